What follows belongs to an exercise in optimizing a design on an open flow for small area; a production flow would make more cautious choices.
The RTL was checked by simulation tests, not by an equivalence proof against the original design.
Runs are listed by start time; runs that overlapped did not see each other's results, and the first one shown may already differ from the original design.
The series may have gaps, and a smaller design here may also do less where the tests do not look.
No activity file was given, so power comes from the tool's default toggle rates.

==> design/flow/design.v <==
function integer clog2;
	input integer value;
	begin  
		value = value-1;
		for (clog2=0; value>0; clog2=clog2+1)
			value = value>>1;
		end  
endfunction
function integer clog4;
	input integer value2;
	begin  
		value2 = value2-1;
		for (clog4=0; value2>0; clog4=clog4+1)
			value2 = value2>>2;
		end  
endfunction
`timescale 1 ns/ 1 ps
module cordic#(
	parameter pipeline = 16
)(
	input				sys_clk,
	input				sys_nrst,
	input				sys_en,
	input	[15 : 0]	phase_in,
	output	[16 : 0]	eps,
	output	[16 : 0]	sin,
	output	[16 : 0]	cos
);
	localparam const_k = 16'h9b74;
	wire			[15 : 0]	rot			[15 : 0];
	assign rot[0]		= 16'h2000;     
	assign rot[1]		= 16'h12e4;     
	assign rot[2]		= 16'h09fb;     
	assign rot[3]		= 16'h0511;     
	assign rot[4]		= 16'h028b;     
	assign rot[5]		= 16'h0145;     
	assign rot[6]		= 16'h00a3;     
	assign rot[7]		= 16'h0051;     
	assign rot[8]		= 16'h0028;     
	assign rot[9]		= 16'h0014;     
	assign rot[10]		= 16'h000a;     
	assign rot[11]		= 16'h0005;     
	assign rot[12]		= 16'h0003;     
	assign rot[13]		= 16'h0002;     
	assign rot[14]		= 16'h0001;     
	assign rot[15]		= 16'h0000;     
	reg signed		[16 : 0]	eps_r;
	reg signed		[16 : 0]	sin_r;
	reg signed		[16 : 0]	cos_r;
	reg signed		[16 : 0]	x			[pipeline : 0];
	reg signed		[16 : 0]	y			[pipeline : 0];
	reg signed		[16 : 0]	z			[pipeline : 0];
	reg				[1 : 0]		quadrant	[pipeline : 0];
	always@(posedge sys_clk or negedge sys_nrst)begin
		if(!sys_nrst)begin
			x[0] <= 17'b0;
			y[0] <= 17'b0;
			z[0] <= 17'b0;
		end else begin
			if(sys_en)begin
				x[0] <= {1'b0, const_k};
				y[0] <= 17'b0;
				z[0] <= {3'b0,phase_in[13:0]};
			end
		end
	end
	always@(posedge sys_clk or negedge sys_nrst)begin
		if(!sys_nrst)begin
			x[1] <= 17'b0;
			y[1] <= 17'b0;
			z[1] <= 17'b0;
		end else begin
			if(sys_en)begin
				if(z[0][16])begin
					x[1] <= x[0] + y[0];
					y[1] <= x[0] - y[0];
					z[1] <= z[0] + rot[0];
				end else begin
					x[1] <= x[0] - y[0]; 
					y[1] <= x[0] + y[0]; 
					z[1] <= z[0] - rot[0]; 
				end
			end
		end
	end
	generate
		genvar j;
		for(j = 2; j <= pipeline; j = j + 1)begin : pipeline_comp_loop0
			always@(posedge sys_clk or negedge sys_nrst)begin
				if(!sys_nrst)begin
					x[j] <= 17'b0;
					y[j] <= 17'b0;
					z[j] <= 17'b0;
				end else begin
					if(sys_en)begin
						if(z[j-1][16])begin
							x[j] <= x[j-1] + (y[j-1]>>>(j-1));
							y[j] <= y[j-1] - (x[j-1]>>>(j-1));
							z[j] <= z[j-1] + rot[j-1]; 
						end else begin
							x[j] <= x[j-1] - (y[j-1]>>>(j-1));
							y[j] <= y[j-1] + (x[j-1]>>>(j-1));
							z[j] <= z[j-1] - rot[j-1]; 
						end
					end
				end
			end
		end
	endgenerate
	always@(posedge sys_clk or negedge sys_nrst)begin
		if(!sys_nrst)begin
			quadrant[0] <= 'b0;
		end else begin
			if(sys_en)begin
				quadrant[0] <= phase_in[15:14];
			end
		end
	end
	generate
		genvar i;
		for(i = 1; i <= pipeline; i = i + 1)begin : pipeline_loop0
			always@(posedge sys_clk or negedge sys_nrst)begin
				if(!sys_nrst)begin
					quadrant[i] <= 'b0;
				end else begin
					if(sys_en)begin
						quadrant[i] <= quadrant[i-1];
					end
				end
			end
		end
	endgenerate
	assign sin = sin_r;
	assign cos = cos_r;
	assign eps = eps_r;
	always@(posedge sys_clk or negedge sys_nrst)begin
		if(!sys_nrst)begin
			eps_r <= 'd0;
		end else begin
			if(sys_en)begin
				eps_r <= z[16];
			end
		end
	end
	always@(posedge sys_clk or negedge sys_nrst)begin
		if(!sys_nrst)begin
			cos_r <= 'd0;
			sin_r <= 'd0;
		end else begin
			if(sys_en)begin
				case(quadrant[16])
					2'b00:begin
						cos_r <= $signed(x[16]);
						sin_r <= $signed(y[16]);
					end
					2'b01:begin
						cos_r <= -$signed(y[16]); 
						sin_r <= $signed(x[16]); 
					end
					2'b10:begin
						cos_r <= -$signed(x[16]); 
						sin_r <= -$signed(y[16]); 
					end
					2'b11:begin
						cos_r <= $signed(y[16]); 
						sin_r <= -$signed(x[16]); 
					end
				endcase
			end
		end
	end
endmodule
`timescale 1 ns/ 1 ps
module twiddle_mod#(
	parameter division		= 16,
	parameter fft_length	= 16,
	parameter ff_in_en		= 0,
	parameter ff_out_en		= 0,
	parameter dsp_ff_num	= 0
)(
	input							sys_clk,
	input							sys_nrst,
	input							sys_en,
	output	[16 : 0]				tw_fac_r,
	output	[16 : 0]				tw_fac_i,
	output							cordic_rdy
);
function integer clog2;
	input integer value;
	begin  
		value = value-1;
		for (clog2=0; value>0; clog2=clog2+1)
			value = value>>1;
		end  
endfunction
function integer clog4;
	input integer value2;
	begin  
		value2 = value2-1;
		for (clog4=0; value2>0; clog4=clog4+1)
			value2 = value2>>2;
		end  
endfunction
	localparam phase_bw = 16;
	localparam cordic_bw = clog2(division);
	localparam tick_bw = clog2(fft_length);
	localparam pwr_cmp = clog4(fft_length) - clog4(division);
	localparam offset = (pwr_cmp > 0) ? 1 : 0;
	localparam tick_ff_path_dsp = (dsp_ff_num > 0) ? pwr_cmp * dsp_ff_num : 0;
	localparam tick_ff_path_num = (ff_in_en + ff_out_en) * 2;
	localparam cordic_offset = (tick_ff_path_num) * (pwr_cmp + 1) + tick_ff_path_dsp;
	localparam cordic_rdy_cnt = 17 + (fft_length / 4) - cordic_offset;
	localparam cordic_init_cnt = (division / 4) * offset - cordic_offset;
	reg							cordic_rdy_r;
	reg		[tick_bw : 0]		cordic_init;
	reg		[cordic_bw-1 : 0]	phase_cnt;
	always@(posedge sys_clk or negedge sys_nrst)begin
		if(!sys_nrst)begin
			phase_cnt <= 'd0;
		end else begin
			if(sys_en)begin
				if(cordic_init[0+:(cordic_bw-2)] == {(cordic_bw-2){1'b1}})begin
					phase_cnt <= 'd0;
				end else begin
					phase_cnt <= phase_cnt - 
						{{(cordic_bw-2){1'b0}}, cordic_init[cordic_bw-2], cordic_init[cordic_bw-1]};
				end
			end
		end
	end
	cordic#(
		.pipeline		(16)
	)cordic_s0(
		.sys_clk		(sys_clk),
		.sys_nrst		(sys_nrst),
		.sys_en			(sys_en),
		.phase_in		({phase_cnt, {(phase_bw-cordic_bw){1'b0}}}),
		.cos			(tw_fac_r),
		.sin			(tw_fac_i),
		.eps			()
	);
	always@(posedge sys_clk or negedge sys_nrst)begin
		if(!sys_nrst)begin
			cordic_init <= cordic_init_cnt;
		end else if(sys_en)begin
			cordic_init <= cordic_init + 'd1;
		end
	end
	always@(posedge sys_clk)begin
		if(!sys_nrst)begin
			cordic_rdy_r <= 1'b0;
		end else if(sys_en)begin
			if(cordic_init == cordic_rdy_cnt)begin
				cordic_rdy_r <= 1'b1;
			end
		end
	end
	assign cordic_rdy = cordic_rdy_r;
endmodule
`timescale 1 ns/ 1 ps
module mult_r22sdf#(
	parameter data_resolution = 16,
	parameter pipeline_num = 0
)(
	input								sys_clk,
	input								sys_nrst,
	input								sys_en,
	input	[data_resolution-1 : 0]		din_r,
	input	[data_resolution-1 : 0]		din_i,
	input	[data_resolution : 0]		tw_fac_r,
	input	[data_resolution : 0]		tw_fac_i,
	output	[data_resolution-1 : 0]		dout_r,
	output	[data_resolution-1 : 0]		dout_i
);
	wire	[data_resolution*2+1 : 0]		mul_r;
	wire	[data_resolution*2+1 : 0]		mul_i;
	wire									glb_rst;
	assign glb_rst = !sys_nrst;
	generate
		if(pipeline_num == 1)begin: BALANCE_PIPELINE
			reg		[data_resolution*2 : 0]		r_ac;
			reg		[data_resolution*2 : 0]		r_bd;
			reg		[data_resolution*2 : 0]		r_bc;
			reg		[data_resolution*2 : 0]		r_ad;
			always@(posedge sys_clk)begin
				if(glb_rst)begin
					r_ac <= 'd0;
					r_bd <= 'd0;
					r_bc <= 'd0;
					r_ad <= 'd0;
				end else if(sys_en) begin
					r_ac <= $signed(din_r) * $signed(tw_fac_r);
					r_bd <= $signed(din_i) * $signed(tw_fac_i);
					r_bc <= $signed(din_i) * $signed(tw_fac_r);
					r_ad <= $signed(din_r) * $signed(tw_fac_i);
				end
			end
			assign mul_r = $signed(r_ac) - $signed(r_bd);
			assign mul_i = $signed(r_bc) + $signed(r_ad);
		end else if(pipeline_num == 2)begin: INTERMEDIATE_OUT_PIPELINE
			reg		[data_resolution*2 : 0]		r_ac;
			reg		[data_resolution*2 : 0]		r_bd;
			reg		[data_resolution*2 : 0]		r_bc;
			reg		[data_resolution*2 : 0]		r_ad;
			reg		[data_resolution*2+1 : 0]	mul_r_r;
			reg		[data_resolution*2+1 : 0]	mul_i_r;
			always@(posedge sys_clk)begin
				if(glb_rst)begin
					r_ac <= 'd0;
					r_bd <= 'd0;
					r_bc <= 'd0;
					r_ad <= 'd0;
				end else if(sys_en) begin
					r_ac <= $signed(din_r) * $signed(tw_fac_r);
					r_bd <= $signed(din_i) * $signed(tw_fac_i);
					r_bc <= $signed(din_i) * $signed(tw_fac_r);
					r_ad <= $signed(din_r) * $signed(tw_fac_i);
				end
			end
			always@(posedge sys_clk)begin
				if(glb_rst)begin
					mul_r_r <= 'd0;
					mul_i_r <= 'd0;
				end else if(sys_en) begin
					mul_r_r <= $signed(r_ac) - $signed(r_bd);
					mul_i_r <= $signed(r_bc) + $signed(r_ad);
				end
			end
			assign mul_r = mul_r_r;
			assign mul_i = mul_i_r;
		end else if(pipeline_num == 3)begin: IO_INTER_PIPELINE
			reg		[data_resolution-1 : 0]		din_r_r;
			reg		[data_resolution-1 : 0]		din_i_r;
			reg		[data_resolution : 0]		tw_fac_r_r;
			reg		[data_resolution : 0]		tw_fac_i_r;
			reg		[data_resolution*2 : 0]		r_ac;
			reg		[data_resolution*2 : 0]		r_bd;
			reg		[data_resolution*2 : 0]		r_bc;
			reg		[data_resolution*2 : 0]		r_ad;
			reg		[data_resolution*2+1 : 0]	mul_r_r;
			reg		[data_resolution*2+1 : 0]	mul_i_r;
			always@(posedge sys_clk)begin
				if(glb_rst)begin
					din_r_r <= 'd0;
					din_i_r <= 'd0;
					tw_fac_r_r <= 'd0;
					tw_fac_i_r <= 'd0;
				end else if(sys_en) begin
					din_r_r <= din_r;
					din_i_r <= din_i;
					tw_fac_r_r <= tw_fac_r;
					tw_fac_i_r <= tw_fac_i;
				end
			end
			always@(posedge sys_clk)begin
				if(glb_rst)begin
					r_ac <= 'd0;
					r_bd <= 'd0;
					r_bc <= 'd0;
					r_ad <= 'd0;
				end else if(sys_en) begin
					r_ac <= $signed(din_r_r) * $signed(tw_fac_r_r);
					r_bd <= $signed(din_i_r) * $signed(tw_fac_i_r);
					r_bc <= $signed(din_i_r) * $signed(tw_fac_r_r);
					r_ad <= $signed(din_r_r) * $signed(tw_fac_i_r);
				end
			end
			always@(posedge sys_clk)begin
				if(glb_rst)begin
					mul_r_r <= 'd0;
					mul_i_r <= 'd0;
				end else if(sys_en) begin
					mul_r_r <= $signed(r_ac) - $signed(r_bd);
					mul_i_r <= $signed(r_bc) + $signed(r_ad);
				end
			end
			assign mul_r = mul_r_r;
			assign mul_i = mul_i_r;
		end else begin: NO_PIPELINE
			assign mul_r = $signed(din_r) * $signed(tw_fac_r) - $signed(din_i) * $signed(tw_fac_i);
			assign mul_i = $signed(din_i) * $signed(tw_fac_r) + $signed(din_r) * $signed(tw_fac_i);
		end
	endgenerate
	assign dout_r = mul_r[16 +: data_resolution];
	assign dout_i = mul_i[16 +: data_resolution];
endmodule
`timescale 1 ns/ 1 ps
module bf2i#(
	parameter data_resolution = 16,
	parameter delay_num = 2,
	parameter ff_in_en = 0,
	parameter ff_out_en = 0
)(
	input								sys_clk,
	input								sys_nrst,
	input								sys_en,
	input								sel,
	input	[data_resolution-1 : 0]		din_r,
	input	[data_resolution-1 : 0]		din_i,
	output	[data_resolution-1 : 0]		dout_r,
	output	[data_resolution-1 : 0]		dout_i
);
function integer clog2;
	input integer value;
	begin  
		value = value-1;
		for (clog2=0; value>0; clog2=clog2+1)
			value = value>>1;
		end  
endfunction
function integer clog4;
	input integer value2;
	begin  
		value2 = value2-1;
		for (clog4=0; value2>0; clog4=clog4+1)
			value2 = value2>>2;
		end  
endfunction
	reg		[data_resolution-1 : 0]		buff_r_d0;
	reg		[data_resolution-1 : 0]		buff_r_d1;
	reg		[data_resolution-1 : 0]		buff_i_d0;
	reg		[data_resolution-1 : 0]		buff_i_d1;
	wire	[data_resolution-1 : 0]		din_r_w;
	wire	[data_resolution-1 : 0]		din_i_w;
	wire								sel_w;
	wire	[data_resolution-1 : 0]		delay_r_w;
	wire	[data_resolution-1 : 0]		delay_i_w;
	genvar i;
	generate
		if(delay_num < 4096)begin : DELAY_FRABIC
			reg		[data_resolution-1 : 0]		delay_r		[delay_num-1 : 0];
			reg		[data_resolution-1 : 0]		delay_i		[delay_num-1 : 0];
			for(i=0;i<delay_num;i=i+1)begin
				always@(posedge sys_clk or negedge sys_nrst)begin
					if(!sys_nrst)begin
						delay_r[i] <= 'd0;
						delay_i[i] <= 'd0;
					end else begin
						if(sys_en)begin
							if(i == 0)begin
								delay_r[0] <= buff_r_d1;
								delay_i[0] <= buff_i_d1;
							end else begin
								delay_r[i] <= delay_r[i-1];
								delay_i[i] <= delay_i[i-1];
							end
						end
					end
				end
			end
			assign delay_r_w = delay_r[delay_num-1];
			assign delay_i_w = delay_i[delay_num-1];
		end else begin : DELAY_BRAM
			reg		[clog2(delay_num)-1 : 0]	delay_bram_tick_in;
			reg		[clog2(delay_num)-1 : 0]	delay_bram_tick_out;
			always@(posedge sys_clk)begin
				if(!sys_nrst)begin
					delay_bram_tick_in <= 'd0;
					delay_bram_tick_out <= 'd1;
				end else if(sys_en)begin
					if(delay_bram_tick_in == (delay_num - 2))begin
						delay_bram_tick_in <= 'd0;
					end else begin
						delay_bram_tick_in <= delay_bram_tick_in + 'd1;
					end
					if(delay_bram_tick_out == (delay_num - 2))begin
						delay_bram_tick_out <= 'd0;
					end else begin
						delay_bram_tick_out <= delay_bram_tick_out + 'd1;
					end
				end
			end
			xilinx_simple_dual_port_2_clock_ram #(
				.RAM_WIDTH			(data_resolution),
				.RAM_DEPTH			(delay_num - 1),
				.RAM_PERFORMANCE	("HIGH_PERFORMANCE"),
				.INIT_FILE			("")
			)delay_line_real(
				.rstb	(!sys_nrst),
				.clka	(sys_clk),
				.wea	(sys_en),
				.addra	(delay_bram_tick_in),
				.dina	(buff_r_d1),
				.clkb	(sys_clk),
				.enb	(sys_en),
				.regceb	(1'b1),
				.addrb	(delay_bram_tick_out),
				.doutb	(delay_r_w)
			);
			xilinx_simple_dual_port_2_clock_ram #(
				.RAM_WIDTH			(data_resolution),
				.RAM_DEPTH			(delay_num - 1),
				.RAM_PERFORMANCE	("HIGH_PERFORMANCE"),
				.INIT_FILE			("")
			)delay_line_imag(
				.rstb	(!sys_nrst),
				.clka	(sys_clk),
				.wea	(sys_en),
				.addra	(delay_bram_tick_in),
				.dina	(buff_i_d1),
				.clkb	(sys_clk),
				.enb	(sys_en),
				.regceb	(1'b1),
				.addrb	(delay_bram_tick_out),
				.doutb	(delay_i_w)
			);
		end
	endgenerate
	always@(*)begin
		case(sel_w)
			1'b0: begin
				buff_r_d0 = $signed(delay_r_w);
				buff_i_d0 = $signed(delay_i_w);
				buff_r_d1 = $signed(din_r_w);
				buff_i_d1 = $signed(din_i_w);
			end
			1'b1: begin
				buff_r_d1 = $signed(delay_r_w) - $signed(din_r_w);
				buff_i_d1 = $signed(delay_i_w) - $signed(din_i_w);
				buff_r_d0 = $signed(delay_r_w) + $signed(din_r_w);
				buff_i_d0 = $signed(delay_i_w) + $signed(din_i_w);
			end
		endcase
	end
	generate
		if(ff_in_en)begin : FF_IN_EN
			reg		[data_resolution-1 : 0]		din_r_r;
			reg		[data_resolution-1 : 0]		din_i_r;
			reg									sel_r;
			always@(posedge sys_clk or negedge sys_nrst)begin
				if(!sys_nrst)begin
					din_r_r <= 'd0;
					din_i_r <= 'd0;
					sel_r <= 1'b0;
				end else begin
					if(sys_en)begin
						din_r_r <= din_r;
						din_i_r <= din_i;
						sel_r <= sel;
					end
				end
			end
			assign din_r_w = din_r_r;
			assign din_i_w = din_i_r;
			assign sel_w = sel_r;
		end else begin
			assign din_r_w = din_r;
			assign din_i_w = din_i;
			assign sel_w = sel;
		end
	endgenerate
	generate
		if(ff_out_en)begin : FF_OUT_EN
			reg	[data_resolution-1 : 0]		buff_r_d0_r;
			reg	[data_resolution-1 : 0]		buff_i_d0_r;
			always@(posedge sys_clk or negedge sys_nrst)begin
				if(!sys_nrst)begin
					buff_r_d0_r <= 'd0;
					buff_i_d0_r <= 'd0;
				end else begin
					if(sys_en)begin
						buff_r_d0_r <= buff_r_d0;
						buff_i_d0_r <= buff_i_d0;
					end
				end
			end
			assign dout_r = buff_r_d0_r;
			assign dout_i = buff_i_d0_r;
		end else begin
			assign dout_r = buff_r_d0;
			assign dout_i = buff_i_d0;
		end
	endgenerate
endmodule
`timescale 1 ns/ 1 ps
module bf2ii#(
	parameter data_resolution = 16,
	parameter delay_num = 1,
	parameter ff_in_en = 0,
	parameter ff_out_en = 0
)(
	input								sys_clk,
	input								sys_nrst,
	input								sys_en,
	input	[1 : 0]						sel,
	input	[data_resolution-1 : 0]		din_r,
	input	[data_resolution-1 : 0]		din_i,
	output	[data_resolution-1 : 0]		dout_r,
	output	[data_resolution-1 : 0]		dout_i
);
function integer clog2;
	input integer value;
	begin  
		value = value-1;
		for (clog2=0; value>0; clog2=clog2+1)
			value = value>>1;
		end  
endfunction
function integer clog4;
	input integer value2;
	begin  
		value2 = value2-1;
		for (clog4=0; value2>0; clog4=clog4+1)
			value2 = value2>>2;
		end  
endfunction
	reg		[data_resolution-1 : 0]		buff_r_d0;
	reg		[data_resolution-1 : 0]		buff_r_d1;
	reg		[data_resolution-1 : 0]		buff_i_d0;
	reg		[data_resolution-1 : 0]		buff_i_d1;
	wire	[data_resolution-1 : 0]		din_r_w;
	wire	[data_resolution-1 : 0]		din_i_w;
	wire	[1 : 0]						sel_w;
	wire	[data_resolution-1 : 0]		delay_r_w;
	wire	[data_resolution-1 : 0]		delay_i_w;
	genvar i;
	generate
		if(delay_num < 4096)begin : DELAY_FRABIC
			reg		[data_resolution-1 : 0]		delay_r		[delay_num-1 : 0];
			reg		[data_resolution-1 : 0]		delay_i		[delay_num-1 : 0];
			for(i=0;i<delay_num;i=i+1)begin
				always@(posedge sys_clk or negedge sys_nrst)begin
					if(!sys_nrst)begin
						delay_r[i] <= 'd0;
						delay_i[i] <= 'd0;
					end else begin
						if(sys_en)begin
							if(i == 0)begin
								delay_r[0] <= buff_r_d1;
								delay_i[0] <= buff_i_d1;
							end else begin
								delay_r[i] <= delay_r[i-1];
								delay_i[i] <= delay_i[i-1];
							end
						end
					end
				end
			end
			assign delay_r_w = delay_r[delay_num-1];
			assign delay_i_w = delay_i[delay_num-1];
		end else begin : DELAY_BRAM
			reg		[clog2(delay_num)-1 : 0]	delay_bram_tick_in;
			reg		[clog2(delay_num)-1 : 0]	delay_bram_tick_out;
			always@(posedge sys_clk)begin
				if(!sys_nrst)begin
					delay_bram_tick_in <= 'd0;
					delay_bram_tick_out <= 'd1;
				end else if(sys_en)begin
					if(delay_bram_tick_in == (delay_num - 2))begin
						delay_bram_tick_in <= 'd0;
					end else begin
						delay_bram_tick_in <= delay_bram_tick_in + 'd1;
					end
					if(delay_bram_tick_out == (delay_num - 2))begin
						delay_bram_tick_out <= 'd0;
					end else begin
						delay_bram_tick_out <= delay_bram_tick_out + 'd1;
					end
				end
			end
			xilinx_simple_dual_port_2_clock_ram #(
				.RAM_WIDTH			(data_resolution),
				.RAM_DEPTH			(delay_num - 1),
				.RAM_PERFORMANCE	("HIGH_PERFORMANCE"),
				.INIT_FILE			("")
			)delay_line_real(
				.rstb	(!sys_nrst),
				.clka	(sys_clk),
				.wea	(sys_en),
				.addra	(delay_bram_tick_in),
				.dina	(buff_r_d1),
				.clkb	(sys_clk),
				.enb	(sys_en),
				.regceb	(1'b1),
				.addrb	(delay_bram_tick_out),
				.doutb	(delay_r_w)
			);
			xilinx_simple_dual_port_2_clock_ram #(
				.RAM_WIDTH			(data_resolution),
				.RAM_DEPTH			(delay_num - 1),
				.RAM_PERFORMANCE	("HIGH_PERFORMANCE"),
				.INIT_FILE			("")
			)delay_line_imag(
				.rstb	(!sys_nrst),
				.clka	(sys_clk),
				.wea	(sys_en),
				.addra	(delay_bram_tick_in),
				.dina	(buff_i_d1),
				.clkb	(sys_clk),
				.enb	(sys_en),
				.regceb	(1'b1),
				.addrb	(delay_bram_tick_out),
				.doutb	(delay_i_w)
			);
		end
	endgenerate
	always@(*)begin
		case(sel_w)
			2'b10, 2'b00: begin
				buff_r_d0 = $signed(delay_r_w);
				buff_i_d0 = $signed(delay_i_w);
				buff_r_d1 = $signed(din_r_w);
				buff_i_d1 = $signed(din_i_w);
			end
			2'b01: begin
				buff_r_d1 = $signed(delay_r_w) - $signed(din_i_w);
				buff_i_d1 = $signed(delay_i_w) + $signed(din_r_w);
				buff_r_d0 = $signed(delay_r_w) + $signed(din_i_w);
				buff_i_d0 = $signed(delay_i_w) - $signed(din_r_w);
			end
			2'b11: begin
				buff_r_d1 = $signed(delay_r_w) - $signed(din_r_w);
				buff_i_d1 = $signed(delay_i_w) - $signed(din_i_w);
				buff_r_d0 = $signed(delay_r_w) + $signed(din_r_w);
				buff_i_d0 = $signed(delay_i_w) + $signed(din_i_w);
			end
		endcase
	end
	generate
		if(ff_in_en)begin : FF_IN_EN
			reg		[data_resolution-1 : 0]		din_r_r;
			reg		[data_resolution-1 : 0]		din_i_r;
			reg		[1 : 0]						sel_r;
			always@(posedge sys_clk or negedge sys_nrst)begin
				if(!sys_nrst)begin
					din_r_r <= 'd0;
					din_i_r <= 'd0;
					sel_r <= 'd0;
				end else begin
					if(sys_en)begin
						din_r_r <= din_r;
						din_i_r <= din_i;
						sel_r <= sel;
					end
				end
			end
			assign din_r_w = din_r_r;
			assign din_i_w = din_i_r;
			assign sel_w = sel_r;
		end else begin
			assign din_r_w = din_r;
			assign din_i_w = din_i;
			assign sel_w = sel;
		end
	endgenerate
	generate
		if(ff_out_en)begin : FF_OUT_EN
			reg	[data_resolution-1 : 0]		buff_r_d0_r;
			reg	[data_resolution-1 : 0]		buff_i_d0_r;
			always@(posedge sys_clk or negedge sys_nrst)begin
				if(!sys_nrst)begin
					buff_r_d0_r <= 'd0;
					buff_i_d0_r <= 'd0;
				end else begin
					if(sys_en)begin
						buff_r_d0_r <= buff_r_d0;
						buff_i_d0_r <= buff_i_d0;
					end
				end
			end
			assign dout_r = buff_r_d0_r;
			assign dout_i = buff_i_d0_r;
		end else begin
			assign dout_r = buff_r_d0;
			assign dout_i = buff_i_d0;
		end
	endgenerate
endmodule
`timescale 1 ns/ 1 ps
module r22sdf_4pt#(
	parameter data_resolution	= 16,
	parameter delay_tick		= 0,
	parameter delay_stage		= 0,
	parameter ff_in_en			= 0,
	parameter ff_out_en			= 0,
	parameter dsp_ff_num		= 0
)(
	input								sys_clk,
	input								sys_nrst,
	input								sys_en,
	input	[data_resolution-1 : 0]		din_r,
	input	[data_resolution-1 : 0]		din_i,
	output	[data_resolution-1 : 0]		dout_r,
	output	[data_resolution-1 : 0]		dout_i
);
function integer clog2;
	input integer value;
	begin  
		value = value-1;
		for (clog2=0; value>0; clog2=clog2+1)
			value = value>>1;
		end  
endfunction
function integer clog4;
	input integer value2;
	begin  
		value2 = value2-1;
		for (clog4=0; value2>0; clog4=clog4+1)
			value2 = value2>>2;
		end  
endfunction
	localparam bf2i_delay = 4**(delay_stage)*2;
	localparam bf2ii_delay = 4**(delay_stage);
	localparam tick_bit_width = clog2(bf2i_delay);
	localparam tickd_ff_path_dsp = (dsp_ff_num * delay_tick);
	localparam tickd_ff_path_in_bf2i	= (ff_in_en > 0) ? (2 * delay_tick + 0) : 0;
	localparam tickd_ff_path_in_bf2ii	= (ff_in_en > 0) ? (2 * delay_tick + 1) : 0;
	localparam tickd_ff_path_out_bf2i	= (ff_out_en > 0) ? (2 * delay_tick + 0) : 0;
	localparam tickd_ff_path_out_bf2ii	= (ff_out_en > 0) ? (2 * delay_tick + 1) : 0;
	localparam tick_cnt_bf2i_init	= -(tickd_ff_path_in_bf2i + tickd_ff_path_out_bf2i + tickd_ff_path_dsp);
	localparam tick_cnt_bf2ii_init	= -(tickd_ff_path_in_bf2ii + tickd_ff_path_out_bf2ii + tickd_ff_path_dsp);
	wire	[data_resolution-1 : 0]		d_bus_r;
	wire	[data_resolution-1 : 0]		d_bus_i;
	reg		[tick_bit_width : 0]		tick_cnt_bf2i;
	always@(posedge sys_clk or negedge sys_nrst)begin
		if(!sys_nrst)begin
			tick_cnt_bf2i <= tick_cnt_bf2i_init;
		end else begin
			if(sys_en)begin
				tick_cnt_bf2i <= tick_cnt_bf2i + 'd1;
			end
		end
	end
	bf2i#(
		.data_resolution	(data_resolution),
		.delay_num			(bf2i_delay),
		.ff_in_en			(ff_in_en),
		.ff_out_en			(ff_out_en)
	)bf2i_inst_s0(
		.sys_clk			(sys_clk),
		.sys_nrst			(sys_nrst),
		.sys_en				(sys_en),
		.sel				(tick_cnt_bf2i[tick_bit_width]),
		.din_r				(din_r),
		.din_i				(din_i),
		.dout_r				(d_bus_r),
		.dout_i				(d_bus_i)
	);
	reg		[tick_bit_width : 0]		tick_cnt_bf2ii;
	always@(posedge sys_clk or negedge sys_nrst)begin
		if(!sys_nrst)begin
			tick_cnt_bf2ii <= tick_cnt_bf2ii_init;
		end else begin
			if(sys_en)begin
				tick_cnt_bf2ii <= tick_cnt_bf2ii + 'd1;
			end
		end
	end
	bf2ii#(
		.data_resolution	(data_resolution),
		.delay_num			(bf2ii_delay),
		.ff_in_en			(ff_in_en),
		.ff_out_en			(ff_out_en)
	)bf2ii_inst_s0(
		.sys_clk			(sys_clk),
		.sys_nrst			(sys_nrst),
		.sys_en				(sys_en),
		.sel				(tick_cnt_bf2ii[tick_bit_width:tick_bit_width-1]),
		.din_r				(d_bus_r),
		.din_i				(d_bus_i),
		.dout_r				(dout_r),
		.dout_i				(dout_i)
	);
endmodule
`timescale 1 ns/ 1 ps
module r22sdf_mod#(
	parameter data_resolution	= 16,
	parameter fft_length		= 4,
	parameter mod_stage			= 0,
	parameter ff_in_en			= 0,
	parameter ff_out_en			= 0,
	parameter dsp_ff_num		= 0
)(
	input								sys_clk,
	input								sys_nrst,
	input								sys_en,
	input	[data_resolution-1 : 0]		din_r,
	input	[data_resolution-1 : 0]		din_i,
	input								sys_en_glb,
	output								cordic_rdy,
	output	[data_resolution-1 : 0]		dout_r,
	output	[data_resolution-1 : 0]		dout_i
);
function integer clog2;
	input integer value;
	begin  
		value = value-1;
		for (clog2=0; value>0; clog2=clog2+1)
			value = value>>1;
		end  
endfunction
function integer clog4;
	input integer value2;
	begin  
		value2 = value2-1;
		for (clog4=0; value2>0; clog4=clog4+1)
			value2 = value2>>2;
		end  
endfunction
	localparam delay_tick		= clog4(fft_length) - 1 - mod_stage;
	localparam delay_stage		= mod_stage;
	localparam division			= 4**(mod_stage + 1);
	wire	[data_resolution-1 : 0]		dout_r_w;
	wire	[data_resolution-1 : 0]		dout_i_w;
	r22sdf_4pt#(
		.data_resolution	(data_resolution),
		.delay_tick			(delay_tick),
		.delay_stage		(mod_stage),
		.ff_in_en			(ff_in_en),
		.ff_out_en			(ff_out_en),
		.dsp_ff_num			(dsp_ff_num)
	)r22sdf_4pt_inst0(
		.sys_clk			(sys_clk),
		.sys_nrst			(sys_nrst),
		.sys_en				(sys_en_glb),
		.din_r				(din_r),
		.din_i				(din_i),
		.dout_r				(dout_r_w),
		.dout_i				(dout_i_w)
	);
	generate
		if(mod_stage > 0)begin: intermediate_stages
			wire	[data_resolution : 0]		tw_fac_r;
			wire	[data_resolution : 0]		tw_fac_i;
			wire	[data_resolution-1 : 0]		dout_r_mul;
			wire	[data_resolution-1 : 0]		dout_i_mul;
			twiddle_mod#(
				.division			(division),
				.fft_length			(fft_length),
				.ff_in_en			(ff_in_en),
				.ff_out_en			(ff_out_en),
				.dsp_ff_num			(dsp_ff_num)
			)twiddle_mod_inst0(
				.sys_clk			(sys_clk),
				.sys_nrst			(sys_nrst),
				.sys_en				(sys_en),
				.tw_fac_r			(tw_fac_r),
				.tw_fac_i			(tw_fac_i),
				.cordic_rdy			(cordic_rdy)
			);
			mult_r22sdf#(
				.data_resolution	(data_resolution),
				.pipeline_num		(dsp_ff_num)
			)mult_r22sdf_inst0(
				.sys_clk			(sys_clk),
				.sys_nrst			(sys_nrst),
				.sys_en				(sys_en),
				.din_r				(dout_r_w),
				.din_i				(dout_i_w),
				.tw_fac_r			(tw_fac_r),
				.tw_fac_i			(tw_fac_i),
				.dout_r				(dout_r_mul),
				.dout_i				(dout_i_mul)
			);
			assign dout_r = dout_r_mul;
			assign dout_i = dout_i_mul;
		end else begin
			assign cordic_rdy = 1;
			assign dout_r = dout_r_w;
			assign dout_i = dout_i_w;
		end
	endgenerate
endmodule
`timescale 1 ns/ 1 ps
module r22sdf_64pt#(
	parameter data_resolution	= 16,
	parameter fft_length		= 64,
	parameter inter_input_ff	= 1,
	parameter inter_output_ff	= 1,
	parameter dsp_ff_num		= 3
)(
	input								sys_clk,
	input								sys_nrst,
	input								sys_en,
	input	[data_resolution-1 : 0]		din_r,
	input	[data_resolution-1 : 0]		din_i,
	output	[data_resolution-1 : 0]		dout_r,
	output	[data_resolution-1 : 0]		dout_i
);
	wire	[data_resolution-1 : 0]		dout_r_2t1;
	wire	[data_resolution-1 : 0]		dout_i_2t1;
	wire	[data_resolution-1 : 0]		dout_r_1t0;
	wire	[data_resolution-1 : 0]		dout_i_1t0;
	wire					sys_en_glb;
	wire	[2 : 0]			cordic_rdy;
	assign sys_en_glb = sys_en & cordic_rdy[2];
	r22sdf_mod#(
		.mod_stage			(2),
		.data_resolution	(data_resolution),
		.fft_length			(fft_length),
		.ff_in_en			(inter_input_ff),
		.ff_out_en			(inter_output_ff),
		.dsp_ff_num			(dsp_ff_num)
	)r22sdf_mod_s2(
		.sys_clk			(sys_clk),
		.sys_nrst			(sys_nrst),
		.sys_en				(sys_en),
		.sys_en_glb			(sys_en_glb),
		.cordic_rdy			(cordic_rdy[2]),
		.din_r				(din_r),
		.din_i				(din_i),
		.dout_r				(dout_r_2t1),
		.dout_i				(dout_i_2t1)
	);
	r22sdf_mod#(
		.mod_stage			(1),
		.data_resolution	(data_resolution),
		.fft_length			(fft_length),
		.ff_in_en			(inter_input_ff),
		.ff_out_en			(inter_output_ff),
		.dsp_ff_num			(dsp_ff_num)
	)r22sdf_mod_s1(
		.sys_clk			(sys_clk),
		.sys_nrst			(sys_nrst),
		.sys_en				(sys_en),
		.sys_en_glb			(sys_en_glb),
		.cordic_rdy			(cordic_rdy[1]),
		.din_r				(dout_r_2t1),
		.din_i				(dout_i_2t1),
		.dout_r				(dout_r_1t0),
		.dout_i				(dout_i_1t0)
	);
	r22sdf_mod#(
		.mod_stage			(0),
		.data_resolution	(data_resolution),
		.fft_length			(fft_length),
		.ff_in_en			(inter_input_ff),
		.ff_out_en			(inter_output_ff),
		.dsp_ff_num			(dsp_ff_num)
	)r22sdf_mod_s0(
		.sys_clk			(sys_clk),
		.sys_nrst			(sys_nrst),
		.sys_en				(sys_en),
		.sys_en_glb			(sys_en_glb),
		.cordic_rdy			(cordic_rdy[0]),
		.din_r				(dout_r_1t0),
		.din_i				(dout_i_1t0),
		.dout_r				(dout_r),
		.dout_i				(dout_i)
	);
endmodule
==> design/flow/run.sh <==
#!/bin/bash
# synth_recipe.tcl (not shown) runs the flow's synth.tcl, then flattens the netlist and writes it again
# the make line also repeats each setting of config.mk as NAME=value (left out here)
make -C /OpenROAD-flow-scripts/flow DESIGN_CONFIG=/design/flow/config.mk WORK_HOME=/design/flow/orfs CLKGATE_MAP_FILE= SYNTH_SCRIPT=/design/flow/synth_recipe.tcl finish
==> design/flow/config.mk <==
export PLATFORM = sky130hd
export DESIGN_NAME = r22sdf_64pt
export DESIGN_NICKNAME = r22sdf_64pt
export VERILOG_FILES = /design/flow/design.v
export SDC_FILE = /design/flow/constraint.sdc
export NUM_CORES = 4
export LEC_CHECK = 0
export CAP_MARGIN = 20
export CORE_MARGIN = 2
export CORE_UTILIZATION = 40
export SLEW_MARGIN = 20
==> design/flow/constraint.sdc <==
create_clock -name core_clock -period 10.0 [get_ports {sys_clk}]
set_input_delay 2.0000 -clock core_clock [delete_from_list [all_inputs] [get_ports {sys_clk}]]
set_output_delay 2.0000 -clock core_clock [all_outputs]
set_load 0.01 [all_outputs]
==> impl_metrics.json, run 1 <==
{
  "status": "no timing/DRC/antenna violations",
  "ys_ff_latch": 4424,
  "vias_per_cell": 5.17,
  "drive_gt1_frac": 0.0692,
  "synthMuxAreaShare": 0.0568,
  "min_period_ns": 8.19,
  "drtAntennaViolNets": 0,
  "synth-edff-count": 0,
  "slew-limit-headroom": 0.204,
  "syn2layout_area_growth_pct": 9.01,
  "post_cts_buffers": 0,
  "cts_resized": 0,
  "setup_viol": 0,
  "dieWidth_um": 919,
  "period_share": 0.819,
  "finalNonFillerCells": 48100,
  "place.gp.congestion": 0.892,
  "cts_buffer_depth": 4,
  "ys_types": 88,
  "cts_inserted_buffers": 542,
  "synth_top_area_frac": 0.296,
  "io_pins": 67,
  "syn_inst": 37300,
  "final_util": 0.438,
  "dpl.hpwl_um": 619000,
  "remaining_drc_errors": 0,
  "ys_warn_count": 29,
  "hold-worst-slack_ns": 0.427,
  "vias": 249000,
  "clk_pin_slew_ns": 0.06,
  "cp-start-kind": "flip-flop",
  "powerDensity_nw_per_um2": 302,
  "antenna_found_initial": 26,
  "coreArea_um2": 833000,
  "pre_cts_ws_ns": 1.90,
  "cts_max_level": 6,
  "clk_latency_ns": 1.10,
  "skew_ns": 0.0786,
  "criticalPathCategory": "flip-flop to flip-flop",
  "rows": 335,
  "fmax_ghz": 0.122,
  "layout_commonest_cell": "nand2_1",
  "syn_area_per_cell_um2": 8.98,
  "grt-ovfl-total": 0,
  "yosys.area_share.simple": 0.178,
  "crit_required_ns": 10.94,
  "synth_xor_area_frac": 0.0517,
  "dieArea_um2": 844000,
  "yosysTopAreaCell": "dfrtp_1",
  "dr.first_iter.drc_count": 16100,
  "synth_fp_nets": 42100,
  "io_buffers": 66,
  "die_h_um": 919,
  "placed_cells": 47100,
  "crit_fanout": 19,
  "finalSetupTns_ns": 0,
  "globalRouteTotalUtil": 0.198,
  "setup_ws_ns": 1.81,
  "grt_first_pass_wirelength_um": 1390000,
  "grt_max_degree": 244,
  "tightestPinTransition_ns": 1.19,
  "cts-root-buf": "clkbuf_16",
  "hold_viol": 0,
  "slew_violations": 0,
  "cp.arrival_ns": 9.13,
  "synth_compound_area_frac": 0.0986,
  "cts_sinks": 4424,
  "ys_top_cells_by_area": "dfrtp_1 30%, fa_1 14%, ha_1 9.5%, nand2_1 9.4%, inv_1 4.1%",
  "start_util": 0.402,
  "peakVddDrop_mv": 0.242,
  "fin_nets": 41400,
  "rsz0062_at_grt": "no",
  "ys.flop_type": "dfrtp_1",
  "final_cell_mix": "8362 x nand2_1, 3943 x dfrtp_1, 3630 x inv_1, 2541 x ha_1, 2270 x fa_1",
  "synth_top_family_by_area": "adder cells",
  "ys_seq_area_frac": 0.324,
  "cp-end-kind": "flip-flop",
  "synthesis.area_um2": 335000,
  "async_reset_ff_frac": 0.898,
  "routedWlPerCell_um": 17.6,
  "hold_path.class": "flip-flop to flip-flop",
  "p_leak_nw": 181,
  "drt_wl_total_um": 848000,
  "cap_violations": 0,
  "holdBufCountCts": 0,
  "synth-adder-area-share": 0.231,
  "cts_tree": "built",
  "grt_pass1_vias": 253000,
  "drt-pass1-iter-count": 8
}
[critical path, stage by stage, from the launching register on]
cell	delay (ns)
dfxtp_1	0.96
buf_4	0.44
and2_1	0.21
fa_1	0.42
fa_1	0.49
ha_1	0.21
fa_1	0.49
inv_1	0.06
fa_1	0.49
fa_1	0.49
inv_1	0.05
ha_1	0.33
o21a_1	0.24
o211ai_1	0.17
a211oi_1	0.12
o211a_1	0.33
a2111oi_1	1.00
o311ai_1	0.21
buf_4	0.23
a2111oi_0	0.65
o31ai_1	0.20
xnor2_1	0.16
o21ai_0	0.08
[layout make-up]
cell class / instances / area, um^2
fill: 80800 / 468000
antenna: 9 / 22.5
inverter: 3646 / 13700
clock buffer: 763 / 15500
tap: 11100 / 13900
clock inverter: 212 / 3150
timing repair buffer: 407 / 3810
sequential: 4424 / 108000
multi-input combinational: 27500 / 206000
[cell families (layout without fill, tap and decap cells)]
logic type / count (synthesis) / after routing
simple gates: 13700 / 13700
buf+inv: 5337 / 5028
compound gates: 5298 / 5298
fa+ha+maj: 4811 / 4811
flops: 4424 / 4424
xor+xnor: 1973 / 1973
mux: 1692 / 1692
other cells: 0 / 9
[metal layers]
layer  vias to the layer above  global-route usage  part of all wire
li1                     121000                   -                 -
met5                         -                   0          0.000013
met1                    123000               0.277              0.47
met2                      4268               0.328              0.46
met3                      1160              0.0224             0.042
met4                         2              0.0516             0.028
[path summary, 6_finish.rpt]
path | startpoint | to | slack [ns] | cells after the start
min in group asynchronous | sys_nrst | asynchronous set/reset pin | 0.88 | 1
setup / recovery | flip-flop | flip-flop | 1.81 | 22
hold / removal | flip-flop | flip-flop | 0.43 | 2
hold reg to reg | flip-flop | flip-flop | 0.43 | 2
setup reg to reg | flip-flop | flip-flop | 1.81 | 22
max in group asynchronous | sys_nrst | asynchronous set/reset pin | 6.20 | 4
[synth_stat cells, types with 89 or more instances]
cell       number
mux2i_1       584
a31oi_1       181
inv_1        3635
and3_1        181
nand2_1      8364
ha_1         2541
a21oi_1      1534
a211o_1       105
xnor2_1      1548
fa_1         2270
nor2_1       1806
nor3_1        560
and2_1       1061
nand3_1       644
clkbuf_1     1565
nor2b_1       261
nand4_1       110
nand2b_1      135
a211oi_1      235
dfrtp_1      3953
mux2_2       1047
buf_1         113
o21a_1         89
xor2_1        424
o31ai_1       208
dfxtp_1       453
a21o_1        387
o2111ai_1     121
o21ai_0      1490
or3_1         196
o21bai_1      270
[report_power, final]
| part | switching [mW] | internal (mW) | total [mW] |
|---|---|---|---|
| clock network | 8.50 | 12.0 | 20.5 |
| registers | 4.93 | 22.4 | 27.4 |
| logic | 33.7 | 28.5 | 62.2 |
| total | 47.2 | 62.9 | 110 |
[metrics by stage]
step	instance area [um^2]	power, mW
floorplan	335000	74.5
global placement	346000	87.9
detailed placement	346000	89.6
CTS	365000	111
global route	365000	120
finish	365000	110
==> run 2: changes to the inputs <==
==> design/flow/design.v (replaced) <==
`timescale 1 ns/ 1 ps
module twiddle_mod#(
	parameter mod_stage		= 2
)(
	input		[5 : 0]			phase,
	output reg	[16 : 0]		tw_fac_r,
	output reg	[16 : 0]		tw_fac_i
);
	generate
		if(mod_stage == 2)begin : ROM64
			always@(*)begin
				case(phase)
					6'd0: begin tw_fac_r = 17'h0b507; tw_fac_i = 17'h14afe; end
					6'd1: begin tw_fac_r = 17'h0a274; tw_fac_i = 17'h13a29; end
					6'd2: begin tw_fac_r = 17'h08e37; tw_fac_i = 17'h12b25; end
					6'd3: begin tw_fac_r = 17'h078a8; tw_fac_i = 17'h11e39; end
					6'd4: begin tw_fac_r = 17'h06204; tw_fac_i = 17'h11385; end
					6'd5: begin tw_fac_r = 17'h04a56; tw_fac_i = 17'h10b08; end
					6'd6: begin tw_fac_r = 17'h03201; tw_fac_i = 17'h104ef; end
					6'd7: begin tw_fac_r = 17'h01915; tw_fac_i = 17'h1013c; end
					6'd8: begin tw_fac_r = 17'h0fffd; tw_fac_i = 17'h1fffa; end
					6'd9: begin tw_fac_r = 17'h0f4fa; tw_fac_i = 17'h1b5ae; end
					6'd10: begin tw_fac_r = 17'h0d4dd; tw_fac_i = 17'h171cd; end
					6'd11: begin tw_fac_r = 17'h0a274; tw_fac_i = 17'h13a29; end
					6'd12: begin tw_fac_r = 17'h06204; tw_fac_i = 17'h11385; end
					6'd13: begin tw_fac_r = 17'h01915; tw_fac_i = 17'h1013c; end
					6'd14: begin tw_fac_r = 17'h1ce05; tw_fac_i = 17'h104ed; end
					6'd15: begin tw_fac_r = 17'h1875c; tw_fac_i = 17'h11e37; end
					6'd16: begin tw_fac_r = 17'h14afe; tw_fac_i = 17'h14af9; end
					6'd17: begin tw_fac_r = 17'h11e39; tw_fac_i = 17'h18758; end
					6'd18: begin tw_fac_r = 17'h104ef; tw_fac_i = 17'h1cdff; end
					6'd19: begin tw_fac_r = 17'h1013c; tw_fac_i = 17'h01911; end
					6'd20: begin tw_fac_r = 17'h11381; tw_fac_i = 17'h061fe; end
					6'd21: begin tw_fac_r = 17'h13a25; tw_fac_i = 17'h0a270; end
					6'd22: begin tw_fac_r = 17'h171c9; tw_fac_i = 17'h0d4db; end
					6'd23: begin tw_fac_r = 17'h1b5aa; tw_fac_i = 17'h0f4f8; end
					6'd24: begin tw_fac_r = 17'h0fffd; tw_fac_i = 17'h1fffa; end
					6'd25: begin tw_fac_r = 17'h0fffd; tw_fac_i = 17'h1fffa; end
					6'd26: begin tw_fac_r = 17'h0fffd; tw_fac_i = 17'h1fffa; end
					6'd27: begin tw_fac_r = 17'h0fffd; tw_fac_i = 17'h1fffa; end
					6'd28: begin tw_fac_r = 17'h0fffd; tw_fac_i = 17'h1fffa; end
					6'd29: begin tw_fac_r = 17'h0fffd; tw_fac_i = 17'h1fffa; end
					6'd30: begin tw_fac_r = 17'h0fffd; tw_fac_i = 17'h1fffa; end
					6'd31: begin tw_fac_r = 17'h0fffd; tw_fac_i = 17'h1fffa; end
					6'd32: begin tw_fac_r = 17'h0fffd; tw_fac_i = 17'h1fffa; end
					6'd33: begin tw_fac_r = 17'h0fffd; tw_fac_i = 17'h1fffa; end
					6'd34: begin tw_fac_r = 17'h0fffd; tw_fac_i = 17'h1fffa; end
					6'd35: begin tw_fac_r = 17'h0fffd; tw_fac_i = 17'h1fffa; end
					6'd36: begin tw_fac_r = 17'h0fffd; tw_fac_i = 17'h1fffa; end
					6'd37: begin tw_fac_r = 17'h0fffd; tw_fac_i = 17'h1fffa; end
					6'd38: begin tw_fac_r = 17'h0fffd; tw_fac_i = 17'h1fffa; end
					6'd39: begin tw_fac_r = 17'h0fffd; tw_fac_i = 17'h1fffa; end
					6'd40: begin tw_fac_r = 17'h0fffd; tw_fac_i = 17'h1fffa; end
					6'd41: begin tw_fac_r = 17'h0fb13; tw_fac_i = 17'h1ce05; end
					6'd42: begin tw_fac_r = 17'h0ec7f; tw_fac_i = 17'h19e02; end
					6'd43: begin tw_fac_r = 17'h0d4dd; tw_fac_i = 17'h171cd; end
					6'd44: begin tw_fac_r = 17'h0b507; tw_fac_i = 17'h14afe; end
					6'd45: begin tw_fac_r = 17'h08e37; tw_fac_i = 17'h12b25; end
					6'd46: begin tw_fac_r = 17'h06204; tw_fac_i = 17'h11385; end
					6'd47: begin tw_fac_r = 17'h03201; tw_fac_i = 17'h104ef; end
					6'd48: begin tw_fac_r = 17'h1fffa; tw_fac_i = 17'h10003; end
					6'd49: begin tw_fac_r = 17'h1ce05; tw_fac_i = 17'h104ed; end
					6'd50: begin tw_fac_r = 17'h19e02; tw_fac_i = 17'h11381; end
					6'd51: begin tw_fac_r = 17'h171cd; tw_fac_i = 17'h12b23; end
					6'd52: begin tw_fac_r = 17'h14afe; tw_fac_i = 17'h14af9; end
					6'd53: begin tw_fac_r = 17'h12b25; tw_fac_i = 17'h171c9; end
					6'd54: begin tw_fac_r = 17'h11385; tw_fac_i = 17'h19dfc; end
					6'd55: begin tw_fac_r = 17'h104ef; tw_fac_i = 17'h1cdff; end
					6'd56: begin tw_fac_r = 17'h0fffd; tw_fac_i = 17'h1fffa; end
					6'd57: begin tw_fac_r = 17'h0fec4; tw_fac_i = 17'h1e6ef; end
					6'd58: begin tw_fac_r = 17'h0fb13; tw_fac_i = 17'h1ce05; end
					6'd59: begin tw_fac_r = 17'h0f4fa; tw_fac_i = 17'h1b5ae; end
					6'd60: begin tw_fac_r = 17'h0ec7f; tw_fac_i = 17'h19e02; end
					6'd61: begin tw_fac_r = 17'h0e1c9; tw_fac_i = 17'h1875c; end
					6'd62: begin tw_fac_r = 17'h0d4dd; tw_fac_i = 17'h171cd; end
					6'd63: begin tw_fac_r = 17'h0c5db; tw_fac_i = 17'h15d90; end
				endcase
			end
		end else begin : ROM16
			always@(*)begin
				case(phase[3:0])
					4'd0: begin tw_fac_r = 17'h0b507; tw_fac_i = 17'h14afe; end
					4'd1: begin tw_fac_r = 17'h1fffa; tw_fac_i = 17'h10003; end
					4'd2: begin tw_fac_r = 17'h14afe; tw_fac_i = 17'h14af9; end
					4'd3: begin tw_fac_r = 17'h0fffd; tw_fac_i = 17'h1fffa; end
					4'd4: begin tw_fac_r = 17'h0ec7f; tw_fac_i = 17'h19e02; end
					4'd5: begin tw_fac_r = 17'h0b507; tw_fac_i = 17'h14afe; end
					4'd6: begin tw_fac_r = 17'h06204; tw_fac_i = 17'h11385; end
					4'd7: begin tw_fac_r = 17'h0fffd; tw_fac_i = 17'h1fffa; end
					4'd8: begin tw_fac_r = 17'h06204; tw_fac_i = 17'h11385; end
					4'd9: begin tw_fac_r = 17'h14afe; tw_fac_i = 17'h14af9; end
					4'd10: begin tw_fac_r = 17'h11381; tw_fac_i = 17'h061fe; end
					4'd11: begin tw_fac_r = 17'h0fffd; tw_fac_i = 17'h1fffa; end
					4'd12: begin tw_fac_r = 17'h0fffd; tw_fac_i = 17'h1fffa; end
					4'd13: begin tw_fac_r = 17'h0fffd; tw_fac_i = 17'h1fffa; end
					4'd14: begin tw_fac_r = 17'h0fffd; tw_fac_i = 17'h1fffa; end
					4'd15: begin tw_fac_r = 17'h0fffd; tw_fac_i = 17'h1fffa; end
				endcase
			end
		end
	endgenerate
endmodule
`timescale 1 ns/ 1 ps
module mult_r22sdf#(
	parameter data_resolution = 16
)(
	input								sys_clk,
	input								sys_en,
	input	[data_resolution-1 : 0]		din_r,
	input	[data_resolution-1 : 0]		din_i,
	input	[data_resolution : 0]		tw_fac_r,
	input	[data_resolution : 0]		tw_fac_i,
	output	[data_resolution-1 : 0]		dout_r,
	output	[data_resolution-1 : 0]		dout_i
);
	reg		[data_resolution-1 : 0]		din_r_d0;
	reg		[data_resolution-1 : 0]		din_i_d0;
	reg		[data_resolution-1 : 0]		din_r_d1;
	reg		[data_resolution-1 : 0]		din_i_d1;
	reg		[data_resolution-1 : 0]		dout_r_r;
	reg		[data_resolution-1 : 0]		dout_i_r;
	wire	[31 : 0]	mul_r = $signed(din_r_d1) * $signed(tw_fac_r) - $signed(din_i_d1) * $signed(tw_fac_i);
	wire	[31 : 0]	mul_i = $signed(din_i_d1) * $signed(tw_fac_r) + $signed(din_r_d1) * $signed(tw_fac_i);
	always@(posedge sys_clk)begin
		if(sys_en)begin
			din_r_d0 <= din_r;
			din_i_d0 <= din_i;
			din_r_d1 <= din_r_d0;
			din_i_d1 <= din_i_d0;
			dout_r_r <= mul_r[16 +: data_resolution];
			dout_i_r <= mul_i[16 +: data_resolution];
		end
	end
	assign dout_r = dout_r_r;
	assign dout_i = dout_i_r;
endmodule
`timescale 1 ns/ 1 ps
module bf2i#(
	parameter data_resolution = 16,
	parameter delay_num = 2
)(
	input								sys_clk,
	input								sys_en,
	input								sel,
	input	[data_resolution-1 : 0]		din_r,
	input	[data_resolution-1 : 0]		din_i,
	output	[data_resolution-1 : 0]		dout_r,
	output	[data_resolution-1 : 0]		dout_i
);
	reg		[data_resolution-1 : 0]		din_r_r;
	reg		[data_resolution-1 : 0]		din_i_r;
	reg		[data_resolution-1 : 0]		delay_r		[delay_num-1 : 0];
	reg		[data_resolution-1 : 0]		delay_i		[delay_num-1 : 0];
	reg		[data_resolution-1 : 0]		dout_r_r;
	reg		[data_resolution-1 : 0]		dout_i_r;
	wire	[data_resolution-1 : 0]		delay_r_w = delay_r[delay_num-1];
	wire	[data_resolution-1 : 0]		delay_i_w = delay_i[delay_num-1];
	wire	[data_resolution-1 : 0]		buff_r_d0 = sel ? delay_r_w + din_r_r : delay_r_w;
	wire	[data_resolution-1 : 0]		buff_i_d0 = sel ? delay_i_w + din_i_r : delay_i_w;
	wire	[data_resolution-1 : 0]		buff_r_d1 = sel ? delay_r_w - din_r_r : din_r_r;
	wire	[data_resolution-1 : 0]		buff_i_d1 = sel ? delay_i_w - din_i_r : din_i_r;
	integer k;
	always@(posedge sys_clk)begin
		if(sys_en)begin
			din_r_r <= din_r;
			din_i_r <= din_i;
			delay_r[0] <= buff_r_d1;
			delay_i[0] <= buff_i_d1;
			for(k=1;k<delay_num;k=k+1)begin
				delay_r[k] <= delay_r[k-1];
				delay_i[k] <= delay_i[k-1];
			end
			dout_r_r <= buff_r_d0;
			dout_i_r <= buff_i_d0;
		end
	end
	assign dout_r = dout_r_r;
	assign dout_i = dout_i_r;
endmodule
`timescale 1 ns/ 1 ps
module bf2ii#(
	parameter data_resolution = 16,
	parameter delay_num = 1
)(
	input								sys_clk,
	input								sys_en,
	input	[1 : 0]						sel,
	input	[data_resolution-1 : 0]		din_r,
	input	[data_resolution-1 : 0]		din_i,
	output	[data_resolution-1 : 0]		dout_r,
	output	[data_resolution-1 : 0]		dout_i
);
	reg		[data_resolution-1 : 0]		din_r_r;
	reg		[data_resolution-1 : 0]		din_i_r;
	reg		[data_resolution-1 : 0]		delay_r		[delay_num-1 : 0];
	reg		[data_resolution-1 : 0]		delay_i		[delay_num-1 : 0];
	reg		[data_resolution-1 : 0]		dout_r_r;
	reg		[data_resolution-1 : 0]		dout_i_r;
	wire	[data_resolution-1 : 0]		delay_r_w = delay_r[delay_num-1];
	wire	[data_resolution-1 : 0]		delay_i_w = delay_i[delay_num-1];
	wire								rot = (sel == 2'b01);
	wire								bfly = sel[0];
	wire	[data_resolution-1 : 0]		x_r = rot ? din_i_r : din_r_r;
	wire	[data_resolution-1 : 0]		x_i = rot ? din_r_r : din_i_r;
	wire	[data_resolution-1 : 0]		x_i_add = x_i ^ {data_resolution{rot}};
	wire	[data_resolution-1 : 0]		x_i_sub = x_i ^ {data_resolution{!rot}};
	wire	[data_resolution-1 : 0]		buff_r_d0 = bfly ? delay_r_w + x_r : delay_r_w;
	wire	[data_resolution-1 : 0]		buff_i_d0 = bfly ? delay_i_w + x_i_add + rot : delay_i_w;
	wire	[data_resolution-1 : 0]		buff_r_d1 = bfly ? delay_r_w - x_r : din_r_r;
	wire	[data_resolution-1 : 0]		buff_i_d1 = bfly ? delay_i_w + x_i_sub + !rot : din_i_r;
	integer k;
	always@(posedge sys_clk)begin
		if(sys_en)begin
			din_r_r <= din_r;
			din_i_r <= din_i;
			delay_r[0] <= buff_r_d1;
			delay_i[0] <= buff_i_d1;
			for(k=1;k<delay_num;k=k+1)begin
				delay_r[k] <= delay_r[k-1];
				delay_i[k] <= delay_i[k-1];
			end
			dout_r_r <= buff_r_d0;
			dout_i_r <= buff_i_d0;
		end
	end
	assign dout_r = dout_r_r;
	assign dout_i = dout_i_r;
endmodule
`timescale 1 ns/ 1 ps
module r22sdf_4pt#(
	parameter data_resolution	= 16,
	parameter delay_stage		= 0
)(
	input								sys_clk,
	input								sys_en,
	input								sel_bf2i,
	input	[1 : 0]						sel_bf2ii,
	input	[data_resolution-1 : 0]		din_r,
	input	[data_resolution-1 : 0]		din_i,
	output	[data_resolution-1 : 0]		dout_r,
	output	[data_resolution-1 : 0]		dout_i
);
	localparam bf2i_delay = 4**(delay_stage)*2;
	localparam bf2ii_delay = 4**(delay_stage);
	wire	[data_resolution-1 : 0]		d_bus_r;
	wire	[data_resolution-1 : 0]		d_bus_i;
	bf2i#(
		.data_resolution	(data_resolution),
		.delay_num			(bf2i_delay)
	)bf2i_inst_s0(
		.sys_clk			(sys_clk),
		.sys_en				(sys_en),
		.sel				(sel_bf2i),
		.din_r				(din_r),
		.din_i				(din_i),
		.dout_r				(d_bus_r),
		.dout_i				(d_bus_i)
	);
	bf2ii#(
		.data_resolution	(data_resolution),
		.delay_num			(bf2ii_delay)
	)bf2ii_inst_s0(
		.sys_clk			(sys_clk),
		.sys_en				(sys_en),
		.sel				(sel_bf2ii),
		.din_r				(d_bus_r),
		.din_i				(d_bus_i),
		.dout_r				(dout_r),
		.dout_i				(dout_i)
	);
endmodule
`timescale 1 ns/ 1 ps
module r22sdf_mod#(
	parameter data_resolution	= 16,
	parameter mod_stage			= 0
)(
	input								sys_clk,
	input								sys_en,
	input	[5 : 0]						phase,
	input	[data_resolution-1 : 0]		din_r,
	input	[data_resolution-1 : 0]		din_i,
	output	[data_resolution-1 : 0]		dout_r,
	output	[data_resolution-1 : 0]		dout_i
);
	localparam [5:0] off_bf2i	= (mod_stage == 2) ? 6'd29 : (mod_stage == 1) ? 6'd6 : 6'd3;
	localparam [5:0] off_bf2ii	= (mod_stage == 2) ? 6'd27 : (mod_stage == 1) ? 6'd4 : 6'd1;
	wire	[5 : 0]		ph_bf2i		= phase + off_bf2i;
	wire	[5 : 0]		ph_bf2ii	= phase + off_bf2ii;
	wire	[data_resolution-1 : 0]		dout_r_w;
	wire	[data_resolution-1 : 0]		dout_i_w;
	r22sdf_4pt#(
		.data_resolution	(data_resolution),
		.delay_stage		(mod_stage)
	)r22sdf_4pt_inst0(
		.sys_clk			(sys_clk),
		.sys_en				(sys_en),
		.sel_bf2i			(ph_bf2i[2*mod_stage+1]),
		.sel_bf2ii			(ph_bf2ii[2*mod_stage +: 2]),
		.din_r				(din_r),
		.din_i				(din_i),
		.dout_r				(dout_r_w),
		.dout_i				(dout_i_w)
	);
	generate
		if(mod_stage > 0)begin: intermediate_stages
			wire	[data_resolution : 0]		tw_fac_r;
			wire	[data_resolution : 0]		tw_fac_i;
			twiddle_mod#(
				.mod_stage			(mod_stage)
			)twiddle_mod_inst0(
				.phase				(phase),
				.tw_fac_r			(tw_fac_r),
				.tw_fac_i			(tw_fac_i)
			);
			mult_r22sdf#(
				.data_resolution	(data_resolution)
			)mult_r22sdf_inst0(
				.sys_clk			(sys_clk),
				.sys_en				(sys_en),
				.din_r				(dout_r_w),
				.din_i				(dout_i_w),
				.tw_fac_r			(tw_fac_r),
				.tw_fac_i			(tw_fac_i),
				.dout_r				(dout_r),
				.dout_i				(dout_i)
			);
		end else begin
			assign dout_r = dout_r_w;
			assign dout_i = dout_i_w;
		end
	endgenerate
endmodule
`timescale 1 ns/ 1 ps
module r22sdf_64pt#(
	parameter data_resolution	= 16,
	parameter fft_length		= 64
)(
	input								sys_clk,
	input								sys_nrst,
	input								sys_en,
	input	[data_resolution-1 : 0]		din_r,
	input	[data_resolution-1 : 0]		din_i,
	output	[data_resolution-1 : 0]		dout_r,
	output	[data_resolution-1 : 0]		dout_i
);
	reg		[5 : 0]		phase;
	reg					run_en;		 
	reg					wrapped;	 
	reg					out_vld;	 
	always@(posedge sys_clk or negedge sys_nrst)begin
		if(!sys_nrst)begin
			phase <= 'd0;
			run_en <= 1'b0;
			wrapped <= 1'b0;
			out_vld <= 1'b0;
		end else begin
			if(sys_en)begin
				phase <= phase + 'd1;
				if(phase == 6'd33)
					run_en <= 1'b1;
				if(run_en && phase == 6'd63)
					wrapped <= 1'b1;
				if(wrapped && phase == 6'd50)
					out_vld <= 1'b1;
			end
		end
	end
	wire					sys_en_glb = sys_en & run_en;
	wire	[data_resolution-1 : 0]		dout_r_2t1;
	wire	[data_resolution-1 : 0]		dout_i_2t1;
	wire	[data_resolution-1 : 0]		dout_r_1t0;
	wire	[data_resolution-1 : 0]		dout_i_1t0;
	wire	[data_resolution-1 : 0]		dout_r_w;
	wire	[data_resolution-1 : 0]		dout_i_w;
	r22sdf_mod#(
		.mod_stage			(2),
		.data_resolution	(data_resolution)
	)r22sdf_mod_s2(
		.sys_clk			(sys_clk),
		.sys_en				(sys_en_glb),
		.phase				(phase),
		.din_r				(din_r),
		.din_i				(din_i),
		.dout_r				(dout_r_2t1),
		.dout_i				(dout_i_2t1)
	);
	r22sdf_mod#(
		.mod_stage			(1),
		.data_resolution	(data_resolution)
	)r22sdf_mod_s1(
		.sys_clk			(sys_clk),
		.sys_en				(sys_en_glb),
		.phase				(phase),
		.din_r				(dout_r_2t1),
		.din_i				(dout_i_2t1),
		.dout_r				(dout_r_1t0),
		.dout_i				(dout_i_1t0)
	);
	r22sdf_mod#(
		.mod_stage			(0),
		.data_resolution	(data_resolution)
	)r22sdf_mod_s0(
		.sys_clk			(sys_clk),
		.sys_en				(sys_en_glb),
		.phase				(phase),
		.din_r				(dout_r_1t0),
		.din_i				(dout_i_1t0),
		.dout_r				(dout_r_w),
		.dout_i				(dout_i_w)
	);
	assign dout_r = dout_r_w & {data_resolution{out_vld}};
	assign dout_i = dout_i_w & {data_resolution{out_vld}};
endmodule
==> run 2 against run 1 <==
Still clean. Synthesized cell count shrank 61%. Wire length is 49% lower. Global-route usage is 0.52 points lower. Setup slack lost 1.6 ns. Register-to-register slack got worse by 1.6 ns. First-iteration DRC count shrank 51%. Via count is 59% lower. Cell count fell by 57%. Clock skew shrank 0.012 ns. Core utilization up 0.79 points. Critical path type unchanged.
==> impl_metrics.json, run 2 <==
{
  "status": "no timing/DRC/antenna violations",
  "min_period_ns": 9.77,
  "vias_per_cell": 4.95,
  "rsz0062_at_grt": "no",
  "yosysTopAreaCell": "edfxtp_1",
  "path_common_cell": "fa_1",
  "cts_max_level": 5,
  "async_reset_ff_frac": 0.00346,
  "cts_buffer_depth": 4,
  "ys_types": 104,
  "cts_tree": "built",
  "period_share": 0.977,
  "hold_viol": 0,
  "coreArea_um2": 444000,
  "largestRegisters": "r22sdf_mod_s2.r22sdf_4pt_inst0.bf2i_inst_s0.delay_i x512, r22sdf_mod_s2.r22sdf_4pt_inst0.bf2i_inst_s0.delay_r x512",
  "drt_wl_total_um": 432000,
  "start_util": 0.401,
  "dieArea_um2": 451000,
  "r2r.worst_path.cells": 36,
  "synth_common_cells": "2920 x inv_1, 2592 x edfxtp_1, 2351 x fa_1",
  "setup_viol": 0,
  "cp_slowest_cell": "fa_1",
  "synth_top_area_frac": 0.437,
  "ys_top_cells_by_area": "edfxtp_1 44%, fa_1 26%, ha_1 6.8%, inv_1 6.1%, nand2_1 3.3%",
  "crit_required_ns": 10.60,
  "clk_pin_slew_ns": 0.06,
  "place_area_um2": 189000,
  "syn_area_per_cell_um2": 12.4,
  "ys_ff_latch": 2601,
  "crit_start": "phase[2]",
  "cp_slowest_stage_delay_ns": 0.57,
  "layout_commonest_cell": "inv_1",
  "cp-end-kind": "flip-flop",
  "drive_gt1_frac": 0.0701,
  "holdBufCountCts": 0,
  "die_h_um": 672,
  "grt_first_pass_wirelength_um": 663000,
  "place.gp.congestion": 0.958,
  "ys_seq_area_frac": 0.438,
  "rows": 245,
  "grt_max_degree": 202,
  "io_buffers": 66,
  "grt-ovfl-total": 0,
  "slew_violations": 0,
  "final_util": 0.446,
  "cp.arrival_ns": 10.37,
  "globalRouteTotalUtil": 0.193,
  "synthesis.area_um2": 178000,
  "remaining_drc_errors": 0,
  "criticalPathCategory": "flip-flop to flip-flop",
  "drtAntennaViolNets": 0,
  "fin_nets": 18100,
  "finalSetupTns_ns": 0,
  "routedWlPerCell_um": 20.7,
  "antenna_found_initial": 17,
  "io_pins": 67,
  "slew-limit-headroom": 0.211,
  "dpl.hpwl_um": 329000,
  "final_area_um2": 198000,
  "synth_fp_nets": 17800,
  "crit_fanout": 13,
  "ys.flop_type": "edfxtp_1",
  "cap_violations": 0,
  "syn_inst": 14400,
  "synth_most_common_cell": "inv_1",
  "synth-edff-count": 2592,
  "vias": 103000,
  "fmax_ghz": 0.102,
  "timing.rr.start": "phase[2]",
  "final_cell_mix": "2918 x inv_1, 2592 x edfxtp_1, 2350 x fa_1, 1542 x nand2_1, 965 x ha_1",
  "cp-start-kind": "flip-flop",
  "drt-pass1-iter-count": 6,
  "hold_path.class": "flip-flop to flip-flop",
  "cts_sinks": 2601,
  "tightestPinTransition_ns": 1.18,
  "syn2layout_area_growth_pct": 11.1,
  "cts-root-buf": "clkbuf_16",
  "clk_latency_ns": 0.90,
  "ys_warn_count": 22,
  "dr.first_iter.drc_count": 7865,
  "worst-r2r-setup-slack_ns": 0.23,
  "grt_pass1_vias": 110000,
  "cts_inserted_buffers": 271,
  "dieWidth_um": 672,
  "nFillCells": 40600,
  "skew_ns": 0.0663
}
## run 2: changes by cell type after synthesis, sizes merged, moves of 717 or more
cell	previous run	this run
nand2	8364	1546
nor2	1806	398
xnor2	1548	355
clkbuf	1566	477
a21oi	1534	379
inv	3638	2921
edfxtp	0	2592
mux2	1049	31
ha	2541	972
dfrtp	3953	9
o21ai	1490	469
## run 2: routing by layer
metal  GRT usage  share of wire  vias up  wire length (um)
li1            -              -    46700                 -
met1       0.245           0.41    52800            176000
met2       0.329           0.49     2700            211000
met3      0.0256          0.051     1007             22100
met4      0.0908          0.055        6             23900
met5           0        0.00011        -                48
## run 2: worst max-delay path: cells and delay by family, from the launching register on
kind,cells,cell delay [ns]
adders and majority gates,9,4.37
AOI/OAI and AO/OA,7,1.66
buffers and inverters,13,1.63
and+or+nand+nor,6,1.23
DFF,1,0.43
xor gates and xnor gates,1,0.15
## run 2: kinds of logic (layout without fill, tap and decap cells)
kind of cell | count (synthesis) | count (layout) | synth area share
adder cells (fa/ha/maj) | 3323 | 3323 | 0.332
XOR/XNOR | 444 | 444 | 0.0218
AND/OR/NAND/NOR | 3115 | 3115 | 0.0813
buffers and inverters | 3442 | 3951 | 0.0726
other | 1 | 5 | 0.0000210
multiplexers | 61 | 61 | 0.00371
flip-flops | 2601 | 2601 | 0.438
AO/OA/AOI/OAI | 1436 | 1436 | 0.0506
## run 2: worst min-delay path by stage
stage | end | slack [ns] | depth (start not counted) | start
2_1_floorplan | flip-flop | 0.40 | 0 | flip-flop
3_3_place_gp | flip-flop | 0.40 | 0 | flip-flop
3_5_place_dp | flip-flop | 0.40 | 0 | flip-flop
4_1_cts | flip-flop | 0.36 | 0 | flip-flop
5_1_grt | flip-flop | 0.37 | 0 | flip-flop
6_report | flip-flop | 0.37 | 0 | flip-flop
## run 2: final cells by class
| class | instances | area, um^2 | area share |
|---|---|---|---|
| timing repair buffer | 543 | 5030 | 0.0254 |
| tap | 5928 | 7420 | 0.0374 |
| inverter | 2926 | 11000 | 0.0554 |
| multi-input combinational | 8380 | 87800 | 0.443 |
| sequential | 2601 | 78100 | 0.394 |
| clock inverter | 170 | 1800 | 0.00909 |
| antenna | 4 | 10.0 | 0.0000505 |
| clock buffer | 312 | 7000 | 0.0353 |
## run 2: metrics by stage
stage	setup slack, ns	cells	hold WS, ns
2_1_floorplan	-10.40	14400	0.400
3_3_place_gp	-0.330	20300	0.400
3_5_place_dp	-0.333	20300	0.405
4_1_cts	0.00235	20800	0.357
5_1_grt	0.000310	20900	0.374
6_report	0.231	20900	0.372
## run 2: timing repair
item,in CTS,in global routing
gates resized for setup,11,54
cloned,0,3
buffers inserted,9,23
endpoints found under the setup margin,6,9
pin swaps,4,10
Power of run 2 is left out: the tool's default activity adds up to more than one toggle a clock period on the data nets, which glitch-free logic cannot reach.
--- run 3: outline of the changes from run 2 ---
design/flow/design.v: 413 -> 2025 lines; modules unchanged: 4
  twiddle_mod: edited, 101 -> 102 lines
  mult_r22sdf: edited, 33 -> 43 lines
  cmul_r22sdf: new, 1598 lines, shown in part
  r22sdf_mod: edited, 60 -> 63 lines
==> module twiddle_mod as of run 3 <==
module twiddle_mod#(
	parameter mod_stage		= 2
)(
	input		[5 : 0]			phase,
	output reg	[16 : 0]		tw_c,		 
	output reg	[17 : 0]		tw_e,		 
	output reg	[17 : 0]		tw_g		 
);
	generate
		if(mod_stage == 2)begin : ROM64
			always@(*)begin
				case(phase)
					6'd0: begin tw_c = 17'h0b507; tw_e = 18'h295f7; tw_g = 18'h3fffb; end
					6'd1: begin tw_c = 17'h0a274; tw_e = 18'h297b5; tw_g = 18'h02363; end
					6'd2: begin tw_c = 17'h08e37; tw_e = 18'h29cee; tw_g = 18'h046a4; end
					6'd3: begin tw_c = 17'h078a8; tw_e = 18'h2a591; tw_g = 18'h0691f; end
					6'd4: begin tw_c = 17'h06204; tw_e = 18'h2b181; tw_g = 18'h08a77; end
					6'd5: begin tw_c = 17'h04a56; tw_e = 18'h2c0b2; tw_g = 18'h0aaa2; end
					6'd6: begin tw_c = 17'h03201; tw_e = 18'h2d2ee; tw_g = 18'h0c910; end
					6'd7: begin tw_c = 17'h01915; tw_e = 18'h2e827; tw_g = 18'h0e5af; end
					6'd8: begin tw_c = 17'h0fffd; tw_e = 18'h2fffd; tw_g = 18'h30009; end
					6'd9: begin tw_c = 17'h0f4fa; tw_e = 18'h2c0b4; tw_g = 18'h35558; end
					6'd10: begin tw_c = 17'h0d4dd; tw_e = 18'h29cf0; tw_g = 18'h3b956; end
					6'd11: begin tw_c = 17'h0a274; tw_e = 18'h297b5; tw_g = 18'h02363; end
					6'd12: begin tw_c = 17'h06204; tw_e = 18'h2b181; tw_g = 18'h08a77; end
					6'd13: begin tw_c = 17'h01915; tw_e = 18'h2e827; tw_g = 18'h0e5af; end
					6'd14: begin tw_c = 17'h1ce05; tw_e = 18'h336e8; tw_g = 18'h12d0e; end
					6'd15: begin tw_c = 17'h1875c; tw_e = 18'h396db; tw_g = 18'h15a6d; end
					6'd16: begin tw_c = 17'h14afe; tw_e = 18'h3fffb; tw_g = 18'h16a09; end
					6'd17: begin tw_c = 17'h11e39; tw_e = 18'h0691f; tw_g = 18'h15a6f; end
					6'd18: begin tw_c = 17'h104ef; tw_e = 18'h0c910; tw_g = 18'h12d12; end
					6'd19: begin tw_c = 17'h1013c; tw_e = 18'h117d5; tw_g = 18'h0e5b3; end
					6'd20: begin tw_c = 17'h11381; tw_e = 18'h14e7d; tw_g = 18'h08a81; end
					6'd21: begin tw_c = 17'h13a25; tw_e = 18'h1684b; tw_g = 18'h0236b; end
					6'd22: begin tw_c = 17'h171c9; tw_e = 18'h16312; tw_g = 18'h3b95c; end
					6'd23: begin tw_c = 17'h1b5aa; tw_e = 18'h13f4e; tw_g = 18'h3555e; end
					6'd24: begin tw_c = 17'h0fffd; tw_e = 18'h2fffd; tw_g = 18'h30009; end
					6'd25: begin tw_c = 17'h0fffd; tw_e = 18'h2fffd; tw_g = 18'h30009; end
					6'd26: begin tw_c = 17'h0fffd; tw_e = 18'h2fffd; tw_g = 18'h30009; end
					6'd27: begin tw_c = 17'h0fffd; tw_e = 18'h2fffd; tw_g = 18'h30009; end
					6'd28: begin tw_c = 17'h0fffd; tw_e = 18'h2fffd; tw_g = 18'h30009; end
					6'd29: begin tw_c = 17'h0fffd; tw_e = 18'h2fffd; tw_g = 18'h30009; end
					6'd30: begin tw_c = 17'h0fffd; tw_e = 18'h2fffd; tw_g = 18'h30009; end
					6'd31: begin tw_c = 17'h0fffd; tw_e = 18'h2fffd; tw_g = 18'h30009; end
					6'd32: begin tw_c = 17'h0fffd; tw_e = 18'h2fffd; tw_g = 18'h30009; end
					6'd33: begin tw_c = 17'h0fffd; tw_e = 18'h2fffd; tw_g = 18'h30009; end
					6'd34: begin tw_c = 17'h0fffd; tw_e = 18'h2fffd; tw_g = 18'h30009; end
					6'd35: begin tw_c = 17'h0fffd; tw_e = 18'h2fffd; tw_g = 18'h30009; end
					6'd36: begin tw_c = 17'h0fffd; tw_e = 18'h2fffd; tw_g = 18'h30009; end
					6'd37: begin tw_c = 17'h0fffd; tw_e = 18'h2fffd; tw_g = 18'h30009; end
					6'd38: begin tw_c = 17'h0fffd; tw_e = 18'h2fffd; tw_g = 18'h30009; end
					6'd39: begin tw_c = 17'h0fffd; tw_e = 18'h2fffd; tw_g = 18'h30009; end
					6'd40: begin tw_c = 17'h0fffd; tw_e = 18'h2fffd; tw_g = 18'h30009; end
					6'd41: begin tw_c = 17'h0fb13; tw_e = 18'h2d2f2; tw_g = 18'h336e8; end
					6'd42: begin tw_c = 17'h0ec7f; tw_e = 18'h2b183; tw_g = 18'h3757f; end
					6'd43: begin tw_c = 17'h0d4dd; tw_e = 18'h29cf0; tw_g = 18'h3b956; end
					6'd44: begin tw_c = 17'h0b507; tw_e = 18'h295f7; tw_g = 18'h3fffb; end
					6'd45: begin tw_c = 17'h08e37; tw_e = 18'h29cee; tw_g = 18'h046a4; end
					6'd46: begin tw_c = 17'h06204; tw_e = 18'h2b181; tw_g = 18'h08a77; end
					6'd47: begin tw_c = 17'h03201; tw_e = 18'h2d2ee; tw_g = 18'h0c910; end
					6'd48: begin tw_c = 17'h1fffa; tw_e = 18'h30009; tw_g = 18'h10003; end
					6'd49: begin tw_c = 17'h1ce05; tw_e = 18'h336e8; tw_g = 18'h12d0e; end
					6'd50: begin tw_c = 17'h19e02; tw_e = 18'h3757f; tw_g = 18'h14e7d; end
					6'd51: begin tw_c = 17'h171cd; tw_e = 18'h3b956; tw_g = 18'h16310; end
					6'd52: begin tw_c = 17'h14afe; tw_e = 18'h3fffb; tw_g = 18'h16a09; end
					6'd53: begin tw_c = 17'h12b25; tw_e = 18'h046a4; tw_g = 18'h16312; end
					6'd54: begin tw_c = 17'h11385; tw_e = 18'h08a77; tw_g = 18'h14e7f; end
					6'd55: begin tw_c = 17'h104ef; tw_e = 18'h0c910; tw_g = 18'h12d12; end
					6'd56: begin tw_c = 17'h0fffd; tw_e = 18'h2fffd; tw_g = 18'h30009; end
					6'd57: begin tw_c = 17'h0fec4; tw_e = 18'h2e82b; tw_g = 18'h31a4d; end
					6'd58: begin tw_c = 17'h0fb13; tw_e = 18'h2d2f2; tw_g = 18'h336e8; end
					6'd59: begin tw_c = 17'h0f4fa; tw_e = 18'h2c0b4; tw_g = 18'h35558; end
					6'd60: begin tw_c = 17'h0ec7f; tw_e = 18'h2b183; tw_g = 18'h3757f; end
					6'd61: begin tw_c = 17'h0e1c9; tw_e = 18'h2a593; tw_g = 18'h396db; end
					6'd62: begin tw_c = 17'h0d4dd; tw_e = 18'h29cf0; tw_g = 18'h3b956; end
					6'd63: begin tw_c = 17'h0c5db; tw_e = 18'h297b5; tw_g = 18'h3dc95; end
				endcase
			end
		end else begin : ROM16
			always@(*)begin
				case(phase[3:0])
					4'd0: begin tw_c = 17'h0b507; tw_e = 18'h295f7; tw_g = 18'h3fffb; end
					4'd1: begin tw_c = 17'h1fffa; tw_e = 18'h30009; tw_g = 18'h10003; end
					4'd2: begin tw_c = 17'h14afe; tw_e = 18'h3fffb; tw_g = 18'h16a09; end
					4'd3: begin tw_c = 17'h0fffd; tw_e = 18'h2fffd; tw_g = 18'h30009; end
					4'd4: begin tw_c = 17'h0ec7f; tw_e = 18'h2b183; tw_g = 18'h3757f; end
					4'd5: begin tw_c = 17'h0b507; tw_e = 18'h295f7; tw_g = 18'h3fffb; end
					4'd6: begin tw_c = 17'h06204; tw_e = 18'h2b181; tw_g = 18'h08a77; end
					4'd7: begin tw_c = 17'h0fffd; tw_e = 18'h2fffd; tw_g = 18'h30009; end
					4'd8: begin tw_c = 17'h06204; tw_e = 18'h2b181; tw_g = 18'h08a77; end
					4'd9: begin tw_c = 17'h14afe; tw_e = 18'h3fffb; tw_g = 18'h16a09; end
					4'd10: begin tw_c = 17'h11381; tw_e = 18'h14e7d; tw_g = 18'h08a81; end
					4'd11: begin tw_c = 17'h0fffd; tw_e = 18'h2fffd; tw_g = 18'h30009; end
					4'd12: begin tw_c = 17'h0fffd; tw_e = 18'h2fffd; tw_g = 18'h30009; end
					4'd13: begin tw_c = 17'h0fffd; tw_e = 18'h2fffd; tw_g = 18'h30009; end
					4'd14: begin tw_c = 17'h0fffd; tw_e = 18'h2fffd; tw_g = 18'h30009; end
					4'd15: begin tw_c = 17'h0fffd; tw_e = 18'h2fffd; tw_g = 18'h30009; end
				endcase
			end
		end
	endgenerate
endmodule
==> module mult_r22sdf as of run 3 <==
module mult_r22sdf#(
	parameter data_resolution = 16
)(
	input								sys_clk,
	input								sys_en,
	input	[data_resolution-1 : 0]		din_r,
	input	[data_resolution-1 : 0]		din_i,
	input	[16 : 0]					tw_c,
	input	[17 : 0]					tw_e,
	input	[17 : 0]					tw_g,
	output	[data_resolution-1 : 0]		dout_r,
	output	[data_resolution-1 : 0]		dout_i
);
	reg		[data_resolution-1 : 0]		din_r_d0;
	reg		[data_resolution-1 : 0]		din_i_d0;
	reg		[data_resolution-1 : 0]		din_r_d1;
	reg		[data_resolution-1 : 0]		din_i_d1;
	reg		[data_resolution-1 : 0]		dout_r_r;
	reg		[data_resolution-1 : 0]		dout_i_r;
	wire	[15 : 0]	mul_r;
	wire	[15 : 0]	mul_i;
	cmul_r22sdf cmul_inst0(
		.a		(din_r_d1),
		.b		(din_i_d1),
		.c		(tw_c),
		.e		(tw_e),
		.g		(tw_g),
		.yr		(mul_r),
		.yi		(mul_i)
	);
	always@(posedge sys_clk)begin
		if(sys_en)begin
			din_r_d0 <= din_r;
			din_i_d0 <= din_i;
			din_r_d1 <= din_r_d0;
			din_i_d1 <= din_i_d0;
			dout_r_r <= mul_r;
			dout_i_r <= mul_i;
		end
	end
	assign dout_r = dout_r_r;
	assign dout_i = dout_i_r;
endmodule
==> module cmul_r22sdf as of run 3, first 36 of 1598 lines <==
module cmul_r22sdf(
	input [15:0] a,
	input [15:0] b,
	input [16:0] c,
	input [17:0] e,
	input [17:0] g,
	output [15:0] yr,
	output [15:0] yi
);
	wire [16:0] s = {a[15], a} + {b[15], b};
	wire k1_one0 = c[0] ^ 1'b0;
	wire k1_two0 = (c[1] & ~c[0] & ~1'b0) | (~c[1] & c[0] & 1'b0);
	wire k1_neg0 = c[1] & ~(c[0] & 1'b0);
	wire k1_pp0_0 = ((k1_one0 & s[0]) | (k1_two0 & 1'b0)) ^ k1_neg0;
	wire k1_pp0_1 = ((k1_one0 & s[1]) | (k1_two0 & s[0])) ^ k1_neg0;
	wire k1_pp0_2 = ((k1_one0 & s[2]) | (k1_two0 & s[1])) ^ k1_neg0;
	wire k1_pp0_3 = ((k1_one0 & s[3]) | (k1_two0 & s[2])) ^ k1_neg0;
	wire k1_pp0_4 = ((k1_one0 & s[4]) | (k1_two0 & s[3])) ^ k1_neg0;
	wire k1_pp0_5 = ((k1_one0 & s[5]) | (k1_two0 & s[4])) ^ k1_neg0;
	wire k1_pp0_6 = ((k1_one0 & s[6]) | (k1_two0 & s[5])) ^ k1_neg0;
	wire k1_pp0_7 = ((k1_one0 & s[7]) | (k1_two0 & s[6])) ^ k1_neg0;
	wire k1_pp0_8 = ((k1_one0 & s[8]) | (k1_two0 & s[7])) ^ k1_neg0;
	wire k1_pp0_9 = ((k1_one0 & s[9]) | (k1_two0 & s[8])) ^ k1_neg0;
	wire k1_pp0_10 = ((k1_one0 & s[10]) | (k1_two0 & s[9])) ^ k1_neg0;
	wire k1_pp0_11 = ((k1_one0 & s[11]) | (k1_two0 & s[10])) ^ k1_neg0;
	wire k1_pp0_12 = ((k1_one0 & s[12]) | (k1_two0 & s[11])) ^ k1_neg0;
	wire k1_pp0_13 = ((k1_one0 & s[13]) | (k1_two0 & s[12])) ^ k1_neg0;
	wire k1_pp0_14 = ((k1_one0 & s[14]) | (k1_two0 & s[13])) ^ k1_neg0;
	wire k1_pp0_15 = ((k1_one0 & s[15]) | (k1_two0 & s[14])) ^ k1_neg0;
	wire k1_pp0_16 = ((k1_one0 & s[16]) | (k1_two0 & s[15])) ^ k1_neg0;
	wire k1_pp0_17 = ~(((k1_one0 & s[16]) | (k1_two0 & s[16])) ^ k1_neg0);
	wire k1_one1 = c[2] ^ c[1];
	wire k1_two1 = (c[3] & ~c[2] & ~c[1]) | (~c[3] & c[2] & c[1]);
	wire k1_neg1 = c[3] & ~(c[2] & c[1]);
	wire k1_pp1_0 = ((k1_one1 & s[0]) | (k1_two1 & 1'b0)) ^ k1_neg1;
	wire k1_pp1_1 = ((k1_one1 & s[1]) | (k1_two1 & s[0])) ^ k1_neg1;
==> module r22sdf_mod, changes in run 3 <==
@@ -31,14 +31,16 @@
 	);
 	generate
 		if(mod_stage > 0)begin: intermediate_stages
-			wire	[data_resolution : 0]		tw_fac_r;
-			wire	[data_resolution : 0]		tw_fac_i;
+			wire	[16 : 0]		tw_c;
+			wire	[17 : 0]		tw_e;
+			wire	[17 : 0]		tw_g;
 			twiddle_mod#(
 				.mod_stage			(mod_stage)
 			)twiddle_mod_inst0(
 				.phase				(phase),
-				.tw_fac_r			(tw_fac_r),
-				.tw_fac_i			(tw_fac_i)
+				.tw_c				(tw_c),
+				.tw_e				(tw_e),
+				.tw_g				(tw_g)
 			);
 			mult_r22sdf#(
 				.data_resolution	(data_resolution)
@@ -47,8 +49,9 @@
 				.sys_en				(sys_en),
 				.din_r				(dout_r_w),
 				.din_i				(dout_i_w),
-				.tw_fac_r			(tw_fac_r),
-				.tw_fac_i			(tw_fac_i),
+				.tw_c				(tw_c),
+				.tw_e				(tw_e),
+				.tw_g				(tw_g),
 				.dout_r				(dout_r),
 				.dout_i				(dout_i)
 			);
==> run 3 against run 2 <==
First-iteration DRC count decreased by 6.2%. Worst hold slack got worse by 0.0086 ns. Core utilization increased by 0.73 points. Setup slack improved by 0.20 ns. Maximum frequency increased by 2.1%. Via count decreased by 14%. Synthesized cell count decreased by 20%. Die area decreased by 18%. Sequential share of layout area increased by 7.8 points. Still clean.
==> impl_metrics.json, run 3 <==
{
  "routedWlPerCell_um": 22.2,
  "crit_start": "phase[2]",
  "largestRegisters": "r22sdf_mod_s2.r22sdf_4pt_inst0.bf2i_inst_s0.delay_i x512, r22sdf_mod_s2.r22sdf_4pt_inst0.bf2i_inst_s0.delay_r x512",
  "dieWidth_um": 609,
  "cp-end-kind": "flip-flop",
  "vias": 89100,
  "cp_top_family": "adder cells",
  "path_common_cell": "fa_1",
  "cts_sinks": 2601,
  "crit_fanout": 16,
  "worst-r2r-setup-slack_ns": 0.43,
  "yosysTopAreaCell": "edfxtp_1",
  "async_reset_ff_frac": 0.00346,
  "multi_input_area_um2": 61600,
  "grt_max_degree": 202,
  "grt-ovfl-total": 0,
  "vias_per_cell": 5.25,
  "fin_nets": 13600,
  "ys_seq_area_frac": 0.533,
  "slew_violations": 0,
  "ys_warn_count": 22,
  "layout.area.seq_um2": 78100,
  "grt_first_pass_wirelength_um": 569000,
  "place.gp.congestion": 0.935,
  "synth_most_common_cell": "edfxtp_1",
  "synth_common_cells": "2592 x edfxtp_1, 1195 x inv_1, 818 x fa_1",
  "start_util": 0.401,
  "crit_required_ns": 10.62,
  "ys_ff_latch": 2601,
  "period_share": 0.957,
  "holdBufCountCts": 0,
  "cts_buffer_depth": 4,
  "post_cts_buffers": 0,
  "nFillCells": 32800,
  "antenna_found_initial": 6,
  "clk_latency_ns": 0.91,
  "die_h_um": 609,
  "cp_slowest_cell": "fa_1",
  "rsz0062_at_grt": "no",
  "syn_inst": 11500,
  "io_buffers": 66,
  "coreArea_um2": 365000,
  "drt_wl_total_um": 376000,
  "cts_tree": "built",
  "criticalPathCategory": "flip-flop to flip-flop",
  "rows": 222,
  "clk_pin_slew_ns": 0.06,
  "hold_viol": 0,
  "finalSetupTns_ns": 0,
  "syn2layout_area_growth_pct": 12.9,
  "min_period_ns": 9.57,
  "slew-limit-headroom": 0.225,
  "dpl.hpwl_um": 277000,
  "synthesis.area_um2": 146000,
  "dieArea_um2": 371000,
  "syn_area_per_cell_um2": 12.7,
  "layout_commonest_cell": "edfxtp_1",
  "grt_pass1_vias": 90900,
  "dr.first_iter.drc_count": 7376,
  "skew_ns": 0.101,
  "io_pins": 67,
  "drive_gt1_frac": 0.101,
  "status": "no timing/DRC/antenna violations",
  "remaining_drc_errors": 0,
  "timing.rr.start": "phase[2]",
  "cp-start-kind": "flip-flop",
  "drt-pass1-iter-count": 8,
  "synth_fp_nets": 13100,
  "synth_top_area_frac": 0.532,
  "cap_violations": 0,
  "cp_slowest_stage_delay_ns": 0.58,
  "drtAntennaViolNets": 0,
  "cts_inserted_buffers": 272,
  "ys_top_cells_by_area": "edfxtp_1 53%, fa_1 11%, ha_1 6.4%, xnor2_1 4.2%, inv_1 3.1%",
  "ys.flop_type": "edfxtp_1",
  "synth-edff-count": 2592,
  "cts-root-buf": "clkbuf_16",
  "ys_types": 98,
  "globalRouteTotalUtil": 0.200,
  "cts_max_level": 5,
  "setup_viol": 0,
  "fmax_ghz": 0.104,
  "tightestPinTransition_ns": 1.16,
  "hold_path.class": "flip-flop to flip-flop",
  "critical_path_buf_inv_count": 6,
  "cp.arrival_ns": 10.19,
  "final_cell_mix": "2592 x edfxtp_1, 1194 x inv_1, 818 x fa_1, 749 x ha_1, 689 x xnor2_1"
}
## run 3: routing by layer
metal / vias to the layer above / track usage / routed length, um
met5: - / 0 / 24
li1: 41300 / - / -
met4: 4 / 0.0944 / 20100
met3: 701 / 0.0239 / 17300
met2: 2456 / 0.334 / 181000
met1: 44600 / 0.259 / 158000
## run 3: layout make-up
class / count / area share
Antenna cell: 2 / 0.0000303
Clock buffer: 334 / 0.0431
Clock inverter: 142 / 0.0103
Inverter: 1209 / 0.0274
Multi-Input combinational cell: 7109 / 0.373
Sequential cell: 2601 / 0.472
Tap cell: 4816 / 0.0364
Timing Repair Buffer: 757 / 0.0378
## run 3: path summary, 6_finish.rpt
check	end	depth (start not counted)
hold / removal	flip-flop	0
hold reg to reg	flip-flop	0
max in group asynchronous	phase[0]	1
setup reg to reg	flip-flop	32
min in group asynchronous	phase[1]	1
setup / recovery	flip-flop	32
## run 3: logic make-up after synthesis
| group | after synthesis | synth area share |
|---|---|---|
| buffers and inverters | 1796 | 0.0473 |
| adder cells (fa/ha/maj) | 1573 | 0.176 |
| flip-flops | 2601 | 0.533 |
| AND/OR/NAND/NOR | 1929 | 0.0619 |
| XOR/XNOR | 1196 | 0.0715 |
| AO/OA/AOI/OAI | 2324 | 0.103 |
| multiplexers | 87 | 0.00635 |
## run 3: per-stage QoR
| stage | instance area, um^2 | utilization | std cells | worst slack (ns) | hold WS (ns) |
|---|---|---|---|---|---|
| floorplan | 146000 | - | 11500 | -10.40 | 0.400 |
| global placement | 156000 | 0.429 | 16500 | 0.112 | 0.400 |
| detailed placement | 156000 | 0.429 | 16500 | 0.101 | 0.405 |
| CTS | 165000 | 0.453 | 17000 | 0.113 | 0.354 |
| global route | 165000 | 0.453 | 17000 | 0.00473 | 0.368 |
| finish | 165000 | 0.453 | 17000 | 0.429 | 0.363 |
## run 3: repair_timing
action,4_1_cts,5_1_grt
gates resized for setup,0,15
setup endpoints to repair,0,20
endpoints found under the hold margin,0,0
Power of run 3 is left out for the same reason.
==> run 4: changes to the inputs <==
--- a/design/flow/design.v
+++ b/design/flow/design.v
@@ -1764,10 +1764,16 @@
 	reg		[data_resolution-1 : 0]		dout_i_r;
 	wire	[data_resolution-1 : 0]		delay_r_w = delay_r[delay_num-1];
 	wire	[data_resolution-1 : 0]		delay_i_w = delay_i[delay_num-1];
-	wire	[data_resolution-1 : 0]		buff_r_d0 = sel ? delay_r_w + din_r_r : delay_r_w;
-	wire	[data_resolution-1 : 0]		buff_i_d0 = sel ? delay_i_w + din_i_r : delay_i_w;
-	wire	[data_resolution-1 : 0]		buff_r_d1 = sel ? delay_r_w - din_r_r : din_r_r;
-	wire	[data_resolution-1 : 0]		buff_i_d1 = sel ? delay_i_w - din_i_r : din_i_r;
+	wire	[data_resolution-1 : 0]		dly_r_g = delay_r_w & {data_resolution{sel}};
+	wire	[data_resolution-1 : 0]		dly_i_g = delay_i_w & {data_resolution{sel}};
+	wire	[data_resolution-1 : 0]		buff_r_d0;
+	wire	[data_resolution-1 : 0]		buff_i_d0;
+	wire	[data_resolution-1 : 0]		buff_r_d1;
+	wire	[data_resolution-1 : 0]		buff_i_d1;
+	rca#(.width(data_resolution)) add_r(.a(delay_r_w), .b(din_r_r & {data_resolution{sel}}), .ci(1'b0), .s(buff_r_d0));
+	rca#(.width(data_resolution)) add_i(.a(delay_i_w), .b(din_i_r & {data_resolution{sel}}), .ci(1'b0), .s(buff_i_d0));
+	rca#(.width(data_resolution)) sub_r(.a(dly_r_g), .b(din_r_r ^ {data_resolution{sel}}), .ci(sel), .s(buff_r_d1));
+	rca#(.width(data_resolution)) sub_i(.a(dly_i_g), .b(din_i_r ^ {data_resolution{sel}}), .ci(sel), .s(buff_i_d1));
 	integer k;
 	always@(posedge sys_clk)begin
 		if(sys_en)begin
@@ -1786,6 +1792,23 @@
 	assign dout_r = dout_r_r;
 	assign dout_i = dout_i_r;
 endmodule
+module rca#(
+	parameter width = 16
+)(
+	input	[width-1 : 0]	a,
+	input	[width-1 : 0]	b,
+	input					ci,
+	output	[width-1 : 0]	s
+);
+	wire	[width : 0]		c;
+	assign c[0] = ci;
+	genvar i;
+	generate
+		for(i=0;i<width;i=i+1)begin : bit_loop
+			assign {c[i+1], s[i]} = a[i] + b[i] + c[i];
+		end
+	endgenerate
+endmodule
 `timescale 1 ns/ 1 ps
 module bf2ii#(
 	parameter data_resolution = 16,
@@ -1811,12 +1834,18 @@
 	wire								bfly = sel[0];
 	wire	[data_resolution-1 : 0]		x_r = rot ? din_i_r : din_r_r;
 	wire	[data_resolution-1 : 0]		x_i = rot ? din_r_r : din_i_r;
-	wire	[data_resolution-1 : 0]		x_i_add = x_i ^ {data_resolution{rot}};
-	wire	[data_resolution-1 : 0]		x_i_sub = x_i ^ {data_resolution{!rot}};
-	wire	[data_resolution-1 : 0]		buff_r_d0 = bfly ? delay_r_w + x_r : delay_r_w;
-	wire	[data_resolution-1 : 0]		buff_i_d0 = bfly ? delay_i_w + x_i_add + rot : delay_i_w;
-	wire	[data_resolution-1 : 0]		buff_r_d1 = bfly ? delay_r_w - x_r : din_r_r;
-	wire	[data_resolution-1 : 0]		buff_i_d1 = bfly ? delay_i_w + x_i_sub + !rot : din_i_r;
+	wire	[data_resolution-1 : 0]		dly_r_g = delay_r_w & {data_resolution{bfly}};
+	wire	[data_resolution-1 : 0]		dly_i_g = delay_i_w & {data_resolution{bfly}};
+	wire								sub_i0 = bfly & rot;		 
+	wire								sub_i1 = bfly & !rot;		 
+	wire	[data_resolution-1 : 0]		buff_r_d0;
+	wire	[data_resolution-1 : 0]		buff_i_d0;
+	wire	[data_resolution-1 : 0]		buff_r_d1;
+	wire	[data_resolution-1 : 0]		buff_i_d1;
+	rca#(.width(data_resolution)) add_r(.a(delay_r_w), .b(x_r & {data_resolution{bfly}}), .ci(1'b0), .s(buff_r_d0));
+	rca#(.width(data_resolution)) add_i(.a(delay_i_w), .b((x_i & {data_resolution{bfly}}) ^ {data_resolution{sub_i0}}), .ci(sub_i0), .s(buff_i_d0));
+	rca#(.width(data_resolution)) sub_r(.a(dly_r_g), .b(x_r ^ {data_resolution{bfly}}), .ci(bfly), .s(buff_r_d1));
+	rca#(.width(data_resolution)) sub_i(.a(dly_i_g), .b(x_i ^ {data_resolution{sub_i1}}), .ci(sub_i1), .s(buff_i_d1));
 	integer k;
 	always@(posedge sys_clk)begin
 		if(sys_en)begin
==> run 4 against run 3 <==
Cell count shrank 11%. Critical path type unchanged. Still clean on timing, DRC and antenna. Flip-flop and latch count is the same. Non-clock buffer count grew 16. Final area shrank 4.2%. First-iteration DRC count shrank 13%. Via count shrank 14%. Wire length shrank 7.8%. Critical path depth grew 3. Setup slack lost 0.13 ns. Synthesized cell count shrank 16%. Sequential share of layout area grew 2.0 points. Count of clock-buffer cells in the layout grew 5.
==> impl_metrics.json, run 4 <==
{
  "synthesis.area_um2": 139000,
  "tightestPinTransition_ns": 1.09,
  "drt-pass1-iter-count": 6,
  "setup_viol": 0,
  "timing.rr.start": "phase[1]",
  "hold_viol": 0,
  "die_h_um": 594,
  "finalSetupTns_ns": 0,
  "cp-start-kind": "flip-flop",
  "clk_pin_slew_ns": 0.06,
  "final_cell_mix": "2592 x edfxtp_1, 1309 x inv_1, 1130 x fa_1, 662 x buf_4, 584 x a22oi_1",
  "criticalPathCategory": "flip-flop to flip-flop",
  "worst-r2r-setup-slack_ns": 0.30,
  "crit_fanout": 7,
  "drt_wl_total_um": 347000,
  "io_pins": 67,
  "routedWlPerCell_um": 23.1,
  "start_util": 0.402,
  "ys_types": 104,
  "grt_pass1_vias": 80300,
  "cp-end-kind": "flip-flop",
  "grt_first_pass_wirelength_um": 522000,
  "layout_commonest_cell": "edfxtp_1",
  "vias": 76300,
  "place.gp.congestion": 0.961,
  "coreArea_um2": 346000,
  "drive_gt1_frac": 0.120,
  "cts_max_level": 5,
  "globalRouteTotalUtil": 0.196,
  "dieArea_um2": 353000,
  "cts_sinks": 2601,
  "cp_slowest_stage_delay_ns": 0.55,
  "ys_seq_area_frac": 0.560,
  "cp_slowest_cell": "fa_1",
  "cts-root-buf": "clkbuf_16",
  "ys_ff_latch": 2601,
  "fin_nets": 12000,
  "rows": 216,
  "skew_ns": 0.0749,
  "remaining_drc_errors": 0,
  "dieWidth_um": 594,
  "ys_top_cells_by_area": "edfxtp_1 56%, fa_1 16%, ha_1 5.0%, inv_1 3.5%, xnor2_1 3.4%",
  "vias_per_cell": 5.08,
  "fmax_ghz": 0.103,
  "async_reset_ff_frac": 0.00346,
  "r2r.worst_path.cells": 35,
  "cts_tree": "built",
  "grt_max_degree": 213,
  "drtAntennaViolNets": 0,
  "clk_latency_ns": 0.90,
  "status": "no timing/DRC/antenna violations",
  "slew-limit-headroom": 0.272,
  "min_period_ns": 9.70,
  "cts_inserted_buffers": 272,
  "crit_required_ns": 10.62,
  "synth_top_area_frac": 0.558,
  "period_share": 0.970,
  "synth_fp_nets": 11400,
  "cp_top_family": "adder cells",
  "hold_path.class": "flip-flop to flip-flop",
  "antenna_found_initial": 8,
  "ys.flop_type": "edfxtp_1",
  "ys_warn_count": 22,
  "synth_common_cells": "2592 x edfxtp_1, 1313 x inv_1, 1130 x fa_1",
  "cp.arrival_ns": 10.32,
  "synth_most_common_cell": "edfxtp_1",
  "synth-edff-count": 2592,
  "dr.first_iter.drc_count": 6445,
  "cts_buffer_depth": 4,
  "syn2layout_area_growth_pct": 13.7,
  "dpl.hpwl_um": 257000,
  "cap_violations": 0,
  "yosysTopAreaCell": "edfxtp_1",
  "syn_area_per_cell_um2": 14.4,
  "largestRegisters": "r22sdf_mod_s2.r22sdf_4pt_inst0.bf2i_inst_s0.delay_i x512, r22sdf_mod_s2.r22sdf_4pt_inst0.bf2i_inst_s0.delay_r x512",
  "slew_violations": 0,
  "io_buffers": 66,
  "critical_path_buf_inv_count": 11,
  "rsz0062_at_grt": "no",
  "grt-ovfl-total": 0,
  "syn_inst": 9675,
  "crit_cells": 35,
  "crit_start": "phase[1]"
}
## run 4: worst register-to-register path, delay by kind of cell, from the launching register on
kind            cells  cell delay [ns]
fa+ha+maj          11             4.70
compound gates     10             2.39
buf+inv            11             1.60
flops               1             0.38
xor+xnor            2             0.24
simple gates        1             0.18
## run 4: timing repair
item / in CTS / in global routing
hold buffers: 0 / 0
resized for setup: 7 / 24
buffers inserted: 0 / 4
endpoints found under the setup margin: 18 / 19
## run 4: how the worst min path moves through the flow
stage               from  slack (ns)  depth (start not counted)         to
2_1_floorplan  flip-flop        0.40                          0  flip-flop
3_3_place_gp   flip-flop        0.40                          0  flip-flop
3_5_place_dp   flip-flop        0.40                          0  flip-flop
4_1_cts        flip-flop        0.37                          0  flip-flop
5_1_grt        flip-flop        0.39                          0  flip-flop
6_report       flip-flop        0.37                          0  flip-flop
## run 4: metrics by stage
step                      std cells  setup WS (ns)  cell area [um^2]  hold WS (ns)   util
after detailed placement      14500         -0.761            150000         0.405  0.432
after global placement        14500         -0.754            150000         0.401  0.432
after CTS                     15000         0.0416            158000         0.372  0.457
after floorplan                9675         -10.40            139000         0.400      -
final                         15000          0.297            158000         0.370  0.457
after global routing          15000         0.0149            158000         0.387  0.457
## run 4: per-layer routing
metal  track usage  up-vias  wire length, um
li1              -    34400                -
met1         0.265    39300           150000
met2         0.323     1999           167000
met3        0.0209      565            13900
met4        0.0857        4            16300
met5             0        -               34
## run 4: cells by family (layout without fill, tap and decap cells)
family / count (synthesis) / after routing / synth area share
AO/OA/AOI/OAI: 1351 / 1351 / 0.0663
XOR/XNOR: 1023 / 1023 / 0.0645
adder cells (fa/ha/maj): 1686 / 1686 / 0.212
buffers and inverters: 1809 / 2587 / 0.0507
flip-flops: 2601 / 2601 / 0.560
multiplexers: 116 / 116 / 0.00938
other: 0 / 6 / 0
AND/OR/NAND/NOR: 1089 / 1089 / 0.0373
## run 4: final cells by class
type                    count  area [um^2]
well taps                4578         5730
multi-input cells        5265        54600
inverters                1329         4990
clock inverters           146         1400
repair buffers            773         6550
diodes                      6         15.0
flip-flops and latches   2601        78100
fillers                 30500       188000
clock buffers             339         7190
Power of run 4 is left out for the same reason.
==> run 5: changes to the inputs <==
--- a/design/flow/design.v
+++ b/design/flow/design.v
@@ -477,141 +477,127 @@
 	wire t1_s67, t1_c67;
 	assign {t1_c67, t1_s67} = k1_pp6_5 + k1_pp7_3 + k1_pp8_1;
 	wire t1_s68, t1_c68;
-	assign {t1_c68, t1_s68} = 1'b1 + t1_c57 + t1_c58;
+	assign {t1_c68, t1_s68} = t1_c57 + t1_c58 + t1_c59;
 	wire t1_s69, t1_c69;
-	assign {t1_c69, t1_s69} = t1_c59 + t1_s65 + t1_s66;
+	assign {t1_c69, t1_s69} = t1_s65 + t1_s66 + t1_s67;
 	wire t1_s70, t1_c70;
-	assign {t1_c70, t1_s70} = t1_s67 + t1_c60 + t1_c61;
+	assign {t1_c70, t1_s70} = t1_c60 + t1_c61 + t1_s68;
 	wire t1_s71, t1_c71;
-	assign {t1_c71, t1_s71} = t1_s68 + t1_s69 + t1_c62;
-	wire t1_s72, t1_c72;
-	assign {t1_c72, t1_s72} = t1_s70 + t1_c63 + t1_s71;
+	assign {t1_c71, t1_s71} = t1_s69 + t1_c62 + t1_s70;
+	wire t1_s72 = t1_c63 ^ t1_s71;
+	wire t1_c72 = t1_c63 & t1_s71;
 	wire t1_s73, t1_c73;
 	assign {t1_c73, t1_s73} = k1_pp1_16 + k1_pp2_14 + k1_pp3_12;
 	wire t1_s74, t1_c74;
 	assign {t1_c74, t1_s74} = k1_pp4_10 + k1_pp5_8 + k1_pp6_6;
 	wire t1_s75, t1_c75;
-	assign {t1_c75, t1_s75} = k1_pp7_4 + k1_pp8_2 + 1'b1;
+	assign {t1_c75, t1_s75} = k1_pp7_4 + k1_pp8_2 + t1_c65;
 	wire t1_s76, t1_c76;
-	assign {t1_c76, t1_s76} = t1_c65 + t1_c66 + t1_c67;
+	assign {t1_c76, t1_s76} = t1_c66 + t1_c67 + t1_s73;
 	wire t1_s77, t1_c77;
-	assign {t1_c77, t1_s77} = t1_s73 + t1_s74 + t1_s75;
+	assign {t1_c77, t1_s77} = t1_s74 + t1_c68 + t1_c69;
 	wire t1_s78, t1_c78;
-	assign {t1_c78, t1_s78} = t1_c68 + t1_c69 + t1_s76;
+	assign {t1_c78, t1_s78} = t1_s75 + t1_s76 + t1_c70;
 	wire t1_s79, t1_c79;
-	assign {t1_c79, t1_s79} = t1_s77 + t1_c70 + t1_s78;
-	wire t1_s80 = t1_c71 ^ t1_s79;
-	wire t1_c80 = t1_c71 & t1_s79;
+	assign {t1_c79, t1_s79} = t1_s77 + t1_c71 + t1_s78;
+	wire t1_s80, t1_c80;
+	assign {t1_c80, t1_s80} = k1_pp1_17 + k1_pp2_15 + k1_pp3_13;
 	wire t1_s81, t1_c81;
-	assign {t1_c81, t1_s81} = k1_pp1_17 + k1_pp2_15 + k1_pp3_13;
+	assign {t1_c81, t1_s81} = k1_pp4_11 + k1_pp5_9 + k1_pp6_7;
 	wire t1_s82, t1_c82;
-	assign {t1_c82, t1_s82} = k1_pp4_11 + k1_pp5_9 + k1_pp6_7;
+	assign {t1_c82, t1_s82} = k1_pp7_5 + k1_pp8_3 + t1_c73;
 	wire t1_s83, t1_c83;
-	assign {t1_c83, t1_s83} = k1_pp7_5 + k1_pp8_3 + t1_c73;
+	assign {t1_c83, t1_s83} = t1_c74 + t1_s80 + t1_s81;
 	wire t1_s84, t1_c84;
-	assign {t1_c84, t1_s84} = t1_c74 + t1_c75 + t1_s81;
+	assign {t1_c84, t1_s84} = t1_c75 + t1_c76 + t1_s82;
 	wire t1_s85, t1_c85;
-	assign {t1_c85, t1_s85} = t1_s82 + t1_c76 + t1_c77;
-	wire t1_s86, t1_c86;
-	assign {t1_c86, t1_s86} = t1_s83 + t1_s84 + t1_c78;
+	assign {t1_c85, t1_s85} = t1_s83 + t1_c77 + t1_s84;
+	wire t1_s86 = t1_c78 ^ t1_s85;
+	wire t1_c86 = t1_c78 & t1_s85;
 	wire t1_s87, t1_c87;
-	assign {t1_c87, t1_s87} = t1_s85 + t1_c79 + t1_s86;
+	assign {t1_c87, t1_s87} = k1_pp2_16 + k1_pp3_14 + k1_pp4_12;
 	wire t1_s88, t1_c88;
-	assign {t1_c88, t1_s88} = k1_pp2_16 + k1_pp3_14 + k1_pp4_12;
+	assign {t1_c88, t1_s88} = k1_pp5_10 + k1_pp6_8 + k1_pp7_6;
 	wire t1_s89, t1_c89;
-	assign {t1_c89, t1_s89} = k1_pp5_10 + k1_pp6_8 + k1_pp7_6;
+	assign {t1_c89, t1_s89} = k1_pp8_4 + t1_c80 + t1_c81;
 	wire t1_s90, t1_c90;
-	assign {t1_c90, t1_s90} = k1_pp8_4 + 1'b1 + t1_c81;
+	assign {t1_c90, t1_s90} = t1_s87 + t1_s88 + t1_c82;
 	wire t1_s91, t1_c91;
-	assign {t1_c91, t1_s91} = t1_c82 + t1_s88 + t1_s89;
+	assign {t1_c91, t1_s91} = t1_c83 + t1_s89 + t1_c84;
 	wire t1_s92, t1_c92;
-	assign {t1_c92, t1_s92} = t1_c83 + t1_c84 + t1_s90;
+	assign {t1_c92, t1_s92} = t1_s90 + t1_c85 + t1_s91;
 	wire t1_s93, t1_c93;
-	assign {t1_c93, t1_s93} = t1_s91 + t1_c85 + t1_s92;
-	wire t1_s94 = t1_c86 ^ t1_s93;
-	wire t1_c94 = t1_c86 & t1_s93;
+	assign {t1_c93, t1_s93} = k1_pp2_17 + k1_pp3_15 + k1_pp4_13;
+	wire t1_s94, t1_c94;
+	assign {t1_c94, t1_s94} = k1_pp5_11 + k1_pp6_9 + k1_pp7_7;
 	wire t1_s95, t1_c95;
-	assign {t1_c95, t1_s95} = k1_pp2_17 + k1_pp3_15 + k1_pp4_13;
+	assign {t1_c95, t1_s95} = k1_pp8_5 + t1_c87 + t1_c88;
 	wire t1_s96, t1_c96;
-	assign {t1_c96, t1_s96} = k1_pp5_11 + k1_pp6_9 + k1_pp7_7;
+	assign {t1_c96, t1_s96} = t1_s93 + t1_s94 + t1_c89;
 	wire t1_s97, t1_c97;
-	assign {t1_c97, t1_s97} = k1_pp8_5 + t1_c88 + t1_c89;
-	wire t1_s98, t1_c98;
-	assign {t1_c98, t1_s98} = t1_s95 + t1_s96 + t1_c90;
+	assign {t1_c97, t1_s97} = t1_s95 + t1_c90 + t1_s96;
+	wire t1_s98 = t1_c91 ^ t1_s97;
+	wire t1_c98 = t1_c91 & t1_s97;
 	wire t1_s99, t1_c99;
-	assign {t1_c99, t1_s99} = t1_c91 + t1_s97 + t1_c92;
+	assign {t1_c99, t1_s99} = k1_pp3_16 + k1_pp4_14 + k1_pp5_12;
 	wire t1_s100, t1_c100;
-	assign {t1_c100, t1_s100} = t1_s98 + t1_c93 + t1_s99;
+	assign {t1_c100, t1_s100} = k1_pp6_10 + k1_pp7_8 + k1_pp8_6;
 	wire t1_s101, t1_c101;
-	assign {t1_c101, t1_s101} = k1_pp3_16 + k1_pp4_14 + k1_pp5_12;
+	assign {t1_c101, t1_s101} = t1_c93 + t1_c94 + t1_s99;
 	wire t1_s102, t1_c102;
-	assign {t1_c102, t1_s102} = k1_pp6_10 + k1_pp7_8 + k1_pp8_6;
+	assign {t1_c102, t1_s102} = t1_s100 + t1_c95 + t1_s101;
 	wire t1_s103, t1_c103;
-	assign {t1_c103, t1_s103} = 1'b1 + t1_c95 + t1_c96;
+	assign {t1_c103, t1_s103} = t1_c96 + t1_s102 + t1_c97;
 	wire t1_s104, t1_c104;
-	assign {t1_c104, t1_s104} = t1_s101 + t1_s102 + t1_c97;
+	assign {t1_c104, t1_s104} = k1_pp3_17 + k1_pp4_15 + k1_pp5_13;
 	wire t1_s105, t1_c105;
-	assign {t1_c105, t1_s105} = t1_s103 + t1_c98 + t1_s104;
-	wire t1_s106 = t1_c99 ^ t1_s105;
-	wire t1_c106 = t1_c99 & t1_s105;
+	assign {t1_c105, t1_s105} = k1_pp6_11 + k1_pp7_9 + k1_pp8_7;
+	wire t1_s106, t1_c106;
+	assign {t1_c106, t1_s106} = t1_c99 + t1_c100 + t1_s104;
 	wire t1_s107, t1_c107;
-	assign {t1_c107, t1_s107} = k1_pp3_17 + k1_pp4_15 + k1_pp5_13;
-	wire t1_s108, t1_c108;
-	assign {t1_c108, t1_s108} = k1_pp6_11 + k1_pp7_9 + k1_pp8_7;
+	assign {t1_c107, t1_s107} = t1_s105 + t1_c101 + t1_s106;
+	wire t1_s108 = t1_c102 ^ t1_s107;
+	wire t1_c108 = t1_c102 & t1_s107;
 	wire t1_s109, t1_c109;
-	assign {t1_c109, t1_s109} = t1_c101 + t1_c102 + t1_s107;
+	assign {t1_c109, t1_s109} = k1_pp4_16 + k1_pp5_14 + k1_pp6_12;
 	wire t1_s110, t1_c110;
-	assign {t1_c110, t1_s110} = t1_s108 + t1_c103 + t1_s109;
+	assign {t1_c110, t1_s110} = k1_pp7_10 + k1_pp8_8 + t1_c104;
 	wire t1_s111, t1_c111;
-	assign {t1_c111, t1_s111} = t1_c104 + t1_s110 + t1_c105;
+	assign {t1_c111, t1_s111} = t1_c105 + t1_s109 + t1_c106;
 	wire t1_s112, t1_c112;
-	assign {t1_c112, t1_s112} = k1_pp4_16 + k1_pp5_14 + k1_pp6_12;
+	assign {t1_c112, t1_s112} = t1_s110 + t1_c107 + t1_s111;
 	wire t1_s113, t1_c113;
-	assign {t1_c113, t1_s113} = k1_pp7_10 + k1_pp8_8 + 1'b1;
+	assign {t1_c113, t1_s113} = k1_pp4_17 + k1_pp5_15 + k1_pp6_13;
 	wire t1_s114, t1_c114;
-	assign {t1_c114, t1_s114} = t1_c107 + t1_c108 + t1_s112;
+	assign {t1_c114, t1_s114} = k1_pp7_11 + k1_pp8_9 + t1_c109;
 	wire t1_s115, t1_c115;
-	assign {t1_c115, t1_s115} = t1_s113 + t1_c109 + t1_s114;
-	wire t1_s116 = t1_c110 ^ t1_s115;
-	wire t1_c116 = t1_c110 & t1_s115;
+	assign {t1_c115, t1_s115} = t1_s113 + t1_c110 + t1_s114;
+	wire t1_s116 = t1_c111 ^ t1_s115;
+	wire t1_c116 = t1_c111 & t1_s115;
 	wire t1_s117, t1_c117;
-	assign {t1_c117, t1_s117} = k1_pp4_17 + k1_pp5_15 + k1_pp6_13;
+	assign {t1_c117, t1_s117} = k1_pp5_16 + k1_pp6_14 + k1_pp7_12;
 	wire t1_s118, t1_c118;
-	assign {t1_c118, t1_s118} = k1_pp7_11 + k1_pp8_9 + t1_c112;
+	assign {t1_c118, t1_s118} = k1_pp8_10 + t1_c113 + t1_s117;
 	wire t1_s119, t1_c119;
-	assign {t1_c119, t1_s119} = t1_c113 + t1_s117 + t1_c114;
+	assign {t1_c119, t1_s119} = t1_c114 + t1_s118 + t1_c115;
 	wire t1_s120, t1_c120;
-	assign {t1_c120, t1_s120} = t1_s118 + t1_c115 + t1_s119;
+	assign {t1_c120, t1_s120} = k1_pp5_17 + k1_pp6_15 + k1_pp7_13;
 	wire t1_s121, t1_c121;
-	assign {t1_c121, t1_s121} = k1_pp5_16 + k1_pp6_14 + k1_pp7_12;
-	wire t1_s122, t1_c122;
-	assign {t1_c122, t1_s122} = k1_pp8_10 + 1'b1 + t1_c117;
+	assign {t1_c121, t1_s121} = k1_pp8_11 + t1_c117 + t1_s120;
+	wire t1_s122 = t1_c118 ^ t1_s121;
+	wire t1_c122 = t1_c118 & t1_s121;
 	wire t1_s123, t1_c123;
-	assign {t1_c123, t1_s123} = t1_s121 + t1_c118 + t1_s122;
-	wire t1_s124 = t1_c119 ^ t1_s123;
-	wire t1_c124 = t1_c119 & t1_s123;
+	assign {t1_c123, t1_s123} = k1_pp6_16 + k1_pp7_14 + k1_pp8_12;
+	wire t1_s124, t1_c124;
+	assign {t1_c124, t1_s124} = t1_c120 + t1_s123 + t1_c121;
 	wire t1_s125, t1_c125;
-	assign {t1_c125, t1_s125} = k1_pp5_17 + k1_pp6_15 + k1_pp7_13;
-	wire t1_s126, t1_c126;
-	assign {t1_c126, t1_s126} = k1_pp8_11 + t1_c121 + t1_s125;
+	assign {t1_c125, t1_s125} = k1_pp6_17 + k1_pp7_15 + k1_pp8_13;
+	wire t1_s126 = t1_c123 ^ t1_s125;
+	wire t1_c126 = t1_c123 & t1_s125;
 	wire t1_s127, t1_c127;
-	assign {t1_c127, t1_s127} = t1_c122 + t1_s126 + t1_c123;
-	wire t1_s128, t1_c128;
-	assign {t1_c128, t1_s128} = k1_pp6_16 + k1_pp7_14 + k1_pp8_12;
-	wire t1_s129, t1_c129;
-	assign {t1_c129, t1_s129} = 1'b1 + t1_c125 + t1_s128;
-	wire t1_s130 = t1_c126 ^ t1_s129;
-	wire t1_c130 = t1_c126 & t1_s129;
-	wire t1_s131, t1_c131;
-	assign {t1_c131, t1_s131} = k1_pp6_17 + k1_pp7_15 + k1_pp8_13;
-	wire t1_s132, t1_c132;
-	assign {t1_c132, t1_s132} = t1_c128 + t1_s131 + t1_c129;
-	wire t1_s133, t1_c133;
-	assign {t1_c133, t1_s133} = k1_pp7_16 + k1_pp8_14 + 1'b1;
-	wire t1_s134 = t1_c131 ^ t1_s133;
-	wire t1_c134 = t1_c131 & t1_s133;
-	wire t1_s135, t1_c135;
-	assign {t1_c135, t1_s135} = k1_pp7_17 + k1_pp8_15 + t1_c133;
+	assign {t1_c127, t1_s127} = k1_pp7_16 + k1_pp8_14 + t1_c125;
+	wire t1_s128 = k1_pp7_17 ^ k1_pp8_15;
+	wire t1_c128 = k1_pp7_17 & k1_pp8_15;
 	wire k3_one0 = g[0] ^ 1'b0;
 	wire k3_two0 = (g[1] & ~g[0] & ~1'b0) | (~g[1] & g[0] & 1'b0);
 	wire k3_neg0 = g[1] & ~(g[0] & 1'b0);
@@ -1036,8 +1022,8 @@
 	assign {tr_c32, tr_s32} = tr_c25 + tr_s31 + t1_c12;
 	wire tr_s33, tr_c33;
 	assign {tr_c33, tr_s33} = t1_s16 + tr_c26 + tr_s32;
-	wire tr_s34 = tr_c27 ^ tr_s33;
-	wire tr_c34 = tr_c27 & tr_s33;
+	wire tr_s34, tr_c34;
+	assign {tr_c34, tr_s34} = tr_c27 + tr_s33 + tr_c28;
 	wire tr_s35, tr_c35;
 	assign {tr_c35, tr_s35} = k3_pp0_9 + k3_pp1_7 + k3_pp2_5;
 	wire tr_s36, tr_c36;
@@ -1048,8 +1034,8 @@
 	assign {tr_c38, tr_s38} = tr_s36 + t1_s19 + tr_s37;
 	wire tr_s39, tr_c39;
 	assign {tr_c39, tr_s39} = t1_s20 + tr_c32 + tr_s38;
-	wire tr_s40 = tr_c33 ^ tr_s39;
-	wire tr_c40 = tr_c33 & tr_s39;
+	wire tr_s40, tr_c40;
+	assign {tr_c40, tr_s40} = tr_c33 + tr_s39 + tr_c34;
 	wire tr_s41, tr_c41;
 	assign {tr_c41, tr_s41} = k3_pp0_10 + k3_pp1_8 + k3_pp2_6;
 	wire tr_s42, tr_c42;
@@ -1062,8 +1048,8 @@
 	assign {tr_c45, tr_s45} = tr_c37 + tr_s44 + t1_c20;
 	wire tr_s46, tr_c46;
 	assign {tr_c46, tr_s46} = t1_s25 + tr_c38 + tr_s45;
-	wire tr_s47 = tr_c39 ^ tr_s46;
-	wire tr_c47 = tr_c39 & tr_s46;
+	wire tr_s47, tr_c47;
+	assign {tr_c47, tr_s47} = tr_c39 + tr_s46 + tr_c40;
 	wire tr_s48, tr_c48;
 	assign {tr_c48, tr_s48} = k3_pp0_11 + k3_pp1_9 + k3_pp2_7;
 	wire tr_s49, tr_c49;
@@ -1076,8 +1062,8 @@
 	assign {tr_c52, tr_s52} = tr_c44 + tr_s51 + t1_c25;
 	wire tr_s53, tr_c53;
 	assign {tr_c53, tr_s53} = t1_s30 + tr_c45 + tr_s52;
-	wire tr_s54 = tr_c46 ^ tr_s53;
-	wire tr_c54 = tr_c46 & tr_s53;
+	wire tr_s54, tr_c54;
+	assign {tr_c54, tr_s54} = tr_c46 + tr_s53 + tr_c47;
 	wire tr_s55, tr_c55;
 	assign {tr_c55, tr_s55} = k3_pp0_12 + k3_pp1_10 + k3_pp2_8;
 	wire tr_s56, tr_c56;
@@ -1092,8 +1078,8 @@
 	assign {tr_c60, tr_s60} = tr_c51 + tr_s59 + t1_c30;
 	wire tr_s61, tr_c61;
 	assign {tr_c61, tr_s61} = t1_s36 + tr_c52 + tr_s60;
-	wire tr_s62 = tr_c53 ^ tr_s61;
-	wire tr_c62 = tr_c53 & tr_s61;
+	wire tr_s62, tr_c62;
+	assign {tr_c62, tr_s62} = tr_c53 + tr_s61 + tr_c54;
 	wire tr_s63, tr_c63;
 	assign {tr_c63, tr_s63} = k3_pp0_13 + k3_pp1_11 + k3_pp2_9;
 	wire tr_s64, tr_c64;
@@ -1108,8 +1094,8 @@
 	assign {tr_c68, tr_s68} = tr_s66 + t1_s41 + tr_s67;
 	wire tr_s69, tr_c69;
 	assign {tr_c69, tr_s69} = t1_s42 + tr_c60 + tr_s68;
-	wire tr_s70 = tr_c61 ^ tr_s69;
-	wire tr_c70 = tr_c61 & tr_s69;
+	wire tr_s70, tr_c70;
+	assign {tr_c70, tr_s70} = tr_c61 + tr_s69 + tr_c62;
 	wire tr_s71, tr_c71;
 	assign {tr_c71, tr_s71} = k3_pp0_14 + k3_pp1_12 + k3_pp2_10;
 	wire tr_s72, tr_c72;
@@ -1126,8 +1112,8 @@
 	assign {tr_c77, tr_s77} = tr_c67 + tr_s76 + t1_c42;
 	wire tr_s78, tr_c78;
 	assign {tr_c78, tr_s78} = t1_s49 + tr_c68 + tr_s77;
-	wire tr_s79 = tr_c69 ^ tr_s78;
-	wire tr_c79 = tr_c69 & tr_s78;
+	wire tr_s79, tr_c79;
+	assign {tr_c79, tr_s79} = tr_c69 + tr_s78 + tr_c70;
 	wire tr_s80, tr_c80;
 	assign {tr_c80, tr_s80} = k3_pp0_15 + k3_pp1_13 + k3_pp2_11;
 	wire tr_s81, tr_c81;
@@ -1144,8 +1130,8 @@
 	assign {tr_c86, tr_s86} = tr_c76 + tr_s85 + t1_c49;
 	wire tr_s87, tr_c87;
 	assign {tr_c87, tr_s87} = t1_s56 + tr_c77 + tr_s86;
-	wire tr_s88 = tr_c78 ^ tr_s87;
-	wire tr_c88 = tr_c78 & tr_s87;
+	wire tr_s88, tr_c88;
+	assign {tr_c88, tr_s88} = tr_c78 + tr_s87 + tr_c79;
 	wire tr_s89, tr_c89;
 	assign {tr_c89, tr_s89} = k3_pp0_16 + k3_pp1_14 + k3_pp2_12;
 	wire tr_s90, tr_c90;
@@ -1171,189 +1157,173 @@
 	wire tr_s100, tr_c100;
 	assign {tr_c100, tr_s100} = k3_pp4_9 + k3_pp5_7 + k3_pp6_5;
 	wire tr_s101, tr_c101;
-	assign {tr_c101, tr_s101} = k3_pp7_3 + k3_pp8_1 + 1'b1;
+	assign {tr_c101, tr_s101} = k3_pp7_3 + k3_pp8_1 + tr_c89;
 	wire tr_s102, tr_c102;
-	assign {tr_c102, tr_s102} = tr_c89 + tr_c90 + tr_c91;
+	assign {tr_c102, tr_s102} = tr_c90 + tr_c91 + tr_s99;
 	wire tr_s103, tr_c103;
-	assign {tr_c103, tr_s103} = tr_s99 + tr_s100 + tr_s101;
+	assign {tr_c103, tr_s103} = tr_s100 + tr_c92 + tr_c93;
 	wire tr_s104, tr_c104;
-	assign {tr_c104, tr_s104} = tr_c92 + tr_c93 + tr_s102;
+	assign {tr_c104, tr_s104} = tr_s101 + tr_s102 + tr_c94;
 	wire tr_s105, tr_c105;
-	assign {tr_c105, tr_s105} = tr_s103 + tr_c94 + tr_s104;
+	assign {tr_c105, tr_s105} = tr_s103 + tr_c95 + tr_s104;
 	wire tr_s106, tr_c106;
-	assign {tr_c106, tr_s106} = tr_c95 + tr_s105 + t1_c64;
+	assign {tr_c106, tr_s106} = t1_c64 + t1_s72 + tr_c96;
 	wire tr_s107, tr_c107;
-	assign {tr_c107, tr_s107} = t1_s72 + tr_c96 + tr_s106;
-	wire tr_s108 = tr_c97 ^ tr_s107;
-	wire tr_c108 = tr_c97 & tr_s107;
+	assign {tr_c107, tr_s107} = tr_s105 + tr_c97 + tr_s106;
+	wire tr_s108, tr_c108;
+	assign {tr_c108, tr_s108} = k3_pp1_16 + k3_pp2_14 + k3_pp3_12;
 	wire tr_s109, tr_c109;
-	assign {tr_c109, tr_s109} = k3_pp1_16 + k3_pp2_14 + k3_pp3_12;
+	assign {tr_c109, tr_s109} = k3_pp4_10 + k3_pp5_8 + k3_pp6_6;
 	wire tr_s110, tr_c110;
-	assign {tr_c110, tr_s110} = k3_pp4_10 + k3_pp5_8 + k3_pp6_6;
+	assign {tr_c110, tr_s110} = k3_pp7_4 + k3_pp8_2 + tr_c99;
 	wire tr_s111, tr_c111;
-	assign {tr_c111, tr_s111} = k3_pp7_4 + k3_pp8_2 + tr_c99;
+	assign {tr_c111, tr_s111} = tr_c100 + tr_s108 + tr_s109;
 	wire tr_s112, tr_c112;
-	assign {tr_c112, tr_s112} = tr_c100 + tr_c101 + tr_s109;
+	assign {tr_c112, tr_s112} = tr_c101 + tr_c102 + tr_s110;
 	wire tr_s113, tr_c113;
-	assign {tr_c113, tr_s113} = tr_s110 + tr_c102 + tr_c103;
+	assign {tr_c113, tr_s113} = tr_s111 + tr_c103 + tr_s112;
 	wire tr_s114, tr_c114;
-	assign {tr_c114, tr_s114} = tr_s111 + tr_s112 + tr_c104;
+	assign {tr_c114, tr_s114} = tr_c104 + tr_s113 + t1_c72;
 	wire tr_s115, tr_c115;
-	assign {tr_c115, tr_s115} = tr_s113 + tr_c105 + tr_s114;
-	wire tr_s116, tr_c116;
-	assign {tr_c116, tr_s116} = t1_s80 + t1_c72 + tr_s115;
+	assign {tr_c115, tr_s115} = t1_s79 + tr_c105 + tr_s114;
+	wire tr_s116 = tr_c106 ^ tr_s115;
+	wire tr_c116 = tr_c106 & tr_s115;
 	wire tr_s117, tr_c117;
-	assign {tr_c117, tr_s117} = tr_c106 + tr_s116 + tr_c107;
+	assign {tr_c117, tr_s117} = k3_pp2_15 + k3_pp3_13 + k3_pp4_11;
 	wire tr_s118, tr_c118;
-	assign {tr_c118, tr_s118} = k3_pp2_15 + k3_pp3_13 + k3_pp4_11;
+	assign {tr_c118, tr_s118} = k3_pp5_9 + k3_pp6_7 + k3_pp7_5;
 	wire tr_s119, tr_c119;
-	assign {tr_c119, tr_s119} = k3_pp5_9 + k3_pp6_7 + k3_pp7_5;
+	assign {tr_c119, tr_s119} = k3_pp8_3 + tr_c108 + tr_c109;
 	wire tr_s120, tr_c120;
-	assign {tr_c120, tr_s120} = k3_pp8_3 + 1'b1 + tr_c109;
+	assign {tr_c120, tr_s120} = tr_s117 + tr_s118 + tr_c110;
 	wire tr_s121, tr_c121;
-	assign {tr_c121, tr_s121} = tr_c110 + tr_s118 + tr_s119;
+	assign {tr_c121, tr_s121} = tr_c111 + tr_s119 + tr_c112;
 	wire tr_s122, tr_c122;
-	assign {tr_c122, tr_s122} = tr_c111 + tr_c112 + tr_s120;
+	assign {tr_c122, tr_s122} = tr_s120 + tr_c113 + tr_s121;
 	wire tr_s123, tr_c123;
-	assign {tr_c123, tr_s123} = tr_s121 + tr_c113 + tr_s122;
+	assign {tr_c123, tr_s123} = t1_s86 + t1_c79 + tr_s122;
 	wire tr_s124, tr_c124;
-	assign {tr_c124, tr_s124} = tr_c114 + tr_s123 + t1_c80;
+	assign {tr_c124, tr_s124} = tr_c114 + tr_s123 + tr_c115;
 	wire tr_s125, tr_c125;
-	assign {tr_c125, tr_s125} = t1_s87 + tr_c115 + tr_s124;
-	wire tr_s126 = tr_c116 ^ tr_s125;
-	wire tr_c126 = tr_c116 & tr_s125;
+	assign {tr_c125, tr_s125} = k3_pp2_16 + k3_pp3_14 + k3_pp4_12;
+	wire tr_s126, tr_c126;
+	assign {tr_c126, tr_s126} = k3_pp5_10 + k3_pp6_8 + k3_pp7_6;
 	wire tr_s127, tr_c127;
-	assign {tr_c127, tr_s127} = k3_pp2_16 + k3_pp3_14 + k3_pp4_12;
+	assign {tr_c127, tr_s127} = k3_pp8_4 + tr_c117 + tr_c118;
 	wire tr_s128, tr_c128;
-	assign {tr_c128, tr_s128} = k3_pp5_10 + k3_pp6_8 + k3_pp7_6;
+	assign {tr_c128, tr_s128} = tr_s125 + tr_s126 + tr_c119;
 	wire tr_s129, tr_c129;
-	assign {tr_c129, tr_s129} = k3_pp8_4 + tr_c118 + tr_c119;
+	assign {tr_c129, tr_s129} = tr_s127 + tr_c120 + tr_s128;
 	wire tr_s130, tr_c130;
-	assign {tr_c130, tr_s130} = tr_s127 + tr_s128 + tr_c120;
+	assign {tr_c130, tr_s130} = tr_c121 + tr_s129 + t1_c86;
 	wire tr_s131, tr_c131;
-	assign {tr_c131, tr_s131} = tr_c121 + tr_s129 + tr_c122;
-	wire tr_s132, tr_c132;
-	assign {tr_c132, tr_s132} = tr_s130 + tr_c123 + tr_s131;
+	assign {tr_c131, tr_s131} = t1_s92 + tr_c122 + tr_s130;
+	wire tr_s132 = tr_c123 ^ tr_s131;
+	wire tr_c132 = tr_c123 & tr_s131;
 	wire tr_s133, tr_c133;
-	assign {tr_c133, tr_s133} = t1_s94 + t1_c87 + tr_s132;
+	assign {tr_c133, tr_s133} = k3_pp3_15 + k3_pp4_13 + k3_pp5_11;
 	wire tr_s134, tr_c134;
-	assign {tr_c134, tr_s134} = tr_c124 + tr_s133 + tr_c125;
+	assign {tr_c134, tr_s134} = k3_pp6_9 + k3_pp7_7 + k3_pp8_5;
 	wire tr_s135, tr_c135;
-	assign {tr_c135, tr_s135} = k3_pp3_15 + k3_pp4_13 + k3_pp5_11;
+	assign {tr_c135, tr_s135} = tr_c125 + tr_c126 + tr_s133;
 	wire tr_s136, tr_c136;
-	assign {tr_c136, tr_s136} = k3_pp6_9 + k3_pp7_7 + k3_pp8_5;
+	assign {tr_c136, tr_s136} = tr_s134 + tr_c127 + tr_s135;
 	wire tr_s137, tr_c137;
-	assign {tr_c137, tr_s137} = 1'b1 + tr_c127 + tr_c128;
+	assign {tr_c137, tr_s137} = tr_c128 + tr_s136 + tr_c129;
 	wire tr_s138, tr_c138;
-	assign {tr_c138, tr_s138} = tr_s135 + tr_s136 + tr_c129;
+	assign {tr_c138, tr_s138} = t1_s98 + t1_c92 + tr_s137;
 	wire tr_s139, tr_c139;
-	assign {tr_c139, tr_s139} = tr_s137 + tr_c130 + tr_s138;
+	assign {tr_c139, tr_s139} = tr_c130 + tr_s138 + tr_c131;
 	wire tr_s140, tr_c140;
-	assign {tr_c140, tr_s140} = tr_c131 + tr_s139 + t1_c94;
+	assign {tr_c140, tr_s140} = k3_pp3_16 + k3_pp4_14 + k3_pp5_12;
 	wire tr_s141, tr_c141;
-	assign {tr_c141, tr_s141} = t1_s100 + tr_c132 + tr_s140;
-	wire tr_s142 = tr_c133 ^ tr_s141;
-	wire tr_c142 = tr_c133 & tr_s141;
+	assign {tr_c141, tr_s141} = k3_pp6_10 + k3_pp7_8 + k3_pp8_6;
+	wire tr_s142, tr_c142;
+	assign {tr_c142, tr_s142} = tr_c133 + tr_c134 + tr_s140;
 	wire tr_s143, tr_c143;
-	assign {tr_c143, tr_s143} = k3_pp3_16 + k3_pp4_14 + k3_pp5_12;
+	assign {tr_c143, tr_s143} = tr_s141 + tr_c135 + tr_s142;
 	wire tr_s144, tr_c144;
-	assign {tr_c144, tr_s144} = k3_pp6_10 + k3_pp7_8 + k3_pp8_6;
+	assign {tr_c144, tr_s144} = tr_c136 + tr_s143 + t1_c98;
 	wire tr_s145, tr_c145;
-	assign {tr_c145, tr_s145} = tr_c135 + tr_c136 + tr_s143;
-	wire tr_s146, tr_c146;
-	assign {tr_c146, tr_s146} = tr_s144 + tr_c137 + tr_s145;
+	assign {tr_c145, tr_s145} = t1_s103 + tr_c137 + tr_s144;
+	wire tr_s146 = tr_c138 ^ tr_s145;
+	wire tr_c146 = tr_c138 & tr_s145;
 	wire tr_s147, tr_c147;
-	assign {tr_c147, tr_s147} = tr_c138 + tr_s146 + tr_c139;
+	assign {tr_c147, tr_s147} = k3_pp4_15 + k3_pp5_13 + k3_pp6_11;
 	wire tr_s148, tr_c148;
-	assign {tr_c148, tr_s148} = t1_s106 + t1_c100 + tr_s147;
+	assign {tr_c148, tr_s148} = k3_pp7_9 + k3_pp8_7 + tr_c140;
 	wire tr_s149, tr_c149;
-	assign {tr_c149, tr_s149} = tr_c140 + tr_s148 + tr_c141;
+	assign {tr_c149, tr_s149} = tr_c141 + tr_s147 + tr_c142;
 	wire tr_s150, tr_c150;
-	assign {tr_c150, tr_s150} = k3_pp4_15 + k3_pp5_13 + k3_pp6_11;
+	assign {tr_c150, tr_s150} = tr_s148 + tr_c143 + tr_s149;
 	wire tr_s151, tr_c151;
-	assign {tr_c151, tr_s151} = k3_pp7_9 + k3_pp8_7 + 1'b1;
+	assign {tr_c151, tr_s151} = t1_s108 + tr_s150 + t1_c103;
 	wire tr_s152, tr_c152;
-	assign {tr_c152, tr_s152} = tr_c143 + tr_c144 + tr_s150;
+	assign {tr_c152, tr_s152} = tr_c144 + tr_s151 + tr_c145;
 	wire tr_s153, tr_c153;
-	assign {tr_c153, tr_s153} = tr_s151 + tr_c145 + tr_s152;
+	assign {tr_c153, tr_s153} = k3_pp4_16 + k3_pp5_14 + k3_pp6_12;
 	wire tr_s154, tr_c154;
-	assign {tr_c154, tr_s154} = tr_c146 + tr_s153 + t1_c106;
+	assign {tr_c154, tr_s154} = k3_pp7_10 + k3_pp8_8 + tr_c147;
 	wire tr_s155, tr_c155;
-	assign {tr_c155, tr_s155} = t1_s111 + tr_c147 + tr_s154;
-	wire tr_s156 = tr_c148 ^ tr_s155;
-	wire tr_c156 = tr_c148 & tr_s155;
+	assign {tr_c155, tr_s155} = tr_s153 + tr_c148 + tr_s154;
+	wire tr_s156, tr_c156;
+	assign {tr_c156, tr_s156} = tr_c149 + tr_s155 + t1_c108;
 	wire tr_s157, tr_c157;
-	assign {tr_c157, tr_s157} = k3_pp4_16 + k3_pp5_14 + k3_pp6_12;
-	wire tr_s158, tr_c158;
-	assign {tr_c158, tr_s158} = k3_pp7_10 + k3_pp8_8 + tr_c150;
+	assign {tr_c157, tr_s157} = t1_s112 + tr_c150 + tr_s156;
+	wire tr_s158 = tr_s157 ^ tr_c151;
+	wire tr_c158 = tr_s157 & tr_c151;
 	wire tr_s159, tr_c159;
-	assign {tr_c159, tr_s159} = tr_c151 + tr_s157 + tr_c152;
+	assign {tr_c159, tr_s159} = k3_pp5_15 + k3_pp6_13 + k3_pp7_11;
 	wire tr_s160, tr_c160;
-	assign {tr_c160, tr_s160} = tr_s158 + tr_c153 + tr_s159;
+	assign {tr_c160, tr_s160} = k3_pp8_9 + tr_c153 + tr_s159;
 	wire tr_s161, tr_c161;
-	assign {tr_c161, tr_s161} = t1_s116 + tr_s160 + t1_c111;
+	assign {tr_c161, tr_s161} = tr_c154 + tr_s160 + tr_c155;
 	wire tr_s162, tr_c162;
-	assign {tr_c162, tr_s162} = tr_c154 + tr_s161 + tr_c155;
+	assign {tr_c162, tr_s162} = t1_s116 + t1_c112 + tr_s161;
 	wire tr_s163, tr_c163;
-	assign {tr_c163, tr_s163} = k3_pp5_15 + k3_pp6_13 + k3_pp7_11;
+	assign {tr_c163, tr_s163} = tr_c156 + tr_s162 + tr_c157;
 	wire tr_s164, tr_c164;
-	assign {tr_c164, tr_s164} = k3_pp8_9 + 1'b1 + tr_c157;
+	assign {tr_c164, tr_s164} = k3_pp5_16 + k3_pp6_14 + k3_pp7_12;
 	wire tr_s165, tr_c165;
-	assign {tr_c165, tr_s165} = tr_s163 + tr_c158 + tr_s164;
+	assign {tr_c165, tr_s165} = k3_pp8_10 + tr_c159 + tr_s164;
 	wire tr_s166, tr_c166;
-	assign {tr_c166, tr_s166} = tr_c159 + tr_s165 + t1_c116;
+	assign {tr_c166, tr_s166} = tr_c160 + tr_s165 + t1_c116;
 	wire tr_s167, tr_c167;
-	assign {tr_c167, tr_s167} = t1_s120 + tr_c160 + tr_s166;
-	wire tr_s168 = tr_s167 ^ tr_c161;
-	wire tr_c168 = tr_s167 & tr_c161;
+	assign {tr_c167, tr_s167} = t1_s119 + tr_c161 + tr_s166;
+	wire tr_s168 = tr_c162 ^ tr_s167;
+	wire tr_c168 = tr_c162 & tr_s167;
 	wire tr_s169, tr_c169;
-	assign {tr_c169, tr_s169} = k3_pp5_16 + k3_pp6_14 + k3_pp7_12;
+	assign {tr_c169, tr_s169} = k3_pp6_15 + k3_pp7_13 + k3_pp8_11;
 	wire tr_s170, tr_c170;
-	assign {tr_c170, tr_s170} = k3_pp8_10 + tr_c163 + tr_s169;
+	assign {tr_c170, tr_s170} = tr_c164 + tr_s169 + tr_c165;
 	wire tr_s171, tr_c171;
-	assign {tr_c171, tr_s171} = tr_c164 + tr_s170 + tr_c165;
+	assign {tr_c171, tr_s171} = t1_s122 + tr_s170 + t1_c119;
 	wire tr_s172, tr_c172;
-	assign {tr_c172, tr_s172} = t1_s124 + t1_c120 + tr_s171;
+	assign {tr_c172, tr_s172} = tr_c166 + tr_s171 + tr_c167;
 	wire tr_s173, tr_c173;
-	assign {tr_c173, tr_s173} = tr_c166 + tr_s172 + tr_c167;
+	assign {tr_c173, tr_s173} = k3_pp6_16 + k3_pp7_14 + k3_pp8_12;
 	wire tr_s174, tr_c174;
-	assign {tr_c174, tr_s174} = k3_pp6_15 + k3_pp7_13 + k3_pp8_11;
+	assign {tr_c174, tr_s174} = tr_c169 + tr_s173 + t1_c122;
 	wire tr_s175, tr_c175;
-	assign {tr_c175, tr_s175} = 1'b1 + tr_c169 + tr_s174;
-	wire tr_s176, tr_c176;
-	assign {tr_c176, tr_s176} = tr_c170 + tr_s175 + t1_c124;
+	assign {tr_c175, tr_s175} = t1_s124 + tr_c170 + tr_s174;
+	wire tr_s176 = tr_s175 ^ tr_c171;
+	wire tr_c176 = tr_s175 & tr_c171;
 	wire tr_s177, tr_c177;
-	assign {tr_c177, tr_s177} = t1_s127 + tr_c171 + tr_s176;
-	wire tr_s178 = tr_c172 ^ tr_s177;
-	wire tr_c178 = tr_c172 & tr_s177;
+	assign {tr_c177, tr_s177} = k3_pp7_15 + k3_pp8_13 + tr_c173;
+	wire tr_s178, tr_c178;
+	assign {tr_c178, tr_s178} = t1_s126 + tr_s177 + t1_c124;
 	wire tr_s179, tr_c179;
-	assign {tr_c179, tr_s179} = k3_pp6_16 + k3_pp7_14 + k3_pp8_12;
+	assign {tr_c179, tr_s179} = tr_c174 + tr_s178 + tr_c175;
 	wire tr_s180, tr_c180;
-	assign {tr_c180, tr_s180} = tr_c174 + tr_s179 + tr_c175;
+	assign {tr_c180, tr_s180} = k3_pp7_16 + k3_pp8_14 + t1_c126;
 	wire tr_s181, tr_c181;
-	assign {tr_c181, tr_s181} = t1_s130 + tr_s180 + t1_c127;
-	wire tr_s182, tr_c182;
-	assign {tr_c182, tr_s182} = tr_c176 + tr_s181 + tr_c177;
+	assign {tr_c181, tr_s181} = t1_s127 + tr_c177 + tr_s180;
+	wire tr_s182 = tr_s181 ^ tr_c178;
+	wire tr_c182 = tr_s181 & tr_c178;
 	wire tr_s183, tr_c183;
-	assign {tr_c183, tr_s183} = k3_pp7_15 + k3_pp8_13 + 1'b1;
+	assign {tr_c183, tr_s183} = k3_pp8_15 + t1_s128 + t1_c127;
 	wire tr_s184, tr_c184;
-	assign {tr_c184, tr_s184} = tr_c179 + tr_s183 + t1_c130;
-	wire tr_s185, tr_c185;
-	assign {tr_c185, tr_s185} = t1_s132 + tr_c180 + tr_s184;
-	wire tr_s186 = tr_s185 ^ tr_c181;
-	wire tr_c186 = tr_s185 & tr_c181;
-	wire tr_s187, tr_c187;
-	assign {tr_c187, tr_s187} = k3_pp7_16 + k3_pp8_14 + tr_c183;
-	wire tr_s188, tr_c188;
-	assign {tr_c188, tr_s188} = t1_s134 + tr_s187 + t1_c132;
-	wire tr_s189, tr_c189;
-	assign {tr_c189, tr_s189} = tr_c184 + tr_s188 + tr_c185;
-	wire tr_s190, tr_c190;
-	assign {tr_c190, tr_s190} = k3_pp8_15 + 1'b1 + t1_c134;
-	wire tr_s191, tr_c191;
-	assign {tr_c191, tr_s191} = t1_s135 + tr_c187 + tr_s190;
-	wire tr_s192 = tr_s191 ^ tr_c188;
-	wire tr_c192 = tr_s191 & tr_c188;
+	assign {tr_c184, tr_s184} = tr_c180 + tr_s183 + tr_c181;
 	wire ti_s1, ti_c1;
 	assign {ti_c1, ti_s1} = k1_pp0_0 + k1_neg0 + k2_pp0_0;
 	wire ti_s2 = k2_neg0 ^ ti_s1;
@@ -1420,8 +1390,8 @@
 	assign {ti_c32, ti_s32} = ti_c25 + ti_s31 + t1_c12;
 	wire ti_s33, ti_c33;
 	assign {ti_c33, ti_s33} = t1_s16 + ti_c26 + ti_s32;
-	wire ti_s34 = ti_c27 ^ ti_s33;
-	wire ti_c34 = ti_c27 & ti_s33;
+	wire ti_s34, ti_c34;
+	assign {ti_c34, ti_s34} = ti_c27 + ti_s33 + ti_c28;
 	wire ti_s35, ti_c35;
 	assign {ti_c35, ti_s35} = k2_pp0_9 + k2_pp1_7 + k2_pp2_5;
 	wire ti_s36, ti_c36;
@@ -1432,8 +1402,8 @@
 	assign {ti_c38, ti_s38} = ti_s36 + t1_s19 + ti_s37;
 	wire ti_s39, ti_c39;
 	assign {ti_c39, ti_s39} = t1_s20 + ti_c32 + ti_s38;
-	wire ti_s40 = ti_c33 ^ ti_s39;
-	wire ti_c40 = ti_c33 & ti_s39;
+	wire ti_s40, ti_c40;
+	assign {ti_c40, ti_s40} = ti_c33 + ti_s39 + ti_c34;
 	wire ti_s41, ti_c41;
 	assign {ti_c41, ti_s41} = k2_pp0_10 + k2_pp1_8 + k2_pp2_6;
 	wire ti_s42, ti_c42;
@@ -1446,8 +1416,8 @@
 	assign {ti_c45, ti_s45} = ti_c37 + ti_s44 + t1_c20;
 	wire ti_s46, ti_c46;
 	assign {ti_c46, ti_s46} = t1_s25 + ti_c38 + ti_s45;
-	wire ti_s47 = ti_c39 ^ ti_s46;
-	wire ti_c47 = ti_c39 & ti_s46;
+	wire ti_s47, ti_c47;
+	assign {ti_c47, ti_s47} = ti_c39 + ti_s46 + ti_c40;
 	wire ti_s48, ti_c48;
 	assign {ti_c48, ti_s48} = k2_pp0_11 + k2_pp1_9 + k2_pp2_7;
 	wire ti_s49, ti_c49;
@@ -1460,8 +1430,8 @@
 	assign {ti_c52, ti_s52} = ti_c44 + ti_s51 + t1_c25;
 	wire ti_s53, ti_c53;
 	assign {ti_c53, ti_s53} = t1_s30 + ti_c45 + ti_s52;
-	wire ti_s54 = ti_c46 ^ ti_s53;
-	wire ti_c54 = ti_c46 & ti_s53;
+	wire ti_s54, ti_c54;
+	assign {ti_c54, ti_s54} = ti_c46 + ti_s53 + ti_c47;
 	wire ti_s55, ti_c55;
 	assign {ti_c55, ti_s55} = k2_pp0_12 + k2_pp1_10 + k2_pp2_8;
 	wire ti_s56, ti_c56;
@@ -1476,8 +1446,8 @@
 	assign {ti_c60, ti_s60} = ti_c51 + ti_s59 + t1_c30;
 	wire ti_s61, ti_c61;
 	assign {ti_c61, ti_s61} = t1_s36 + ti_c52 + ti_s60;
-	wire ti_s62 = ti_c53 ^ ti_s61;
-	wire ti_c62 = ti_c53 & ti_s61;
+	wire ti_s62, ti_c62;
+	assign {ti_c62, ti_s62} = ti_c53 + ti_s61 + ti_c54;
 	wire ti_s63, ti_c63;
 	assign {ti_c63, ti_s63} = k2_pp0_13 + k2_pp1_11 + k2_pp2_9;
 	wire ti_s64, ti_c64;
@@ -1492,8 +1462,8 @@
 	assign {ti_c68, ti_s68} = ti_s66 + t1_s41 + ti_s67;
 	wire ti_s69, ti_c69;
 	assign {ti_c69, ti_s69} = t1_s42 + ti_c60 + ti_s68;
-	wire ti_s70 = ti_c61 ^ ti_s69;
-	wire ti_c70 = ti_c61 & ti_s69;
+	wire ti_s70, ti_c70;
+	assign {ti_c70, ti_s70} = ti_c61 + ti_s69 + ti_c62;
 	wire ti_s71, ti_c71;
 	assign {ti_c71, ti_s71} = k2_pp0_14 + k2_pp1_12 + k2_pp2_10;
 	wire ti_s72, ti_c72;
@@ -1510,8 +1480,8 @@
 	assign {ti_c77, ti_s77} = ti_c67 + ti_s76 + t1_c42;
 	wire ti_s78, ti_c78;
 	assign {ti_c78, ti_s78} = t1_s49 + ti_c68 + ti_s77;
-	wire ti_s79 = ti_c69 ^ ti_s78;
-	wire ti_c79 = ti_c69 & ti_s78;
+	wire ti_s79, ti_c79;
+	assign {ti_c79, ti_s79} = ti_c69 + ti_s78 + ti_c70;
 	wire ti_s80, ti_c80;
 	assign {ti_c80, ti_s80} = k2_pp0_15 + k2_pp1_13 + k2_pp2_11;
 	wire ti_s81, ti_c81;
@@ -1528,8 +1498,8 @@
 	assign {ti_c86, ti_s86} = ti_c76 + ti_s85 + t1_c49;
 	wire ti_s87, ti_c87;
 	assign {ti_c87, ti_s87} = t1_s56 + ti_c77 + ti_s86;
-	wire ti_s88 = ti_c78 ^ ti_s87;
-	wire ti_c88 = ti_c78 & ti_s87;
+	wire ti_s88, ti_c88;
+	assign {ti_c88, ti_s88} = ti_c78 + ti_s87 + ti_c79;
 	wire ti_s89, ti_c89;
 	assign {ti_c89, ti_s89} = k2_pp0_16 + k2_pp1_14 + k2_pp2_12;
 	wire ti_s90, ti_c90;
@@ -1555,191 +1525,175 @@
 	wire ti_s100, ti_c100;
 	assign {ti_c100, ti_s100} = k2_pp4_9 + k2_pp5_7 + k2_pp6_5;
 	wire ti_s101, ti_c101;
-	assign {ti_c101, ti_s101} = k2_pp7_3 + k2_pp8_1 + 1'b1;
+	assign {ti_c101, ti_s101} = k2_pp7_3 + k2_pp8_1 + ti_c89;
 	wire ti_s102, ti_c102;
-	assign {ti_c102, ti_s102} = ti_c89 + ti_c90 + ti_c91;
+	assign {ti_c102, ti_s102} = ti_c90 + ti_c91 + ti_s99;
 	wire ti_s103, ti_c103;
-	assign {ti_c103, ti_s103} = ti_s99 + ti_s100 + ti_s101;
+	assign {ti_c103, ti_s103} = ti_s100 + ti_c92 + ti_c93;
 	wire ti_s104, ti_c104;
-	assign {ti_c104, ti_s104} = ti_c92 + ti_c93 + ti_s102;
+	assign {ti_c104, ti_s104} = ti_s101 + ti_s102 + ti_c94;
 	wire ti_s105, ti_c105;
-	assign {ti_c105, ti_s105} = ti_s103 + ti_c94 + ti_s104;
+	assign {ti_c105, ti_s105} = ti_s103 + ti_c95 + ti_s104;
 	wire ti_s106, ti_c106;
-	assign {ti_c106, ti_s106} = ti_c95 + ti_s105 + t1_c64;
+	assign {ti_c106, ti_s106} = t1_c64 + t1_s72 + ti_c96;
 	wire ti_s107, ti_c107;
-	assign {ti_c107, ti_s107} = t1_s72 + ti_c96 + ti_s106;
-	wire ti_s108 = ti_c97 ^ ti_s107;
-	wire ti_c108 = ti_c97 & ti_s107;
+	assign {ti_c107, ti_s107} = ti_s105 + ti_c97 + ti_s106;
+	wire ti_s108, ti_c108;
+	assign {ti_c108, ti_s108} = k2_pp1_16 + k2_pp2_14 + k2_pp3_12;
 	wire ti_s109, ti_c109;
-	assign {ti_c109, ti_s109} = k2_pp1_16 + k2_pp2_14 + k2_pp3_12;
+	assign {ti_c109, ti_s109} = k2_pp4_10 + k2_pp5_8 + k2_pp6_6;
 	wire ti_s110, ti_c110;
-	assign {ti_c110, ti_s110} = k2_pp4_10 + k2_pp5_8 + k2_pp6_6;
+	assign {ti_c110, ti_s110} = k2_pp7_4 + k2_pp8_2 + ti_c99;
 	wire ti_s111, ti_c111;
-	assign {ti_c111, ti_s111} = k2_pp7_4 + k2_pp8_2 + ti_c99;
+	assign {ti_c111, ti_s111} = ti_c100 + ti_s108 + ti_s109;
 	wire ti_s112, ti_c112;
-	assign {ti_c112, ti_s112} = ti_c100 + ti_c101 + ti_s109;
+	assign {ti_c112, ti_s112} = ti_c101 + ti_c102 + ti_s110;
 	wire ti_s113, ti_c113;
-	assign {ti_c113, ti_s113} = ti_s110 + ti_c102 + ti_c103;
+	assign {ti_c113, ti_s113} = ti_s111 + ti_c103 + ti_s112;
 	wire ti_s114, ti_c114;
-	assign {ti_c114, ti_s114} = ti_s111 + ti_s112 + ti_c104;
+	assign {ti_c114, ti_s114} = ti_c104 + ti_s113 + t1_c72;
 	wire ti_s115, ti_c115;
-	assign {ti_c115, ti_s115} = ti_s113 + ti_c105 + ti_s114;
-	wire ti_s116, ti_c116;
-	assign {ti_c116, ti_s116} = t1_s80 + t1_c72 + ti_s115;
+	assign {ti_c115, ti_s115} = t1_s79 + ti_c105 + ti_s114;
+	wire ti_s116 = ti_c106 ^ ti_s115;
+	wire ti_c116 = ti_c106 & ti_s115;
 	wire ti_s117, ti_c117;
-	assign {ti_c117, ti_s117} = ti_c106 + ti_s116 + ti_c107;
+	assign {ti_c117, ti_s117} = k2_pp2_15 + k2_pp3_13 + k2_pp4_11;
 	wire ti_s118, ti_c118;
-	assign {ti_c118, ti_s118} = k2_pp2_15 + k2_pp3_13 + k2_pp4_11;
+	assign {ti_c118, ti_s118} = k2_pp5_9 + k2_pp6_7 + k2_pp7_5;
 	wire ti_s119, ti_c119;
-	assign {ti_c119, ti_s119} = k2_pp5_9 + k2_pp6_7 + k2_pp7_5;
+	assign {ti_c119, ti_s119} = k2_pp8_3 + ti_c108 + ti_c109;
 	wire ti_s120, ti_c120;
-	assign {ti_c120, ti_s120} = k2_pp8_3 + 1'b1 + ti_c109;
+	assign {ti_c120, ti_s120} = ti_s117 + ti_s118 + ti_c110;
 	wire ti_s121, ti_c121;
-	assign {ti_c121, ti_s121} = ti_c110 + ti_s118 + ti_s119;
+	assign {ti_c121, ti_s121} = ti_c111 + ti_s119 + ti_c112;
 	wire ti_s122, ti_c122;
-	assign {ti_c122, ti_s122} = ti_c111 + ti_c112 + ti_s120;
+	assign {ti_c122, ti_s122} = ti_s120 + ti_c113 + ti_s121;
 	wire ti_s123, ti_c123;
-	assign {ti_c123, ti_s123} = ti_s121 + ti_c113 + ti_s122;
+	assign {ti_c123, ti_s123} = t1_s86 + t1_c79 + ti_s122;
 	wire ti_s124, ti_c124;
-	assign {ti_c124, ti_s124} = ti_c114 + ti_s123 + t1_c80;
+	assign {ti_c124, ti_s124} = ti_c114 + ti_s123 + ti_c115;
 	wire ti_s125, ti_c125;
-	assign {ti_c125, ti_s125} = t1_s87 + ti_c115 + ti_s124;
-	wire ti_s126 = ti_c116 ^ ti_s125;
-	wire ti_c126 = ti_c116 & ti_s125;
+	assign {ti_c125, ti_s125} = k2_pp2_16 + k2_pp3_14 + k2_pp4_12;
+	wire ti_s126, ti_c126;
+	assign {ti_c126, ti_s126} = k2_pp5_10 + k2_pp6_8 + k2_pp7_6;
 	wire ti_s127, ti_c127;
-	assign {ti_c127, ti_s127} = k2_pp2_16 + k2_pp3_14 + k2_pp4_12;
+	assign {ti_c127, ti_s127} = k2_pp8_4 + ti_c117 + ti_c118;
 	wire ti_s128, ti_c128;
-	assign {ti_c128, ti_s128} = k2_pp5_10 + k2_pp6_8 + k2_pp7_6;
+	assign {ti_c128, ti_s128} = ti_s125 + ti_s126 + ti_c119;
 	wire ti_s129, ti_c129;
-	assign {ti_c129, ti_s129} = k2_pp8_4 + ti_c118 + ti_c119;
+	assign {ti_c129, ti_s129} = ti_s127 + ti_c120 + ti_s128;
 	wire ti_s130, ti_c130;
-	assign {ti_c130, ti_s130} = ti_s127 + ti_s128 + ti_c120;
+	assign {ti_c130, ti_s130} = ti_c121 + ti_s129 + t1_c86;
 	wire ti_s131, ti_c131;
-	assign {ti_c131, ti_s131} = ti_c121 + ti_s129 + ti_c122;
-	wire ti_s132, ti_c132;
-	assign {ti_c132, ti_s132} = ti_s130 + ti_c123 + ti_s131;
+	assign {ti_c131, ti_s131} = t1_s92 + ti_c122 + ti_s130;
+	wire ti_s132 = ti_c123 ^ ti_s131;
+	wire ti_c132 = ti_c123 & ti_s131;
 	wire ti_s133, ti_c133;
-	assign {ti_c133, ti_s133} = t1_s94 + t1_c87 + ti_s132;
+	assign {ti_c133, ti_s133} = k2_pp3_15 + k2_pp4_13 + k2_pp5_11;
 	wire ti_s134, ti_c134;
-	assign {ti_c134, ti_s134} = ti_c124 + ti_s133 + ti_c125;
+	assign {ti_c134, ti_s134} = k2_pp6_9 + k2_pp7_7 + k2_pp8_5;
 	wire ti_s135, ti_c135;
-	assign {ti_c135, ti_s135} = k2_pp3_15 + k2_pp4_13 + k2_pp5_11;
+	assign {ti_c135, ti_s135} = ti_c125 + ti_c126 + ti_s133;
 	wire ti_s136, ti_c136;
-	assign {ti_c136, ti_s136} = k2_pp6_9 + k2_pp7_7 + k2_pp8_5;
+	assign {ti_c136, ti_s136} = ti_s134 + ti_c127 + ti_s135;
 	wire ti_s137, ti_c137;
-	assign {ti_c137, ti_s137} = 1'b1 + ti_c127 + ti_c128;
+	assign {ti_c137, ti_s137} = ti_c128 + ti_s136 + ti_c129;
 	wire ti_s138, ti_c138;
-	assign {ti_c138, ti_s138} = ti_s135 + ti_s136 + ti_c129;
+	assign {ti_c138, ti_s138} = t1_s98 + t1_c92 + ti_s137;
 	wire ti_s139, ti_c139;
-	assign {ti_c139, ti_s139} = ti_s137 + ti_c130 + ti_s138;
+	assign {ti_c139, ti_s139} = ti_c130 + ti_s138 + ti_c131;
 	wire ti_s140, ti_c140;
-	assign {ti_c140, ti_s140} = ti_c131 + ti_s139 + t1_c94;
+	assign {ti_c140, ti_s140} = k2_pp3_16 + k2_pp4_14 + k2_pp5_12;
 	wire ti_s141, ti_c141;
-	assign {ti_c141, ti_s141} = t1_s100 + ti_c132 + ti_s140;
-	wire ti_s142 = ti_c133 ^ ti_s141;
-	wire ti_c142 = ti_c133 & ti_s141;
+	assign {ti_c141, ti_s141} = k2_pp6_10 + k2_pp7_8 + k2_pp8_6;
+	wire ti_s142, ti_c142;
+	assign {ti_c142, ti_s142} = ti_c133 + ti_c134 + ti_s140;
 	wire ti_s143, ti_c143;
-	assign {ti_c143, ti_s143} = k2_pp3_16 + k2_pp4_14 + k2_pp5_12;
+	assign {ti_c143, ti_s143} = ti_s141 + ti_c135 + ti_s142;
 	wire ti_s144, ti_c144;
-	assign {ti_c144, ti_s144} = k2_pp6_10 + k2_pp7_8 + k2_pp8_6;
+	assign {ti_c144, ti_s144} = ti_c136 + ti_s143 + t1_c98;
 	wire ti_s145, ti_c145;
-	assign {ti_c145, ti_s145} = ti_c135 + ti_c136 + ti_s143;
-	wire ti_s146, ti_c146;
-	assign {ti_c146, ti_s146} = ti_s144 + ti_c137 + ti_s145;
+	assign {ti_c145, ti_s145} = t1_s103 + ti_c137 + ti_s144;
+	wire ti_s146 = ti_c138 ^ ti_s145;
+	wire ti_c146 = ti_c138 & ti_s145;
 	wire ti_s147, ti_c147;
-	assign {ti_c147, ti_s147} = ti_c138 + ti_s146 + ti_c139;
+	assign {ti_c147, ti_s147} = k2_pp4_15 + k2_pp5_13 + k2_pp6_11;
 	wire ti_s148, ti_c148;
-	assign {ti_c148, ti_s148} = t1_s106 + t1_c100 + ti_s147;
+	assign {ti_c148, ti_s148} = k2_pp7_9 + k2_pp8_7 + ti_c140;
 	wire ti_s149, ti_c149;
-	assign {ti_c149, ti_s149} = ti_c140 + ti_s148 + ti_c141;
+	assign {ti_c149, ti_s149} = ti_c141 + ti_s147 + ti_c142;
 	wire ti_s150, ti_c150;
-	assign {ti_c150, ti_s150} = k2_pp4_15 + k2_pp5_13 + k2_pp6_11;
+	assign {ti_c150, ti_s150} = ti_s148 + ti_c143 + ti_s149;
 	wire ti_s151, ti_c151;
-	assign {ti_c151, ti_s151} = k2_pp7_9 + k2_pp8_7 + 1'b1;
+	assign {ti_c151, ti_s151} = t1_s108 + ti_s150 + t1_c103;
 	wire ti_s152, ti_c152;
-	assign {ti_c152, ti_s152} = ti_c143 + ti_c144 + ti_s150;
+	assign {ti_c152, ti_s152} = ti_c144 + ti_s151 + ti_c145;
 	wire ti_s153, ti_c153;
-	assign {ti_c153, ti_s153} = ti_s151 + ti_c145 + ti_s152;
+	assign {ti_c153, ti_s153} = k2_pp4_16 + k2_pp5_14 + k2_pp6_12;
 	wire ti_s154, ti_c154;
-	assign {ti_c154, ti_s154} = ti_c146 + ti_s153 + t1_c106;
+	assign {ti_c154, ti_s154} = k2_pp7_10 + k2_pp8_8 + ti_c147;
 	wire ti_s155, ti_c155;
-	assign {ti_c155, ti_s155} = t1_s111 + ti_c147 + ti_s154;
-	wire ti_s156 = ti_c148 ^ ti_s155;
-	wire ti_c156 = ti_c148 & ti_s155;
+	assign {ti_c155, ti_s155} = ti_s153 + ti_c148 + ti_s154;
+	wire ti_s156, ti_c156;
+	assign {ti_c156, ti_s156} = ti_c149 + ti_s155 + t1_c108;
 	wire ti_s157, ti_c157;
-	assign {ti_c157, ti_s157} = k2_pp4_16 + k2_pp5_14 + k2_pp6_12;
-	wire ti_s158, ti_c158;
-	assign {ti_c158, ti_s158} = k2_pp7_10 + k2_pp8_8 + ti_c150;
+	assign {ti_c157, ti_s157} = t1_s112 + ti_c150 + ti_s156;
+	wire ti_s158 = ti_s157 ^ ti_c151;
+	wire ti_c158 = ti_s157 & ti_c151;
 	wire ti_s159, ti_c159;
-	assign {ti_c159, ti_s159} = ti_c151 + ti_s157 + ti_c152;
+	assign {ti_c159, ti_s159} = k2_pp5_15 + k2_pp6_13 + k2_pp7_11;
 	wire ti_s160, ti_c160;
-	assign {ti_c160, ti_s160} = ti_s158 + ti_c153 + ti_s159;
+	assign {ti_c160, ti_s160} = k2_pp8_9 + ti_c153 + ti_s159;
 	wire ti_s161, ti_c161;
-	assign {ti_c161, ti_s161} = t1_s116 + ti_s160 + t1_c111;
+	assign {ti_c161, ti_s161} = ti_c154 + ti_s160 + ti_c155;
 	wire ti_s162, ti_c162;
-	assign {ti_c162, ti_s162} = ti_c154 + ti_s161 + ti_c155;
+	assign {ti_c162, ti_s162} = t1_s116 + t1_c112 + ti_s161;
 	wire ti_s163, ti_c163;
-	assign {ti_c163, ti_s163} = k2_pp5_15 + k2_pp6_13 + k2_pp7_11;
+	assign {ti_c163, ti_s163} = ti_c156 + ti_s162 + ti_c157;
 	wire ti_s164, ti_c164;
-	assign {ti_c164, ti_s164} = k2_pp8_9 + 1'b1 + ti_c157;
+	assign {ti_c164, ti_s164} = k2_pp5_16 + k2_pp6_14 + k2_pp7_12;
 	wire ti_s165, ti_c165;
-	assign {ti_c165, ti_s165} = ti_s163 + ti_c158 + ti_s164;
+	assign {ti_c165, ti_s165} = k2_pp8_10 + ti_c159 + ti_s164;
 	wire ti_s166, ti_c166;
-	assign {ti_c166, ti_s166} = ti_c159 + ti_s165 + t1_c116;
+	assign {ti_c166, ti_s166} = ti_c160 + ti_s165 + t1_c116;
 	wire ti_s167, ti_c167;
-	assign {ti_c167, ti_s167} = t1_s120 + ti_c160 + ti_s166;
-	wire ti_s168 = ti_s167 ^ ti_c161;
-	wire ti_c168 = ti_s167 & ti_c161;
+	assign {ti_c167, ti_s167} = t1_s119 + ti_c161 + ti_s166;
+	wire ti_s168 = ti_c162 ^ ti_s167;
+	wire ti_c168 = ti_c162 & ti_s167;
 	wire ti_s169, ti_c169;
-	assign {ti_c169, ti_s169} = k2_pp5_16 + k2_pp6_14 + k2_pp7_12;
+	assign {ti_c169, ti_s169} = k2_pp6_15 + k2_pp7_13 + k2_pp8_11;
 	wire ti_s170, ti_c170;
-	assign {ti_c170, ti_s170} = k2_pp8_10 + ti_c163 + ti_s169;
+	assign {ti_c170, ti_s170} = ti_c164 + ti_s169 + ti_c165;
 	wire ti_s171, ti_c171;
-	assign {ti_c171, ti_s171} = ti_c164 + ti_s170 + ti_c165;
+	assign {ti_c171, ti_s171} = t1_s122 + ti_s170 + t1_c119;
 	wire ti_s172, ti_c172;
-	assign {ti_c172, ti_s172} = t1_s124 + t1_c120 + ti_s171;
+	assign {ti_c172, ti_s172} = ti_c166 + ti_s171 + ti_c167;
 	wire ti_s173, ti_c173;
-	assign {ti_c173, ti_s173} = ti_c166 + ti_s172 + ti_c167;
+	assign {ti_c173, ti_s173} = k2_pp6_16 + k2_pp7_14 + k2_pp8_12;
 	wire ti_s174, ti_c174;
-	assign {ti_c174, ti_s174} = k2_pp6_15 + k2_pp7_13 + k2_pp8_11;
+	assign {ti_c174, ti_s174} = ti_c169 + ti_s173 + t1_c122;
 	wire ti_s175, ti_c175;
-	assign {ti_c175, ti_s175} = 1'b1 + ti_c169 + ti_s174;
-	wire ti_s176, ti_c176;
-	assign {ti_c176, ti_s176} = ti_c170 + ti_s175 + t1_c124;
+	assign {ti_c175, ti_s175} = t1_s124 + ti_c170 + ti_s174;
+	wire ti_s176 = ti_s175 ^ ti_c171;
+	wire ti_c176 = ti_s175 & ti_c171;
 	wire ti_s177, ti_c177;
-	assign {ti_c177, ti_s177} = t1_s127 + ti_c171 + ti_s176;
-	wire ti_s178 = ti_c172 ^ ti_s177;
-	wire ti_c178 = ti_c172 & ti_s177;
+	assign {ti_c177, ti_s177} = k2_pp7_15 + k2_pp8_13 + ti_c173;
+	wire ti_s178, ti_c178;
+	assign {ti_c178, ti_s178} = t1_s126 + ti_s177 + t1_c124;
 	wire ti_s179, ti_c179;
-	assign {ti_c179, ti_s179} = k2_pp6_16 + k2_pp7_14 + k2_pp8_12;
+	assign {ti_c179, ti_s179} = ti_c174 + ti_s178 + ti_c175;
 	wire ti_s180, ti_c180;
-	assign {ti_c180, ti_s180} = ti_c174 + ti_s179 + ti_c175;
+	assign {ti_c180, ti_s180} = k2_pp7_16 + k2_pp8_14 + t1_c126;
 	wire ti_s181, ti_c181;
-	assign {ti_c181, ti_s181} = t1_s130 + ti_s180 + t1_c127;
-	wire ti_s182, ti_c182;
-	assign {ti_c182, ti_s182} = ti_c176 + ti_s181 + ti_c177;
+	assign {ti_c181, ti_s181} = t1_s127 + ti_c177 + ti_s180;
+	wire ti_s182 = ti_s181 ^ ti_c178;
+	wire ti_c182 = ti_s181 & ti_c178;
 	wire ti_s183, ti_c183;
-	assign {ti_c183, ti_s183} = k2_pp7_15 + k2_pp8_13 + 1'b1;
+	assign {ti_c183, ti_s183} = k2_pp8_15 + t1_s128 + t1_c127;
 	wire ti_s184, ti_c184;
-	assign {ti_c184, ti_s184} = ti_c179 + ti_s183 + t1_c130;
-	wire ti_s185, ti_c185;
-	assign {ti_c185, ti_s185} = t1_s132 + ti_c180 + ti_s184;
-	wire ti_s186 = ti_s185 ^ ti_c181;
-	wire ti_c186 = ti_s185 & ti_c181;
-	wire ti_s187, ti_c187;
-	assign {ti_c187, ti_s187} = k2_pp7_16 + k2_pp8_14 + ti_c183;
-	wire ti_s188, ti_c188;
-	assign {ti_c188, ti_s188} = t1_s134 + ti_s187 + t1_c132;
-	wire ti_s189, ti_c189;
-	assign {ti_c189, ti_s189} = ti_c184 + ti_s188 + ti_c185;
-	wire ti_s190, ti_c190;
-	assign {ti_c190, ti_s190} = k2_pp8_15 + 1'b1 + t1_c134;
-	wire ti_s191, ti_c191;
-	assign {ti_c191, ti_s191} = t1_s135 + ti_c187 + ti_s190;
-	wire ti_s192 = ti_s191 ^ ti_c188;
-	wire ti_c192 = ti_s191 & ti_c188;
-	wire [31:0] sum_r = {tr_c189, tr_c186, tr_c182, tr_c178, tr_c173, tr_c168, tr_c162, tr_c156, tr_c149, tr_c142, tr_c134, tr_c126, tr_c117, tr_c108, tr_c98, tr_c88, tr_c79, tr_c70, tr_c62, tr_c54, tr_c47, tr_c40, tr_c34, tr_c28, tr_s28, tr_s23, tr_s18, tr_s14, tr_s10, tr_s7, tr_s4, tr_s2} + {tr_s192, tr_s189, tr_s186, tr_s182, tr_s178, tr_s173, tr_s168, tr_s162, tr_s156, tr_s149, tr_s142, tr_s134, tr_s126, tr_s117, tr_s108, tr_s98, tr_s88, tr_s79, tr_s70, tr_s62, tr_s54, tr_s47, tr_s40, tr_s34, 1'b0, 1'b0, 1'b0, 1'b0, 1'b0, 1'b0, 1'b0, 1'b0};
-	wire [31:0] sum_i = {ti_c189, ti_c186, ti_c182, ti_c178, ti_c173, ti_c168, ti_c162, ti_c156, ti_c149, ti_c142, ti_c134, ti_c126, ti_c117, ti_c108, ti_c98, ti_c88, ti_c79, ti_c70, ti_c62, ti_c54, ti_c47, ti_c40, ti_c34, ti_c28, ti_s28, ti_s23, ti_s18, ti_s14, ti_s10, ti_s7, ti_s4, ti_s2} + {ti_s192, ti_s189, ti_s186, ti_s182, ti_s178, ti_s173, ti_s168, ti_s162, ti_s156, ti_s149, ti_s142, ti_s134, ti_s126, ti_s117, ti_s108, ti_s98, ti_s88, ti_s79, ti_s70, ti_s62, ti_s54, ti_s47, ti_s40, ti_s34, 1'b0, 1'b0, 1'b0, 1'b0, 1'b0, 1'b0, 1'b0, 1'b0};
+	assign {ti_c184, ti_s184} = ti_c180 + ti_s183 + ti_c181;
+	wire [31:0] sum_r = {tr_c182, tr_c179, tr_c176, tr_c172, tr_c168, tr_c163, tr_c158, tr_c152, tr_c146, tr_c139, tr_c132, tr_c124, tr_c116, tr_c107, tr_c98, tr_c88, tr_s88, tr_s79, tr_s70, tr_s62, tr_s54, tr_s47, tr_s40, tr_s34, tr_s28, tr_s23, tr_s18, tr_s14, tr_s10, tr_s7, tr_s4, tr_s2} + {tr_s184, tr_s182, tr_s179, tr_s176, tr_s172, tr_s168, tr_s163, tr_s158, tr_s152, tr_s146, tr_s139, tr_s132, tr_s124, tr_s116, tr_s107, tr_s98, 1'b0, 1'b0, 1'b0, 1'b0, 1'b0, 1'b0, 1'b0, 1'b0, 1'b0, 1'b0, 1'b0, 1'b0, 1'b0, 1'b0, 1'b0, 1'b0};
+	wire [31:0] sum_i = {ti_c182, ti_c179, ti_c176, ti_c172, ti_c168, ti_c163, ti_c158, ti_c152, ti_c146, ti_c139, ti_c132, ti_c124, ti_c116, ti_c107, ti_c98, ti_c88, ti_s88, ti_s79, ti_s70, ti_s62, ti_s54, ti_s47, ti_s40, ti_s34, ti_s28, ti_s23, ti_s18, ti_s14, ti_s10, ti_s7, ti_s4, ti_s2} + {ti_s184, ti_s182, ti_s179, ti_s176, ti_s172, ti_s168, ti_s163, ti_s158, ti_s152, ti_s146, ti_s139, ti_s132, ti_s124, ti_s116, ti_s107, ti_s98, 1'b0, 1'b0, 1'b0, 1'b0, 1'b0, 1'b0, 1'b0, 1'b0, 1'b0, 1'b0, 1'b0, 1'b0, 1'b0, 1'b0, 1'b0, 1'b0};
 	assign yr = sum_r[31:16];
 	assign yi = sum_i[31:16];
 endmodule
--- a/design/flow/config.mk
+++ b/design/flow/config.mk
@@ -7,5 +7,8 @@
 export LEC_CHECK = 0
 export CAP_MARGIN = 20
 export CORE_MARGIN = 2
-export CORE_UTILIZATION = 40
+export CORE_UTILIZATION = 55
+export CTS_BUF_LIST = sky130_fd_sc_hd__clkbuf_8
+export CTS_CLUSTER_DIAMETER = 60
+export CTS_CLUSTER_SIZE = 16
 export SLEW_MARGIN = 20
==> run 5 against run 4 <==
The layout now fails its checks (setup timing). Core utilization up 16 points. Non-clock buffer count grew 331. Worst hold slack improved by 0.0028 ns. Largest cell class unchanged. Highest routed layer unchanged.
==> impl_metrics.json, run 5 <==
{
  "status": "failed layout checks",
  "violatedChecks": "setup timing",
  "cts_inserted_buffers": 196,
  "drtAntennaViolNets": 0,
  "grt_max_degree": 181,
  "io_pins": 67,
  "pre_cts_ws_ns": -2.27,
  "clk_pin_slew_ns": 0.10,
  "holdBufCountCts": 0,
  "dieArea_um2": 257000,
  "hold_path.class": "flip-flop to flip-flop",
  "crit_fanout": 6,
  "antenna_found_initial": 17,
  "cts-root-buf": "clkbuf_8",
  "r2r.worst_path.cells": 53,
  "setup_ws_ns": -1.44,
  "synth-edff-count": 2592,
  "cp-start-kind": "flip-flop",
  "drt-pass1-iter-count": 6,
  "cap_violations": 0,
  "worst-r2r-setup-slack_ns": -1.44,
  "dr.first_iter.drc_count": 7746,
  "ys_types": 97,
  "hold_depth": 0,
  "synth_top_area_frac": 0.559,
  "place.gp.congestion": 0.956,
  "remaining_drc_errors": 0,
  "coreArea_um2": 252000,
  "synth_most_common_cell": "edfxtp_1",
  "dpl.hpwl_um": 265000,
  "fmax_ghz": 0.0874,
  "cts_buffer_depth": 3,
  "cp_top_family": "adder cells",
  "layout.area.seq_um2": 78100,
  "clk_latency_ns": 1.05,
  "cp_slowest_stage_delay_ns": 0.64,
  "routedWlPerCell_um": 25.4,
  "start_util": 0.554,
  "syn_inst": 9677,
  "globalRouteTotalUtil": 0.278,
  "min_period_ns": 11.44,
  "grt-ovfl-total": 0,
  "vias_per_cell": 5.62,
  "crit_required_ns": 10.75,
  "synth_fp_nets": 11300,
  "criticalPathCategory": "flip-flop to flip-flop",
  "cp-end-kind": "flip-flop",
  "io_buffers": 66,
  "period_share": 1.14,
  "layout_commonest_cell": "edfxtp_1",
  "ys_seq_area_frac": 0.560,
  "cp.arrival_ns": 12.19,
  "final_util": 0.619,
  "setup_viol": 56,
  "die_h_um": 507,
  "synth_common_cells": "2592 x edfxtp_1, 1320 x inv_1, 1136 x fa_1",
  "grt_pass1_vias": 80800,
  "grt_first_pass_wirelength_um": 526000,
  "cts_max_level": 4,
  "drive_gt1_frac": 0.159,
  "slew-limit-headroom": 0.244,
  "dieWidth_um": 507,
  "hold_viol": 0,
  "critical_path_buf_inv_count": 8,
  "fin_nets": 12100,
  "ys.flop_type": "edfxtp_1",
  "vias": 78200,
  "path_common_cell": "a21o_1",
  "syn2layout_area_growth_pct": 11.8,
  "async_reset_ff_frac": 0.00346,
  "largestRegisters": "r22sdf_mod_s2.r22sdf_4pt_inst0.bf2i_inst_s0.delay_i x512, r22sdf_mod_s2.r22sdf_4pt_inst0.bf2i_inst_s0.delay_r x512",
  "rsz0062_at_grt": "yes",
  "synthesis.area_um2": 139000,
  "final_cell_mix": "2592 x edfxtp_1, 1306 x inv_1, 1131 x fa_1, 944 x buf_4, 592 x xnor2_1",
  "yosysTopAreaCell": "edfxtp_1",
  "slew_violations": 0,
  "cp_slowest_cell": "fa_2",
  "nFillCells": 18900,
  "ys_warn_count": 22,
  "cts_tree": "built",
  "rows": 184,
  "drt_wl_total_um": 353000,
  "syn_area_per_cell_um2": 14.4,
  "multi_input_area_um2": 55700,
  "skew_ns": 0.158,
  "ys_ff_latch": 2601,
  "ys_top_cells_by_area": "edfxtp_1 56%, fa_1 16%, ha_1 4.3%, xnor2_1 3.8%, inv_1 3.6%",
  "cts_sinks": 2601,
  "tightestPinTransition_ns": 1.13,
  "timing.rr.start": "phase[0]"
}
## run 5: changes by cell type in the layout (fill, tap and decap cells not counted), moves of 63 or more
cell	delta
buf_4	+282
clkbuf_16	-277
clkbuf_8	+196
ha_1	-98
xnor2_1	+63
xor2_1	-74
## run 5: logic make-up (layout without fill, tap and decap cells)
kind of cell | count (synthesis) | in the layout | synth area share
compound gates | 1381 | 1381 | 0.0681
xor+xnor | 1026 | 1026 | 0.0649
fa+ha+maj | 1617 | 1617 | 0.206
buf+inv | 1823 | 2691 | 0.0513
flops | 2601 | 2601 | 0.560
mux | 134 | 134 | 0.0117
other cells | 0 | 15 | 0
simple gates | 1095 | 1095 | 0.0374
## run 5: layer usage
metal | part of all wire | up-vias | global-route usage
li1 | - | 34700 | -
met1 | 0.45 | 40400 | 0.420
met2 | 0.45 | 2538 | 0.417
met3 | 0.070 | 514 | 0.0500
met4 | 0.029 | 8 | 0.0741
met5 | 0.00013 | - | 0
## run 5: layout make-up
cell class | count | area share
Multi-Input combinational cell | 5253 | 0.357
Clock inverter | 56 | 0.00516
Sequential cell | 2601 | 0.501
Clock buffer | 196 | 0.0173
Inverter | 1335 | 0.0323
Timing Repair Buffer | 1104 | 0.0597
Antenna cell | 15 | 0.000241
Tap cell | 3348 | 0.0269
## run 5: through the flow
step                hold WS [ns]  cells  area [um^2]  setup TNS, ns
floorplan                  0.400   9677       139000              -
global placement           0.400  13600       150000         -84.87
detailed placement         0.405  13600       150000         -84.05
CTS                        0.361  13900       155000         -53.60
global route               0.371  13900       156000         -67.74
finish                     0.373  13900       156000         -47.40
## run 5: what timing repair did
item,in CTS,in global routing
endpoints found under the setup margin,63,64
setup buffers,40,30
cloned,2,1
gates resized for setup,177,206
pin swaps,89,206
## run 5: worst max-delay path by stage
stage / startpoint / end / slack [ns] / cells past startpoint
after global routing: phase[0] / flip-flop / -1.77 / 52
after detailed placement: phase[0] / flip-flop / -2.27 / 50
after global placement: phase[0] / flip-flop / -2.23 / 50
final: phase[0] / flip-flop / -1.44 / 53
after CTS: phase[0] / flip-flop / -1.61 / 50
after floorplan: sys_en / flip-flop / -10.40 / 2
Power of run 5 is left out for the same reason.
==> run 6: changes to the inputs <==
--- a/design/flow/config.mk
+++ b/design/flow/config.mk
@@ -9,6 +9,6 @@
 export CORE_MARGIN = 2
 export CORE_UTILIZATION = 55
 export CTS_BUF_LIST = sky130_fd_sc_hd__clkbuf_8
-export CTS_CLUSTER_DIAMETER = 60
-export CTS_CLUSTER_SIZE = 16
+export CTS_CLUSTER_DIAMETER = 70
+export CTS_CLUSTER_SIZE = 18
 export SLEW_MARGIN = 20
==> run 6 against run 5 <==
Still fails the layout checks on setup timing. Wire length fell by 0.21%. First-iteration DRC count is 1.2% lower. Non-clock buffer count up 17. Area after synthesis stayed put. Global-route usage about the same. Critical path type unchanged.
==> impl_metrics.json, run 6 <==
{
  "coreArea_um2": 252000,
  "io_pins": 67,
  "hold_viol": 0,
  "crit_fanout": 6,
  "setup_viol": 59,
  "cts-root-buf": "clkbuf_8",
  "synth_top_area_frac": 0.559,
  "min_period_ns": 11.52,
  "cp_slowest_stage_delay_ns": 0.56,
  "final_cell_mix": "2592 x edfxtp_1, 1306 x inv_1, 1130 x fa_1, 946 x buf_4, 591 x xnor2_1",
  "final_util": 0.619,
  "violatedChecks": "setup timing",
  "remaining_drc_errors": 0,
  "synth_common_cells": "2592 x edfxtp_1, 1320 x inv_1, 1136 x fa_1",
  "vias": 78000,
  "wl_met3_um": 24300,
  "cp-start-kind": "flip-flop",
  "synth_most_common_cell": "edfxtp_1",
  "fin_nets": 12100,
  "timing.rr.start": "phase[0]",
  "dr.max_layer_used": "met5",
  "hold_path.class": "flip-flop to flip-flop",
  "cts_tree": "built",
  "globalRouteTotalUtil": 0.277,
  "fmax_ghz": 0.0868,
  "met2_length_um": 158000,
  "rows": 184,
  "yosysTopAreaCell": "edfxtp_1",
  "status": "failed layout checks",
  "tightestPinTransition_ns": 1.11,
  "cp.arrival_ns": 12.29,
  "die_h_um": 507,
  "synth_fp_nets": 11300,
  "grt_first_pass_wirelength_um": 525000,
  "clk_pin_slew_ns": 0.11,
  "cap_violations": 0,
  "clk_latency_ns": 1.04,
  "drt_wl_total_um": 353000,
  "ys_types": 97,
  "cp_slowest_cell": "fa_1",
  "synth_compound_area_frac": 0.0681,
  "dr.first_iter.drc_count": 7656,
  "finalSetupTns_ns": -50.46,
  "synthesis.area_um2": 139000,
  "cts_max_level": 4,
  "final_area_um2": 156000,
  "drive_gt1_frac": 0.159,
  "crit_required_ns": 10.77,
  "layout_commonest_cell": "edfxtp_1",
  "worst-r2r-setup-slack_ns": -1.52,
  "ys_top_cells_by_area": "edfxtp_1 56%, fa_1 16%, ha_1 4.3%, xnor2_1 3.8%, inv_1 3.6%",
  "period_share": 1.15,
  "place_area_um2": 150000,
  "syn_inst": 9677,
  "syn_area_per_cell_um2": 14.4,
  "rsz0062_at_grt": "yes",
  "drtAntennaViolNets": 0,
  "synth_xor_area_frac": 0.0649,
  "cp-end-kind": "flip-flop",
  "ys_ff_latch": 2601,
  "synth-edff-count": 2592,
  "vias_per_cell": 5.62,
  "cts_buffer_depth": 3,
  "start_util": 0.554,
  "grt-ovfl-total": 0,
  "synth-adder-area-share": 0.206,
  "cts_inserted_buffers": 173,
  "dieWidth_um": 507,
  "yosys.area_share.simple": 0.0374,
  "criticalPathCategory": "flip-flop to flip-flop",
  "synthMuxAreaShare": 0.0117,
  "dpl.hpwl_um": 265000,
  "io_buffers": 66,
  "grt_pass1_vias": 80600,
  "ys_seq_area_frac": 0.560,
  "crit_start": "phase[0]",
  "path_common_cell": "a21o_1",
  "grt_max_degree": 181,
  "drt-pass1-iter-count": 8,
  "routedWlPerCell_um": 25.4,
  "place.gp.congestion": 0.956,
  "hold-worst-slack_ns": 0.338,
  "ys_warn_count": 22,
  "met1_length_um": 160000,
  "async_reset_ff_frac": 0.00346,
  "hold_depth": 0,
  "skew_ns": 0.139,
  "ys.flop_type": "edfxtp_1",
  "dieArea_um2": 257000,
  "slew-limit-headroom": 0.260,
  "largestRegisters": "r22sdf_mod_s2.r22sdf_4pt_inst0.bf2i_inst_s0.delay_i x512, r22sdf_mod_s2.r22sdf_4pt_inst0.bf2i_inst_s0.delay_r x512",
  "setup_ws_ns": -1.52,
  "slew_violations": 0,
  "synth_top_family_by_area": "adder cells",
  "antenna_found_initial": 16,
  "cts_sinks": 2601,
  "r2r.worst_path.cells": 53,
  "syn2layout_area_growth_pct": 11.7
}
run 6: cell counts after synthesis:
No cell type changed its count.
run 6: through the flow:
stage	setup WS (ns)	instances
after floorplan	-10.40	9677
after global placement	-2.23	13600
after detailed placement	-2.27	13600
after CTS	-1.67	13900
after global routing	-1.89	13900
final	-1.52	13900
run 6: cells by family after synthesis:
logic type               after synthesis
AO/OA/AOI/OAI                       1381
XOR/XNOR                            1026
flip-flops                          2601
multiplexers                         134
AND/OR/NAND/NOR                     1095
adder cells (fa/ha/maj)             1617
buffers and inverters               1823
run 6: layout make-up:
cell class              instances  area [um^2]
inverters                    1335         5030
repair buffers               1121         9470
fillers                     18900        96000
clock buffers                 173         2380
multi-input cells            5253        55800
diodes                         15         37.5
clock inverters                42          647
well taps                    3348         4190
flip-flops and latches       2601        78100
run 6: worst max path at each step:
stage / end / slack (ns) / cells past startpoint
2_1_floorplan: flip-flop / -10.40 / 2
3_3_place_gp: flip-flop / -2.23 / 50
3_5_place_dp: flip-flop / -2.27 / 50
4_1_cts: flip-flop / -1.67 / 50
5_1_grt: flip-flop / -1.89 / 54
6_report: flip-flop / -1.52 / 53
run 6: worst max-delay path: cells and delay by family (launching register included):
family / cells / cell delay (ns)
AOI/OAI and AO/OA: 21 / 3.70
DFF: 1 / 0.51
buffers and inverters: 8 / 0.99
and+or+nand+nor: 4 / 0.69
adders and majority gates: 20 / 5.49
run 6: repair_timing:
| item | CTS | global route |
|---|---|---|
| setup endpoints to repair | 65 | 64 |
| hold buffers | 0 | 0 |
| pin swaps | 135 | 201 |
| setup buffers | 57 | 36 |
| gates resized for setup | 252 | 172 |
| gates cloned | 2 | 0 |
run 6: routing by layer:
| metal | track usage | up-vias |
|---|---|---|
| met2 | 0.419 | 2539 |
| met3 | 0.0470 | 512 |
| met4 | 0.0696 | 4 |
| li1 | - | 34700 |
| met1 | 0.421 | 40300 |
| met5 | 0 | - |
Power of run 6 is left out for the same reason.
==> run 7: changes to the inputs <==
==> design/flow/design.v: back to that of run 4 <==
--- a/design/flow/config.mk
+++ b/design/flow/config.mk
@@ -9,6 +9,6 @@
 export CORE_MARGIN = 2
 export CORE_UTILIZATION = 55
 export CTS_BUF_LIST = sky130_fd_sc_hd__clkbuf_8
-export CTS_CLUSTER_DIAMETER = 70
-export CTS_CLUSTER_SIZE = 18
+export CTS_CLUSTER_DIAMETER = 60
+export CTS_CLUSTER_SIZE = 16
 export SLEW_MARGIN = 20
==> run 7 against run 6 <==
Now clean on timing, DRC and antenna. Global-route usage fell by 1.1 points. Critical path depth decreased by 21. Cell count fell by 3.1%. Flip-flop and latch count did not move. Clock skew down 0.011 ns. Maximum frequency increased by 20%. Non-clock buffer count is 467 lower. Area after synthesis about the same.
==> impl_metrics.json, run 7 <==
{
  "vias_per_cell": 5.62,
  "hold_path.class": "flip-flop to flip-flop",
  "layout_commonest_cell": "edfxtp_1",
  "worst-r2r-setup-slack_ns": 0.39,
  "slew-limit-headroom": 0.223,
  "timing.rr.start": "phase[2]",
  "min_period_ns": 9.61,
  "grt_pass1_vias": 77200,
  "rsz0062_at_grt": "no",
  "status": "no timing/DRC/antenna violations",
  "synth-edff-count": 2592,
  "criticalPathCategory": "flip-flop to flip-flop",
  "drtAntennaViolNets": 0,
  "cts_max_level": 4,
  "drive_gt1_frac": 0.0998,
  "cts_buffer_depth": 4,
  "dpl.hpwl_um": 256000,
  "synth_top_area_frac": 0.558,
  "start_util": 0.554,
  "remaining_drc_errors": 0,
  "largestRegisters": "r22sdf_mod_s2.r22sdf_4pt_inst0.bf2i_inst_s0.delay_i x512, r22sdf_mod_s2.r22sdf_4pt_inst0.bf2i_inst_s0.delay_r x512",
  "drt_wl_total_um": 338000,
  "tightestPinTransition_ns": 1.17,
  "grt_first_pass_wirelength_um": 505000,
  "clk_latency_ns": 1.01,
  "cap_violations": 0,
  "ys_types": 104,
  "coreArea_um2": 252000,
  "crit_fanout": 15,
  "crit_required_ns": 10.75,
  "fmax_ghz": 0.104,
  "cp.arrival_ns": 10.36,
  "period_share": 0.961,
  "slew_violations": 0,
  "syn_inst": 9675,
  "cts-root-buf": "clkbuf_8",
  "routedWlPerCell_um": 25.1,
  "place.gp.congestion": 0.986,
  "dr.first_iter.drc_count": 7471,
  "vias": 75600,
  "final_cell_mix": "2592 x edfxtp_1, 1317 x inv_1, 1128 x fa_1, 584 x a22oi_1, 552 x buf_4",
  "syn2layout_area_growth_pct": 8.05,
  "crit_start": "phase[2]",
  "setup_viol": 0,
  "cp-start-kind": "flip-flop",
  "ys.flop_type": "edfxtp_1",
  "synth_common_cells": "2592 x edfxtp_1, 1313 x inv_1, 1130 x fa_1",
  "skew_ns": 0.128,
  "ys_seq_area_frac": 0.560,
  "globalRouteTotalUtil": 0.266,
  "ys_top_cells_by_area": "edfxtp_1 56%, fa_1 16%, ha_1 5.0%, inv_1 3.5%, xnor2_1 3.4%",
  "ys_warn_count": 22,
  "crit_cells": 32,
  "holdBufCountCts": 0,
  "synth_fp_nets": 11400,
  "cp-end-kind": "flip-flop",
  "cp_slowest_cell": "mux4_2",
  "die_h_um": 508,
  "async_reset_ff_frac": 0.00346,
  "io_buffers": 66,
  "cts_inserted_buffers": 205,
  "cts_tree": "built",
  "dieWidth_um": 508,
  "antenna_found_initial": 20,
  "path_common_cell": "fa_1",
  "critical_path_buf_inv_count": 10,
  "r2r.worst_path.cells": 32,
  "cts_sinks": 2601,
  "syn_area_per_cell_um2": 14.4,
  "cp_slowest_stage_delay_ns": 0.62,
  "hold-worst-slack_ns": 0.342,
  "grt-ovfl-total": 0,
  "clk_pin_slew_ns": 0.10,
  "final_util": 0.599,
  "synth_most_common_cell": "edfxtp_1",
  "rows": 184,
  "synthesis.area_um2": 139000,
  "drt-pass1-iter-count": 6,
  "grt_max_degree": 216,
  "finalSetupTns_ns": 0,
  "dieArea_um2": 258000,
  "ys_ff_latch": 2601,
  "fin_nets": 11800,
  "nFillCells": 19400,
  "yosysTopAreaCell": "edfxtp_1",
  "cp_top_family": "adder cells",
  "io_pins": 67,
  "hold_viol": 0
}
## run 7: changes by cell type in the layout (fill, tap and decap cells not counted), moves of 21 or more
cell	before	now
a21oi_1	193	217
buf_4	946	552
buf_6	55	1
clkbuf_8	173	207
ha_1	453	545
ha_4	24	3
o21ai_0	165	200
xnor2_1	591	528
xor2_1	409	482
## run 7: area by class of cell
type                            instances  area [um^2]  area share
Tap cell                             3348         4190      0.0278
Multi-Input combinational cell       5265        54500       0.362
Sequential cell                      2601        78100       0.518
Timing Repair Buffer                  654         5520      0.0366
Antenna cell                            9         22.5    0.000149
Inverter                             1329         4990      0.0332
Clock buffer                          207         2850      0.0189
Clock inverter                         47          477     0.00316
## run 7: worst min-delay path by stage
stage | startpoint | to | slack, ns | cells after the start
5_1_grt | flip-flop | flip-flop | 0.34 | 0
2_1_floorplan | flip-flop | flip-flop | 0.40 | 0
3_5_place_dp | flip-flop | flip-flop | 0.40 | 0
3_3_place_gp | flip-flop | flip-flop | 0.40 | 0
6_report | flip-flop | flip-flop | 0.34 | 0
4_1_cts | flip-flop | flip-flop | 0.32 | 0
## run 7: logic make-up after synthesis
| logic type | Yosys count | synth area share |
|---|---|---|
| multiplexers | 116 | 0.00938 |
| AND/OR/NAND/NOR | 1089 | 0.0373 |
| XOR/XNOR | 1023 | 0.0645 |
| AO/OA/AOI/OAI | 1351 | 0.0663 |
| flip-flops | 2601 | 0.560 |
| adder cells (fa/ha/maj) | 1686 | 0.212 |
| buffers and inverters | 1809 | 0.0507 |
## run 7: metrics by stage
| step | cell area, um^2 | setup slack (ns) | instances |
|---|---|---|---|
| floorplan | 139000 | -10.40 | 9675 |
| global placement | 147000 | 0.0785 | 13200 |
| detailed placement | 147000 | 0.172 | 13200 |
| CTS | 150000 | 0.124 | 13400 |
| global route | 151000 | 0.0137 | 13500 |
| finish | 151000 | 0.391 | 13500 |
## run 7: layer usage
layer  vias up  part of all wire  global-route usage
met4        22             0.024              0.0615
met5         -           0.00074             0.00370
met1     39100              0.46               0.403
met3       429             0.072              0.0528
met2      2156              0.45               0.399
li1      33800                 -                   -
## run 7: repair_timing
action / in CTS / in global routing
gates resized for setup: 0 / 32
endpoints found under the setup margin: 0 / 17
setup buffers: 0 / 5
Power of run 7 is left out for the same reason.
==> run 8: changes to the inputs <==
==> design/flow/flow/run.sh (new file) <==
#!/bin/bash
# The standard layout, with one change to synthesis: the fine stage of
# Yosys's synth runs without its early "abc -fast", so that ORFS's full-adder
# extraction sees the adders as written (no inverters between adder cells).
# Registers, their names and cell types are those of the standard synthesis.
set -euo pipefail
W="$(pwd)"
{
  echo 'proc synth {args} { if {[lsearch -exact $args "fine:"] >= 0} { yosys synth -nofsm -noshare -noabc {*}$args } else { yosys synth -nofsm -noshare {*}$args } }'
  tail -n +2 "$W/synth_recipe.tcl"
} > "$W/noabc_synth.tcl"
head -1 "$W/synth_recipe.tcl" > "$W/flow_check.log"
grep -c "synth_recipe.tcl" "$W/standard.sh" >> "$W/flow_check.log"
sed "s|$W/synth_recipe.tcl|$W/noabc_synth.tcl|g" "$W/standard.sh" > "$W/noabc_standard.sh"
grep -q "noabc_synth.tcl" "$W/noabc_standard.sh"
bash "$W/noabc_standard.sh" > "$W/flow_make.log" 2>&1
==> design/flow/standard.sh (new file) <==
#!/bin/bash
# synth_recipe.tcl (not shown) runs the flow's synth.tcl, then flattens the netlist and writes it again
# the make line also repeats each setting of config.mk as NAME=value (left out here)
make -C /OpenROAD-flow-scripts/flow DESIGN_CONFIG=/design/flow/config.mk WORK_HOME=/design/flow/orfs CLKGATE_MAP_FILE= SYNTH_SCRIPT=/design/flow/synth_recipe.tcl "${@:-finish}"
removed: design/flow/run.sh
==> run 8 against run 7 <==
Non-clock buffer count up 196. Final area down 0.65%. Still clean. Flip-flop and latch count unchanged. Core utilization up 0.49 points.
==> impl_metrics.json, run 8 <==
{
  "status": "no timing/DRC/antenna violations",
  "dpl.hpwl_um": 238000,
  "critical_path_buf_inv_count": 6,
  "dr.first_iter.drc_count": 6850,
  "synth_fp_nets": 10400,
  "hold_viol": 0,
  "cts-root-buf": "clkbuf_8",
  "syn2layout_area_growth_pct": 9.47,
  "post_cts_buffers": 0,
  "skew_ns": 0.140,
  "crit_cells": 30,
  "ys_ff_latch": 2601,
  "hold-worst-slack_ns": 0.343,
  "place.gp.congestion": 0.940,
  "largestRegisters": "r22sdf_mod_s2.r22sdf_4pt_inst0.bf2i_inst_s0.delay_i x512, r22sdf_mod_s2.r22sdf_4pt_inst0.bf2i_inst_s0.delay_r x512",
  "io_buffers": 66,
  "holdBufCountCts": 0,
  "ys_seq_area_frac": 0.571,
  "cp_top_family": "adder cells",
  "layout_commonest_cell": "edfxtp_1",
  "cp_slowest_stage_delay_ns": 0.57,
  "crit_required_ns": 10.76,
  "final_util": 0.604,
  "syn_area_per_cell_um2": 15.9,
  "drtAntennaViolNets": 0,
  "hold_path.class": "flip-flop to flip-flop",
  "coreArea_um2": 248000,
  "start_util": 0.551,
  "slew-limit-headroom": 0.223,
  "clk_latency_ns": 1.04,
  "cts_tree": "built",
  "r2r.worst_path.cells": 30,
  "syn_inst": 8623,
  "synth_top_area_frac": 0.569,
  "cp_slowest_cell": "fa_1",
  "cts_max_level": 4,
  "cp-start-kind": "flip-flop",
  "remaining_drc_errors": 0,
  "wl_met3_um": 19000,
  "fmax_ghz": 0.104,
  "grt_pass1_vias": 74400,
  "clk_pin_slew_ns": 0.10,
  "fin_nets": 10900,
  "finalSetupTns_ns": 0,
  "cap_violations": 0,
  "synth_most_common_cell": "edfxtp_1",
  "vias_per_cell": 5.68,
  "met2_length_um": 148000,
  "crit_start": "phase[3]",
  "setup_viol": 0,
  "rows": 183,
  "ys.flop_type": "edfxtp_1",
  "period_share": 0.958,
  "crit_fanout": 20,
  "globalRouteTotalUtil": 0.258,
  "dieWidth_um": 503,
  "dieArea_um2": 253000,
  "synthesis.area_um2": 137000,
  "worst-r2r-setup-slack_ns": 0.42,
  "ys_warn_count": 22,
  "cts_resized": 0,
  "grt_max_degree": 211,
  "cts_inserted_buffers": 199,
  "drive_gt1_frac": 0.135,
  "dr.max_layer_used": "met4",
  "cp-end-kind": "flip-flop",
  "path_common_cell": "fa_1",
  "rsz0062_at_grt": "no",
  "slew_violations": 0,
  "async_reset_ff_frac": 0.00346,
  "cp.arrival_ns": 10.35,
  "synth_common_cells": "2592 x edfxtp_1, 1168 x fa_1, 848 x xnor2_1",
  "cts_sinks": 2601,
  "tightestPinTransition_ns": 1.16,
  "grt-ovfl-total": 0,
  "ys_types": 106,
  "timing.rr.start": "phase[3]",
  "final_cell_mix": "2592 x edfxtp_1, 1168 x fa_1, 840 x xnor2_1, 736 x buf_4, 546 x ha_1",
  "synth-edff-count": 2592,
  "ys_top_cells_by_area": "edfxtp_1 57%, fa_1 17%, xnor2_1 5.4%, ha_1 5.0%, a22oi_1 2.3%",
  "antenna_found_initial": 14,
  "io_pins": 67,
  "criticalPathCategory": "flip-flop to flip-flop",
  "vias": 71500,
  "yosysTopAreaCell": "edfxtp_1",
  "met1_length_um": 144000,
  "grt_first_pass_wirelength_um": 481000,
  "die_h_um": 503,
  "cts_buffer_depth": 3,
  "routedWlPerCell_um": 25.5,
  "drt-pass1-iter-count": 6,
  "min_period_ns": 9.58,
  "drt_wl_total_um": 321000
}
==> run 8: changes by cell type in the layout (fill, tap and decap cells not counted), sizes merged, moves of 30 or more <==
cell,before,now
inv,1347,325
and2,50,148
nor2,184,228
nand2,444,281
buf,588,784
o21ai,224,194
xor2,482,214
fa,1130,1168
a22oi,586,433
xnor2,540,851
nand2b,54,145
==> run 8: stage by stage <==
stage	cells	instance area (um^2)	worst slack [ns]
6_report	12600	150000	0.418
5_1_grt	12600	150000	0.0231
4_1_cts	12600	150000	0.354
3_5_place_dp	12300	146000	0.359
3_3_place_gp	12300	146000	0.273
2_1_floorplan	8623	137000	-10.54
==> run 8: worst register-to-register path: cells and delay by family (launching register included) <==
kind / cells / cell delay (ns)
flip-flops: 1 / 0.54
AO/OA/AOI/OAI: 8 / 1.75
buffers and inverters: 6 / 1.36
adder cells (fa/ha/maj): 9 / 4.22
XOR/XNOR: 2 / 0.37
AND/OR/NAND/NOR: 5 / 1.16
==> run 8: logic make-up (layout without fill, tap and decap cells) <==
family | Yosys count | in the layout | share of synthesized area
compound gates | 1202 | 1202 | 0.0610
simple gates | 1098 | 1098 | 0.0414
other cells | 0 | 22 | 0
mux | 143 | 143 | 0.0118
xor+xnor | 1067 | 1067 | 0.0687
buf+inv | 795 | 1416 | 0.0250
flops | 2601 | 2601 | 0.571
fa+ha+maj | 1717 | 1717 | 0.221
==> run 8: worst min-delay path by stage <==
stage                     startpoint   endpoint  slack, ns  cells after the start
after detailed placement   flip-flop  flip-flop       0.40                      0
after floorplan            flip-flop  flip-flop       0.40                      0
after CTS                  flip-flop  flip-flop       0.33                      0
after global placement     flip-flop  flip-flop       0.40                      0
final                      flip-flop  flip-flop       0.34                      0
after global routing       flip-flop  flip-flop       0.34                      0
==> run 8: routing by layer <==
layer	vias up	global-route usage
li1	31700	-
met1	37200	0.380
met2	2131	0.398
met3	468	0.0433
met4	0	0.0759
met5	-	0
==> run 8: cell type report <==
type / instances / area, um^2
fill: 18600 / 98300
sequential: 2601 / 78100
multi-input combinational: 5227 / 55400
timing repair buffer: 850 / 7150
tap: 3330 / 4170
clock buffer: 199 / 2740
inverter: 300 / 1130
clock inverter: 67 / 947
antenna: 22 / 55.1
Power of run 8 is left out for the same reason.
==> run 9: too many edits to list; what changed since run 8 <==
design/flow/design.v: 2054 -> 2013 lines; modules unchanged: 5
  twiddle_mod: edited, 102 -> 114 lines
  booth_enc: new, 16 lines
  mult_r22sdf: edited, 43 -> 49 lines
  cmul_r22sdf: edited, 1598 -> 1523 lines, shown in part
  r22sdf_mod: edited, 63 -> 63 lines
==> module twiddle_mod, changes in run 9 <==
@@ -2,12 +2,18 @@
 	parameter mod_stage		= 2
 )(
 	input		[5 : 0]			phase,
-	output reg	[16 : 0]		tw_c,		 
-	output reg	[17 : 0]		tw_e,		 
-	output reg	[17 : 0]		tw_g		 
+	output		[26 : 0]		tw_k1,		 
+	output		[26 : 0]		tw_k2,		 
+	output		[26 : 0]		tw_k3		 
 );
 	generate
 		if(mod_stage == 2)begin : ROM64
+			reg		[16 : 0]		tw_c;
+			reg		[17 : 0]		tw_e;
+			reg		[17 : 0]		tw_g;
+			booth_enc#(.width(17)) enc_c(.k(tw_c), .dig(tw_k1));
+			booth_enc#(.width(18)) enc_e(.k(tw_e), .dig(tw_k2));
+			booth_enc#(.width(18)) enc_g(.k(tw_g), .dig(tw_k3));
 			always@(*)begin
 				case(phase)
 					6'd0: begin tw_c = 17'h0b507; tw_e = 18'h295f7; tw_g = 18'h3fffb; end
@@ -77,24 +83,30 @@
 				endcase
 			end
 		end else begin : ROM16
+			reg		[26 : 0]		k1_r;
+			reg		[26 : 0]		k2_r;
+			reg		[26 : 0]		k3_r;
+			assign tw_k1 = k1_r;
+			assign tw_k2 = k2_r;
+			assign tw_k3 = k3_r;
 			always@(*)begin
 				case(phase[3:0])
-					4'd0: begin tw_c = 17'h0b507; tw_e = 18'h295f7; tw_g = 18'h3fffb; end
-					4'd1: begin tw_c = 17'h1fffa; tw_e = 18'h30009; tw_g = 18'h10003; end
-					4'd2: begin tw_c = 17'h14afe; tw_e = 18'h3fffb; tw_g = 18'h16a09; end
-					4'd3: begin tw_c = 17'h0fffd; tw_e = 18'h2fffd; tw_g = 18'h30009; end
-					4'd4: begin tw_c = 17'h0ec7f; tw_e = 18'h2b183; tw_g = 18'h3757f; end
-					4'd5: begin tw_c = 17'h0b507; tw_e = 18'h295f7; tw_g = 18'h3fffb; end
-					4'd6: begin tw_c = 17'h06204; tw_e = 18'h2b181; tw_g = 18'h08a77; end
-					4'd7: begin tw_c = 17'h0fffd; tw_e = 18'h2fffd; tw_g = 18'h30009; end
-					4'd8: begin tw_c = 17'h06204; tw_e = 18'h2b181; tw_g = 18'h08a77; end
-					4'd9: begin tw_c = 17'h14afe; tw_e = 18'h3fffb; tw_g = 18'h16a09; end
-					4'd10: begin tw_c = 17'h11381; tw_e = 18'h14e7d; tw_g = 18'h08a81; end
-					4'd11: begin tw_c = 17'h0fffd; tw_e = 18'h2fffd; tw_g = 18'h30009; end
-					4'd12: begin tw_c = 17'h0fffd; tw_e = 18'h2fffd; tw_g = 18'h30009; end
-					4'd13: begin tw_c = 17'h0fffd; tw_e = 18'h2fffd; tw_g = 18'h30009; end
-					4'd14: begin tw_c = 17'h0fffd; tw_e = 18'h2fffd; tw_g = 18'h30009; end
-					4'd15: begin tw_c = 17'h0fffd; tw_e = 18'h2fffd; tw_g = 18'h30009; end
+					4'd0: begin k1_r = 27'h7c404c1; k2_r = 27'h5852583; k3_r = 27'h00c0003; end
+					4'd1: begin k1_r = 27'h0000602; k2_r = 27'h4040500; k3_r = 27'h40c0001; end
+					4'd2: begin k1_r = 27'h7c80332; k2_r = 27'h00c0003; k3_r = 27'h5056460; end
+					4'd3: begin k1_r = 27'h40c0002; k2_r = 27'h40c0102; k3_r = 27'h4040500; end
+					4'd4: begin k1_r = 27'h5841061; k2_r = 27'h74c11c1; k3_r = 27'h5853149; end
+					4'd5: begin k1_r = 27'h7c404c1; k2_r = 27'h5852583; k3_r = 27'h00c0003; end
+					4'd6: begin k1_r = 27'h208a000; k2_r = 27'h74411c0; k3_r = 27'h0057403; end
+					4'd7: begin k1_r = 27'h40c0002; k2_r = 27'h40c0102; k3_r = 27'h4040500; end
+					4'd8: begin k1_r = 27'h208a000; k2_r = 27'h74411c0; k3_r = 27'h0057403; end
+					4'd9: begin k1_r = 27'h7c80332; k2_r = 27'h00c0003; k3_r = 27'h5056460; end
+					4'd10: begin k1_r = 27'h5c41110; k2_r = 27'h70c3012; k3_r = 27'h0057000; end
+					4'd11: begin k1_r = 27'h40c0002; k2_r = 27'h40c0102; k3_r = 27'h4040500; end
+					4'd12: begin k1_r = 27'h40c0002; k2_r = 27'h40c0102; k3_r = 27'h4040500; end
+					4'd13: begin k1_r = 27'h40c0002; k2_r = 27'h40c0102; k3_r = 27'h4040500; end
+					4'd14: begin k1_r = 27'h40c0002; k2_r = 27'h40c0102; k3_r = 27'h4040500; end
+					4'd15: begin k1_r = 27'h40c0002; k2_r = 27'h40c0102; k3_r = 27'h4040500; end
 				endcase
 			end
 		end
==> module booth_enc as of run 9 <==
module booth_enc#(
	parameter width = 17
)(
	input	[width-1 : 0]	k,
	output	[26 : 0]		dig
);
	wire	[19 : 0]		kk = {{(19-width){k[width-1]}}, k, 1'b0};
	genvar i;
	generate
		for(i=0;i<9;i=i+1)begin : digit_loop
			assign dig[18+i] = kk[2*i+1] ^ kk[2*i];
			assign dig[9+i] = (kk[2*i+2] & ~kk[2*i+1] & ~kk[2*i]) | (~kk[2*i+2] & kk[2*i+1] & kk[2*i]);
			assign dig[i] = kk[2*i+2] & ~(kk[2*i+1] & kk[2*i]);
		end
	endgenerate
endmodule
==> module mult_r22sdf, changes in run 9 <==
@@ -5,9 +5,9 @@
 	input								sys_en,
 	input	[data_resolution-1 : 0]		din_r,
 	input	[data_resolution-1 : 0]		din_i,
-	input	[16 : 0]					tw_c,
-	input	[17 : 0]					tw_e,
-	input	[17 : 0]					tw_g,
+	input	[26 : 0]					tw_k1,		 
+	input	[26 : 0]					tw_k2,		 
+	input	[26 : 0]					tw_k3,		 
 	output	[data_resolution-1 : 0]		dout_r,
 	output	[data_resolution-1 : 0]		dout_i
 );
@@ -22,9 +22,15 @@
 	cmul_r22sdf cmul_inst0(
 		.a		(din_r_d1),
 		.b		(din_i_d1),
-		.c		(tw_c),
-		.e		(tw_e),
-		.g		(tw_g),
+		.k1_one	(tw_k1[26:18]),
+		.k1_two	(tw_k1[17:9]),
+		.k1_neg	(tw_k1[8:0]),
+		.k2_one	(tw_k2[26:18]),
+		.k2_two	(tw_k2[17:9]),
+		.k2_neg	(tw_k2[8:0]),
+		.k3_one	(tw_k3[26:18]),
+		.k3_two	(tw_k3[17:9]),
+		.k3_neg	(tw_k3[8:0]),
 		.yr		(mul_r),
 		.yi		(mul_i)
 	);
==> module cmul_r22sdf, changes in run 9, first 41 of 1269 lines <==
@@ -1,208 +1,187 @@
 module cmul_r22sdf(
 	input [15:0] a,
 	input [15:0] b,
-	input [16:0] c,
-	input [17:0] e,
-	input [17:0] g,
+	input [8:0] k1_one,
+	input [8:0] k1_two,
+	input [8:0] k1_neg,
+	input [8:0] k2_one,
+	input [8:0] k2_two,
+	input [8:0] k2_neg,
+	input [8:0] k3_one,
+	input [8:0] k3_two,
+	input [8:0] k3_neg,
 	output [15:0] yr,
 	output [15:0] yi
 );
 	wire [16:0] s = {a[15], a} + {b[15], b};
-	wire k1_one0 = c[0] ^ 1'b0;
-	wire k1_two0 = (c[1] & ~c[0] & ~1'b0) | (~c[1] & c[0] & 1'b0);
-	wire k1_neg0 = c[1] & ~(c[0] & 1'b0);
-	wire k1_pp0_0 = ((k1_one0 & s[0]) | (k1_two0 & 1'b0)) ^ k1_neg0;
-	wire k1_pp0_1 = ((k1_one0 & s[1]) | (k1_two0 & s[0])) ^ k1_neg0;
-	wire k1_pp0_2 = ((k1_one0 & s[2]) | (k1_two0 & s[1])) ^ k1_neg0;
-	wire k1_pp0_3 = ((k1_one0 & s[3]) | (k1_two0 & s[2])) ^ k1_neg0;
-	wire k1_pp0_4 = ((k1_one0 & s[4]) | (k1_two0 & s[3])) ^ k1_neg0;
-	wire k1_pp0_5 = ((k1_one0 & s[5]) | (k1_two0 & s[4])) ^ k1_neg0;
-	wire k1_pp0_6 = ((k1_one0 & s[6]) | (k1_two0 & s[5])) ^ k1_neg0;
-	wire k1_pp0_7 = ((k1_one0 & s[7]) | (k1_two0 & s[6])) ^ k1_neg0;
-	wire k1_pp0_8 = ((k1_one0 & s[8]) | (k1_two0 & s[7])) ^ k1_neg0;
-	wire k1_pp0_9 = ((k1_one0 & s[9]) | (k1_two0 & s[8])) ^ k1_neg0;
-	wire k1_pp0_10 = ((k1_one0 & s[10]) | (k1_two0 & s[9])) ^ k1_neg0;
-	wire k1_pp0_11 = ((k1_one0 & s[11]) | (k1_two0 & s[10])) ^ k1_neg0;
-	wire k1_pp0_12 = ((k1_one0 & s[12]) | (k1_two0 & s[11])) ^ k1_neg0;
-	wire k1_pp0_13 = ((k1_one0 & s[13]) | (k1_two0 & s[12])) ^ k1_neg0;
-	wire k1_pp0_14 = ((k1_one0 & s[14]) | (k1_two0 & s[13])) ^ k1_neg0;
-	wire k1_pp0_15 = ((k1_one0 & s[15]) | (k1_two0 & s[14])) ^ k1_neg0;
-	wire k1_pp0_16 = ((k1_one0 & s[16]) | (k1_two0 & s[15])) ^ k1_neg0;
-	wire k1_pp0_17 = ~(((k1_one0 & s[16]) | (k1_two0 & s[16])) ^ k1_neg0);
==> module r22sdf_mod, changes in run 9 <==
@@ -31,16 +31,16 @@
 	);
 	generate
 		if(mod_stage > 0)begin: intermediate_stages
-			wire	[16 : 0]		tw_c;
-			wire	[17 : 0]		tw_e;
-			wire	[17 : 0]		tw_g;
+			wire	[26 : 0]		tw_k1;
+			wire	[26 : 0]		tw_k2;
+			wire	[26 : 0]		tw_k3;
 			twiddle_mod#(
 				.mod_stage			(mod_stage)
 			)twiddle_mod_inst0(
 				.phase				(phase),
-				.tw_c				(tw_c),
-				.tw_e				(tw_e),
-				.tw_g				(tw_g)
+				.tw_k1				(tw_k1),
+				.tw_k2				(tw_k2),
+				.tw_k3				(tw_k3)
 			);
 			mult_r22sdf#(
 				.data_resolution	(data_resolution)
@@ -49,9 +49,9 @@
 				.sys_en				(sys_en),
 				.din_r				(dout_r_w),
 				.din_i				(dout_i_w),
-				.tw_c				(tw_c),
-				.tw_e				(tw_e),
-				.tw_g				(tw_g),
+				.tw_k1				(tw_k1),
+				.tw_k2				(tw_k2),
+				.tw_k3				(tw_k3),
 				.dout_r				(dout_r),
 				.dout_i				(dout_i)
 			);
removed: design/flow/flow/run.sh
removed: design/flow/standard.sh
==> design/flow/run.sh (new file) <==
#!/bin/bash
# synth_recipe.tcl (not shown) runs the flow's synth.tcl, then flattens the netlist and writes it again
# the make line also repeats each setting of config.mk as NAME=value (left out here)
make -C /OpenROAD-flow-scripts/flow DESIGN_CONFIG=/design/flow/config.mk WORK_HOME=/design/flow/orfs CLKGATE_MAP_FILE= SYNTH_SCRIPT=/design/flow/synth_recipe.tcl finish
==> run 9 against run 8 <==
Setup slack worse by 0.089 ns. Cell count is 4.2% higher. Wire length increased by 0.82%.
==> impl_metrics.json, run 9 <==
{
  "status": "no timing/DRC/antenna violations",
  "setup_ws_ns": 0.329,
  "coreArea_um2": 246000,
  "path_common_cell": "fa_1",
  "grt_first_pass_wirelength_um": 489000,
  "final_area_um2": 148000,
  "crit_required_ns": 10.70,
  "period_share": 0.967,
  "cp_slowest_stage_delay_ns": 0.57,
  "setup_viol": 0,
  "synth_top_area_frac": 0.570,
  "final_cell_mix": "2592 x edfxtp_1, 1338 x inv_1, 1087 x fa_1, 564 x ha_1, 530 x buf_4",
  "ys_top_cells_by_area": "edfxtp_1 57%, fa_1 16%, ha_1 5.2%, inv_1 3.7%, xnor2_1 3.1%",
  "clk_latency_ns": 1.01,
  "ys_ff_latch": 2601,
  "cts_sinks": 2601,
  "ys_types": 102,
  "skew_ns": 0.162,
  "dpl.hpwl_um": 242000,
  "cp_slowest_cell": "ha_2",
  "fin_nets": 11400,
  "rows": 182,
  "worst-r2r-setup-slack_ns": 0.33,
  "hold_depth": 0,
  "cp-end-kind": "flip-flop",
  "syn_inst": 9388,
  "cts-root-buf": "clkbuf_8",
  "cts_inserted_buffers": 195,
  "grt_max_degree": 198,
  "ys_seq_area_frac": 0.572,
  "start_util": 0.554,
  "ys_warn_count": 22,
  "globalRouteTotalUtil": 0.262,
  "syn2layout_area_growth_pct": 8.08,
  "antenna_found_initial": 15,
  "min_period_ns": 9.67,
  "ys.flop_type": "edfxtp_1",
  "holdBufCountCts": 0,
  "cts_max_level": 4,
  "syn_area_per_cell_um2": 14.5,
  "post_cts_buffers": 0,
  "cap_violations": 0,
  "layout_commonest_cell": "edfxtp_1",
  "io_buffers": 66,
  "clk_pin_slew_ns": 0.09,
  "dieWidth_um": 502,
  "placed_cells": 12900,
  "vias_per_cell": 5.56,
  "finalSetupTns_ns": 0,
  "grt_pass1_vias": 75200,
  "r2r.worst_path.cells": 32,
  "slew-limit-headroom": 0.271,
  "place.gp.congestion": 0.984,
  "synthesis.area_um2": 137000,
  "hold_path.class": "flip-flop to flip-flop",
  "synth_most_common_cell": "edfxtp_1",
  "grt-ovfl-total": 0,
  "synth-edff-count": 2592,
  "yosysTopAreaCell": "edfxtp_1",
  "cp-start-kind": "flip-flop",
  "synth_common_cells": "2592 x edfxtp_1, 1335 x inv_1, 1088 x fa_1",
  "routedWlPerCell_um": 24.6,
  "cp.arrival_ns": 10.37,
  "drt-pass1-iter-count": 5,
  "place_area_um2": 144000,
  "io_pins": 67,
  "cts_buffer_depth": 3,
  "synth_fp_nets": 11100,
  "drt_wl_total_um": 323000,
  "largestRegisters": "r22sdf_mod_s2.r22sdf_4pt_inst0.bf2i_inst_s0.delay_i x512, r22sdf_mod_s2.r22sdf_4pt_inst0.bf2i_inst_s0.delay_r x512",
  "hold_viol": 0,
  "vias": 73000,
  "crit_start": "phase[0]",
  "cts_tree": "built",
  "drive_gt1_frac": 0.100,
  "criticalPathCategory": "flip-flop to flip-flop",
  "fmax_ghz": 0.103,
  "slew_violations": 0,
  "dieArea_um2": 252000,
  "timing.rr.start": "phase[0]",
  "remaining_drc_errors": 0,
  "finalNonFillerCells": 13100,
  "tightestPinTransition_ns": 1.09,
  "drtAntennaViolNets": 0,
  "dr.first_iter.drc_count": 7077,
  "async_reset_ff_frac": 0.00346,
  "crit_fanout": 12,
  "pre_cts_ws_ns": 0.231,
  "die_h_um": 502
}
==> run 9: worst min path at each step <==
| stage | startpoint | to |
|---|---|---|
| global placement | flip-flop | flip-flop |
| floorplan | flip-flop | flip-flop |
| finish | flip-flop | flip-flop |
| global route | flip-flop | flip-flop |
| CTS | flip-flop | flip-flop |
| detailed placement | flip-flop | flip-flop |
==> run 9: timing repair <==
| item | in CTS | in global routing |
|---|---|---|
| gates resized for setup | 0 | 8 |
| hold endpoints to repair | 0 | 0 |
| endpoints found under the setup margin | 0 | 13 |
==> run 9: layer usage <==
| layer | vias to the layer above | wire [um] | global-route usage |
|---|---|---|---|
| met3 | 400 | 21100 | 0.0459 |
| met1 | 37700 | 145000 | 0.392 |
| met2 | 2189 | 148000 | 0.401 |
| met4 | 2 | 9260 | 0.0708 |
| li1 | 32700 | - | - |
| met5 | - | 13 | 0 |
==> run 9: layout make-up <==
class | instances | area (um^2)
Tap cell | 3312 | 4140
Antenna cell | 9 | 22.5
Clock buffer | 195 | 2680
Inverter | 1349 | 5060
Multi-Input combinational cell | 4981 | 51500
Sequential cell | 2601 | 78100
Fill cell | 19200 | 98800
Timing Repair Buffer | 625 | 5220
Clock inverter | 53 | 800
==> run 9: cell families (layout without fill, tap and decap cells) <==
kind of cell / count (synthesis) / after routing / share of synthesized area
AO/OA/AOI/OAI: 1223 / 1223 / 0.0605
flip-flops: 2601 / 2601 / 0.572
AND/OR/NAND/NOR: 1075 / 1075 / 0.0355
XOR/XNOR: 921 / 921 / 0.0597
multiplexers: 109 / 109 / 0.00893
adder cells (fa/ha/maj): 1653 / 1653 / 0.211
buffers and inverters: 1806 / 2222 / 0.0522
other: 0 / 9 / 0
==> run 9: worst max-delay path, delay by kind of cell, from the launching register on <==
family                     cells  cell delay [ns]
adders and majority gates     11             4.69
buffers and inverters          6             0.55
xor gates and xnor gates       2             0.24
and+or+nand+nor                4             1.22
AOI/OAI and AO/OA              9             2.20
DFF                            1             0.45
==> run 9: metrics by stage <==
step           utilization  hold WS (ns)
5_1_grt              0.599         0.295
6_report             0.599         0.282
2_1_floorplan            -         0.400
3_3_place_gp         0.584         0.401
3_5_place_dp         0.584         0.405
4_1_cts              0.599         0.267
Power of run 9 is left out for the same reason.
==> run 10: changes to the inputs <==
--- a/design/flow/config.mk
+++ b/design/flow/config.mk
@@ -10,5 +10,5 @@
 export CORE_UTILIZATION = 55
 export CTS_BUF_LIST = sky130_fd_sc_hd__clkbuf_8
 export CTS_CLUSTER_DIAMETER = 60
-export CTS_CLUSTER_SIZE = 16
+export CTS_CLUSTER_SIZE = 18
 export SLEW_MARGIN = 20
==> run 10 against run 9 <==
Area after synthesis unchanged. Via count decreased by 0.26%. Maximum frequency decreased by 0.74%. Flip-flop and latch count unchanged. Synthesized cell count unchanged. Setup slack got worse by 0.072 ns. Wire length decreased by 0.17%. First-iteration DRC count decreased by 3.6%. Non-clock buffer count unchanged. Cell count about the same. Critical path depth decreased by 7. Largest cell class unchanged.
==> impl_metrics.json, run 10 <==
{
  "cp.arrival_ns": 10.45,
  "syn_inst": 9388,
  "skew_ns": 0.0665,
  "cts_inserted_buffers": 179,
  "yosysTopAreaCell": "edfxtp_1",
  "min_period_ns": 9.74,
  "fmax_ghz": 0.103,
  "ys_seq_area_frac": 0.572,
  "syn_area_per_cell_um2": 14.5,
  "clk_latency_ns": 0.98,
  "ys.flop_type": "edfxtp_1",
  "criticalPathCategory": "flip-flop to flip-flop",
  "antenna_found_initial": 15,
  "place.gp.congestion": 0.984,
  "cp_slowest_stage_delay_ns": 0.63,
  "synth_most_common_cell": "edfxtp_1",
  "cts_buffer_depth": 3,
  "remaining_drc_errors": 0,
  "synth_top_area_frac": 0.570,
  "period_share": 0.974,
  "setup_viol": 0,
  "fin_nets": 11400,
  "start_util": 0.554,
  "grt_pass1_vias": 75100,
  "drtAntennaViolNets": 0,
  "status": "no timing/DRC/antenna violations",
  "dieArea_um2": 252000,
  "tightestPinTransition_ns": 1.09,
  "dr.first_iter.drc_count": 6819,
  "slew-limit-headroom": 0.267,
  "grt_max_degree": 198,
  "cts_tree": "built",
  "final_cell_mix": "2592 x edfxtp_1, 1339 x inv_1, 1087 x fa_1, 564 x ha_1, 530 x buf_4",
  "io_buffers": 66,
  "cts_max_level": 4,
  "cp-end-kind": "flip-flop",
  "synth-edff-count": 2592,
  "post_cts_buffers": 0,
  "layout_commonest_cell": "edfxtp_1",
  "cp-start-kind": "flip-flop",
  "io_pins": 67,
  "ys_top_cells_by_area": "edfxtp_1 57%, fa_1 16%, ha_1 5.2%, inv_1 3.7%, xnor2_1 3.1%",
  "clk_pin_slew_ns": 0.10,
  "cp_slowest_cell": "dfrtp_4",
  "cts-root-buf": "clkbuf_8",
  "dpl.hpwl_um": 242000,
  "hold_viol": 0,
  "crit_required_ns": 10.71,
  "vias": 72800,
  "path_common_cell": "fa_1",
  "coreArea_um2": 246000,
  "dieWidth_um": 502,
  "async_reset_ff_frac": 0.00346,
  "routedWlPerCell_um": 24.6,
  "cts_resized": 0,
  "die_h_um": 502,
  "placed_cells": 12900,
  "ys_ff_latch": 2601,
  "hold_path.class": "flip-flop to flip-flop",
  "slew_violations": 0,
  "grt-ovfl-total": 0,
  "holdBufCountCts": 0,
  "syn2layout_area_growth_pct": 7.86,
  "synth_common_cells": "2592 x edfxtp_1, 1335 x inv_1, 1088 x fa_1",
  "drt_wl_total_um": 323000,
  "drt-pass1-iter-count": 8,
  "r2r.worst_path.cells": 25,
  "crit_fanout": 43,
  "synth_fp_nets": 11100,
  "drive_gt1_frac": 0.0991,
  "ys_warn_count": 22,
  "finalNonFillerCells": 13100,
  "ys_types": 102,
  "synthesis.area_um2": 137000,
  "rows": 182,
  "vias_per_cell": 5.55,
  "globalRouteTotalUtil": 0.262,
  "hold_depth": 0,
  "cts_sinks": 2601,
  "largestRegisters": "r22sdf_mod_s2.r22sdf_4pt_inst0.bf2i_inst_s0.delay_i x512, r22sdf_mod_s2.r22sdf_4pt_inst0.bf2i_inst_s0.delay_r x512",
  "cap_violations": 0,
  "grt_first_pass_wirelength_um": 488000
}
[run 10: kinds of logic after synthesis]
kind of cell    count (synthesis)  synth area share
mux                           109           0.00893
fa+ha+maj                    1653             0.211
simple gates                 1075            0.0355
compound gates               1223            0.0605
buf+inv                      1806            0.0522
flops                        2601             0.572
xor+xnor                      921            0.0597
[run 10: final cells by class]
cell class,instances,area (um^2)
fillers,19200,99100
flip-flops and latches,2601,78100
multi-input cells,4981,51500
repair buffers,625,5220
inverters,1349,5060
well taps,3312,4140
clock buffers,180,2480
clock inverters,59,707
diodes,13,32.5
[run 10: worst max-delay path: cells and delay by family (launching register included)]
kind	cells	cell delay, ns
multiplexers	1	0.45
adder cells (fa/ha/maj)	16	6.23
XOR/XNOR	3	0.65
flip-flops	1	0.63
buffers and inverters	2	0.32
AND/OR/NAND/NOR	3	1.19
[run 10: stage by stage]
stage	hold WS, ns	TNS (ns)	util	setup WS (ns)	cell area [um^2]
after floorplan	0.400	-	-	-10.40	137000
after global placement	0.401	0	0.584	0.199	144000
after global routing	0.387	-0.0925	0.598	-0.0925	147000
after detailed placement	0.405	0	0.584	0.231	144000
final	0.395	0	0.598	0.257	147000
after CTS	0.383	0	0.597	0.167	147000
[run 10: per-layer routing]
metal | track usage | part of all wire | up-vias
met2 | 0.400 | 0.46 | 2159
met5 | 0 | 0.00011 | -
li1 | - | - | 32700
met3 | 0.0519 | 0.069 | 422
met1 | 0.386 | 0.45 | 37500
met4 | 0.0733 | 0.030 | 6
[run 10: final timing paths]
path	start	to	slack [ns]
worst max-delay path	phase[3]	flip-flop	0.26
worst min-delay path	flip-flop	flip-flop	0.39
worst max register to register	phase[3]	flip-flop	0.26
worst min register to register	flip-flop	flip-flop	0.39
max in group asynchronous	sys_nrst	phase[5]	8.22
min in group asynchronous	sys_nrst	phase[1]	1.39
Power of run 10 is left out for the same reason.
==> run 11: changes to the inputs <==
--- a/design/flow/config.mk
+++ b/design/flow/config.mk
@@ -10,5 +10,5 @@
 export CORE_UTILIZATION = 55
 export CTS_BUF_LIST = sky130_fd_sc_hd__clkbuf_8
 export CTS_CLUSTER_DIAMETER = 60
-export CTS_CLUSTER_SIZE = 18
+export CTS_CLUSTER_SIZE = 20
 export SLEW_MARGIN = 20
==> run 11 against run 10 <==
Count of clock-buffer cells in the layout shrank 12. Clock skew is 0.064 ns higher. Die area did not move. Register-to-register slack gained 0.099 ns. Core utilization barely moved. Global-route usage hardly changed. Maximum frequency rose by 1.0%. Area after synthesis is the same. Non-clock buffer count is the same. Largest cell class unchanged. Highest routed layer unchanged.
==> impl_metrics.json, run 11 <==
{
  "status": "no timing/DRC/antenna violations",
  "synth_compound_area_frac": 0.0605,
  "slew-limit-headroom": 0.279,
  "slew_violations": 0,
  "cts_inserted_buffers": 168,
  "vias_per_cell": 5.54,
  "dpl.hpwl_um": 242000,
  "syn2layout_area_growth_pct": 7.91,
  "drt_wl_total_um": 323000,
  "ys_types": 102,
  "synthMuxAreaShare": 0.00893,
  "fmax_ghz": 0.104,
  "synth-edff-count": 2592,
  "cp.arrival_ns": 10.34,
  "io_buffers": 66,
  "hold_path.class": "flip-flop to flip-flop",
  "placed_cells": 12900,
  "min_period_ns": 9.64,
  "hold_viol": 0,
  "io_pins": 67,
  "synth_xor_area_frac": 0.0597,
  "cp-end-kind": "flip-flop",
  "vias": 72700,
  "async_reset_ff_frac": 0.00346,
  "clk_latency_ns": 1.01,
  "synth_top_family_by_area": "adder cells",
  "criticalPathCategory": "flip-flop to flip-flop",
  "synth_fp_nets": 11100,
  "ys_top_cells_by_area": "edfxtp_1 57%, fa_1 16%, ha_1 5.2%, inv_1 3.7%, xnor2_1 3.1%",
  "tightestPinTransition_ns": 1.08,
  "grt_max_degree": 198,
  "dr.first_iter.drc_count": 7138,
  "ys.flop_type": "edfxtp_1",
  "final_area_um2": 147000,
  "yosysTopAreaCell": "edfxtp_1",
  "fin_nets": 11400,
  "syn_area_per_cell_um2": 14.5,
  "start_util": 0.554,
  "drive_gt1_frac": 0.0989,
  "ys_ff_latch": 2601,
  "cts_buffer_depth": 3,
  "ys_seq_area_frac": 0.572,
  "nFillCells": 19200,
  "coreArea_um2": 246000,
  "dieWidth_um": 502,
  "synth_top_area_frac": 0.570,
  "post_cts_buffers": 0,
  "grt_first_pass_wirelength_um": 487000,
  "clk_pin_slew_ns": 0.11,
  "rows": 182,
  "largestRegisters": "r22sdf_mod_s2.r22sdf_4pt_inst0.bf2i_inst_s0.delay_i x512, r22sdf_mod_s2.r22sdf_4pt_inst0.bf2i_inst_s0.delay_r x512",
  "cts_max_level": 4,
  "cp_slowest_cell": "dfrtp_4",
  "remaining_drc_errors": 0,
  "synth-adder-area-share": 0.211,
  "antenna_found_initial": 13,
  "final_cell_mix": "2592 x edfxtp_1, 1339 x inv_1, 1088 x fa_1, 564 x ha_1, 530 x buf_4",
  "synth_common_cells": "2592 x edfxtp_1, 1335 x inv_1, 1088 x fa_1",
  "path_common_cell": "fa_1",
  "cts-root-buf": "clkbuf_8",
  "dieArea_um2": 252000,
  "drtAntennaViolNets": 0,
  "crit_fanout": 43,
  "cts_tree": "built",
  "place.gp.congestion": 0.984,
  "cp-start-kind": "flip-flop",
  "synthesis.area_um2": 137000,
  "layout.area.seq_um2": 78100,
  "syn_inst": 9388,
  "ys_warn_count": 22,
  "place_area_um2": 144000,
  "cts_sinks": 2601,
  "routedWlPerCell_um": 24.6,
  "globalRouteTotalUtil": 0.262,
  "grt_pass1_vias": 75000,
  "grt-ovfl-total": 0,
  "setup_viol": 0,
  "multi_input_area_um2": 51500,
  "holdBufCountCts": 0,
  "period_share": 0.964,
  "finalNonFillerCells": 13100,
  "yosys.area_share.simple": 0.0355,
  "cap_violations": 0,
  "finalSetupTns_ns": 0,
  "cp_slowest_stage_delay_ns": 0.62,
  "drt-pass1-iter-count": 6,
  "crit_required_ns": 10.70,
  "layout_commonest_cell": "edfxtp_1",
  "synth_most_common_cell": "edfxtp_1",
  "skew_ns": 0.131,
  "die_h_um": 502
}
-- run 11: cell counts after synthesis --
No cell type changed its count.
-- run 11: cell type report --
type / instances / share of cell area
Timing Repair Buffer: 625 / 0.0354
Clock inverter: 72 / 0.00645
Antenna cell: 10 / 0.000170
Multi-Input combinational cell: 4981 / 0.350
Clock buffer: 168 / 0.0157
Sequential cell: 2601 / 0.530
Inverter: 1349 / 0.0344
Tap cell: 3312 / 0.0281
-- run 11: per-stage QoR --
| step | hold slack (ns) | util | setup slack, ns |
|---|---|---|---|
| finish | 0.368 | 0.598 | 0.356 |
| global route | 0.365 | 0.598 | -0.0252 |
| CTS | 0.349 | 0.598 | 0.276 |
| detailed placement | 0.405 | 0.584 | 0.231 |
| global placement | 0.401 | 0.584 | 0.199 |
| floorplan | 0.400 | - | -10.40 |
-- run 11: critical path: cells and delay by family, from the launching register on --
family	cells	cell delay, ns
adders and majority gates	16	6.23
buffers and inverters	2	0.33
DFF	1	0.62
and+or+nand+nor	3	1.12
muxes	1	0.45
xor gates and xnor gates	3	0.65
-- run 11: logic make-up (layout without fill, tap and decap cells) --
family,Yosys count,count (layout)
flip-flops,2601,2601
buffers and inverters,1806,2214
adder cells (fa/ha/maj),1653,1653
AO/OA/AOI/OAI,1223,1223
AND/OR/NAND/NOR,1075,1075
XOR/XNOR,921,921
multiplexers,109,109
other,0,10
-- run 11: final timing paths --
path,start,to,slack [ns],cells past startpoint
hold reg to reg,flip-flop,flip-flop,0.37,0
setup reg to reg,phase[3],flip-flop,0.36,25
hold / removal,flip-flop,flip-flop,0.37,0
max in group asynchronous,sys_nrst,phase[3],8.23,1
min in group asynchronous,sys_nrst,phase[4],1.42,1
setup / recovery,phase[3],flip-flop,0.36,25
-- run 11: repair_timing --
action | in CTS | in global routing
resized for setup | 0 | 6
endpoints found under the setup margin | 0 | 7
hold endpoints to repair | 0 | 0
-- run 11: metal layers --
metal	part of all wire	global-route usage	vias to the layer above	wire length, um
li1	-	-	32600	-
met1	0.45	0.389	37500	145000
met2	0.46	0.402	2109	148000
met3	0.065	0.0459	404	21000
met4	0.028	0.0698	2	9090
met5	0.000040	0	-	13
Power of run 11 is left out for the same reason.
==> run 12: changes to the inputs <==
--- a/design/flow/config.mk
+++ b/design/flow/config.mk
@@ -7,8 +7,8 @@
 export LEC_CHECK = 0
 export CAP_MARGIN = 20
 export CORE_MARGIN = 2
-export CORE_UTILIZATION = 55
+export CORE_UTILIZATION = 50
 export CTS_BUF_LIST = sky130_fd_sc_hd__clkbuf_8
 export CTS_CLUSTER_DIAMETER = 60
-export CTS_CLUSTER_SIZE = 20
+export CTS_CLUSTER_SIZE = 18
 export SLEW_MARGIN = 20
==> run 12 against run 11 <==
Setup slack improved by 0.086 ns. Worst hold slack worse by 0.055 ns. Clock skew up 0.026 ns. Flip-flop and latch count stayed put. Via count increased by 0.21%.
==> impl_metrics.json, run 12 <==
{
  "synth_most_common_cell": "edfxtp_1",
  "skew_ns": 0.157,
  "final_cell_mix": "2592 x edfxtp_1, 1338 x inv_1, 1088 x fa_1, 565 x buf_4, 563 x ha_1",
  "syn_inst": 9388,
  "synth_fp_nets": 11100,
  "largestRegisters": "r22sdf_mod_s2.r22sdf_4pt_inst0.bf2i_inst_s0.delay_i x512, r22sdf_mod_s2.r22sdf_4pt_inst0.bf2i_inst_s0.delay_r x512",
  "dpl.hpwl_um": 246000,
  "drtAntennaViolNets": 0,
  "crit_cells": 34,
  "cp_top_family": "adder cells",
  "slew-limit-headroom": 0.280,
  "globalRouteTotalUtil": 0.241,
  "status": "no timing/DRC/antenna violations",
  "dieWidth_um": 527,
  "tightestPinTransition_ns": 1.08,
  "cp.arrival_ns": 10.32,
  "yosysTopAreaCell": "edfxtp_1",
  "min_period_ns": 9.56,
  "ys_top_cells_by_area": "edfxtp_1 57%, fa_1 16%, ha_1 5.2%, inv_1 3.7%, xnor2_1 3.1%",
  "cts_tree": "built",
  "grt_pass1_vias": 75600,
  "drt_wl_total_um": 331000,
  "cp-start-kind": "flip-flop",
  "layout_commonest_cell": "edfxtp_1",
  "synthesis.area_um2": 137000,
  "drt-pass1-iter-count": 8,
  "critical_path_buf_inv_count": 5,
  "routedWlPerCell_um": 24.6,
  "remaining_drc_errors": 0,
  "antenna_found_initial": 18,
  "clk_latency_ns": 1.02,
  "grt-ovfl-total": 0,
  "cts_sinks": 2601,
  "vias": 72800,
  "syn2layout_area_growth_pct": 8.47,
  "hold_viol": 0,
  "grt_first_pass_wirelength_um": 496000,
  "dieArea_um2": 277000,
  "rsz0062_at_grt": "no",
  "grt_max_degree": 214,
  "layout.area.seq_um2": 78100,
  "finalSetupTns_ns": 0,
  "cts_buffer_depth": 4,
  "ys.flop_type": "edfxtp_1",
  "cts-root-buf": "clkbuf_8",
  "place.gp.congestion": 0.961,
  "drive_gt1_frac": 0.105,
  "vias_per_cell": 5.42,
  "ys_seq_area_frac": 0.572,
  "multi_input_area_um2": 51500,
  "nFillCells": 22100,
  "cp_slowest_stage_delay_ns": 0.58,
  "io_buffers": 66,
  "path_common_cell": "fa_1",
  "cap_violations": 0,
  "io_pins": 67,
  "criticalPathCategory": "flip-flop to flip-flop",
  "hold_depth": 0,
  "clk_pin_slew_ns": 0.11,
  "async_reset_ff_frac": 0.00346,
  "rows": 191,
  "cp-end-kind": "flip-flop",
  "period_share": 0.956,
  "syn_area_per_cell_um2": 14.5,
  "slew_violations": 0,
  "crit_fanout": 13,
  "hold_path.class": "flip-flop to flip-flop",
  "synth_top_area_frac": 0.570,
  "synth_common_cells": "2592 x edfxtp_1, 1335 x inv_1, 1088 x fa_1",
  "cts_inserted_buffers": 186,
  "dr.first_iter.drc_count": 6961,
  "r2r.worst_path.cells": 34,
  "ys_ff_latch": 2601,
  "cp_slowest_cell": "fa_1",
  "synth-edff-count": 2592,
  "coreArea_um2": 271000,
  "cts_max_level": 4,
  "ys_warn_count": 22,
  "fin_nets": 11500,
  "die_h_um": 527,
  "setup_viol": 0,
  "fmax_ghz": 0.105,
  "crit_required_ns": 10.76,
  "ys_types": 102,
  "start_util": 0.503
}
## run 12: cell count changes in the layout (fill, tap and decap cells not counted), moves of 3 or more
cell | previous run | this run
buf_12 | 29 | 34
clkinvlp_4 | 6 | 10
clkinv_16 | 4 | 0
clkinv_2 | 5 | 16
inv_16 | 7 | 1
inv_6 | 9 | 6
clkbuf_8 | 168 | 187
buf_4 | 530 | 565
diode_2 | 10 | 5
## run 12: final timing paths
path / endpoint / slack (ns)
max reg2reg: flip-flop / 0.44
min in group asynchronous: phase[2] / 1.50
max: flip-flop / 0.44
min: flip-flop / 0.31
min reg2reg: flip-flop / 0.31
max in group asynchronous: phase[5] / 7.97
## run 12: area by class of cell
cell class | count | area share
Inverter | 1349 | 0.0342
Sequential cell | 2601 | 0.527
Antenna cell | 5 | 0.0000845
Clock buffer | 187 | 0.0174
Clock inverter | 71 | 0.00479
Tap cell | 3570 | 0.0302
Timing Repair Buffer | 669 | 0.0382
Multi-Input combinational cell | 4981 | 0.348
## run 12: layer usage
metal,GRT usage,share of wire,up-vias,wire (um)
met4,0.0812,0.037,0,12300
met1,0.356,0.45,37600,149000
met2,0.375,0.46,2023,152000
met5,0,0,-,0
met3,0.0281,0.052,432,17200
li1,-,-,32800,-
## run 12: timing repair
item	in CTS	in global routing
buffers inserted	0	0
gates resized for setup	0	8
setup endpoints to repair	0	7
hold buffers	0	0
hold endpoints to repair	0	0
## run 12: stage by stage
step	utilization	std cells	setup slack (ns)	cell area [um^2]	hold WS (ns)
2_1_floorplan	-	9388	-10.40	137000	0.400
3_3_place_gp	0.533	13200	0.193	145000	0.400
3_5_place_dp	0.533	13200	0.120	145000	0.405
4_1_cts	0.546	13400	0.179	148000	0.316
5_1_grt	0.546	13400	0.0141	148000	0.335
6_report	0.546	13400	0.442	148000	0.313
## run 12: cell families (layout without fill, tap and decap cells)
group / Yosys count / after routing / share of synthesized area
simple gates: 1075 / 1075 / 0.0355
compound gates: 1223 / 1223 / 0.0605
buf+inv: 1806 / 2276 / 0.0522
mux: 109 / 109 / 0.00893
fa+ha+maj: 1653 / 1653 / 0.211
xor+xnor: 921 / 921 / 0.0597
flops: 2601 / 2601 / 0.572
other cells: 0 / 5 / 0
Power of run 12 is left out for the same reason.

-- what the ideal ports hide --
Ports are ideal in the flow. The routed layouts listed here were re-timed in OpenROAD. Step 1 sets driving cells, clkbuf_16 on the clock port and buf_2 on the other inputs (assumed; they add their load-dependent delay and slew). Step 2 moves the port delays by t, midway between the first and last clock arrival at a register: inputs arrive t later, outputs are due t later. That takes back most of the time a late clock gives input paths. a / b / c = ideal / step 1 / step 2; a / b = the first two.
run	shift t [ns]	setup WS [ns]	latest minus earliest clock arrival (ns)
run 1	1.204	1.810 / 1.810 / 1.810	0.091 / 0.091
run 2	0.986	0.231 / 0.231 / 0.231	0.083 / 0.083
run 3	0.965	0.429 / 0.429 / 0.429	0.101 / 0.102
run 4	0.962	0.297 / 0.297 / 0.297	0.075 / 0.076
run 5	1.064	-1.443 / -1.443 / -1.443	0.158 / 0.158
run 6	1.066	-1.524 / -1.524 / -1.524	0.140 / 0.140
run 7	1.040	0.391 / 0.391 / 0.391	0.133 / 0.133
run 8	1.069	0.418 / 0.418 / 0.418	0.145 / 0.145
run 9	1.023	0.329 / 0.329 / 0.329	0.162 / 0.162
run 10	1.030	0.257 / 0.257 / 0.257	0.085 / 0.085
run 11	1.034	0.356 / 0.356 / 0.356	0.131 / 0.131
run 12	1.049	0.442 / 0.442 / 0.442	0.173 / 0.173
